This is an optimization exercise on Yosys and OpenROAD, whose aim is small area, not a production implementation.
RTL that was checked went through simulation tests only; none was proved equivalent to the original.
Runs are listed by start time; runs that overlapped did not see each other's results, and the first one shown may already differ from the original design.
Not every run is shown, and edits may drop behaviour that the tests do not exercise.
Function not checked in runs 11 and 12: the RTL went through the layout flow alone.
In runs 14 to 17 the design's own scripts or RTL, not TritonCTS, make the clock network.
The clock input has no modelled driver; a real chip could not lean on it and would need a root buffer or a full tree.
Power figures rest on the tool's default switching activity, not on a simulated workload.

$ cat flow/design.v
module fifo (
  input  logic       clk, rst,
  input  logic       wr, rd,
  input  logic [7:0] data_in,
  output logic [7:0] data_out,
  output logic       full, empty
);
  reg [3:0] wptr,rptr;
  reg [15:0] mem [16];
  reg [4:0] cnt;
  always@(posedge clk) begin
    if(rst == 1'b1)begin
      wptr <= 0;
      rptr <= 0;
      cnt <= 0;
    end
    else if (wr && !full)begin
      mem[wptr] <= data_in;
      wptr <= wptr+1;
      cnt <= cnt+1;
    end
    else if(rd && !empty)begin
      data_out <= mem[rptr];
      rptr <= rptr+1;
      cnt <= cnt-1;
    end
  end
  assign full = (cnt==16)? 1'b1:1'b0;
  assign empty = (cnt==0)? 1'b1:1'b0;
endmodule
$ cat flow/run.sh
#!/bin/bash
# synth_recipe.tcl (not shown) runs the flow's synth.tcl, then flattens the netlist and writes it again
# the make line also repeats each setting of config.mk as NAME=value (left out here)
make -C /OpenROAD-flow-scripts/flow DESIGN_CONFIG=/design/flow/config.mk WORK_HOME=/design/flow/orfs CLKGATE_MAP_FILE= SYNTH_SCRIPT=/design/flow/synth_recipe.tcl finish
$ cat flow/config.mk
export PLATFORM = sky130hd
export DESIGN_NAME = fifo
export DESIGN_NICKNAME = fifo
export VERILOG_FILES = /design/flow/design.v
export SDC_FILE = /design/flow/constraint.sdc
export NUM_CORES = 4
export LEC_CHECK = 0
export CAP_MARGIN = 20
export CORE_MARGIN = 2
export CORE_UTILIZATION = 40
export SLEW_MARGIN = 20
$ cat flow/constraint.sdc
create_clock -name core_clock -period 5.0 [get_ports {clk}]
set_input_delay 1.0000 -clock core_clock [delete_from_list [all_inputs] [get_ports {clk}]]
set_output_delay 1.0000 -clock core_clock [all_outputs]
set_load 0.01 [all_outputs]
==> flow_summary.json, run 1 <==
{
  "swShare": 0.2485,
  "synth_xor_area_frac": 0.01011,
  "worstSetupStartpointType": "flip-flop",
  "path_buf_inv": 2,
  "tightest_slew_ns": 1.015,
  "synth-compound-area-share": 0.07280,
  "cts-root-buf": "clkbuf_16",
  "critical_path_depth": 4,
  "die-area_um2": 16170,
  "pwr_density_cell_nw_per_um2": 491.2,
  "ctsResizeCount": 0,
  "final_cell_mix": "edfxtp_1 (136), mux2i_1 (34), nor2_1 (23)",
  "cts_tree": "done",
  "nets": 405,
  "initialDrtViolationCount": 339,
  "synth_cells": 357,
  "status": "complete, no violations",
  "yosys.area_share.simple": 0.04413,
  "final_common_cell": "edfxtp_1",
  "antennaDiodeCount": 0,
  "viasPerCell": 5.390,
  "min_to": "wptr[1]",
  "fp.dieW_um": 127.2,
  "regToRegEndpoint": "cnt[4]",
  "required_ns": 4.00,
  "p_switching_w": 0.0008655,
  "clk_path_buf_depth": 2,
  "max_cap_violations": 0,
  "path_max_fanout": 6,
  "cp-startpoint": "cnt[1]",
  "fmax_ghz": 0.3035,
  "overflow": 0,
  "boundaryPins": 22,
  "synth-edff-count": 136,
  "synthMuxAreaShare": 0.1173,
  "dp_hpwl_mm": 7.989,
  "cpLargestDelayFamily": "simple AND/OR/NAND/NOR gates",
  "die_y_um": 127.2,
  "min_period_ns": 3.295,
  "synthAdderAreaFrac": 0.01980,
  "critPathCaptureType": "primary output",
  "wl_mm": 12.23,
  "antenna_found_initial": 0,
  "drt_pass1_iterations": 4,
  "wl_per_cell_um": 20.91,
  "synth_area_leader_cell": "edfxtp_1",
  "ff2ff_setup_slack_ns": 2.09,
  "worstHoldStart": "wptr[1]",
  "nFillCells": 1256,
  "grt_max_degree": 41,
  "yosys_register_bits": 149,
  "finalHoldViolCount": 0,
  "hp-class": "reg -> reg",
  "vias": 3153,
  "drc_errors": 0,
  "synth.area.top_cells": "edfxtp_1 (67%), mux4_2 (5.9%), mux2i_1 (5.6%)",
  "fin_area_um2": 7091,
  "slew_viol_final": 0,
  "pwr-share-comb": 0.182,
  "netlist_area_um2": 6067,
  "rsz0062_at_grt": "false",
  "initial_core_util": 0.4036,
  "synth_warnings": 1,
  "relSlewSlack": 0.3221,
  "synth.distinct_cells": 41,
  "routabilityCongestion": 0.7885,
  "ctsHoldBuffers": 0,
  "worstPathArrival_ns": 2.30,
  "crit_chain": "nor4_1, nand2_1, inv_1, clkdlybuf4s50_1",
  "finalSetupTns_ns": 0,
  "syn_to_final_growth_pct": 16.87,
  "crit-reg2reg-launch": "cnt[1]",
  "power_frac_clock": 0.382,
  "antenna_left": 0,
  "drive_above_1_share": 0.1436,
  "dpl-instance-area_um2": 6469,
  "synth_top_family_by_area": "multiplexers",
  "grt_pass1_vias": 3179,
  "skew_ns": 0.006411,
  "crit_path_top_delay_cell": "nor4_1",
  "synthFlopType": "edfxtp_1",
  "cts.clk_slew.worst_paths_ns": 0.06,
  "cpPeakStageDelay_ns": 0.75,
  "grt_pass1_wl_mm": 18.84,
  "peakVddDrop_v": 0.0003263,
  "postSynthAreaPerCell_um2": 16.99,
  "fp-row-count": 45,
  "rr_worst_depth": 8,
  "setup_viol": 0,
  "clock_sinks": 149,
  "p_int_w": 0.002617,
  "htreeDepth": 4,
  "portBuffers": 21,
  "yosysTopAreaCellShare": 0.6731,
  "clk_latency_ns": 0.42,
  "crit_type": "reg -> out",
  "async_flop_share": 0,
  "final.period_utilization": 0.6591,
  "gr-usage-all-layers": 0.1626,
  "seqPwrFrac": 0.436,
  "numCtsBuffers": 17,
  "core-area_um2": 15030,
  "p_leak_nw": 2.292,
  "holdPathStages": 2,
  "cts_setup_buffers": 0,
  "yosysSeqAreaShare": 0.7160,
  "syn_nets": 378
}
[state kept, by name, summed over array words and instances (netlist names)]
| register | flops |
|---|---|
| mem | 128 |
| data_out | 8 |
| cnt | 5 |
| rptr | 4 |
| wptr | 4 |
[final cells by class]
class / count / area, um^2 / area share
flip-flops and latches: 149 / 4345 / 0.6128
clock buffers: 19 / 432.9 / 0.06106
inverters: 8 / 30.03 / 0.004235
well taps: 188 / 235.2 / 0.03317
repair buffers: 27 / 255.2 / 0.03600
multi-input cells: 181 / 1605 / 0.2264
clock inverters: 13 / 186.4 / 0.02629
[worst reg2reg max path: cells and delay by family, from the launching register on]
family	cells	cell delay (ns)
AND/OR/NAND/NOR	1	0.75
adder cells (fa/ha/maj)	1	0.29
AO/OA/AOI/OAI	5	1.19
buffers and inverters	1	0.20
flip-flops	1	0.39
[routing by layer]
layer | vias to the layer above | GRT usage | wire (um)
met5 | - | 0 | 0
met4 | 0 | 0.06270 | 187
met3 | 13 | 0.04523 | 777
met2 | 79 | 0.2571 | 5881
met1 | 1596 | 0.2156 | 5383
li1 | 1465 | - | -
[stage by stage]
| stage | instances | hold WS (ns) | utilization | power, W | setup WS [ns] |
|---|---|---|---|---|---|
| after global routing | 585 | 0.6135 | 0.4717 | 0.003631 | 1.525 |
| after detailed placement | 553 | 0.5676 | 0.4303 | 0.002184 | 1.341 |
| after global placement | 553 | 0.5634 | 0.4303 | 0.002174 | 1.455 |
| final | 585 | 0.5773 | 0.4717 | 0.003483 | 1.705 |
| after CTS | 585 | 0.5810 | 0.4715 | 0.003514 | 1.700 |
| after floorplan | 357 | 0.5334 | - | 0.001996 | 2.220 |
[cells by family (layout without fill, tap and decap cells)]
kind of cell / after synthesis / in the layout
XOR/XNOR: 7 / 7
multiplexers: 51 / 51
buffers and inverters: 27 / 67
flip-flops: 149 / 149
AO/OA/AOI/OAI: 56 / 56
adder cells (fa/ha/maj): 9 / 9
AND/OR/NAND/NOR: 58 / 58
[synth_stat cells (4+ instances only)]
| library cell | n |
|---|---|
| mux2i_1 | 34 |
| clkbuf_1 | 5 |
| a21oi_1 | 4 |
| edfxtp_1 | 136 |
| a221oi_1 | 16 |
| mux4_2 | 16 |
| inv_1 | 8 |
| buf_2 | 12 |
| dfxtp_1 | 13 |
| nand2_1 | 15 |
| nor2b_1 | 4 |
| nor2_1 | 23 |
| a22oi_1 | 8 |
| xor2_1 | 4 |
| nand2b_1 | 4 |
| nor3_1 | 4 |
| o21ai_0 | 13 |
| ha_1 | 8 |
[power by group through the flow]
stage          Combinational, W  Clock [W]  Sequential [W]
6_report               0.000634    0.00133         0.00152
5_1_grt                0.000694    0.00141         0.00153
4_1_cts                0.000643    0.00135         0.00152
3_5_place_dp           0.000640          0         0.00154
3_3_place_gp           0.000632          0         0.00154
2_1_floorplan          0.000506          0         0.00149
[how the worst max path moves through the flow]
| stage | to | slack, ns |
|---|---|---|
| CTS | full | 1.70 |
| finish | full | 1.70 |
| global placement | cnt[4] | 1.45 |
| detailed placement | cnt[4] | 1.34 |
| global route | full | 1.53 |
| floorplan | cnt[4] | 2.22 |
==> inputs of run 2 (changes only) <==
==> flow/design.v (replaced) <==
module fifo (
  input  logic       clk, rst,
  input  logic       wr, rd,
  input  logic [7:0] data_in,
  output logic [7:0] data_out,
  output logic       full, empty
);
  logic [7:0] mem [16];
  logic [4:0] r;
  assign empty = r[4];
  assign full  = (r == 5'b01111);
  wire do_wr = wr && !full;
  wire do_rd = rd && !empty && !do_wr;
  always_ff @(posedge clk) begin
    if (do_wr) begin
      mem[0] <= data_in;
      for (int i = 1; i < 16; i++) mem[i] <= mem[i-1];
    end
  end
  always_ff @(posedge clk) begin
    if (do_rd) data_out <= mem[r[3:0]];
  end
  always_ff @(posedge clk) begin
    if (rst)        r <= 5'b11111;
    else if (do_wr) r <= r + 5'd1;
    else if (do_rd) r <= r - 5'd1;
  end
endmodule
==> run 2 against run 1 <==
Sequential share of layout area grew 1.1 points. Die area shrank 5.6%. Sequential power is 5% higher. Global-route usage rose by 0.92 points. Worst setup slack gained 0.030 ns. Total power up 1.2%. Utilization is 0.93 points higher. Area after synthesis shrank 5.8%. Critical endpoint unchanged. Via count rose by 4.8%. Critical path type unchanged. Clock skew is 0.0018 ns higher. Non-clock buffer count stayed put. Sequential cell count shrank 8.
==> flow_summary.json, run 2 <==
{
  "initial_core_util": 0.4103,
  "clk_path_buf_depth": 2,
  "peakVddDrop_v": 0.0002661,
  "core-area_um2": 13930,
  "ctsResizeCount": 0,
  "ff2ff_setup_slack_ns": 1.81,
  "routabilityCongestion": 0.8156,
  "final_common_cell": "edfxtp_1",
  "postSynthAreaPerCell_um2": 16.15,
  "path_max_fanout": 43,
  "ctsHoldBuffers": 0,
  "antenna_found_initial": 0,
  "worstSetupStartpointType": "flip-flop",
  "setup_viol": 0,
  "regToRegEndpoint": "data_out[6]",
  "wl_per_cell_um": 21.01,
  "die_y_um": 123.6,
  "numCtsBuffers": 17,
  "p_leak_nw": 2.299,
  "worstPathArrival_ns": 2.27,
  "drc_errors": 0,
  "drt_pass1_iterations": 6,
  "overflow": 0,
  "synthFlopType": "edfxtp_1",
  "antennaDiodeCount": 0,
  "worstHoldStart": "mem[11][3]",
  "swShare": 0.2687,
  "min_to": "mem[12][3]",
  "rr_worst_depth": 5,
  "synth_common_cells": "edfxtp_1 (136), a21oi_1 (15), buf_2 (13)",
  "required_ns": 4.00,
  "fp-row-count": 43,
  "yosys_register_bits": 141,
  "slew_viol_final": 0,
  "grt_max_degree": 58,
  "min_period_ns": 3.266,
  "hp-class": "reg -> reg",
  "dp_hpwl_mm": 7.124,
  "vias": 3305,
  "largest_reg_flops": 128,
  "tightest_slew_ns": 0.9522,
  "viasPerCell": 5.778,
  "power_frac_clock": 0.374,
  "synth.distinct_cells": 60,
  "final_cell_mix": "edfxtp_1 (136), clkdlybuf4s50_1 (21), clkbuf_16 (17)",
  "synth_cells": 354,
  "p_int_w": 0.002577,
  "pwr_density_cell_nw_per_um2": 525.9,
  "die-area_um2": 15260,
  "yosysSeqAreaShare": 0.7319,
  "synth_area_leader_cell": "edfxtp_1",
  "clk_latency_ns": 0.42,
  "p_switching_w": 0.0009471,
  "max_cap_violations": 0,
  "finalSetupTns_ns": 0,
  "place_ws_ns": 1.692,
  "cts-root-buf": "clkbuf_16",
  "top_regs": "mem: 128 flops, data_out: 8 flops, r: 5 flops",
  "antenna_left": 0,
  "synth.area.top_cells": "edfxtp_1 (71%), mux2i_1 (2.1%), dfxtp_1 (1.8%)",
  "synth-edff-count": 136,
  "initialDrtViolationCount": 423,
  "cts_setup_buffers": 0,
  "gr-usage-all-layers": 0.1718,
  "syn_nets": 370,
  "finalHoldViolCount": 0,
  "cts.clk_slew.worst_paths_ns": 0.06,
  "async_flop_share": 0,
  "regMostFlops": "mem",
  "status": "complete, no violations",
  "relSlewSlack": 0.3639,
  "syn_to_final_growth_pct": 17.22,
  "boundaryPins": 22,
  "crit-reg2reg-launch": "r[0]",
  "fmax_ghz": 0.3062,
  "portBuffers": 21,
  "grt_pass1_wl_mm": 18.98,
  "synth_warnings": 2,
  "critPathCaptureType": "primary output",
  "cts_tree": "done",
  "crit_type": "reg -> out",
  "dpl-instance-area_um2": 6083,
  "fin_area_um2": 6701,
  "holdPathStages": 0,
  "yosysTopAreaCellShare": 0.7144,
  "htreeDepth": 4,
  "yosysMostFrequentCell": "edfxtp_1",
  "final.setup.worst_slack_ns": 1.734,
  "rsz0062_at_grt": "false",
  "final.period_utilization": 0.6532,
  "pwr-share-comb": 0.175,
  "clock_sinks": 141,
  "grt_pass1_vias": 3218,
  "seqPwrFrac": 0.452,
  "nets": 395,
  "fp.dieW_um": 123.6,
  "wl_mm": 12.02,
  "netlist_area_um2": 5717,
  "skew_ns": 0.008208,
  "drive_above_1_share": 0.1199
}
[run 2: worst max path at each step]
| stage | start | to | cells past startpoint |
|---|---|---|---|
| floorplan | wr | data_out[0] | 3 |
| global route | r[0] | data_out[0] | 5 |
| detailed placement | wr | data_out[0] | 4 |
| finish | r[0] | full | 4 |
| global placement | wr | mem[0][0] | 4 |
| CTS | r[0] | full | 4 |
[run 2: cell families (layout without fill, tap and decap cells)]
group	Yosys count	after routing	synth area share
buf+inv	28	66	0.02539
simple gates	75	75	0.07376
xor+xnor	2	2	0.003065
compound gates	83	83	0.1086
fa+ha+maj	4	4	0.01007
mux	21	21	0.04728
flops	141	141	0.7319
[run 2: area by class of cell]
class | instances | area [um^2]
Fill cell | 1200 | 7233
Sequential cell | 141 | 4184
Multi-Input combinational cell | 185 | 1390
Clock buffer | 17 | 425.4
Timing Repair Buffer | 27 | 255.2
Tap cell | 180 | 225.2
Clock inverter | 15 | 192.7
Inverter | 7 | 28.78
[run 2: critical path, cell delays in order, from the launching register on]
cell	delay, ns
dfxtp_1	0.30
buf_4	0.42
nand2_1	0.29
nor3_1	0.26
clkdlybuf4s50_1	0.57
[run 2: power by group through the flow]
| stage | clock [W] | sequential [W] | combinational (W) |
|---|---|---|---|
| 4_1_cts | 0.00134 | 0.00159 | 0.000615 |
| 3_5_place_dp | 0 | 0.00161 | 0.000611 |
| 2_1_floorplan | 0 | 0.00159 | 0.000453 |
| 6_report | 0.00132 | 0.00159 | 0.000616 |
| 5_1_grt | 0.00139 | 0.00161 | 0.000669 |
| 3_3_place_gp | 0 | 0.00161 | 0.000596 |
[run 2: metrics by stage]
stage	hold WS (ns)	total power (W)	utilization	instances
6_report	0.4457	0.003524	0.4809	572
2_1_floorplan	0.4168	0.002044	-	354
3_3_place_gp	0.4250	0.002206	0.4364	540
5_1_grt	0.4606	0.003669	0.4809	572
3_5_place_dp	0.4281	0.002225	0.4366	540
4_1_cts	0.4443	0.003549	0.4809	572
[run 2: routing by layer]
metal | part of all wire | vias up | GRT usage
li1 | - | 1484 | -
met1 | 0.44 | 1668 | 0.2494
met2 | 0.46 | 139 | 0.2414
met3 | 0.078 | 14 | 0.04797
met4 | 0.019 | 0 | 0.07457
met5 | 0 | - | 0
==> inputs of run 3 (changes only) <==
--- a/flow/config.mk
+++ b/flow/config.mk
@@ -6,6 +6,10 @@
 export NUM_CORES = 4
 export LEC_CHECK = 0
+export ABC_AREA = 1
 export CAP_MARGIN = 20
 export CORE_MARGIN = 2
 export CORE_UTILIZATION = 40
+export CTS_BUF_LIST = sky130_fd_sc_hd__clkbuf_8
+export CTS_CLUSTER_DIAMETER = 100
+export CTS_CLUSTER_SIZE = 40
 export SLEW_MARGIN = 20
==> run 3 against run 2 <==
Non-clock buffer count down 5. Largest cell class unchanged. Still clean. Clock-buffer cell count did not move. Largest power group unchanged. Utilization decreased by 2.2 points. Critical endpoint unchanged.
==> flow_summary.json, run 3 <==
{
  "htreeDepth": 4,
  "final_common_cell": "nand2_1",
  "postSynthAreaPerCell_um2": 11.91,
  "crit_type": "reg -> out",
  "drc_errors": 0,
  "relSlewSlack": 0.5081,
  "yosys_register_bits": 141,
  "regToRegEndpoint": "data_out[5]",
  "ff2ff_setup_slack_ns": 2.62,
  "drive_above_1_share": 0.06551,
  "die-area_um2": 14920,
  "worstPathArrival_ns": 2.05,
  "die_y_um": 122.2,
  "required_ns": 4.00,
  "clock_sinks": 141,
  "finalHoldViolCount": 0,
  "grt_pass1_wl_mm": 16.23,
  "antennaDiodeCount": 0,
  "cpPeakStageDelay_ns": 0.53,
  "viasPerCell": 4.704,
  "critPathCaptureType": "primary output",
  "nets": 526,
  "ctsHoldBuffers": 0,
  "drt_pass1_iterations": 5,
  "cts.clk_slew.worst_paths_ns": 0.07,
  "routabilityCongestion": 0.8191,
  "path_buf_inv": 2,
  "rsz0062_at_grt": "false",
  "synthFlopType": "edfxtp_1",
  "hp-class": "reg -> reg",
  "holdPathStages": 0,
  "setup_viol": 0,
  "overflow": 0,
  "yosysSeqAreaShare": 0.7491,
  "boundaryPins": 22,
  "yosysTopAreaCellShare": 0.7312,
  "skew_ns": 0.009708,
  "crit_chain": "nand2_2, nor2_4, nand2_2, inv_1, clkdlybuf4s50_1",
  "peakVddDrop_v": 0.0002198,
  "async_flop_share": 0,
  "synth_warnings": 2,
  "synth_area_leader_cell": "edfxtp_1",
  "grt_pass1_vias": 3091,
  "synth.distinct_cells": 18,
  "regMostFlops": "mem",
  "finalSetupTns_ns": 0,
  "netlist_area_um2": 5585,
  "fmax_ghz": 0.3277,
  "clk_latency_ns": 0.43,
  "ctsResizeCount": 0,
  "syn_nets": 485,
  "clk_path_buf_depth": 2,
  "status": "complete, no violations",
  "vias": 3288,
  "max_cap_violations": 0,
  "gr-usage-all-layers": 0.1487,
  "core-area_um2": 13770,
  "path_max_fanout": 9,
  "fp.dieW_um": 122.2,
  "numCtsBuffers": 17,
  "synth_cells": 469,
  "fp-row-count": 43,
  "wl_mm": 10.15,
  "place_ws_ns": 1.996,
  "worstSetupStartpointType": "flip-flop",
  "final_cell_mix": "nand2_1 (189), edfxtp_1 (136), inv_1 (40)",
  "wl_per_cell_um": 14.52,
  "largest_reg_flops": 128,
  "antenna_found_initial": 0,
  "initialDrtViolationCount": 254,
  "worstHoldStart": "mem[5][0]",
  "tightest_slew_ns": 0.7352,
  "min_to": "mem[6][0]",
  "final.period_utilization": 0.6103,
  "cts-root-buf": "clkbuf_8",
  "cpLargestDelayFamily": "buffers and inverters",
  "synth.area.top_cells": "edfxtp_1 (73%), nand2_1 (13%), nand3_1 (3.4%)",
  "min_period_ns": 3.052,
  "grt_max_degree": 94,
  "cts_tree": "done",
  "rr_worst_depth": 6,
  "syn_to_final_growth_pct": 13.15,
  "p_leak_nw": 2.519,
  "crit-reg2reg-launch": "r[0]",
  "portBuffers": 21,
  "synth_common_cells": "nand2_1 (189), edfxtp_1 (136), nor2_1 (39)",
  "initial_core_util": 0.4055,
  "worst_path_most_repeated_cell": "nand2_2",
  "cts_setup_buffers": 0,
  "final.setup.worst_slack_ns": 1.948,
  "top_regs": "mem: 128 flops, data_out: 8 flops, r: 5 flops",
  "pwr_density_cell_nw_per_um2": 412.6,
  "cp-startpoint": "r[0]",
  "dp_hpwl_mm": 6.869,
  "yosysMostFrequentCell": "nand2_1",
  "synth-edff-count": 136,
  "power_w": 0.002608,
  "slew_viol_final": 0,
  "antenna_left": 0,
  "crit_path_top_delay_cell": "clkdlybuf4s50_1"
}
[run 3: changes by cell type in the layout (fill, tap and decap cells not counted), moves of 12 or more]
cell       change
a21oi_1       -12
clkbuf_16     -17
clkbuf_8      +17
inv_1         +36
mux2i_1       -12
nand2_1      +179
nand3_1       +29
nor2_1        +28
[run 3: worst register-to-register path, stage by stage, from the launching register on]
cell	delay (ns)
dfxtp_1	0.46
nand2_2	0.16
nor2_4	0.26
nand2_2	0.13
nand2_4	0.15
inv_4	0.20
nor2_1	0.63
[run 3: kinds of logic after synthesis]
kind of cell,count (synthesis),share of synthesized area
compound gates,6,0.005824
xor+xnor,1,0.001568
fa+ha+maj,4,0.01031
buf+inv,37,0.02487
flops,141,0.7491
simple gates,280,0.2083
[run 3: where the power goes]
part / total [W] / switching (W) / internal (W) / leakage, nW
Combinational: 0.000374 / 0.000255 / 0.000119 / 1.00
Clock: 0.000688 / 0.000376 / 0.000312 / 0.157
Sequential: 0.00155 / 0.0000698 / 0.00148 / 1.36
[run 3: worst max-delay path by stage]
| stage | end | depth (start not counted) |
|---|---|---|
| CTS | full | 5 |
| floorplan | data_out[0] | 3 |
| finish | full | 5 |
| global route | full | 5 |
| detailed placement | r[4] | 7 |
| global placement | r[4] | 7 |
[run 3: area by class of cell]
type,count,area [um^2]
clock inverter,11,42.54
clock buffer,17,234.0
inverter,37,141.4
sequential,141,4184
tap,180,225.2
fill,1282,7453
timing repair buffer,22,230.2
multi-input combinational,291,1262
[run 3: per-layer routing]
metal	wire [um]	GRT usage	vias to the layer above	share of wire
met5	0	0	-	0
met4	88	0.06466	0	0.0087
met3	412	0.04213	8	0.041
met2	4939	0.2235	59	0.49
met1	4712	0.2025	1567	0.46
li1	-	-	1654	-
[run 3: stage by stage]
step | cells | cell area (um^2) | utilization | hold WS [ns]
3_5_place_dp | 671 | 6043 | 0.4388 | 0.4331
3_3_place_gp | 671 | 6043 | 0.4388 | 0.4292
4_1_cts | 699 | 6320 | 0.4588 | 0.4488
2_1_floorplan | 469 | 5585 | - | 0.4268
5_1_grt | 699 | 6320 | 0.4588 | 0.4566
6_report | 699 | 6320 | 0.4588 | 0.4474
==> inputs of run 4 (changes only) <==
==> flow/design.v (replaced) <==
module fifo (
  input  logic       clk, rst,
  input  logic       wr, rd,
  input  logic [7:0] data_in,
  output logic [7:0] data_out,
  output logic       full, empty
);
  logic [7:0] mem [16];
  logic [4:0] r;
  logic all1_2, all1_3, all1_4, all0_2, all0_3, all0_4;
  logic do_wr, do_rd, rst_n;
  logic [4:0] t, nxt;
  fifo_and2  u_a2 (.a(r[0]), .b(r[1]), .y(all1_2));
  fifo_and3  u_a3 (.a(r[0]), .b(r[1]), .c(r[2]), .y(all1_3));
  fifo_and4  u_a4 (.a(r[0]), .b(r[1]), .c(r[2]), .d(r[3]), .y(all1_4));
  fifo_nor2  u_z2 (.a(r[0]), .b(r[1]), .y(all0_2));
  fifo_nor3  u_z3 (.a(r[0]), .b(r[1]), .c(r[2]), .y(all0_3));
  fifo_nor4  u_z4 (.a(r[0]), .b(r[1]), .c(r[2]), .d(r[3]), .y(all0_4));
  fifo_andn  u_full (.a(all1_4), .b(r[4]), .y(full));      
  assign empty = r[4];
  fifo_andn  u_wr (.a(wr), .b(full), .y(do_wr));           
  fifo_and1n2 u_rd (.a(rd), .b(r[4]), .c(do_wr), .y(do_rd));  
  fifo_or2   u_t0 (.a(do_wr), .b(do_rd), .y(t[0]));
  fifo_ao22  u_t1 (.a1(do_wr), .a2(r[0]),   .b1(do_rd), .b2(~r[0]), .y(t[1]));
  fifo_ao22  u_t2 (.a1(do_wr), .a2(all1_2), .b1(do_rd), .b2(all0_2), .y(t[2]));
  fifo_ao22  u_t3 (.a1(do_wr), .a2(all1_3), .b1(do_rd), .b2(all0_3), .y(t[3]));
  fifo_ao22  u_t4 (.a1(do_wr), .a2(all1_4), .b1(do_rd), .b2(all0_4), .y(t[4]));
  fifo_inv   u_rstn (.a(rst), .y(rst_n));
  for (genvar k = 0; k < 5; k++) begin : g_nxt
    logic x;
    fifo_xnor2 u_x (.a(r[k]), .b(t[k]), .y(x));
    fifo_nand2 u_n (.a(x), .b(rst_n), .y(nxt[k]));        
  end
  always_ff @(posedge clk) begin
    if (do_wr) begin
      mem[0] <= data_in;
      for (int i = 1; i < 16; i++) mem[i] <= mem[i-1];
    end
  end
  logic [15:0] sel;
  fifo_dec16 u_dec (.a(r[3:0]), .y(sel));
  logic [7:0] head;
  for (genvar b = 0; b < 8; b++) begin : g_bit
    logic [15:0] m;
    for (genvar i = 0; i < 16; i++) begin : g_m
      assign m[i] = mem[i][b];
    end
    fifo_mux16 u_mux (.s(sel), .d(m), .y(head[b]));
  end
  always_ff @(posedge clk) begin
    if (do_rd) data_out <= head;
  end
  always_ff @(posedge clk) r <= nxt;
endmodule
module fifo_dec16 (
  input  logic [3:0]  a,
  output logic [15:0] y
);
  logic [3:0] an;
  logic [3:0] lo_n, hi_n;
  for (genvar k = 0; k < 4; k++) begin : g_inv
    fifo_inv u (.a(a[k]), .y(an[k]));
  end
  for (genvar j = 0; j < 4; j++) begin : g_pre
    fifo_nand2 u_lo (.a(j[0] ? a[0] : an[0]), .b(j[1] ? a[1] : an[1]), .y(lo_n[j]));
    fifo_nand2 u_hi (.a(j[0] ? a[2] : an[2]), .b(j[1] ? a[3] : an[3]), .y(hi_n[j]));
  end
  for (genvar i = 0; i < 16; i++) begin : g_out
    fifo_nor2 u (.a(lo_n[i % 4]), .b(hi_n[i / 4]), .y(y[i]));
  end
endmodule
module fifo_mux16 (
  input  logic [15:0] s,
  input  logic [15:0] d,
  output logic        y
);
  logic [5:0] t;   
  for (genvar k = 0; k < 5; k++) begin : g_aoi
    fifo_aoi222 u (.a1(s[3*k]), .a2(d[3*k]), .b1(s[3*k+1]), .b2(d[3*k+1]),
                   .c1(s[3*k+2]), .c2(d[3*k+2]), .y(t[k]));
  end
  fifo_nand2 u_last (.a(s[15]), .b(d[15]), .y(t[5]));
  logic t012;
  fifo_and3  u_and (.a(t[0]), .b(t[1]), .c(t[2]), .y(t012));
  fifo_nand4 u_out (.a(t012), .b(t[3]), .c(t[4]), .d(t[5]), .y(y));
endmodule
module fifo_aoi222 (input logic a1, a2, b1, b2, c1, c2, output logic y);
  assign y = ~((a1 & a2) | (b1 & b2) | (c1 & c2));
endmodule
module fifo_nand2 (input logic a, b, output logic y);
  assign y = ~(a & b);
endmodule
module fifo_nor2 (input logic a, b, output logic y);
  assign y = ~(a | b);
endmodule
module fifo_inv (input logic a, output logic y);
  assign y = ~a;
endmodule
module fifo_and3 (input logic a, b, c, output logic y);
  assign y = a & b & c;
endmodule
module fifo_nand4 (input logic a, b, c, d, output logic y);
  assign y = ~(a & b & c & d);
endmodule
module fifo_and2 (input logic a, b, output logic y);
  assign y = a & b;
endmodule
module fifo_and4 (input logic a, b, c, d, output logic y);
  assign y = a & b & c & d;
endmodule
module fifo_nor3 (input logic a, b, c, output logic y);
  assign y = ~(a | b | c);
endmodule
module fifo_nor4 (input logic a, b, c, d, output logic y);
  assign y = ~(a | b | c | d);
endmodule
module fifo_andn (input logic a, b, output logic y);
  assign y = a & ~b;
endmodule
module fifo_and1n2 (input logic a, b, c, output logic y);
  assign y = a & ~b & ~c;
endmodule
module fifo_or2 (input logic a, b, output logic y);
  assign y = a | b;
endmodule
module fifo_ao22 (input logic a1, a2, b1, b2, output logic y);
  assign y = (a1 & a2) | (b1 & b2);
endmodule
module fifo_xnor2 (input logic a, b, output logic y);
  assign y = ~(a ^ b);
endmodule
--- a/flow/config.mk
+++ b/flow/config.mk
@@ -6,10 +6,11 @@
 export NUM_CORES = 4
 export LEC_CHECK = 0
-export ABC_AREA = 1
 export CAP_MARGIN = 20
 export CORE_MARGIN = 2
 export CORE_UTILIZATION = 40
-export CTS_BUF_LIST = sky130_fd_sc_hd__clkbuf_8
+export CTS_BUF_LIST = sky130_fd_sc_hd__clkbuf_4
 export CTS_CLUSTER_DIAMETER = 100
 export CTS_CLUSTER_SIZE = 40
 export SLEW_MARGIN = 20
+export SYNTH_HIERARCHICAL = 1
+export SYNTH_MINIMUM_KEEP_SIZE = 0
==> run 4 against run 3 <==
Clock skew increased by 0.0026 ns. Non-clock buffer count increased by 1. Final cell count decreased by 31%. Largest cell class unchanged. Total power increased by 17%. Via count decreased by 21%.
==> flow_summary.json, run 4 <==
{
  "crit_type": "reg -> out",
  "critPathCaptureType": "primary output",
  "rr_worst_depth": 7,
  "worstPathArrival_ns": 2.12,
  "yosysTopAreaCellShare": 0.8138,
  "wl_per_cell_um": 17.82,
  "antenna_left": 0,
  "top_regs": "mem: 128 flops, data_out: 8 flops, r: 5 flops",
  "core-area_um2": 12110,
  "grt_pass1_wl_mm": 13.54,
  "final_cell_mix": "edfxtp_1 (136), a222oi_1 (40), nand2_1 (21), clkdlybuf4s50_1 (21), clkbuf_4 (18)",
  "vias": 2598,
  "cpLargestDelayFamily": "flip-flops",
  "drt_pass1_iterations": 5,
  "fp-row-count": 40,
  "cpPeakStageDelay_ns": 0.61,
  "async_flop_share": 0,
  "cts.clk_slew.worst_paths_ns": 0.12,
  "synthFlopType": "edfxtp_1",
  "numCtsBuffers": 17,
  "clk_latency_ns": 0.50,
  "pwr-share-comb": 0.155,
  "nets": 313,
  "ff2ff_setup_slack_ns": 2.55,
  "initialDrtViolationCount": 368,
  "finalHoldViolCount": 0,
  "clock_sinks": 141,
  "viasPerCell": 5.390,
  "overflow": 0,
  "regToRegEndpoint": "r[3]",
  "syn_nets": 271,
  "setup_viol": 0,
  "drc_errors": 0,
  "tightest_slew_ns": 0.9254,
  "clk_path_buf_depth": 2,
  "synth_area_leader_cell": "edfxtp_1",
  "die_y_um": 116.0,
  "synth.distinct_cells": 17,
  "boundaryPins": 22,
  "power_frac_clock": 0.268,
  "p_switching_w": 0.0008351,
  "syn_to_final_growth_pct": 15.21,
  "yosysSeqAreaShare": 0.8337,
  "pwr_density_cell_nw_per_um2": 525.8,
  "grt_max_degree": 68,
  "max_cap_violations": 0,
  "p_int_w": 0.002205,
  "finalSetupTns_ns": 0,
  "slew_viol_final": 0,
  "regMostFlops": "mem",
  "synth-edff-count": 136,
  "synth.area.top_cells": "edfxtp_1 (81%), a222oi_1 (8.0%), dfxtp_1 (2.0%)",
  "fp.dieW_um": 116.0,
  "p_leak_nw": 1.878,
  "worstHoldStart": "mem[4][4]",
  "dp_hpwl_mm": 5.521,
  "cts_setup_buffers": 0,
  "path_max_fanout": 12,
  "hp-class": "reg -> reg",
  "grt_pass1_vias": 2474,
  "relSlewSlack": 0.3804,
  "required_ns": 4.00,
  "initial_core_util": 0.4144,
  "min_to": "mem[5][4]",
  "yosysMostFrequentCell": "edfxtp_1",
  "crit_path_top_delay_cell": "dfxtp_1",
  "synth_common_cells": "edfxtp_1 (136), a222oi_1 (40), nand2_1 (21)",
  "yosys_register_bits": 141,
  "final.period_utilization": 0.6245,
  "seqPwrFrac": 0.577,
  "final_common_cell": "edfxtp_1",
  "portBuffers": 21,
  "skew_ns": 0.01227,
  "antennaDiodeCount": 0,
  "postSynthAreaPerCell_um2": 19.38,
  "path_buf_inv": 1,
  "rsz0062_at_grt": "false",
  "crit_chain": "and4_1, nor2b_4, clkdlybuf4s50_1",
  "drive_above_1_share": 0.1210,
  "worstSetupStartpointType": "flip-flop",
  "cts-root-buf": "clkbuf_4",
  "status": "complete, no violations",
  "cts_tree": "done",
  "die-area_um2": 13460,
  "holdPathStages": 0,
  "fmax_ghz": 0.3203,
  "gr-usage-all-layers": 0.1353,
  "htreeDepth": 4,
  "synth_warnings": 8,
  "netlist_area_um2": 5019,
  "synth_cells": 259,
  "largest_reg_flops": 128,
  "min_period_ns": 3.122,
  "antenna_found_initial": 0,
  "ctsResizeCount": 0,
  "wl_mm": 8.588,
  "fin_util": 0.4774,
  "routabilityCongestion": 0.7024,
  "swShare": 0.2747,
  "crit-reg2reg-launch": "r[0]",
  "ctsHoldBuffers": 0,
  "peakVddDrop_v": 0.0002512
}
run 4: cell types whose count changed in the layout (fill, tap and decap cells not counted), sizes merged, moves of 8 or more:
cell and change:
nand3 -42, nand4 +8, a222oi +40, inv -33, nor2 -26, and3 +9
nand2 -173
run 4: kinds of logic after synthesis:
kind of cell           synth area share
buffers and inverters          0.004487
AO/OA/AOI/OAI                   0.08676
AND/OR/NAND/NOR                 0.06632
XOR/XNOR                       0.008726
flip-flops                       0.8337
run 4: power groups by stage:
stage	Sequential [W]	Combinational, W	Clock, W
2_1_floorplan	0.00174	0.000321	0
4_1_cts	0.00175	0.000472	0.000839
3_3_place_gp	0.00176	0.000464	0
6_report	0.00175	0.000471	0.000815
5_1_grt	0.00178	0.000520	0.000891
3_5_place_dp	0.00178	0.000471	0
run 4: modules after synthesis (local to each module, per instance), a selection:
| module | cell area [um^2] | cells inside | flops+latches | copies in the design |
|---|---|---|---|---|
| fifo_andn | 13.76 | 1 | 0 | 2 |
| fifo_ao22 | 8.758 | 1 | 0 | 4 |
| fifo_and4 | 8.758 | 1 | 0 | 1 |
| fifo_nor2 | 3.754 | 1 | 0 | 17 |
| fifo_nand4 | 6.256 | 1 | 0 | 8 |
| fifo_inv | 3.754 | 1 | 0 | 5 |
| fifo_and1n2 | 12.51 | 1 | 0 | 1 |
| fifo_nor3 | 10.01 | 1 | 0 | 1 |
| fifo_or2 | 6.256 | 1 | 0 | 1 |
run 4: final cells by class:
type,instances,area (um^2)
Fill cell,1069,6330
Sequential cell,141,4184
Multi-Input combinational cell,112,812.0
Timing Repair Buffer,23,225.2
Tap cell,168,210.2
Clock inverter,14,192.7
Clock buffer,18,135.1
Inverter,6,22.52
run 4: how the worst max path moves through the flow:
| stage | start | end | slack [ns] | depth (start not counted) |
|---|---|---|---|---|
| floorplan | wr | r[0] | 0.89 | 5 |
| global placement | wr | r[2] | 2.13 | 6 |
| detailed placement | wr | r[1] | 2.06 | 6 |
| CTS | r[0] | full | 1.82 | 3 |
| global route | r[0] | full | 1.74 | 3 |
| finish | r[0] | full | 1.88 | 3 |
run 4: through the flow:
step | cells | instance area (um^2) | power [W] | hold WS, ns | worst slack (ns)
after floorplan | 259 | 5019 | 0.002066 | 0.4252 | 0.8928
after global placement | 450 | 5454 | 0.002225 | 0.4271 | 2.126
after detailed placement | 450 | 5454 | 0.002252 | 0.4348 | 2.062
after CTS | 482 | 5782 | 0.003065 | 0.4578 | 1.823
after global routing | 482 | 5782 | 0.003193 | 0.4630 | 1.736
final | 482 | 5782 | 0.003040 | 0.4550 | 1.878
run 4: per-layer routing:
metal  global-route usage  share of wire  vias to the layer above
li1                     -              -                     1213
met1               0.2034           0.48                     1305
met2               0.1852           0.46                       76
met3              0.03609          0.053                        4
met4              0.05952         0.0054                        0
met5                    0              0                        -
run 4: worst reg2reg max path: stages, from the launching register on:
cell     delay, ns
dfxtp_1       0.61
and4_1        0.30
nor2b_4       0.18
nor2b_4       0.06
nor3b_2       0.75
a22o_1        0.26
xnor2_1       0.12
nand2_1       0.07
==> inputs of run 5 (changes only) <==
==> flow/flow/run.sh (new file) <==
#!/bin/bash
# Layout flow: the standard ORFS flow (standard.sh) with these changes:
#  - port buffers use the smallest buffer (buf_1),
#  - clock tree synthesis without dummy loads, on clkbuf_8.
set -euo pipefail
export BUFFER_PORTS_ARGS="-buffer_cell sky130_fd_sc_hd__buf_1"
export CTS_ARGS="-sink_clustering_enable -repair_clock_nets -dont_use_dummy_load -buf_list sky130_fd_sc_hd__clkbuf_8"
bash standard.sh finish > standard_finish.log 2>&1
==> flow/standard.sh (new file) <==
#!/bin/bash
# synth_recipe.tcl (not shown) runs the flow's synth.tcl, then flattens the netlist and writes it again
# the make line also repeats each setting of config.mk as NAME=value (left out here)
make -C /OpenROAD-flow-scripts/flow DESIGN_CONFIG=/design/flow/config.mk WORK_HOME=/design/flow/orfs CLKGATE_MAP_FILE= SYNTH_SCRIPT=/design/flow/synth_recipe.tcl "${@:-finish}"
--- a/flow/config.mk
+++ b/flow/config.mk
@@ -8,8 +8,6 @@
 export CAP_MARGIN = 20
 export CORE_MARGIN = 2
-export CORE_UTILIZATION = 40
-export CTS_BUF_LIST = sky130_fd_sc_hd__clkbuf_4
-export CTS_CLUSTER_DIAMETER = 100
-export CTS_CLUSTER_SIZE = 40
+export CORE_UTILIZATION = 70
+export PLACE_DENSITY = 0.8
 export SLEW_MARGIN = 20
 export SYNTH_HIERARCHICAL = 1
removed: flow/run.sh
==> run 5 against run 4 <==
Still clean on timing, DRC and antenna. Design area down 5.5%. Final cell count decreased by 18%. Combinational power fell by 4.9%. Utilization rose by 32 points. Routed wire length fell by 5.3%. Worst setup slack gained 0.36 ns. Sequential cell count is the same. Clock power decreased by 22%. Synthesized cell count unchanged. Sequential share of layout area is 4.2 points higher. Fmax rose by 13%. Clock-buffer cell count fell by 1.
==> flow_summary.json, run 5 <==
{
  "multi_input_area_um2": 812.0,
  "status": "complete, no violations",
  "synth_cells": 259,
  "overflow": 0,
  "netlist_area_um2": 5019,
  "peakVddDrop_v": 0.0002919,
  "synth-edff-count": 136,
  "synth_area_leader_cell": "edfxtp_1",
  "yosysTopAreaCellShare": 0.8138,
  "cts_setup_buffers": 0,
  "cpLargestDelayFamily": "buffers and inverters",
  "yosys.area_share.simple": 0.06632,
  "fp-row-count": 30,
  "final.period_utilization": 0.5528,
  "synth.area.top_cells": "edfxtp_1 (81%), a222oi_1 (8.0%), dfxtp_1 (2.0%)",
  "htreeDepth": 4,
  "synth-compound-area-share": 0.08676,
  "synth.distinct_cells": 17,
  "path_buf_inv": 2,
  "cts-root-buf": "clkbuf_8",
  "tightest_slew_ns": 1.022,
  "yosysMostFrequentCell": "edfxtp_1",
  "drc_errors": 0,
  "cts.clk_slew.worst_paths_ns": 0.07,
  "die_y_um": 88.67,
  "async_flop_share": 0,
  "grt_max_degree": 71,
  "synth_top_family_by_area": "compound AO/OA/AOI/OAI gates",
  "synth_warnings": 8,
  "rr_worst_depth": 5,
  "antenna_found_initial": 0,
  "met2_usage": 0.3263,
  "viasPerCell": 6.719,
  "synthFlopType": "edfxtp_1",
  "synthAdderAreaFrac": 0,
  "postSynthAreaPerCell_um2": 19.38,
  "instances_no_fill": 395,
  "p_leak_nw": 1.784,
  "final_cell_mix": "edfxtp_1 (136), a222oi_1 (40), nand2_1 (21), buf_1 (21)",
  "critPathCaptureType": "flip-flop",
  "dp_cells": 378,
  "fin_area_um2": 5466,
  "syn_to_final_growth_pct": 8.925,
  "fp.dieW_um": 88.67,
  "fmax_ghz": 0.3618,
  "antennaDiodeCount": 0,
  "dp_hpwl_mm": 5.208,
  "critical_path_depth": 5,
  "die-area_um2": 7862,
  "cts_tree": "done",
  "dpl-instance-area_um2": 5233,
  "finalHoldViolCount": 0,
  "clk_latency_ns": 0.42,
  "clock_sinks": 141,
  "ctsResizeCount": 0,
  "use_met1": 0.3408,
  "rsz0062_at_grt": "false",
  "grt_use_met3": 0.08302,
  "hp-class": "reg -> reg",
  "gr-usage-all-layers": 0.2329,
  "syn_nets": 271,
  "seq_area_um2": 4184,
  "worstPathArrival_ns": 2.80,
  "ctsHoldBuffers": 0,
  "drive_above_1_share": 0.08027,
  "holdPathStages": 0,
  "worstSetupStartpointType": "flip-flop",
  "setup_viol": 0,
  "numCtsBuffers": 17,
  "initial_core_util": 0.7306,
  "pwr_density_cell_nw_per_um2": 519.2,
  "crit_chain": "and4_1, nor2b_4, nor2b_4, buf_4, buf_4",
  "drt_pass1_iterations": 7,
  "nFillCells": 371,
  "synth_common_cells": "edfxtp_1 (136), a222oi_1 (40), nand2_1 (21)",
  "finalSetupTns_ns": 0,
  "clk_path_buf_depth": 2,
  "initialDrtViolationCount": 424,
  "routabilityCongestion": 0.8120,
  "antenna_left": 0,
  "final.setup.worst_slack_ns": 2.236,
  "wl_mm": 8.132,
  "wl_per_cell_um": 20.59,
  "slew_viol_final": 0,
  "cpPeakStageDelay_ns": 0.77,
  "regMostFlops": "mem",
  "top_regs": "mem: 128 flops, data_out: 8 flops, r: 5 flops",
  "required_ns": 5.04,
  "path_max_fanout": 70,
  "max_cap_violations": 0,
  "final_common_cell": "edfxtp_1",
  "nets": 313,
  "grt_pass1_vias": 2535,
  "portBuffers": 21,
  "grt_pass1_wl_mm": 12.98,
  "yosys_register_bits": 141,
  "min_period_ns": 2.764,
  "place_ws_ns": 1.900,
  "synth_xor_area_frac": 0.008726,
  "yosysSeqAreaShare": 0.8337,
  "grt.busiest_layer": "met1",
  "skew_ns": 0.01830,
  "relSlewSlack": 0.3157,
  "crit_path_top_delay_cell": "buf_4",
  "core-area_um2": 6869,
  "boundaryPins": 22,
  "vias": 2654,
  "largest_reg_flops": 128,
  "synthMuxAreaShare": 0,
  "crit_type": "reg -> reg"
}
run 5: changes by cell type in the layout (fill, tap and decap cells not counted), moves of 4 or more:
cell	delta
buf_1	+21
clkdlybuf4s50_1	-21
bufinv_16	-4
clkinvlp_4	-5
clkbuf_4	-18
clkbuf_8	+17
run 5: layer usage:
metal | up-vias | wire (um)
met5 | - | 0
met4 | 0 | 70
met3 | 5 | 592
met2 | 137 | 3895
met1 | 1324 | 3575
li1 | 1188 | -
run 5: final cells by class:
cell class | instances | area share
timing repair buffer | 23 | 0.01717
clock buffer | 17 | 0.04280
tap | 96 | 0.02197
inverter | 6 | 0.004120
multi-input combinational | 112 | 0.1485
sequential | 141 | 0.7654
run 5: worst paths after layout:
kind              from         end  slack [ns]
max               r[0]  mem[11][6]        2.24
min          mem[6][7]   mem[7][7]        0.45
max reg2reg       r[0]  mem[11][6]        2.24
min reg2reg  mem[6][7]   mem[7][7]        0.45
run 5: where the power goes:
part / total (W) / switching, W / internal [W]
clock network: 0.000632 / 0.000333 / 0.000299
registers: 0.00176 / 0.000134 / 0.00162
logic: 0.000448 / 0.000287 / 0.000161
total: 0.00284 / 0.000754 / 0.00208
run 5: per-module statistics from Yosys, one instance, submodules excluded, excerpt:
| module | cells | times used |
|---|---|---|
| fifo_nand4 | 1 | 8 |
| fifo_and2 | 1 | 1 |
| fifo_nor3 | 1 | 1 |
| fifo_or2 | 1 | 1 |
| fifo_nand2 | 1 | 21 |
| fifo | 142 | 1 |
| fifo_and1n2 | 1 | 1 |
| fifo_nor4 | 1 | 1 |
| fifo_xnor2 | 1 | 5 |
| fifo_inv | 1 | 5 |
| fifo_ao22 | 1 | 4 |
| fifo_nor2 | 1 | 17 |
| fifo_and4 | 1 | 1 |
| fifo_andn | 1 | 2 |
| fifo_aoi222 | 1 | 40 |
| fifo_and3 | 1 | 9 |
run 5: per-stage QoR:
stage               total power [W]    util  hold WS, ns
floorplan                  0.002066       -       0.4252
global placement           0.002184  0.7617       0.4272
detailed placement         0.002221  0.7617       0.4351
CTS                        0.002851  0.7958       0.4417
global route               0.002974  0.7958       0.4532
finish                     0.002838  0.7958       0.4463
run 5: cell families after synthesis:
kind of cell	after synthesis
AND/OR/NAND/NOR	63
XOR/XNOR	5
buffers and inverters	6
AO/OA/AOI/OAI	44
flip-flops	141
==> inputs of run 6 (changes only) <==
==> flow/flow/run.sh (replaced) <==
#!/bin/bash
# Layout flow: the standard ORFS flow (standard.sh) with these changes:
#  - port buffers use the smallest buffer (buf_1),
#  - clock tree synthesis without dummy loads, on clkbuf_4 to 16.
set -euo pipefail
export BUFFER_PORTS_ARGS="-buffer_cell sky130_fd_sc_hd__buf_1"
export CTS_ARGS="-sink_clustering_enable -repair_clock_nets -dont_use_dummy_load -buf_list {sky130_fd_sc_hd__clkbuf_4 sky130_fd_sc_hd__clkbuf_8 sky130_fd_sc_hd__clkbuf_16}"
bash standard.sh finish > standard_finish.log 2>&1
==> run 6 against run 5 <==
Register-to-register slack about the same. Global-route usage up 0.45 points. Sequential cell count unchanged. Critical endpoint is now mem[6][6]. Largest power group unchanged. Highest routed layer unchanged.
==> flow_summary.json, run 6 <==
{
  "status": "complete, no violations",
  "dp_hpwl_mm": 5.208,
  "nets": 313,
  "finalSetupTns_ns": 0,
  "synth_cells": 259,
  "drt_pass1_iterations": 6,
  "p_leak_nw": 1.866,
  "final_common_cell": "edfxtp_1",
  "largest_reg_flops": 128,
  "fp.dieW_um": 88.67,
  "dp_cells": 378,
  "gr-usage-all-layers": 0.2375,
  "ctsHoldBuffers": 0,
  "yosysSeqAreaShare": 0.8337,
  "min_period_ns": 2.771,
  "syn_to_final_growth_pct": 12.52,
  "relSlewSlack": 0.3095,
  "swShare": 0.2570,
  "p_switching_w": 0.0008128,
  "finalHoldViolCount": 0,
  "regMostFlops": "mem",
  "synth_xor_area_frac": 0.008726,
  "synth_area_leader_cell": "edfxtp_1",
  "portBuffers": 21,
  "pwr-share-comb": 0.143,
  "wl_per_cell_um": 21.74,
  "synth_warnings": 8,
  "cp-startpoint": "r[0]",
  "timing.hold.ws_ns": 0.4417,
  "crit_type": "reg -> reg",
  "clk_latency_ns": 0.51,
  "pwr_density_cell_nw_per_um2": 560.1,
  "syn_nets": 271,
  "power_frac_clock": 0.299,
  "synth-compound-area-share": 0.08676,
  "synth_top_family_by_area": "compound AO/OA/AOI/OAI gates",
  "path_max_fanout": 70,
  "yosysMostFrequentCell": "edfxtp_1",
  "worstSetupStartpointType": "flip-flop",
  "peakVddDrop_v": 0.0004971,
  "seqPwrFrac": 0.559,
  "antenna_left": 0,
  "power_w": 0.003163,
  "synthAdderAreaFrac": 0,
  "tightest_slew_ns": 1.031,
  "cts-root-buf": "clkbuf_8",
  "instances_no_fill": 395,
  "place_ws_ns": 1.900,
  "top_regs": "mem: 128 flops, data_out: 8 flops, r: 5 flops",
  "die-area_um2": 7862,
  "initial_core_util": 0.7306,
  "netlist_area_um2": 5019,
  "overflow": 0,
  "core-area_um2": 6869,
  "antennaDiodeCount": 0,
  "slew_viol_final": 0,
  "drive_above_1_share": 0.08027,
  "hp-class": "reg -> reg",
  "async_flop_share": 0,
  "met2WireLength_mm": 4.187,
  "boundaryPins": 22,
  "viasPerCell": 6.858,
  "p_int_w": 0.002350,
  "required_ns": 5.12,
  "grt_pass1_vias": 2569,
  "postSynthAreaPerCell_um2": 19.38,
  "critPathCaptureType": "flip-flop",
  "yosysTopAreaCellShare": 0.8138,
  "top_layer": "met4",
  "worstPathArrival_ns": 2.89,
  "fp-row-count": 30,
  "die_y_um": 88.67,
  "yosys_register_bits": 141,
  "final.setup.worst_slack_ns": 2.229,
  "synth-edff-count": 136,
  "synth.area.top_cells": "edfxtp_1 (81%), a222oi_1 (8.0%), dfxtp_1 (2.0%)",
  "grt_max_degree": 71,
  "htreeDepth": 4,
  "setup_viol": 0,
  "yosys.area_share.simple": 0.06632,
  "cts_tree": "done",
  "max_cap_violations": 0,
  "final.period_utilization": 0.5541,
  "numCtsBuffers": 17,
  "ctsResizeCount": 0,
  "antenna_found_initial": 0,
  "synthMuxAreaShare": 0,
  "grt_pass1_wl_mm": 13.21,
  "rsz0062_at_grt": "false",
  "vias": 2709,
  "met1Wirelength_mm": 3.516,
  "final_cell_mix": "edfxtp_1 (136), a222oi_1 (40), nand2_1 (21), buf_1 (21), nor2_1 (17)",
  "drc_errors": 0,
  "synthFlopType": "edfxtp_1",
  "worstHoldStart": "mem[9][7]",
  "synth.distinct_cells": 17,
  "wl_mm": 8.586,
  "clk_path_buf_depth": 2,
  "crit-reg2reg-launch": "r[0]",
  "initialDrtViolationCount": 546,
  "cts_setup_buffers": 0,
  "routabilityCongestion": 0.8120,
  "clock_sinks": 141,
  "fmax_ghz": 0.3609,
  "synth_common_cells": "edfxtp_1 (136), a222oi_1 (40), nand2_1 (21)",
  "wl_met3_um": 810,
  "skew_ns": 0.01573,
  "cts.clk_slew.worst_paths_ns": 0.05
}
-- run 6: cell count changes in the layout (fill, tap and decap cells not counted) --
cell | before | now
clkbuf_16 | 0 | 16
clkbuf_8 | 17 | 1
-- run 6: worst paths after layout --
check	endpoint	cells past startpoint	slack, ns
max reg2reg	mem[6][6]	5	2.23
min	mem[10][7]	0	0.44
max	mem[6][6]	5	2.23
min reg2reg	mem[10][7]	0	0.44
-- run 6: critical path: stages (launching register included) --
cell and delay (ns):
dfxtp_1 0.42, and4_1 0.25, nor2b_4 0.14, nor2b_4 0.12, buf_4 0.64, buf_4 0.76
-- run 6: metrics by stage --
step	util	instance area [um^2]
after floorplan	-	5019
after global placement	0.7617	5233
after detailed placement	0.7617	5233
after CTS	0.8220	5647
after global routing	0.8220	5647
final	0.8220	5647
-- run 6: modules after synthesis, one instance, submodules excluded, excerpt --
| module | copies in the design | cell area [um^2] |
|---|---|---|
| fifo_nor2 | 17 | 3.754 |
| fifo_nor3 | 1 | 10.01 |
| fifo_nand4 | 8 | 6.256 |
| fifo_and3 | 9 | 6.256 |
| fifo_ao22 | 4 | 8.758 |
| fifo_nor4 | 1 | 12.51 |
| fifo_aoi222 | 40 | 10.01 |
| fifo_inv | 5 | 3.754 |
| fifo_and1n2 | 1 | 12.51 |
| fifo_andn | 2 | 13.76 |
| fifo | 1 | 4188 |
| fifo_or2 | 1 | 6.256 |
| fifo_nand2 | 21 | 3.754 |
| fifo_xnor2 | 5 | 8.758 |
| fifo_and4 | 1 | 8.758 |
-- run 6: routing by layer --
metal / vias to the layer above / global-route usage
li1: 1192 / -
met2: 170 / 0.3562
met5: - / 0
met3: 11 / 0.08769
met4: 0 / 0.08127
met1: 1336 / 0.3293
-- run 6: layout make-up --
cell class | instances | area [um^2]
sequential | 141 | 4184
fill | 349 | 1222
multi-input combinational | 112 | 812.0
clock buffer | 17 | 414.1
tap | 96 | 120.1
timing repair buffer | 23 | 93.84
inverter | 6 | 22.52
-- run 6: power by group through the flow --
| stage | sequential [W] | combinational (W) | clock, W |
|---|---|---|---|
| after floorplan | 0.00174 | 0.000321 | 0 |
| after global placement | 0.00176 | 0.000427 | 0 |
| after detailed placement | 0.00178 | 0.000444 | 0 |
| after CTS | 0.00176 | 0.000446 | 0.000957 |
| after global routing | 0.00179 | 0.000495 | 0.00100 |
| final | 0.00177 | 0.000451 | 0.000945 |
-- run 6: kinds of logic after synthesis --
group,Yosys count
XOR/XNOR,5
AO/OA/AOI/OAI,44
buffers and inverters,6
flip-flops,141
AND/OR/NAND/NOR,63
==> inputs of run 7 (changes only) <==
==> flow/flow/run.sh (replaced) <==
#!/bin/bash
# Layout flow: the standard ORFS flow (standard.sh) with these changes:
#  - port buffers use the smallest buffer (buf_1),
#  - clock tree synthesis without dummy loads, on clkbuf_4.
set -euo pipefail
export BUFFER_PORTS_ARGS="-buffer_cell sky130_fd_sc_hd__buf_1"
export CTS_ARGS="-sink_clustering_enable -repair_clock_nets -dont_use_dummy_load -buf_list sky130_fd_sc_hd__clkbuf_4"
bash standard.sh finish > standard_finish.log 2>&1
--- a/flow/config.mk
+++ b/flow/config.mk
@@ -8,6 +8,6 @@
 export CAP_MARGIN = 20
 export CORE_MARGIN = 2
-export CORE_UTILIZATION = 70
-export PLACE_DENSITY = 0.8
+export CORE_UTILIZATION = 85
+export PLACE_DENSITY = 0.92
 export SLEW_MARGIN = 20
 export SYNTH_HIERARCHICAL = 1
==> run 7 against run 6 <==
Synthesized cell count unchanged. The run now fails in 3_5_place_dp. Area after synthesis did not move.
==> flow_summary.json, run 7 <==
{
  "status": "did not finish",
  "stop_stage": "3_5_place_dp",
  "firstError": "[ERROR DPL-0033] detailed placement checks failed during check placement.",
  "fp.dieW_um": 80.84,
  "synth-edff-count": 136,
  "synth.distinct_cells": 17,
  "routabilityCongestion": 0.8424,
  "boundaryPins": 22,
  "fp-row-count": 27,
  "dp_hpwl_mm": 8.679,
  "portBuffers": 21,
  "netlist_area_um2": 5019,
  "initial_core_util": 0.8949,
  "synth_warnings": 8,
  "postSynthAreaPerCell_um2": 19.38,
  "synth_area_leader_cell": "edfxtp_1",
  "yosys_register_bits": 141,
  "yosysSeqAreaShare": 0.8337,
  "syn_nets": 271,
  "synth_common_cells": "edfxtp_1 (136), a222oi_1 (40), nand2_1 (21)",
  "yosysMostFrequentCell": "edfxtp_1",
  "synth_cells": 259,
  "synthFlopType": "edfxtp_1",
  "die_y_um": 80.84,
  "synth.area.top_cells": "edfxtp_1 (81%), a222oi_1 (8.0%), dfxtp_1 (2.0%)",
  "async_flop_share": 0,
  "yosysTopAreaCellShare": 0.8138
}
[run 7: worst max-delay path by stage]
stage | startpoint | to | slack [ns] | cells after the start
2_1_floorplan | wr | r[0] | 0.89 | 5
3_3_place_gp | wr | mem[0][4] | 2.09 | 3
[run 7: Yosys stat by module (local to each module, per instance), excerpt]
module	flops+latches	times used	cells inside	cell area, um^2
fifo	141	1	142	4188
fifo_and1n2	0	1	1	12.51
fifo_and2	0	1	1	6.256
fifo_and3	0	9	1	6.256
fifo_ao22	0	4	1	8.758
fifo_aoi222	0	40	1	10.01
fifo_inv	0	5	1	3.754
fifo_nand2	0	21	1	3.754
fifo_nand4	0	8	1	6.256
fifo_nor2	0	17	1	3.754
fifo_nor3	0	1	1	10.01
fifo_nor4	0	1	1	12.51
fifo_or2	0	1	1	6.256
fifo_xnor2	0	5	1	8.758
[run 7: cell families after synthesis]
family,count (synthesis),share of synthesized area
AND/OR/NAND/NOR,63,0.06632
XOR/XNOR,5,0.008726
buffers and inverters,6,0.004487
AO/OA/AOI/OAI,44,0.08676
flip-flops,141,0.8337
[run 7: through the flow]
step	area (um^2)	cells	worst slack, ns
floorplan	5019	259	0.8928
global placement	5202	354	2.088
[run 7: power by group through the flow]
stage                   Clock (W)  Sequential, W  Combinational (W)
after floorplan                 0        0.00174           0.000321
after global placement          0        0.00176           0.000424
==> inputs of run 8 (changes only) <==
==> flow/flow/run.sh (replaced) <==
#!/bin/bash
# Layout flow: the standard ORFS flow (standard.sh) with these changes:
#  - port buffers use the smallest buffer (buf_1),
#  - before the placement resizer, every combinational cell is set to its
#    smallest drive strength (downsize.tcl); repair_design then adds what
#    slew and capacitance limits need,
#  - clock tree synthesis without dummy loads, on clkbuf_4.
set -euo pipefail
export BUFFER_PORTS_ARGS="-buffer_cell sky130_fd_sc_hd__buf_1"
export PRE_RESIZE_TCL="$PWD/flow/downsize.tcl"
export CTS_ARGS="-sink_clustering_enable -repair_clock_nets -dont_use_dummy_load -buf_list sky130_fd_sc_hd__clkbuf_4"
bash standard.sh finish > standard_finish.log 2>&1
==> flow/flow/downsize.tcl (new file) <==
# Set every combinational cell to the smallest drive strength of its type;
# repair_design then adds back the drive that slew and capacitance need.
set n 0
foreach inst [get_cells *] {
  set m [get_property $inst ref_name]
  if {![regexp {^(sky130_fd_sc_hd__[a-z0-9]+)_([0-9]+)$} $m -> base sz]} { continue }
  if {$sz == 1} { continue }
  if {[regexp {__(df|edf|sdf|dl|clk|tap|fill|decap|conb)} $base]} { continue }
  set lc [get_lib_cells -quiet */${base}_1]
  if {[llength $lc] == 0} { continue }
  puts "downsize [get_full_name $inst] $m -> ${base}_1"
  replace_cell $inst [lindex $lc 0]
  incr n
}
puts "downsized $n cells"
--- a/flow/config.mk
+++ b/flow/config.mk
@@ -8,6 +8,6 @@
 export CAP_MARGIN = 20
 export CORE_MARGIN = 2
-export CORE_UTILIZATION = 85
-export PLACE_DENSITY = 0.92
+export CORE_UTILIZATION = 78
+export PLACE_DENSITY = 0.88
 export SLEW_MARGIN = 20
 export SYNTH_HIERARCHICAL = 1
==> run 8 against run 7 <==
Now clean on timing, DRC and antenna. Area after synthesis stayed put. Synthesized cell count is the same.
==> flow_summary.json, run 8 <==
{
  "antennaDiodeCount": 0,
  "viasPerCell": 7.468,
  "wl_per_cell_um": 25.54,
  "nFillCells": 252,
  "critPathCaptureType": "flip-flop",
  "yosys_register_bits": 141,
  "antenna_found_initial": 0,
  "finalHoldViolCount": 0,
  "postSynthAreaPerCell_um2": 19.38,
  "skew_ns": 0.02900,
  "routabilityCongestion": 0.7722,
  "slew_viol_final": 0,
  "cts-root-buf": "clkbuf_4",
  "largest_reg_flops": 128,
  "clk_path_buf_depth": 2,
  "dp_hpwl_mm": 6.174,
  "pwr_density_cell_nw_per_um2": 508.4,
  "fin_util": 0.8583,
  "synth_common_cells": "edfxtp_1 (136), a222oi_1 (40), nand2_1 (21)",
  "finalSetupTns_ns": 0,
  "fp-row-count": 29,
  "clk_latency_ns": 0.50,
  "required_ns": 5.18,
  "syn_nets": 271,
  "fmax_ghz": 0.3257,
  "cts_setup_buffers": 0,
  "fp.dieW_um": 84.21,
  "synth-edff-count": 136,
  "final.period_utilization": 0.6142,
  "p_leak_nw": 1.768,
  "initialDrtViolationCount": 621,
  "drive_above_1_share": 0.07921,
  "overflow": 0,
  "nets": 317,
  "rsz0062_at_grt": "false",
  "multi_input_area_um2": 785.8,
  "synth_area_leader_cell": "edfxtp_1",
  "wl_mm": 9.704,
  "peakVddDrop_v": 0.0003787,
  "synth_cells": 259,
  "grt_pass1_vias": 2770,
  "drc_errors": 0,
  "antenna_left": 0,
  "crit_type": "reg -> reg",
  "min_period_ns": 3.071,
  "path_max_fanout": 38,
  "top_regs": "mem: 128 flops, data_out: 8 flops, r: 5 flops",
  "vias": 2838,
  "htreeDepth": 4,
  "boundaryPins": 22,
  "synth.distinct_cells": 17,
  "relSlewSlack": 0.5547,
  "async_flop_share": 0,
  "worstPathArrival_ns": 3.25,
  "synth_warnings": 8,
  "hp-class": "reg -> reg",
  "power_w": 0.002739,
  "core-area_um2": 6277,
  "grt_max_degree": 39,
  "status": "complete, no violations",
  "ctsHoldBuffers": 0,
  "die_y_um": 84.21,
  "initial_core_util": 0.7995,
  "yosysTopAreaCellShare": 0.8138,
  "synth.area.top_cells": "edfxtp_1 (81%), a222oi_1 (8.0%), dfxtp_1 (2.0%)",
  "gr-usage-all-layers": 0.2931,
  "tightest_slew_ns": 0.6656,
  "final_common_cell": "edfxtp_1",
  "seq_area_um2": 4184,
  "regMostFlops": "mem",
  "timing.hold.ws_ns": 0.4431,
  "portBuffers": 21,
  "synthFlopType": "edfxtp_1",
  "numCtsBuffers": 17,
  "cts.clk_slew.worst_paths_ns": 0.10,
  "worstSetupStartpointType": "flip-flop",
  "setup_viol": 0,
  "syn_to_final_growth_pct": 7.355,
  "yosysSeqAreaShare": 0.8337,
  "cts_tree": "done",
  "max_cap_violations": 0,
  "drt_pass1_iterations": 8,
  "final_cell_mix": "edfxtp_1 (136), a222oi_1 (40), nand2_1 (21), buf_1 (21)",
  "netlist_area_um2": 5019,
  "grt_pass1_wl_mm": 15.10,
  "yosysMostFrequentCell": "edfxtp_1",
  "ctsResizeCount": 0,
  "clock_sinks": 141,
  "die-area_um2": 7091
}
run 8: cell counts after synthesis:
Identical to the previous run, type by type.
run 8: through the flow:
step | setup slack (ns) | instance area, um^2 | instances
2_1_floorplan | 0.8928 | 5019 | 259
3_3_place_gp | 2.022 | 5209 | 359
3_5_place_dp | 1.781 | 5260 | 363
4_1_cts | 1.998 | 5388 | 380
5_1_grt | 1.818 | 5388 | 380
6_report | 1.929 | 5388 | 380
run 8: final timing paths:
path | slack [ns] | to | from | cells after the start
worst min register to register | 0.44 | mem[14][4] | mem[13][4] | 0
worst min-delay path | 0.44 | mem[14][4] | mem[13][4] | 0
worst max register to register | 1.93 | mem[7][4] | r[0] | 7
worst max-delay path | 1.93 | mem[7][4] | r[0] | 7
run 8: critical path: stages, from the launching register on:
cell and delay, ns:
dfxtp_1 0.44, and4_1 0.25, nor2b_1 0.16, nor2b_1 0.24, buf_2 0.54, buf_12 0.30, buf_2 0.53, buf_16 0.26
run 8: per-layer routing:
layer	track usage	part of all wire	routed length [um]	up-vias
li1	-	-	-	1206
met3	0.07768	0.10	993	27
met5	0	0	0	-
met4	0.1188	0.036	354	0
met2	0.4560	0.49	4798	225
met1	0.4095	0.37	3557	1380
run 8: modules after synthesis (local to each module, per instance), excerpt:
module	flops+latches	copies in the design	cell area, um^2	cells
fifo_nand2	0	21	3.754	1
fifo_and2	0	1	6.256	1
fifo_and3	0	9	6.256	1
fifo_aoi222	0	40	10.01	1
fifo_nand4	0	8	6.256	1
fifo_inv	0	5	3.754	1
run 8: cell type report:
| class | instances | area share |
|---|---|---|
| flip-flops and latches | 141 | 0.7766 |
| inverters | 6 | 0.004180 |
| clock buffers | 17 | 0.02369 |
| multi-input cells | 112 | 0.1458 |
| well taps | 77 | 0.01788 |
| repair buffers | 27 | 0.03182 |
run 8: power breakdown:
group	leakage [nW]	total [W]	internal [W]	switching, W
logic	0.329	0.000501	0.000177	0.000323
registers	1.36	0.00176	0.00162	0.000144
clock network	0.0782	0.000475	0.000156	0.000320
total	1.77	0.00274	0.00195	0.000787
run 8: kinds of logic after synthesis:
family | Yosys count | synth area share
flops | 141 | 0.8337
xor+xnor | 5 | 0.008726
buf+inv | 6 | 0.004487
compound gates | 44 | 0.08676
simple gates | 63 | 0.06632
==> inputs of run 9 (changes only) <==
--- a/flow/config.mk
+++ b/flow/config.mk
@@ -8,6 +8,6 @@
 export CAP_MARGIN = 20
 export CORE_MARGIN = 2
-export CORE_UTILIZATION = 78
-export PLACE_DENSITY = 0.88
+export CORE_UTILIZATION = 70
+export PLACE_DENSITY = 0.8
 export SLEW_MARGIN = 20
 export SYNTH_HIERARCHICAL = 1
==> run 9 against run 8 <==
Still clean on timing, DRC and antenna. Sequential share of layout area rose by 0.16 points. Critical path depth did not move. Register-to-register slack got worse by 0.05 ns. Fmax fell by 1.5%. Design area fell by 0.21%. Clock-buffer cell count did not move. Routed wire length fell by 15%. Clock skew fell by 0.0019 ns. Clock power fell by 2%. Combinational power fell by 9.0%. Hold slack got worse by 0.0046 ns. Critical endpoint is now mem[10][7]. Highest routed layer unchanged.
==> flow_summary.json, run 9 <==
{
  "synthFlopType": "edfxtp_1",
  "worstPathArrival_ns": 3.28,
  "p_int_w": 0.001941,
  "clock_sinks": 141,
  "regMostFlops": "mem",
  "clk_latency_ns": 0.49,
  "place_ws_ns": 1.553,
  "postSynthAreaPerCell_um2": 19.38,
  "pwr-share-comb": 0.171,
  "synth-edff-count": 136,
  "pwr_density_cell_nw_per_um2": 496.7,
  "p_switching_w": 0.0007294,
  "synth_area_leader_cell": "edfxtp_1",
  "final.period_utilization": 0.6236,
  "initialDrtViolationCount": 449,
  "antennaDiodeCount": 0,
  "hp-class": "reg -> reg",
  "slew_viol_final": 0,
  "ctsResizeCount": 0,
  "synth.distinct_cells": 17,
  "crit_path_top_delay_cell": "buf_2",
  "drc_errors": 0,
  "fmax_ghz": 0.3207,
  "grt_pass1_wl_mm": 12.92,
  "antenna_left": 0,
  "cts_tree": "done",
  "grt_max_degree": 39,
  "syn_to_final_growth_pct": 7.130,
  "swShare": 0.2731,
  "drive_above_1_share": 0.07616,
  "cts-root-buf": "clkbuf_4",
  "grt_pass1_vias": 2556,
  "antenna_found_initial": 0,
  "timing.hold.ws_ns": 0.4385,
  "syn_nets": 271,
  "final.setup.worst_slack_ns": 1.882,
  "crit_type": "reg -> reg",
  "die-area_um2": 7862,
  "crit_chain": "and4_1, nor2b_1, nor2b_1, buf_2, buf_12, buf_2, buf_12",
  "synth.area.top_cells": "edfxtp_1 (81%), a222oi_1 (8.0%), dfxtp_1 (2.0%)",
  "largest_reg_flops": 128,
  "viasPerCell": 6.623,
  "drt_pass1_iterations": 8,
  "rsz0062_at_grt": "false",
  "overflow": 0,
  "skew_ns": 0.02706,
  "async_flop_share": 0,
  "worstSetupStartpointType": "flip-flop",
  "cpPeakStageDelay_ns": 0.62,
  "critPathCaptureType": "flip-flop",
  "vias": 2636,
  "final_cell_mix": "edfxtp_1 (136), a222oi_1 (40), nand2_1 (21), buf_1 (21)",
  "htreeDepth": 4,
  "finalSetupTns_ns": 0,
  "boundaryPins": 22,
  "die_y_um": 88.67,
  "numCtsBuffers": 17,
  "power_frac_clock": 0.175,
  "cts_setup_buffers": 0,
  "peakVddDrop_v": 0.0002739,
  "p_leak_nw": 1.753,
  "path_max_fanout": 38,
  "yosys_register_bits": 141,
  "top_regs": "mem: 128 flops, data_out: 8 flops, r: 5 flops",
  "dp_hpwl_mm": 5.518,
  "seqPwrFrac": 0.654,
  "finalHoldViolCount": 0,
  "min_period_ns": 3.118,
  "max_cap_violations": 0,
  "required_ns": 5.16,
  "core-area_um2": 6869,
  "gr-usage-all-layers": 0.2311,
  "portBuffers": 21,
  "fp.dieW_um": 88.67,
  "clk_path_buf_depth": 2,
  "wl_per_cell_um": 20.61,
  "netlist_area_um2": 5019,
  "relSlewSlack": 0.5198,
  "cts.clk_slew.worst_paths_ns": 0.11,
  "tightest_slew_ns": 0.7203,
  "ctsHoldBuffers": 0,
  "fp-row-count": 30,
  "synth_cells": 259,
  "status": "complete, no violations",
  "setup_viol": 0,
  "routabilityCongestion": 0.8120,
  "final_common_cell": "edfxtp_1",
  "yosysTopAreaCellShare": 0.8138,
  "yosysSeqAreaShare": 0.8337,
  "synth_warnings": 8,
  "wl_mm": 8.201,
  "synth_common_cells": "edfxtp_1 (136), a222oi_1 (40), nand2_1 (21)",
  "yosysMostFrequentCell": "edfxtp_1",
  "nets": 316,
  "initial_core_util": 0.7306
}
[run 9: cell count changes in the layout (fill, tap and decap cells not counted), sizes merged]
cell,previous run,this run
buf,27,26
[run 9: modules after synthesis (local to each module, per instance), excerpt]
module | flip-flops and latches | area (um^2) | copies in the design
fifo_and4 | 0 | 8.758 | 1
fifo_aoi222 | 0 | 10.01 | 40
fifo_nand4 | 0 | 6.256 | 8
fifo_nor3 | 0 | 10.01 | 1
fifo_or2 | 0 | 6.256 | 1
fifo_xnor2 | 0 | 8.758 | 5
[run 9: worst paths after layout]
| path | from | to | slack [ns] | cells past startpoint |
|---|---|---|---|---|
| worst max-delay path | r[0] | mem[10][7] | 1.88 | 7 |
| worst min-delay path | mem[4][5] | mem[5][5] | 0.44 | 0 |
| worst max register to register | r[0] | mem[10][7] | 1.88 | 7 |
| worst min register to register | mem[4][5] | mem[5][5] | 0.44 | 0 |
[run 9: cells by family after synthesis]
| family | Yosys count | share of synthesized area |
|---|---|---|
| xor gates and xnor gates | 5 | 0.008726 |
| AOI/OAI and AO/OA | 44 | 0.08676 |
| DFF | 141 | 0.8337 |
| and+or+nand+nor | 63 | 0.06632 |
| buffers and inverters | 6 | 0.004487 |
[run 9: through the flow]
stage | cells | total power [W] | utilization | instance area [um^2]
final | 398 | 0.002670 | 0.7827 | 5376
after global routing | 398 | 0.002799 | 0.7827 | 5376
after CTS | 398 | 0.002677 | 0.7827 | 5376
after detailed placement | 381 | 0.002225 | 0.7641 | 5249
after global placement | 378 | 0.002184 | 0.7617 | 5233
after floorplan | 259 | 0.002066 | - | 5019
[run 9: area by class of cell]
type                            count  area [um^2]
Clock buffer                       17        127.6
Fill cell                         403         1493
Inverter                            6        22.52
Multi-Input combinational cell    112        785.8
Sequential cell                   141         4184
Tap cell                           96        120.1
Timing Repair Buffer               26        136.4
[run 9: critical path, delay by kind of cell, from the launching register on]
family / cells / cell delay, ns
buffers and inverters: 4 / 1.79
AND/OR/NAND/NOR: 3 / 0.54
flip-flops: 1 / 0.42
[run 9: power groups by stage]
stage	Clock (W)	Combinational, W	Sequential [W]
floorplan	0	0.000321	0.00174
global placement	0	0.000427	0.00176
detailed placement	0	0.000454	0.00177
CTS	0.000476	0.000454	0.00175
global route	0.000522	0.000503	0.00177
finish	0.000467	0.000456	0.00175
[run 9: layer usage]
metal	share of wire	global-route usage	vias to the layer above	wire, um
met1	0.43	0.3233	1283	3493
met4	0.0078	0.07851	0	64
met5	0	0	-	0
met3	0.080	0.08209	6	660
li1	-	-	1205	-
met2	0.49	0.3467	142	3983
==> inputs of run 10 (changes only) <==
==> flow/flow/run.sh (replaced) <==
#!/bin/bash
# Layout flow: the standard ORFS flow (standard.sh) with these changes:
#  - port buffers use the smallest buffer (buf_1),
#  - clock tree synthesis without dummy loads, on clkbuf_4.
set -euo pipefail
export BUFFER_PORTS_ARGS="-buffer_cell sky130_fd_sc_hd__buf_1"
export CTS_ARGS="-sink_clustering_enable -repair_clock_nets -dont_use_dummy_load -buf_list sky130_fd_sc_hd__clkbuf_4"
bash standard.sh finish > standard_finish.log 2>&1
removed: flow/flow/downsize.tcl
==> run 10 against run 9 <==
Non-clock buffer count fell by 3. Utilization fell by 0.24 points. Clock-buffer cell count did not move. Global-route usage fell by 0.21 points. Largest cell class unchanged.
==> flow_summary.json, run 10 <==
{
  "synth_warnings": 8,
  "peakVddDrop_v": 0.0002779,
  "skew_ns": 0.02816,
  "synthFlopType": "edfxtp_1",
  "boundaryPins": 22,
  "power_frac_clock": 0.175,
  "final_cell_mix": "edfxtp_1 (136), a222oi_1 (40), nand2_1 (21), buf_1 (21)",
  "portBuffers": 21,
  "dp_cells": 378,
  "synth.distinct_cells": 17,
  "path_max_fanout": 70,
  "grt_max_degree": 71,
  "yosysMostFrequentCell": "edfxtp_1",
  "initialDrtViolationCount": 437,
  "vias": 2637,
  "timing.hold.ws_ns": 0.4462,
  "p_switching_w": 0.0007314,
  "finalSetupTns_ns": 0,
  "nets": 313,
  "wl_mm": 7.986,
  "antenna_left": 0,
  "min_period_ns": 2.770,
  "initial_core_util": 0.7306,
  "ctsHoldBuffers": 0,
  "fp.dieW_um": 88.67,
  "netlist_area_um2": 5019,
  "top_regs": "mem: 128 flops, data_out: 8 flops, r: 5 flops",
  "synth-edff-count": 136,
  "rsz0062_at_grt": "false",
  "die-area_um2": 7862,
  "fmax_ghz": 0.3610,
  "regToRegEndpoint": "mem[0][6]",
  "drt_pass1_iterations": 5,
  "p_leak_nw": 1.740,
  "synth_common_cells": "edfxtp_1 (136), a222oi_1 (40), nand2_1 (21)",
  "regMostFlops": "mem",
  "crit-reg2reg-launch": "r[0]",
  "syn_nets": 271,
  "ff2ff_setup_slack_ns": 2.23,
  "numCtsBuffers": 17,
  "overflow": 0,
  "postSynthAreaPerCell_um2": 19.38,
  "drc_errors": 0,
  "required_ns": 5.12,
  "cts-root-buf": "clkbuf_4",
  "crit_type": "reg -> reg",
  "htreeDepth": 4,
  "pwr-share-comb": 0.168,
  "final_common_cell": "edfxtp_1",
  "max_cap_violations": 0,
  "yosys_register_bits": 141,
  "wl_per_cell_um": 20.22,
  "ctsResizeCount": 0,
  "yosysTopAreaCellShare": 0.8138,
  "final.setup.worst_slack_ns": 2.230,
  "tightest_slew_ns": 1.023,
  "cts_setup_buffers": 0,
  "fp-row-count": 30,
  "p_int_w": 0.001937,
  "instances_no_fill": 395,
  "cts_tree": "done",
  "synth_area_leader_cell": "edfxtp_1",
  "crit_path_top_delay_cell": "buf_4",
  "setup_viol": 0,
  "status": "complete, no violations",
  "async_flop_share": 0,
  "die_y_um": 88.67,
  "antennaDiodeCount": 0,
  "worstSetupStartpointType": "flip-flop",
  "dp_hpwl_mm": 5.208,
  "relSlewSlack": 0.3153,
  "holdPathStages": 0,
  "finalHoldViolCount": 0,
  "swShare": 0.2741,
  "largest_reg_flops": 128,
  "worstHoldStart": "mem[6][6]",
  "rr_worst_depth": 5,
  "clk_path_buf_depth": 2,
  "crit_chain": "and4_1, nor2b_4, nor2b_4, buf_4, buf_4",
  "synth.area.top_cells": "edfxtp_1 (81%), a222oi_1 (8.0%), dfxtp_1 (2.0%)",
  "syn_to_final_growth_pct": 6.806,
  "yosysSeqAreaShare": 0.8337,
  "synth_cells": 259,
  "grt_pass1_wl_mm": 12.79,
  "pwr_density_cell_nw_per_um2": 497.8,
  "core-area_um2": 6869,
  "min_to": "mem[7][6]",
  "grt_pass1_vias": 2517,
  "viasPerCell": 6.676,
  "worstPathArrival_ns": 2.89,
  "cts.clk_slew.worst_paths_ns": 0.09,
  "drive_above_1_share": 0.08027,
  "cpPeakStageDelay_ns": 0.77,
  "routabilityCongestion": 0.8120,
  "seqPwrFrac": 0.657,
  "antenna_found_initial": 0,
  "hp-class": "reg -> reg",
  "critPathCaptureType": "flip-flop",
  "final.period_utilization": 0.5539,
  "clk_latency_ns": 0.51,
  "clock_sinks": 141,
  "fin_util": 0.7803,
  "place_ws_ns": 1.900,
  "gr-usage-all-layers": 0.2290,
  "slew_viol_final": 0
}
run 10: cell type report:
type	instances	area, um^2
clock buffers	17	127.6
fillers	390	1509
inverters	6	22.52
multi-input cells	112	812.0
flip-flops and latches	141	4184
well taps	96	120.1
repair buffers	23	93.84
run 10: through the flow:
| step | power (W) | area [um^2] |
|---|---|---|
| 2_1_floorplan | 0.002066 | 5019 |
| 3_3_place_gp | 0.002184 | 5233 |
| 3_5_place_dp | 0.002221 | 5233 |
| 4_1_cts | 0.002679 | 5360 |
| 5_1_grt | 0.002802 | 5360 |
| 6_report | 0.002668 | 5360 |
run 10: kinds of logic (layout without fill, tap and decap cells):
group	after synthesis	after routing	share of synthesized area
AND/OR/NAND/NOR	63	63	0.06632
buffers and inverters	6	46	0.004487
XOR/XNOR	5	5	0.008726
AO/OA/AOI/OAI	44	44	0.08676
flip-flops	141	141	0.8337
run 10: Yosys stat by module (local to each module, per instance), a selection:
module	copies in the design	area, um^2	flip-flops and latches
fifo_or2	1	6.256	0
fifo_nor2	17	3.754	0
fifo_ao22	4	8.758	0
fifo_nor4	1	12.51	0
fifo_and2	1	6.256	0
fifo_and4	1	8.758	0
run 10: worst max-delay path by stage:
stage                     from    endpoint  slack [ns]  cells after the start
final                     r[0]   mem[0][6]        2.23                      5
after global routing      r[0]  mem[11][6]        2.02                      5
after CTS                 r[0]   mem[8][6]        2.24                      5
after detailed placement    wr  mem[10][6]        1.90                      4
after global placement      wr  mem[11][6]        1.99                      4
after floorplan             wr        r[0]        0.89                      5
run 10: routing by layer:
layer	track usage	vias to the layer above	share of wire	wire length, um
met5	0	-	0	0
met4	0.08402	0	0.014	114
met3	0.08862	17	0.075	598
met2	0.3223	122	0.48	3803
met1	0.3331	1303	0.43	3470
li1	-	1195	-	-
run 10: critical path: cells and delay by family, from the launching register on:
| family | cells | cell delay (ns) |
|---|---|---|
| and+or+nand+nor | 3 | 0.51 |
| buffers and inverters | 2 | 1.40 |
| DFF | 1 | 0.43 |
run 10: power by group through the flow:
stage | combinational, W | clock [W] | sequential, W
6_report | 0.000447 | 0.000467 | 0.00175
5_1_grt | 0.000494 | 0.000525 | 0.00178
4_1_cts | 0.000443 | 0.000481 | 0.00175
3_5_place_dp | 0.000444 | 0 | 0.00178
3_3_place_gp | 0.000427 | 0 | 0.00176
2_1_floorplan | 0.000321 | 0 | 0.00174
==> inputs of run 11 (changes only) <==
==> flow/design.v (replaced) <==
module fifo (
  input  logic       clk, rst,
  input  logic       wr, rd,
  input  logic [7:0] data_in,
  output logic [7:0] data_out,
  output logic       full, empty
);
  logic [7:0] mem [16];
  logic [4:0] r;
  logic [3:0]  rn;           
  logic [3:0]  lo_n, hi_n;   
  logic [15:0] sel;          
  for (genvar k = 0; k < 4; k++) begin : g_inv
    fifo_inv u (.a(r[k]), .y(rn[k]));
  end
  for (genvar j = 0; j < 4; j++) begin : g_pre
    fifo_nand2 u_lo (.a(j[0] ? r[0] : rn[0]), .b(j[1] ? r[1] : rn[1]), .y(lo_n[j]));
    fifo_nand2 u_hi (.a(j[0] ? r[2] : rn[2]), .b(j[1] ? r[3] : rn[3]), .y(hi_n[j]));
  end
  for (genvar i = 0; i < 16; i++) begin : g_sel
    fifo_nor2 u (.a(lo_n[i % 4]), .b(hi_n[i / 4]), .y(sel[i]));
  end
  logic do_wr, do_rd, wr_n, rd_n;
  assign empty = r[4];
  fifo_nor3  u_full (.a(r[4]), .b(lo_n[3]), .c(hi_n[3]), .y(full));
  fifo_andn  u_wr   (.a(wr), .b(full), .y(do_wr));
  fifo_and1n2 u_rd  (.a(rd), .b(r[4]), .c(do_wr), .y(do_rd));
  fifo_inv   u_wrn  (.a(do_wr), .y(wr_n));
  fifo_inv   u_rdn  (.a(do_rd), .y(rd_n));
  logic all1_3n, all0_3n, rst_n;
  logic [4:0] t, nxt;
  fifo_or2    u_t0 (.a(do_wr), .b(do_rd), .y(t[0]));
  fifo_oai22  u_t1 (.a1(wr_n), .a2(rn[0]),   .b1(rd_n), .b2(r[0]),    .y(t[1]));
  fifo_oai22  u_t2 (.a1(wr_n), .a2(lo_n[3]), .b1(rd_n), .b2(lo_n[0]), .y(t[2]));
  fifo_nand3  u_a3 (.a(r[0]), .b(r[1]), .c(r[2]), .y(all1_3n));
  fifo_or3    u_z3 (.a(r[0]), .b(r[1]), .c(r[2]), .y(all0_3n));
  fifo_oai22  u_t3 (.a1(wr_n), .a2(all1_3n), .b1(rd_n), .b2(all0_3n), .y(t[3]));
  fifo_ao22   u_t4 (.a1(do_wr), .a2(sel[15]), .b1(do_rd), .b2(sel[0]), .y(t[4]));
  fifo_inv    u_rstn (.a(rst), .y(rst_n));
  for (genvar k = 0; k < 5; k++) begin : g_nxt
    logic x;
    fifo_xnor2 u_x (.a(r[k]), .b(t[k]), .y(x));
    fifo_nand2 u_n (.a(x), .b(rst_n), .y(nxt[k]));        
  end
  always_ff @(posedge clk) r <= nxt;
  always_ff @(posedge clk) begin
    if (do_wr) begin
      mem[0] <= data_in;
      for (int i = 1; i < 16; i++) mem[i] <= mem[i-1];
    end
  end
  logic [7:0] head;
  for (genvar b = 0; b < 8; b++) begin : g_bit
    logic [15:0] m;
    for (genvar i = 0; i < 16; i++) begin : g_m
      assign m[i] = mem[i][b];
    end
    fifo_mux16 u_mux (.s(sel), .d(m), .y(head[b]));
  end
  always_ff @(posedge clk) begin
    if (do_rd) data_out <= head;
  end
endmodule
module fifo_mux16 (
  input  logic [15:0] s,
  input  logic [15:0] d,
  output logic        y
);
  logic [5:0] t;   
  for (genvar k = 0; k < 5; k++) begin : g_aoi
    fifo_aoi222 u (.a1(s[3*k]), .a2(d[3*k]), .b1(s[3*k+1]), .b2(d[3*k+1]),
                   .c1(s[3*k+2]), .c2(d[3*k+2]), .y(t[k]));
  end
  fifo_nand2 u_last (.a(s[15]), .b(d[15]), .y(t[5]));
  logic t012;
  fifo_and3  u_and (.a(t[0]), .b(t[1]), .c(t[2]), .y(t012));
  fifo_nand4 u_out (.a(t012), .b(t[3]), .c(t[4]), .d(t[5]), .y(y));
endmodule
module fifo_aoi222 (input logic a1, a2, b1, b2, c1, c2, output logic y);
  assign y = ~((a1 & a2) | (b1 & b2) | (c1 & c2));
endmodule
module fifo_ao22 (input logic a1, a2, b1, b2, output logic y);
  assign y = (a1 & a2) | (b1 & b2);
endmodule
module fifo_oai22 (input logic a1, a2, b1, b2, output logic y);
  assign y = ~((a1 | a2) & (b1 | b2));
endmodule
module fifo_inv (input logic a, output logic y);
  assign y = ~a;
endmodule
module fifo_nand2 (input logic a, b, output logic y);
  assign y = ~(a & b);
endmodule
module fifo_nand3 (input logic a, b, c, output logic y);
  assign y = ~(a & b & c);
endmodule
module fifo_nand4 (input logic a, b, c, d, output logic y);
  assign y = ~(a & b & c & d);
endmodule
module fifo_nor2 (input logic a, b, output logic y);
  assign y = ~(a | b);
endmodule
module fifo_nor3 (input logic a, b, c, output logic y);
  assign y = ~(a | b | c);
endmodule
module fifo_and3 (input logic a, b, c, output logic y);
  assign y = a & b & c;
endmodule
module fifo_or2 (input logic a, b, output logic y);
  assign y = a | b;
endmodule
module fifo_or3 (input logic a, b, c, output logic y);
  assign y = a | b | c;
endmodule
module fifo_andn (input logic a, b, output logic y);
  assign y = a & ~b;
endmodule
module fifo_and1n2 (input logic a, b, c, output logic y);
  assign y = a & ~b & ~c;
endmodule
module fifo_xnor2 (input logic a, b, output logic y);
  assign y = ~(a ^ b);
endmodule
==> run 11 against run 10 <==
Still clean. Sequential share of layout area rose by 0.59 points. Critical path depth fell by 2. Via count fell by 0.87%. Synthesized cell count fell by 1.2%. First-iteration DRC count rose by 3.0%. Routed wire length fell by 1.3%. Clock skew rose by 0.0033 ns. Combinational power fell by 1%. Hold slack got worse by 0.017 ns. Clock-buffer cell count did not move. Final cell count fell by 0.76%. Highest routed layer unchanged.
==> flow_summary.json, run 11 <==
{
  "synth_cells": 256,
  "rsz0062_at_grt": "false",
  "syn_to_final_growth_pct": 6.942,
  "pwr_density_cell_nw_per_um2": 497.8,
  "grt_max_degree": 93,
  "initialDrtViolationCount": 450,
  "synth_warnings": 8,
  "async_flop_share": 0,
  "setup_viol": 0,
  "yosysMostFrequentCell": "edfxtp_1",
  "ff2ff_setup_slack_ns": 2.46,
  "fp-row-count": 30,
  "fin_util": 0.7788,
  "endpoint": "full",
  "drt_pass1_iterations": 6,
  "rr_worst_depth": 8,
  "required_ns": 4.00,
  "regToRegEndpoint": "r[1]",
  "yosys_register_bits": 141,
  "tightest_slew_ns": 0.8417,
  "dp_hpwl_mm": 5.184,
  "portBuffers": 21,
  "largest_reg_flops": 128,
  "cts_setup_buffers": 0,
  "p_leak_nw": 1.721,
  "final.setup.worst_slack_ns": 2.319,
  "worstSetupStartpointType": "flip-flop",
  "antennaDiodeCount": 0,
  "crit-reg2reg-launch": "r[0]",
  "final_cell_mix": "edfxtp_1 (136), a222oi_1 (40), nand2_1 (21), buf_1 (21), clkbuf_4 (17)",
  "clk_latency_ns": 0.49,
  "fmax_ghz": 0.3730,
  "pwr-share-comb": 0.167,
  "wl_mm": 7.883,
  "cp-startpoint": "r[0]",
  "grt_pass1_vias": 2390,
  "antenna_found_initial": 0,
  "viasPerCell": 6.668,
  "wl_per_cell_um": 20.11,
  "max_cap_violations": 0,
  "nets": 310,
  "synth.area.top_cells": "edfxtp_1 (82%), a222oi_1 (8.0%), dfxtp_1 (2.0%)",
  "worstPathArrival_ns": 1.68,
  "nFillCells": 400,
  "yosysSeqAreaShare": 0.8410,
  "path_max_fanout": 7,
  "place_ws_ns": 2.103,
  "power_frac_clock": 0.174,
  "seqPwrFrac": 0.659,
  "swShare": 0.2723,
  "drc_errors": 0,
  "postSynthAreaPerCell_um2": 19.43,
  "crit_type": "reg -> out",
  "cts.clk_slew.worst_paths_ns": 0.11,
  "hp-class": "reg -> reg",
  "syn_nets": 268,
  "timing.hold.ws_ns": 0.4288,
  "p_switching_w": 0.0007212,
  "final_common_cell": "edfxtp_1",
  "drive_above_1_share": 0.07432,
  "clk_path_buf_depth": 2,
  "final.period_utilization": 0.5362,
  "routabilityCongestion": 0.7836,
  "skew_ns": 0.03146,
  "grt_pass1_wl_mm": 12.01,
  "initial_core_util": 0.7282,
  "finalHoldViolCount": 0,
  "htreeDepth": 4,
  "antenna_left": 0,
  "synth_common_cells": "edfxtp_1 (136), a222oi_1 (40), nand2_1 (21)",
  "min_period_ns": 2.681,
  "slew_viol_final": 0,
  "top_regs": "mem: 128 flops, data_out: 8 flops, r: 5 flops",
  "overflow": 0,
  "synth-edff-count": 136,
  "instances_no_fill": 392,
  "ctsHoldBuffers": 0,
  "cts_tree": "done",
  "clock_sinks": 141,
  "synth_area_leader_cell": "edfxtp_1",
  "peakVddDrop_v": 0.0003091,
  "synthFlopType": "edfxtp_1",
  "die_y_um": 88.30,
  "fp.dieW_um": 88.30,
  "boundaryPins": 22,
  "relSlewSlack": 0.4364,
  "netlist_area_um2": 4975,
  "critPathCaptureType": "primary output",
  "gr-usage-all-layers": 0.2164,
  "synth.distinct_cells": 17,
  "numCtsBuffers": 17,
  "p_int_w": 0.001927,
  "status": "complete, no violations",
  "regMostFlops": "mem",
  "cts-root-buf": "clkbuf_4",
  "finalSetupTns_ns": 0,
  "die-area_um2": 7797,
  "core-area_um2": 6832,
  "yosysTopAreaCellShare": 0.8209,
  "vias": 2614,
  "dp_cells": 375,
  "ctsResizeCount": 0
}
run 11: changes by cell type after synthesis, sizes merged:
cell and change:
a22o -3, o22ai +3, and2 -1, and3 -1, and4 -1, inv +1, nand3 +1, nor2 -1
nor2b -1, nor4 -1, or3 +1
run 11: power by group through the flow:
| stage | combinational (W) | clock [W] | sequential, W |
|---|---|---|---|
| after floorplan | 0.000312 | 0 | 0.00174 |
| final | 0.000442 | 0.000461 | 0.00175 |
| after global routing | 0.000486 | 0.000517 | 0.00177 |
| after global placement | 0.000420 | 0 | 0.00175 |
| after CTS | 0.000437 | 0.000478 | 0.00175 |
| after detailed placement | 0.000437 | 0 | 0.00177 |
run 11: layout make-up:
| cell class | count | area [um^2] | area share |
|---|---|---|---|
| sequential | 141 | 4184 | 0.7865 |
| inverter | 7 | 26.28 | 0.004939 |
| tap | 96 | 120.1 | 0.02258 |
| multi-input combinational | 108 | 764.5 | 0.1437 |
| timing repair buffer | 23 | 97.59 | 0.01834 |
| clock buffer | 17 | 127.6 | 0.02399 |
run 11: kinds of logic (layout without fill, tap and decap cells):
family / Yosys count / after routing / share of synthesized area
flops: 141 / 141 / 0.8410
simple gates: 59 / 59 / 0.05885
compound gates: 44 / 44 / 0.08602
buf+inv: 7 / 47 / 0.005283
xor+xnor: 5 / 5 / 0.008802
run 11: worst min path at each step:
stage,from,end,slack [ns],depth (start not counted)
after global routing,mem[11][4],mem[12][4],0.44,0
after CTS,mem[11][4],mem[12][4],0.43,0
after global placement,mem[6][7],mem[7][7],0.43,0
after detailed placement,mem[3][7],mem[4][7],0.43,0
after floorplan,mem[9][0],mem[10][0],0.43,0
final,mem[9][4],mem[10][4],0.43,0
run 11: per-stage QoR:
stage / power (W) / cell area (um^2)
2_1_floorplan: 0.002049 / 4975
3_3_place_gp: 0.002171 / 5189
3_5_place_dp: 0.002207 / 5189
4_1_cts: 0.002660 / 5316
5_1_grt: 0.002773 / 5320
6_report: 0.002648 / 5320
run 11: layer usage:
metal	global-route usage	vias up	share of wire	routed length, um
met3	0.07743	9	0.083	653
met4	0.07438	0	0.0094	74
met5	0	-	0	0
li1	-	1182	-	-
met1	0.3128	1286	0.42	3328
met2	0.3151	137	0.49	3825
run 11: worst max-delay path, cell delays in order (launching register included):
cell and delay, ns:
dfxtp_1 0.47, nand2_1 0.23, nor3_2 0.32, buf_1 0.18
run 11: modules after synthesis (local to each module, per instance), excerpt:
module,cells inside,cell area [um^2]
fifo_ao22,1,8.758
fifo_nand3,1,5.005
fifo_nand2,1,3.754
fifo_oai22,1,6.256
fifo_and3,1,6.256
fifo_xnor2,1,8.758
fifo_aoi222,1,10.01
fifo_or2,1,6.256
fifo_nand4,1,6.256
fifo_and1n2,1,12.51
fifo_inv,1,3.754
fifo_nor2,1,3.754
fifo,141,4184
fifo_nor3,1,10.01
fifo_or3,1,6.256
fifo_andn,1,13.76
==> inputs of run 12 (changes only) <==
==> flow/flow/run.sh (replaced) <==
#!/bin/bash
# Layout flow: the standard ORFS flow (standard.sh) with these changes:
#  - port buffers use the smallest buffer (buf_1),
#  - before the placement resizer, each combinational cell that drives at
#    most 3 pins is set to its smallest drive strength (downsize.tcl);
#    repair_design then adds what slew and capacitance limits need,
#  - clock tree synthesis without dummy loads, on clkbuf_4.
set -euo pipefail
export BUFFER_PORTS_ARGS="-buffer_cell sky130_fd_sc_hd__buf_1"
export PRE_RESIZE_TCL="$PWD/flow/downsize.tcl"
export CTS_ARGS="-sink_clustering_enable -repair_clock_nets -dont_use_dummy_load -buf_list sky130_fd_sc_hd__clkbuf_4"
bash standard.sh finish > standard_finish.log 2>&1
==> flow/flow/downsize.tcl (new file) <==
# Set each combinational cell that drives at most 3 pins to the smallest drive
# strength of its type (synthesis upsizes some cells that drive a single gate);
# repair_design then adds back any drive that slew and capacitance limits need.
set n 0
foreach inst [get_cells *] {
  set m [get_property $inst ref_name]
  if {![regexp {^(sky130_fd_sc_hd__[a-z0-9]+)_([0-9]+)$} $m -> base sz]} { continue }
  if {$sz == 1} { continue }
  if {[regexp {__(df|edf|sdf|dl|clk|tap|fill|decap|conb|buf)} $base]} { continue }
  set lc [get_lib_cells -quiet */${base}_1]
  if {[llength $lc] == 0} { continue }
  set fo 0
  foreach p [get_pins -of_objects $inst -filter "direction==output"] {
    set net [get_nets -quiet -of_objects $p]
    if {[llength $net] == 0} { continue }
    incr fo [llength [get_pins -quiet -of_objects $net -filter "direction==input"]]
    incr fo [llength [get_ports -quiet -of_objects $net]]
  }
  if {$fo > 3} { continue }
  puts "downsize [get_full_name $inst] $m -> ${base}_1 (fanout $fo)"
  replace_cell $inst [lindex $lc 0]
  incr n
}
puts "downsized $n cells"
==> run 12 against run 11 <==
Largest cell class unchanged. Final cell count did not move. Die area did not move. Via count fell by 0.11%. Design area fell by 0.24%. Area after synthesis did not move. Combinational power fell by 1%. Still clean on timing, DRC and antenna. Non-clock buffer count did not move. Register-to-register slack improved by 0.03 ns. Sequential power barely moved. Largest power group unchanged. Clock-buffer cell count did not move. Highest routed layer unchanged. Routed wire length fell by 0.33%.
==> flow_summary.json, run 12 <==
{
  "regMostFlops": "mem",
  "setup_viol": 0,
  "fmax_ghz": 0.3816,
  "synth_warnings": 8,
  "yosysMostFrequentCell": "edfxtp_1",
  "p_leak_nw": 1.715,
  "finalSetupTns_ns": 0,
  "nets": 310,
  "viasPerCell": 6.661,
  "worstSetupStartpointType": "flip-flop",
  "drt_pass1_iterations": 5,
  "rr_worst_depth": 8,
  "grt_pass1_wl_mm": 11.94,
  "regToRegEndpoint": "r[1]",
  "ctsHoldBuffers": 0,
  "holdPathStages": 0,
  "postSynthAreaPerCell_um2": 19.43,
  "final_common_cell": "edfxtp_1",
  "status": "complete, no violations",
  "tightest_slew_ns": 0.8420,
  "wl_per_cell_um": 20.04,
  "min_to": "mem[5][2]",
  "crit-reg2reg-launch": "r[0]",
  "clk_path_buf_depth": 2,
  "numCtsBuffers": 17,
  "synth.area.top_cells": "edfxtp_1 (82%), a222oi_1 (8.0%), dfxtp_1 (2.0%)",
  "htreeDepth": 4,
  "grt_max_degree": 93,
  "synth_common_cells": "edfxtp_1 (136), a222oi_1 (40), nand2_1 (21)",
  "yosys_register_bits": 141,
  "multi_input_area_um2": 752.0,
  "portBuffers": 21,
  "required_ns": 4.00,
  "drc_errors": 0,
  "antenna_left": 0,
  "power_w": 0.002647,
  "ctsResizeCount": 0,
  "final_cell_mix": "edfxtp_1 (136), a222oi_1 (40), nand2_1 (21), buf_1 (21), clkbuf_4 (17)",
  "synth.distinct_cells": 17,
  "slew_viol_final": 0,
  "peakVddDrop_v": 0.0002632,
  "netlist_area_um2": 4975,
  "yosysTopAreaCellShare": 0.8209,
  "rsz0062_at_grt": "false",
  "fp.dieW_um": 88.30,
  "largest_reg_flops": 128,
  "worstHoldStart": "mem[4][2]",
  "crit_type": "reg -> out",
  "gr-usage-all-layers": 0.2177,
  "path_max_fanout": 7,
  "grt_pass1_vias": 2394,
  "critPathCaptureType": "primary output",
  "wl_mm": 7.857,
  "synth_cells": 256,
  "cts_setup_buffers": 0,
  "vias": 2611,
  "dp_hpwl_mm": 5.122,
  "yosysSeqAreaShare": 0.8410,
  "syn_to_final_growth_pct": 6.690,
  "synth_area_leader_cell": "edfxtp_1",
  "die-area_um2": 7797,
  "initial_core_util": 0.7282,
  "max_cap_violations": 0,
  "synthFlopType": "edfxtp_1",
  "pwr_density_cell_nw_per_um2": 498.7,
  "core-area_um2": 6832,
  "cts.clk_slew.worst_paths_ns": 0.10,
  "cts-root-buf": "clkbuf_4",
  "timing.hold.ws_ns": 0.4387,
  "initialDrtViolationCount": 384,
  "seq_area_um2": 4184,
  "ff2ff_setup_slack_ns": 2.49,
  "boundaryPins": 22,
  "cts_tree": "done",
  "drive_above_1_share": 0.06757,
  "cp-startpoint": "r[0]",
  "nFillCells": 396,
  "antenna_found_initial": 0,
  "syn_nets": 268,
  "fp-row-count": 30,
  "clk_latency_ns": 0.50,
  "antennaDiodeCount": 0,
  "relSlewSlack": 0.4362,
  "top_regs": "mem: 128 flops, data_out: 8 flops, r: 5 flops",
  "routabilityCongestion": 0.7836,
  "overflow": 0,
  "skew_ns": 0.02873,
  "clock_sinks": 141,
  "async_flop_share": 0,
  "hp-class": "reg -> reg",
  "worstPathArrival_ns": 1.62,
  "synth-edff-count": 136,
  "final.period_utilization": 0.5242,
  "min_period_ns": 2.621,
  "die_y_um": 88.30,
  "finalHoldViolCount": 0
}
[run 12: cell counts after synthesis]
Identical to the previous run, type by type.
[run 12: power by group]
group,leakage (nW),internal (W),switching [W],total [W]
sequential,1.36,0.00162,0.000121,0.00174
combinational,0.275,0.000147,0.000289,0.000436
clock,0.0782,0.000156,0.000312,0.000468
total,1.71,0.00193,0.000722,0.00265
[run 12: kinds of logic (layout without fill, tap and decap cells)]
kind of cell | Yosys count | in the layout | synth area share
DFF | 141 | 141 | 0.8410
and+or+nand+nor | 59 | 59 | 0.05885
AOI/OAI and AO/OA | 44 | 44 | 0.08602
buffers and inverters | 7 | 47 | 0.005283
xor gates and xnor gates | 5 | 5 | 0.008802
[run 12: modules after synthesis (local to each module, per instance), excerpt]
module,cells inside,flip-flops and latches,cell area [um^2],copies in the design
fifo_andn,1,0,13.76,1
fifo_aoi222,1,0,10.01,40
fifo_inv,1,0,3.754,7
fifo_or3,1,0,6.256,1
fifo_ao22,1,0,8.758,1
fifo_nand4,1,0,6.256,8
fifo_nor3,1,0,10.01,1
fifo_nand2,1,0,3.754,21
fifo_oai22,1,0,6.256,3
fifo_nand3,1,0,5.005,1
fifo_nor2,1,0,3.754,16
fifo_xnor2,1,0,8.758,5
fifo_and3,1,0,6.256,8
[run 12: routing by layer]
metal  global-route usage  vias up  routed length (um)
met5                    0        -                   0
met4              0.09091        0                  62
met3              0.07556        9                 638
met2               0.3117      156                3780
met1               0.3136     1258                3374
li1                     -     1188                   -
[run 12: worst max-delay path by stage]
stage | end | cells after the start | slack [ns]
2_1_floorplan | r[0] | 5 | 0.97
6_report | full | 3 | 2.38
3_3_place_gp | r[3] | 7 | 2.24
4_1_cts | full | 3 | 2.34
5_1_grt | full | 3 | 2.24
3_5_place_dp | r[1] | 7 | 2.01
[run 12: through the flow]
stage	setup slack (ns)	instances	util	cell area [um^2]
finish	2.379	392	0.7769	5308
global route	2.244	392	0.7769	5308
CTS	2.341	392	0.7764	5304
detailed placement	2.014	375	0.7577	5176
global placement	2.236	375	0.7595	5189
floorplan	0.9656	256	-	4975
[run 12: worst max-delay path, stage by stage (launching register included)]
cell and delay (ns):
dfxtp_1 0.46, nand2_1 0.22, nor3_1 0.28, buf_1 0.18
[run 12: final cells by class]
type,count,area share
sequential,141,0.7883
clock buffer,17,0.02405
multi-input combinational,108,0.1417
timing repair buffer,23,0.01839
inverter,7,0.004950
tap,96,0.02263
==> inputs of run 13 (changes only) <==
--- a/flow/design.v
+++ b/flow/design.v
@@ -8,6 +8,8 @@
   logic [7:0] mem [16];
   logic [4:0] r;
+  logic do_wr, do_rd, wr_n, rd_n;
   logic [3:0]  rn;           
   logic [3:0]  lo_n, hi_n;   
+  logic        hi3_n;        
   logic [15:0] sel;          
   for (genvar k = 0; k < 4; k++) begin : g_inv
@@ -16,12 +18,12 @@
   for (genvar j = 0; j < 4; j++) begin : g_pre
     fifo_nand2 u_lo (.a(j[0] ? r[0] : rn[0]), .b(j[1] ? r[1] : rn[1]), .y(lo_n[j]));
-    fifo_nand2 u_hi (.a(j[0] ? r[2] : rn[2]), .b(j[1] ? r[3] : rn[3]), .y(hi_n[j]));
+    fifo_nand3 u_hi (.a(j[0] ? r[2] : rn[2]), .b(j[1] ? r[3] : rn[3]), .c(do_rd), .y(hi_n[j]));
   end
   for (genvar i = 0; i < 16; i++) begin : g_sel
     fifo_nor2 u (.a(lo_n[i % 4]), .b(hi_n[i / 4]), .y(sel[i]));
   end
-  logic do_wr, do_rd, wr_n, rd_n;
   assign empty = r[4];
-  fifo_nor3  u_full (.a(r[4]), .b(lo_n[3]), .c(hi_n[3]), .y(full));
+  fifo_nand2 u_hi3  (.a(r[2]), .b(r[3]), .y(hi3_n));
+  fifo_nor3  u_full (.a(r[4]), .b(lo_n[3]), .c(hi3_n), .y(full));
   fifo_andn  u_wr   (.a(wr), .b(full), .y(do_wr));
   fifo_and1n2 u_rd  (.a(rd), .b(r[4]), .c(do_wr), .y(do_rd));
@@ -36,5 +38,7 @@
   fifo_or3    u_z3 (.a(r[0]), .b(r[1]), .c(r[2]), .y(all0_3n));
   fifo_oai22  u_t3 (.a1(wr_n), .a2(all1_3n), .b1(rd_n), .b2(all0_3n), .y(t[3]));
-  fifo_ao22   u_t4 (.a1(do_wr), .a2(sel[15]), .b1(do_rd), .b2(sel[0]), .y(t[4]));
+  logic all1_4;
+  fifo_nor2   u_a4 (.a(lo_n[3]), .b(hi3_n), .y(all1_4));
+  fifo_ao21   u_t4 (.a1(do_wr), .a2(all1_4), .b1(sel[0]), .y(t[4]));   
   fifo_inv    u_rstn (.a(rst), .y(rst_n));
   for (genvar k = 0; k < 5; k++) begin : g_nxt
@@ -50,5 +54,5 @@
     end
   end
-  logic [7:0] head;
+  logic [7:0] dout_nxt;
   for (genvar b = 0; b < 8; b++) begin : g_bit
     logic [15:0] m;
@@ -56,13 +60,13 @@
       assign m[i] = mem[i][b];
     end
-    fifo_mux16 u_mux (.s(sel), .d(m), .y(head[b]));
+    fifo_mux17 u_mux (.s(sel), .d(m), .hold(rd_n), .q(data_out[b]), .y(dout_nxt[b]));
   end
-  always_ff @(posedge clk) begin
-    if (do_rd) data_out <= head;
-  end
+  always_ff @(posedge clk) data_out <= dout_nxt;
 endmodule
-module fifo_mux16 (
+module fifo_mux17 (
   input  logic [15:0] s,
   input  logic [15:0] d,
+  input  logic        hold,
+  input  logic        q,
   output logic        y
 );
@@ -72,5 +76,5 @@
                    .c1(s[3*k+2]), .c2(d[3*k+2]), .y(t[k]));
   end
-  fifo_nand2 u_last (.a(s[15]), .b(d[15]), .y(t[5]));
+  fifo_aoi22 u_last (.a1(s[15]), .a2(d[15]), .b1(hold), .b2(q), .y(t[5]));
   logic t012;
   fifo_and3  u_and (.a(t[0]), .b(t[1]), .c(t[2]), .y(t012));
@@ -80,6 +84,9 @@
   assign y = ~((a1 & a2) | (b1 & b2) | (c1 & c2));
 endmodule
-module fifo_ao22 (input logic a1, a2, b1, b2, output logic y);
-  assign y = (a1 & a2) | (b1 & b2);
+module fifo_aoi22 (input logic a1, a2, b1, b2, output logic y);
+  assign y = ~((a1 & a2) | (b1 & b2));
+endmodule
+module fifo_ao21 (input logic a1, a2, b1, output logic y);
+  assign y = (a1 & a2) | b1;
 endmodule
 module fifo_oai22 (input logic a1, a2, b1, b2, output logic y);
==> run 13 against run 12 <==
Still clean. Sequential power about the same. Worst setup slack worse by 0.47 ns. Total power fell by 5.0%. Clock skew grew 0.0043 ns. Sequential share of layout area fell by 0.88 points. Synthesized cell count up 0.78%. Via count increased by 3.3%. Sequential cell count is the same. Non-clock buffer count did not move. Area after synthesis barely moved. Routed wire length grew 7.8%. Clock power barely moved. Critical endpoint is now data_out[0]. Largest cell class unchanged. Highest routed layer unchanged.
==> flow_summary.json, run 13 <==
{
  "drt_pass1_iterations": 6,
  "gr-usage-all-layers": 0.2391,
  "wl_mm": 8.469,
  "peakVddDrop_v": 0.0004072,
  "fp-row-count": 30,
  "grt_pass1_vias": 2543,
  "regMostFlops": "mem",
  "clk_latency_ns": 0.51,
  "finalSetupTns_ns": 0,
  "fin_area_um2": 5265,
  "clk_path_buf_depth": 2,
  "antennaDiodeCount": 0,
  "synth_common_cells": "edfxtp_1 (128), a222oi_1 (40), nor2_1 (17)",
  "dp_hpwl_mm": 5.671,
  "required_ns": 5.42,
  "numCtsBuffers": 17,
  "finalHoldViolCount": 0,
  "synth.area.top_cells": "edfxtp_1 (77%), a222oi_1 (8.0%), dfxtp_1 (5.2%)",
  "drive_above_1_share": 0.06711,
  "skew_ns": 0.03308,
  "synth.distinct_cells": 18,
  "dpl-instance-area_um2": 5137,
  "power_frac_clock": 0.187,
  "cpLargestDelayFamily": "simple AND/OR/NAND/NOR gates",
  "critPathCaptureType": "flip-flop",
  "crit_path_top_delay_cell": "nor2_1",
  "portBuffers": 21,
  "synth_area_leader_cell": "edfxtp_1",
  "grt_max_degree": 88,
  "tightest_slew_ns": 1.046,
  "die-area_um2": 7799,
  "top_regs": "mem: 128 flops, data_out: 8 flops, r: 5 flops",
  "swShare": 0.2609,
  "wl_per_cell_um": 21.49,
  "pwr_density_cell_nw_per_um2": 477.4,
  "boundaryPins": 22,
  "cts_tree": "done",
  "postSynthAreaPerCell_um2": 19.29,
  "p_leak_nw": 1.706,
  "core-area_um2": 6832,
  "initialDrtViolationCount": 436,
  "p_int_w": 0.001858,
  "max_cap_violations": 0,
  "cpPeakStageDelay_ns": 0.53,
  "seqPwrFrac": 0.701,
  "yosysSeqAreaShare": 0.8247,
  "synth_warnings": 8,
  "nets": 312,
  "rr_worst_depth": 10,
  "min_period_ns": 3.093,
  "p_switching_w": 0.0006557,
  "final_cell_mix": "edfxtp_1 (128), a222oi_1 (40), buf_1 (21)",
  "syn_to_final_growth_pct": 5.808,
  "synthFlopType": "edfxtp_1",
  "ctsHoldBuffers": 0,
  "netlist_area_um2": 4976,
  "cts_setup_buffers": 0,
  "routabilityCongestion": 0.7980,
  "overflow": 0,
  "yosysTopAreaCellShare": 0.7724,
  "setup_viol": 0,
  "worstSetupStartpointType": "flip-flop",
  "largest_reg_flops": 128,
  "vias": 2697,
  "crit_chain": "nand2_1, nor3_1, nor2b_1, buf_4, nor3b_2, nand3_1, nor2_1, a222oi_1, and3_1, nand4_1",
  "path_max_fanout": 46,
  "drc_errors": 0,
  "cts.clk_slew.worst_paths_ns": 0.10,
  "cts-root-buf": "clkbuf_4",
  "synth_cells": 258,
  "path_buf_inv": 1,
  "syn_nets": 270,
  "final_common_cell": "edfxtp_1",
  "ctsResizeCount": 0,
  "antenna_found_initial": 0,
  "viasPerCell": 6.845,
  "critical_path_depth": 10,
  "status": "complete, no violations",
  "worstPathArrival_ns": 3.51,
  "final.period_utilization": 0.6187,
  "initial_core_util": 0.7284,
  "die_y_um": 88.31,
  "rsz0062_at_grt": "false",
  "fmax_ghz": 0.3233,
  "htreeDepth": 4,
  "holdPathStages": 0,
  "synth-edff-count": 128,
  "grt_pass1_wl_mm": 13.31,
  "fp.dieW_um": 88.31,
  "yosysMostFrequentCell": "edfxtp_1",
  "slew_viol_final": 0,
  "pwr-share-comb": 0.112,
  "relSlewSlack": 0.3027,
  "clock_sinks": 141,
  "yosys_register_bits": 141,
  "async_flop_share": 0,
  "hp-class": "reg -> reg",
  "crit_type": "reg -> reg",
  "antenna_left": 0
}
[run 13: cell count changes in the layout (fill, tap and decap cells not counted)]
| cell | delta |
|---|---|
| a21o_1 | +1 |
| edfxtp_1 | -8 |
| dfxtp_1 | +8 |
| buf_6 | -1 |
| a22o_1 | -1 |
| buf_4 | +1 |
| nand3_1 | +4 |
| nor2_1 | +1 |
| a22oi_1 | +8 |
| nand2_1 | -11 |
[run 13: logic make-up after synthesis]
kind of cell | after synthesis | synth area share
flops | 141 | 0.8247
simple gates | 53 | 0.05532
compound gates | 52 | 0.1059
xor+xnor | 5 | 0.008800
buf+inv | 7 | 0.005281
[run 13: layout make-up]
class	count	area, um^2
sequential	141	4104
fill	420	1567
multi-input combinational	110	793.3
clock buffer	17	127.6
tap	96	120.1
timing repair buffer	23	93.84
inverter	7	26.28
[run 13: power by group through the flow]
stage / clock network, W / registers [W] / logic, W
4_1_cts: 0.000486 / 0.00176 / 0.000281
3_3_place_gp: 0 / 0.00177 / 0.000287
5_1_grt: 0.000530 / 0.00179 / 0.000315
3_5_place_dp: 0 / 0.00178 / 0.000282
6_report: 0.000470 / 0.00176 / 0.000282
2_1_floorplan: 0 / 0.00175 / 0.000197
[run 13: per-stage QoR]
step	setup WS [ns]	hold slack (ns)	instances	util	power [W]
after floorplan	0.7498	0.4252	258	-	0.001949
after global placement	1.790	0.4267	377	0.7597	0.002054
after detailed placement	1.751	0.4333	377	0.7520	0.002066
after CTS	1.914	0.4340	394	0.7707	0.002525
after global routing	1.551	0.4530	394	0.7707	0.002631
final	1.907	0.4334	394	0.7707	0.002513
[run 13: path summary, 6_finish.rpt]
check	start	end	slack, ns
max	r[0]	data_out[0]	1.91
min	mem[11][1]	mem[12][1]	0.43
max reg2reg	r[0]	data_out[0]	1.91
min reg2reg	mem[11][1]	mem[12][1]	0.43
[run 13: metal layers]
metal  routed length, um  track usage  share of wire  up-vias
met4                 109      0.09091          0.013        0
met3                 800      0.07743          0.094       10
met2                3878       0.3404           0.46      150
met1                3680       0.3539           0.43     1339
li1                    -            -              -     1198
met5                   0            0              0        -
[run 13: Yosys stat by module, one instance, submodules excluded, a selection]
| module | cell area (um^2) | times used | flops+latches | cells |
|---|---|---|---|---|
| fifo_andn | 13.76 | 1 | 0 | 1 |
| fifo_nand3 | 5.005 | 5 | 0 | 1 |
| fifo_nor2 | 3.754 | 17 | 0 | 1 |
| fifo_nor3 | 10.01 | 1 | 0 | 1 |
| fifo_and3 | 6.256 | 8 | 0 | 1 |
| fifo_or3 | 6.256 | 1 | 0 | 1 |
| fifo | 4104 | 1 | 141 | 141 |
| fifo_oai22 | 6.256 | 3 | 0 | 1 |
==> inputs of run 14 (changes only) <==
==> flow/flow/run.sh (replaced) <==
#!/bin/bash
# Layout flow: the standard ORFS flow (standard.sh) with these changes:
#  - port buffers use the smallest buffer (buf_1),
#  - before the placement resizer, each combinational cell that drives at
#    most 3 pins is set to its smallest drive strength (downsize.tcl);
#    repair_design then adds what slew and capacitance limits need,
#  - the clock tree is four clkbuf_16 buffers driven by the clock port, one
#    per quarter of the flip-flops (clocktree.tcl, run at the start of the
#    CTS step in place of TritonCTS).
set -euo pipefail
export BUFFER_PORTS_ARGS="-buffer_cell sky130_fd_sc_hd__buf_1"
export PRE_RESIZE_TCL="$PWD/flow/downsize.tcl"
export PRE_CTS_TCL="$PWD/flow/clocktree.tcl"
bash standard.sh finish > standard_finish.log 2>&1
==> flow/flow/clocktree.tcl (new file) <==
set nbuf 4
set cbuf sky130_fd_sc_hd__clkbuf_16
set block [ord::get_db_block]
set clknet [$block findNet clk]
set sinks {}
foreach it [$clknet getITerms] {
  set b [[$it getInst] getBBox]
  lappend sinks [list [expr {([$b xMin] + [$b xMax]) / 2}] [expr {([$b yMin] + [$b yMax]) / 2}] $it]
}
set n [llength $sinks]
set groups {}
set sy [lsort -integer -index 1 $sinks]
set half [expr {($n + 1) / 2}]
foreach rs [list [lrange $sy 0 [expr {$half - 1}]] [lrange $sy $half end]] {
  set rs [lsort -integer -index 0 $rs]
  set m [llength $rs]
  set h [expr {($m + 1) / 2}]
  lappend groups [lrange $rs 0 [expr {$h - 1}]] [lrange $rs $h end]
}
set master [[ord::get_db] findMaster $cbuf]
set k 0
foreach g $groups {
  if {[llength $g] == 0} { continue }
  set sx 0
  set syy 0
  foreach s $g {
    incr sx [lindex $s 0]
    incr syy [lindex $s 1]
  }
  set cx [expr {$sx / [llength $g]}]
  set cy [expr {$syy / [llength $g]}]
  set inst [odb::dbInst_create $block $master "clkbuf_h_$k"]
  set net [odb::dbNet_create $block "clknet_h_$k"]
  $net setSigType CLOCK
  [$inst findITerm A] connect $clknet
  [$inst findITerm X] connect $net
  foreach s $g {
    set it [lindex $s 2]
    $it disconnect
    $it connect $net
  }
  $inst setLocation $cx $cy
  $inst setPlacementStatus PLACED
  puts "clock buffer clkbuf_h_$k: [llength $g] sinks, placed at ($cx, $cy)"
  incr k
}
$clknet setSigType CLOCK

# The tree is built: make the step's clock_tree_synthesis call do nothing.
rename clock_tree_synthesis orfs_clock_tree_synthesis_unused
proc clock_tree_synthesis {args} {
  puts "clock_tree_synthesis skipped: the clock tree was built by clocktree.tcl"
}
==> run 14 against run 13 <==
Still clean. Hold slack improved by 0.022 ns. Critical path depth did not move. Sequential cell count did not move. Routed wire length shrank 2.8%. Design area shrank 0.52%. Fmax shrank 1.2%. Area after synthesis unchanged. Die area did not move. Global-route usage fell by 2.9 points. Sequential share of layout area grew 0.41 points. Largest cell class unchanged. Largest power group unchanged.
==> flow_summary.json, run 14 <==
{
  "relSlewSlack": 0.3093,
  "p_switching_w": 0.0006003,
  "fmax_ghz": 0.3195,
  "slew_viol_final": 0,
  "synth_area_leader_cell": "edfxtp_1",
  "peakVddDrop_v": 0.0004244,
  "max_cap_violations": 0,
  "clk_latency_ns": 0.18,
  "postSynthAreaPerCell_um2": 19.29,
  "finalHoldViolCount": 0,
  "status": "complete, no violations",
  "crit_chain": "nand2_1, nor3_1, nor2b_1, buf_4, nor3b_2, nand3_1, nor2_1, a222oi_1, and3_1, nand4_1",
  "viasPerCell": 6.879,
  "seqPwrFrac": 0.719,
  "worstPathArrival_ns": 3.25,
  "synth.distinct_cells": 18,
  "antenna_found_initial": 0,
  "fp-row-count": 30,
  "final.period_utilization": 0.6261,
  "ctsResizeCount": 0,
  "worstSetupStartpointType": "flip-flop",
  "portBuffers": 21,
  "largest_reg_flops": 128,
  "pwr-share-comb": 0.116,
  "swShare": 0.2449,
  "synth_cells": 258,
  "synth_common_cells": "edfxtp_1 (128), a222oi_1 (40), nor2_1 (17)",
  "gr-usage-all-layers": 0.2098,
  "drc_errors": 0,
  "drive_above_1_share": 0.02456,
  "drt_pass1_iterations": 6,
  "skew_ns": 0.01640,
  "overflow": 0,
  "nets": 299,
  "power_frac_clock": 0.166,
  "path_max_fanout": 46,
  "tightest_slew_ns": 1.036,
  "cts.clk_slew.worst_paths_ns": 0.12,
  "final.setup.worst_slack_ns": 1.870,
  "ctsHoldBuffers": 0,
  "place_ws_ns": 1.751,
  "crit_type": "reg -> reg",
  "boundaryPins": 22,
  "cpLargestDelayFamily": "simple AND/OR/NAND/NOR gates",
  "grt_pass1_vias": 2451,
  "grt_pass1_wl_mm": 12.81,
  "required_ns": 5.12,
  "min_period_ns": 3.130,
  "async_flop_share": 0,
  "antennaDiodeCount": 0,
  "netlist_area_um2": 4976,
  "synthFlopType": "edfxtp_1",
  "routabilityCongestion": 0.7980,
  "wl_mm": 8.236,
  "syn_to_final_growth_pct": 5.255,
  "synth-edff-count": 128,
  "synth_warnings": 8,
  "cpPeakStageDelay_ns": 0.53,
  "finalSetupTns_ns": 0,
  "regMostFlops": "mem",
  "p_leak_nw": 1.677,
  "top_regs": "mem: 128 flops, data_out: 8 flops, r: 5 flops",
  "final_common_cell": "edfxtp_1",
  "rsz0062_at_grt": "false",
  "core-area_um2": 6832,
  "yosysMostFrequentCell": "edfxtp_1",
  "nFillCells": 415,
  "syn_nets": 270,
  "crit_path_top_delay_cell": "nor2_1",
  "setup_viol": 0,
  "antenna_left": 0,
  "vias": 2621,
  "final_cell_mix": "edfxtp_1 (128), a222oi_1 (40), buf_1 (21)",
  "die_y_um": 88.31,
  "cts_setup_buffers": 0,
  "initialDrtViolationCount": 427,
  "path_buf_inv": 1,
  "critPathCaptureType": "flip-flop",
  "dp_hpwl_mm": 5.671,
  "grt_max_degree": 88,
  "wl_per_cell_um": 21.62,
  "fp.dieW_um": 88.31,
  "initial_core_util": 0.7284,
  "yosysTopAreaCellShare": 0.7724,
  "synth.area.top_cells": "edfxtp_1 (77%), a222oi_1 (8.0%), dfxtp_1 (5.2%)",
  "hp-class": "reg -> reg",
  "yosysSeqAreaShare": 0.8247,
  "p_int_w": 0.001851,
  "pwr_density_cell_nw_per_um2": 468.0,
  "yosys_register_bits": 141,
  "die-area_um2": 7799
}
==> run 14: cell counts after synthesis <==
No cell type changed its count.
==> run 14: worst paths after layout <==
| path | start | end | slack, ns | cells after the start |
|---|---|---|---|---|
| worst max-delay path | r[0] | data_out[5] | 1.87 | 10 |
| worst max register to register | r[0] | data_out[5] | 1.87 | 10 |
| worst min-delay path | mem[6][7] | mem[7][7] | 0.46 | 0 |
| worst min register to register | mem[6][7] | mem[7][7] | 0.46 | 0 |
==> run 14: kinds of logic (layout without fill, tap and decap cells) <==
kind of cell | Yosys count | in the layout | synth area share
flip-flops | 141 | 141 | 0.8247
AND/OR/NAND/NOR | 53 | 53 | 0.05532
AO/OA/AOI/OAI | 52 | 52 | 0.1059
buffers and inverters | 7 | 34 | 0.005281
XOR/XNOR | 5 | 5 | 0.008800
==> run 14: Yosys stat by module, one instance, submodules excluded, a selection <==
module | flops+latches | copies in the design
fifo | 141 | 1
fifo_andn | 0 | 1
fifo_and1n2 | 0 | 1
fifo_aoi22 | 0 | 8
fifo_nor3 | 0 | 1
fifo_aoi222 | 0 | 40
fifo_xnor2 | 0 | 5
fifo_ao21 | 0 | 1
fifo_or3 | 0 | 1
fifo_and3 | 0 | 8
fifo_nand4 | 0 | 8
fifo_nand3 | 0 | 5
fifo_nand2 | 0 | 10
fifo_nor2 | 0 | 17
fifo_inv | 0 | 7
==> run 14: final cells by class <==
cell class | count | area, um^2 | share of cell area
repair buffers | 23 | 93.84 | 0.01792
well taps | 96 | 120.1 | 0.02293
inverters | 7 | 26.28 | 0.005017
plain buffers | 4 | 100.1 | 0.01911
flip-flops and latches | 141 | 4104 | 0.7836
multi-input cells | 110 | 793.3 | 0.1515
==> run 14: per-layer routing <==
| layer | global-route usage | part of all wire | vias to the layer above |
|---|---|---|---|
| met5 | 0 | 0 | - |
| met4 | 0.01928 | 0.0090 | 0 |
| met3 | 0.01493 | 0.078 | 7 |
| met2 | 0.3397 | 0.47 | 156 |
| met1 | 0.3383 | 0.45 | 1285 |
| li1 | - | - | 1173 |
==> run 14: power groups by stage <==
stage / logic, W / clock network (W) / registers (W)
finish: 0.000284 / 0.000406 / 0.00176
floorplan: 0.000197 / 0 / 0.00175
CTS: 0.000282 / 0.000314 / 0.00179
global placement: 0.000287 / 0 / 0.00177
detailed placement: 0.000282 / 0 / 0.00178
global route: 0.000315 / 0.000441 / 0.00179
==> run 14: through the flow <==
| step | util | hold WS, ns | total power [W] | area (um^2) | cells |
|---|---|---|---|---|---|
| CTS | 0.7667 | 0.4333 | 0.002384 | 5238 | 381 |
| floorplan | - | 0.4252 | 0.001949 | 4976 | 258 |
| global route | 0.7667 | 0.4660 | 0.002542 | 5238 | 381 |
| finish | 0.7667 | 0.4550 | 0.002451 | 5238 | 381 |
| global placement | 0.7597 | 0.4267 | 0.002054 | 5190 | 377 |
| detailed placement | 0.7520 | 0.4333 | 0.002066 | 5137 | 377 |
==> inputs of run 15 (changes only) <==
--- a/flow/flow/run.sh
+++ b/flow/flow/run.sh
@@ -6,9 +6,10 @@
 #    repair_design then adds what slew and capacitance limits need,
 #  - the clock tree is four clkbuf_16 buffers driven by the clock port, one
-#    per quarter of the flip-flops (clocktree.tcl, run at the start of the
-#    CTS step in place of TritonCTS).
+#    per quarter of the flip-flops, made before global placement
+#    (clocktree.tcl) in place of TritonCTS (clocktree_cts.tcl).
 set -euo pipefail
 export BUFFER_PORTS_ARGS="-buffer_cell sky130_fd_sc_hd__buf_1"
+export PRE_GLOBAL_PLACE_SKIP_IO_TCL="$PWD/flow/clocktree.tcl"
 export PRE_RESIZE_TCL="$PWD/flow/downsize.tcl"
-export PRE_CTS_TCL="$PWD/flow/clocktree.tcl"
+export PRE_CTS_TCL="$PWD/flow/clocktree_cts.tcl"
 bash standard.sh finish > standard_finish.log 2>&1
==> flow/flow/clocktree.tcl (replaced) <==
set cbuf sky130_fd_sc_hd__clkbuf_16
set block [ord::get_db_block]
set clknet [$block findNet clk]
set groups {{} {} {} {}}
set other {}
foreach it [$clknet getITerms] {
  set name [[$it getInst] getName]
  if {[regexp {^mem\[[0-9]+\]\[([0-9]+)\]} $name -> b] ||
      [regexp {^data_out\[([0-9]+)\]} $name -> b]} {
    set g [expr {$b / 2}]
    lset groups $g [concat [lindex $groups $g] [list $it]]
  } else {
    lappend other $it
  }
}
set g 0
foreach it $other {
  lset groups $g [concat [lindex $groups $g] [list $it]]
  set g [expr {($g + 1) % 4}]
}
set core [$block getCoreArea]
set cx [expr {([$core xMin] + [$core xMax]) / 2}]
set cy [expr {([$core yMin] + [$core yMax]) / 2}]
set master [[ord::get_db] findMaster $cbuf]
set k 0
foreach grp $groups {
  set inst [odb::dbInst_create $block $master "clkbuf_h_$k"]
  set net [odb::dbNet_create $block "clknet_h_$k"]
  $net setSigType CLOCK
  [$inst findITerm A] connect $clknet
  [$inst findITerm X] connect $net
  foreach it $grp {
    $it disconnect
    $it connect $net
  }
  $inst setLocation $cx $cy
  $inst setPlacementStatus PLACED
  $inst setDoNotTouch 1
  $net setDoNotTouch 1
  puts "clock buffer clkbuf_h_$k: [llength $grp] sinks"
  incr k
}
$clknet setSigType CLOCK
$clknet setDoNotTouch 1
==> flow/flow/clocktree_cts.tcl (new file) <==
# The clock tree was built before placement (clocktree.tcl): make the CTS
# step's clock_tree_synthesis call do nothing, and let the optimisation that
# follows it size the clock buffers if it needs to.
foreach n {clk clknet_h_0 clknet_h_1 clknet_h_2 clknet_h_3} {
  [[ord::get_db_block] findNet $n] setDoNotTouch 0
}
foreach i {clkbuf_h_0 clkbuf_h_1 clkbuf_h_2 clkbuf_h_3} {
  [[ord::get_db_block] findInst $i] setDoNotTouch 0
}
rename clock_tree_synthesis orfs_clock_tree_synthesis_unused
proc clock_tree_synthesis {args} {
  puts "clock_tree_synthesis skipped: the clock tree was built by clocktree.tcl"
}
==> run 15 against run 14 <==
Still clean. Clock power is 3% higher. First-iteration DRC count fell by 6.8%. Sequential cell count unchanged. Sequential share of layout area down 0.70 points. Final cell count rose by 0.26%. Worst setup slack better by 0.055 ns. Sequential power about the same. Utilization grew 0.70 points. Via count fell by 1.6%. Total power is 0.16% higher. Highest routed layer unchanged.
==> flow_summary.json, run 15 <==
{
  "status": "complete, no violations",
  "fmax_ghz": 0.3251,
  "min_to": "mem[6][5]",
  "synth_common_cells": "edfxtp_1 (128), a222oi_1 (40), nor2_1 (17)",
  "setup_viol": 0,
  "critPathCaptureType": "flip-flop",
  "top_layer": "met4",
  "synth_area_leader_cell": "edfxtp_1",
  "relSlewSlack": 0.5345,
  "boundaryPins": 22,
  "dp_hpwl_mm": 5.705,
  "grt_max_degree": 93,
  "wl_per_cell_um": 20.70,
  "async_flop_share": 0,
  "antenna_found_initial": 0,
  "synth.distinct_cells": 18,
  "synthFlopType": "edfxtp_1",
  "slew_viol_final": 0,
  "initialDrtViolationCount": 398,
  "rsz0062_at_grt": "false",
  "routabilityCongestion": 0.8461,
  "synth_cells": 258,
  "tightest_slew_ns": 0.6957,
  "fp-row-count": 30,
  "max_cap_violations": 0,
  "yosysTopAreaCellShare": 0.7724,
  "syn_to_final_growth_pct": 6.211,
  "cpPeakStageDelay_ns": 0.59,
  "cts.clk_slew.worst_paths_ns": 0.12,
  "gr-usage-all-layers": 0.1983,
  "nets": 300,
  "postSynthAreaPerCell_um2": 19.29,
  "portBuffers": 21,
  "regMostFlops": "mem",
  "power_w": 0.002455,
  "pwr_density_cell_nw_per_um2": 464.5,
  "antenna_left": 0,
  "die-area_um2": 7799,
  "vias": 2580,
  "finalHoldViolCount": 0,
  "ctsResizeCount": 0,
  "crit_type": "reg -> reg",
  "core-area_um2": 6832,
  "worstPathArrival_ns": 3.20,
  "wl_met3_um": 286,
  "timing.hold.ws_ns": 0.4608,
  "holdPathStages": 0,
  "top_regs": "mem: 128 flops, data_out: 8 flops, r: 5 flops",
  "ff2ff_setup_slack_ns": 1.92,
  "fp.dieW_um": 88.31,
  "synth.area.top_cells": "edfxtp_1 (77%), a222oi_1 (8.0%), dfxtp_1 (5.2%)",
  "crit_path_top_delay_cell": "nor2_1",
  "met1Wirelength_mm": 3.606,
  "hp-class": "reg -> reg",
  "skew_ns": 0.01572,
  "crit-reg2reg-launch": "r[0]",
  "rr_worst_depth": 9,
  "worstHoldStart": "mem[5][5]",
  "finalSetupTns_ns": 0,
  "drt_pass1_iterations": 5,
  "syn_nets": 270,
  "yosysMostFrequentCell": "edfxtp_1",
  "min_period_ns": 3.076,
  "initial_core_util": 0.7284,
  "final.period_utilization": 0.6151,
  "synth-edff-count": 128,
  "regToRegEndpoint": "data_out[1]",
  "wl_mm": 7.906,
  "drive_above_1_share": 0.03147,
  "required_ns": 5.13,
  "worstSetupStartpointType": "flip-flop",
  "overflow": 0,
  "crit_chain": "nand2_1, nor3_1, nor2b_4, nor3b_2, nand3_1, nor2_1, a222oi_1, and3_1, nand4_1",
  "p_leak_nw": 1.699,
  "grt_pass1_wl_mm": 12.17,
  "ctsHoldBuffers": 0,
  "die_y_um": 88.31,
  "grt_pass1_vias": 2443,
  "largest_reg_flops": 128,
  "yosys_register_bits": 141,
  "cts_setup_buffers": 0,
  "clk_latency_ns": 0.18,
  "final_cell_mix": "edfxtp_1 (128), a222oi_1 (40), buf_1 (21)",
  "netlist_area_um2": 4976,
  "viasPerCell": 6.754,
  "drc_errors": 0,
  "yosysSeqAreaShare": 0.8247,
  "peakVddDrop_v": 0.0005934,
  "final_common_cell": "edfxtp_1",
  "antennaDiodeCount": 0,
  "synth_warnings": 8,
  "met2WireLength_mm": 3.999,
  "path_max_fanout": 12
}
[run 15: critical path: cells and delay by family (launching register included)]
family | cells | cell delay [ns]
and+or+nand+nor | 8 | 2.29
DFF | 1 | 0.46
AOI/OAI and AO/OA | 1 | 0.27
[run 15: per-stage QoR]
| step | setup slack (ns) | cell area [um^2] | util | std cells |
|---|---|---|---|---|
| after floorplan | 0.7498 | 4976 | - | 258 |
| after global placement | 1.569 | 5283 | 0.7733 | 380 |
| after detailed placement | 1.448 | 5238 | 0.7667 | 380 |
| after CTS | 1.471 | 5238 | 0.7667 | 380 |
| after global routing | 1.695 | 5285 | 0.7736 | 382 |
| final | 1.924 | 5285 | 0.7736 | 382 |
[run 15: per-layer routing]
metal / GRT usage / up-vias
met1: 0.3030 / 1321
met3: 0.007463 / 2
met4: 0.02204 / 0
met5: 0 / -
li1: - / 1176
met2: 0.3404 / 81
[run 15: kinds of logic (layout without fill, tap and decap cells)]
| group | count (synthesis) | count (layout) | share of synthesized area |
|---|---|---|---|
| AO/OA/AOI/OAI | 52 | 52 | 0.1059 |
| XOR/XNOR | 5 | 5 | 0.008800 |
| buffers and inverters | 7 | 35 | 0.005281 |
| flip-flops | 141 | 141 | 0.8247 |
| AND/OR/NAND/NOR | 53 | 53 | 0.05532 |
[run 15: per-module statistics from Yosys, one instance, submodules excluded, excerpt]
module,copies in the design,cell area [um^2],flops+latches
fifo,1,4104,141
fifo_and1n2,1,12.51,0
fifo_and3,8,6.256,0
fifo_andn,1,13.76,0
fifo_ao21,1,7.507,0
fifo_aoi22,8,12.51,0
fifo_aoi222,40,10.01,0
fifo_inv,7,3.754,0
fifo_nand2,10,3.754,0
fifo_nand3,5,5.005,0
fifo_nand4,8,6.256,0
fifo_nor2,17,3.754,0
fifo_nor3,1,10.01,0
fifo_or2,1,6.256,0
fifo_or3,1,6.256,0
fifo_xnor2,5,8.758,0
[run 15: final cells by class]
type / instances / area, um^2
sequential: 141 / 4104
inverter: 7 / 26.28
multi-input combinational: 110 / 800.8
fill: 398 / 1546
tap: 96 / 120.1
timing repair buffer: 24 / 133.9
buffer: 4 / 100.1
[run 15: worst max path at each step]
| stage | startpoint | cells past startpoint | to |
|---|---|---|---|
| finish | r[0] | 9 | data_out[1] |
| global route | r[0] | 9 | data_out[3] |
| CTS | wr | 6 | r[4] |
| detailed placement | wr | 6 | r[4] |
| global placement | wr | 6 | r[4] |
| floorplan | wr | 7 | data_out[0] |
[run 15: power by group]
group / internal [W] / total, W / switching (W)
clock: 0.000150 / 0.000419 / 0.000269
sequential: 0.00161 / 0.00174 / 0.000135
combinational: 0.000104 / 0.000294 / 0.000190
==> inputs of run 16 (changes only) <==
==> flow/flow/run.sh (replaced) <==
#!/bin/bash
# Layout flow: the standard ORFS flow (standard.sh) with these changes:
#  - port buffers use the smallest buffer (buf_1),
#  - before the placement resizer, each combinational cell that drives at
#    most 8 pins is set to its smallest drive strength (downsize.tcl);
#    repair_design then adds what slew and capacitance limits need,
#  - the clock tree is four clkbuf_16 buffers driven by the clock port, one
#    per quarter of the flip-flops (clocktree.tcl, run at the start of the
#    CTS step in place of TritonCTS).
set -euo pipefail
export BUFFER_PORTS_ARGS="-buffer_cell sky130_fd_sc_hd__buf_1"
export PRE_RESIZE_TCL="$PWD/flow/downsize.tcl"
export PRE_CTS_TCL="$PWD/flow/clocktree.tcl"
bash standard.sh finish > standard_finish.log 2>&1
==> flow/flow/clocktree.tcl (replaced) <==
set nbuf 4
set cbuf sky130_fd_sc_hd__clkbuf_16
set block [ord::get_db_block]
set clknet [$block findNet clk]
set sinks {}
foreach it [$clknet getITerms] {
  set b [[$it getInst] getBBox]
  lappend sinks [list [expr {([$b xMin] + [$b xMax]) / 2}] [expr {([$b yMin] + [$b yMax]) / 2}] $it]
}
set n [llength $sinks]
set groups {}
set sy [lsort -integer -index 1 $sinks]
set half [expr {($n + 1) / 2}]
foreach rs [list [lrange $sy 0 [expr {$half - 1}]] [lrange $sy $half end]] {
  set rs [lsort -integer -index 0 $rs]
  set m [llength $rs]
  set h [expr {($m + 1) / 2}]
  lappend groups [lrange $rs 0 [expr {$h - 1}]] [lrange $rs $h end]
}
set master [[ord::get_db] findMaster $cbuf]
set k 0
foreach g $groups {
  if {[llength $g] == 0} { continue }
  set sx 0
  set syy 0
  foreach s $g {
    incr sx [lindex $s 0]
    incr syy [lindex $s 1]
  }
  set cx [expr {$sx / [llength $g]}]
  set cy [expr {$syy / [llength $g]}]
  set inst [odb::dbInst_create $block $master "clkbuf_h_$k"]
  set net [odb::dbNet_create $block "clknet_h_$k"]
  $net setSigType CLOCK
  [$inst findITerm A] connect $clknet
  [$inst findITerm X] connect $net
  foreach s $g {
    set it [lindex $s 2]
    $it disconnect
    $it connect $net
  }
  $inst setLocation $cx $cy
  $inst setPlacementStatus PLACED
  puts "clock buffer clkbuf_h_$k: [llength $g] sinks, placed at ($cx, $cy)"
  incr k
}
$clknet setSigType CLOCK

# The tree is built: make the step's clock_tree_synthesis call do nothing.
rename clock_tree_synthesis orfs_clock_tree_synthesis_unused
proc clock_tree_synthesis {args} {
  puts "clock_tree_synthesis skipped: the clock tree was built by clocktree.tcl"
}
--- a/flow/flow/downsize.tcl
+++ b/flow/flow/downsize.tcl
@@ -1,3 +1,3 @@
-# Set each combinational cell that drives at most 3 pins to the smallest drive
+# Set each combinational cell that drives at most 8 pins to the smallest drive
 # strength of its type (synthesis upsizes some cells that drive a single gate);
 # repair_design then adds back any drive that slew and capacitance limits need.
@@ -17,5 +17,5 @@
     incr fo [llength [get_ports -quiet -of_objects $net]]
   }
-  if {$fo > 3} { continue }
+  if {$fo > 8} { continue }
   puts "downsize [get_full_name $inst] $m -> ${base}_1 (fanout $fo)"
   replace_cell $inst [lindex $lc 0]
removed: flow/flow/clocktree_cts.tcl
==> run 16 against run 15 <==
Still clean on timing, DRC and antenna. Combinational power down 4%. Global-route usage up 1.0 points. Die area unchanged. Fmax down 8.3%. Critical path type unchanged. Highest routed layer unchanged.
==> flow_summary.json, run 16 <==
{
  "status": "complete, no violations",
  "crit_type": "reg -> reg",
  "ctsHoldBuffers": 0,
  "slew_viol_final": 0,
  "die_y_um": 88.31,
  "yosys.area_share.simple": 0.05532,
  "setup_viol": 0,
  "fp.dieW_um": 88.31,
  "largest_reg_flops": 128,
  "async_flop_share": 0,
  "dpl-instance-area_um2": 5132,
  "core-area_um2": 6832,
  "portBuffers": 21,
  "fin_area_um2": 5233,
  "synth_area_leader_cell": "edfxtp_1",
  "grt_pass1_wl_mm": 12.74,
  "synth.area.top_cells": "edfxtp_1 (77%), a222oi_1 (8.0%), dfxtp_1 (5.2%)",
  "synth_warnings": 8,
  "crit_chain": "nand2_1, nor3_1, nor2b_1, buf_4, nor3b_1, nand3_1, nor2_1, a222oi_1, and3_1, nand4_1",
  "yosysSeqAreaShare": 0.8247,
  "die-area_um2": 7799,
  "drc_errors": 0,
  "grt_max_degree": 88,
  "worstSetupStartpointType": "flip-flop",
  "final_cell_mix": "edfxtp_1 (128), a222oi_1 (40), buf_1 (21)",
  "skew_ns": 0.01580,
  "wl_mm": 8.201,
  "relSlewSlack": 0.3020,
  "antennaDiodeCount": 0,
  "fp-row-count": 30,
  "synth.distinct_cells": 18,
  "netlist_area_um2": 4976,
  "antenna_left": 0,
  "synth_xor_area_frac": 0.008801,
  "synth-edff-count": 128,
  "synth_top_family_by_area": "compound AO/OA/AOI/OAI gates",
  "syn_to_final_growth_pct": 5.155,
  "rsz0062_at_grt": "false",
  "antenna_found_initial": 0,
  "yosysTopAreaCellShare": 0.7724,
  "finalSetupTns_ns": 0,
  "synth-compound-area-share": 0.1059,
  "viasPerCell": 6.759,
  "cpPeakStageDelay_ns": 0.57,
  "routabilityCongestion": 0.7980,
  "regMostFlops": "mem",
  "p_leak_nw": 1.675,
  "path_buf_inv": 1,
  "min_period_ns": 3.356,
  "cpLargestDelayFamily": "simple AND/OR/NAND/NOR gates",
  "vias": 2575,
  "finalHoldViolCount": 0,
  "final_common_cell": "edfxtp_1",
  "tightest_slew_ns": 1.047,
  "grt_pass1_vias": 2394,
  "drive_above_1_share": 0.02105,
  "critPathCaptureType": "flip-flop",
  "place_ws_ns": 1.556,
  "yosys_register_bits": 141,
  "boundaryPins": 22,
  "final.setup.worst_slack_ns": 1.644,
  "required_ns": 5.12,
  "yosysMostFrequentCell": "edfxtp_1",
  "synth_cells": 258,
  "max_cap_violations": 0,
  "synthAdderAreaFrac": 0,
  "clk_latency_ns": 0.18,
  "synthMuxAreaShare": 0,
  "synthFlopType": "edfxtp_1",
  "cts_setup_buffers": 0,
  "final.period_utilization": 0.6712,
  "synth_common_cells": "edfxtp_1 (128), a222oi_1 (40), nor2_1 (17)",
  "nets": 299,
  "top_regs": "mem: 128 flops, data_out: 8 flops, r: 5 flops",
  "cts.clk_slew.worst_paths_ns": 0.12,
  "drt_pass1_iterations": 6,
  "postSynthAreaPerCell_um2": 19.29,
  "peakVddDrop_v": 0.0004116,
  "pwr_density_cell_nw_per_um2": 467.1,
  "hp-class": "reg -> reg",
  "syn_nets": 270,
  "worstPathArrival_ns": 3.48,
  "fmax_ghz": 0.2980,
  "path_max_fanout": 46,
  "crit_path_top_delay_cell": "nor3b_1",
  "initialDrtViolationCount": 390,
  "initial_core_util": 0.7284,
  "ctsResizeCount": 0,
  "gr-usage-all-layers": 0.2083,
  "wl_per_cell_um": 21.52,
  "overflow": 0,
  "dp_hpwl_mm": 5.686
}
[run 16: worst paths after layout]
| kind | to | start | slack, ns | depth (start not counted) |
|---|---|---|---|---|
| worst max-delay path | data_out[6] | r[0] | 1.64 | 10 |
| worst min-delay path | mem[7][7] | mem[6][7] | 0.45 | 0 |
| worst max register to register | data_out[6] | r[0] | 1.64 | 10 |
| worst min register to register | mem[7][7] | mem[6][7] | 0.45 | 0 |
[run 16: cell families (layout without fill, tap and decap cells)]
logic type | count (synthesis) | in the layout
flip-flops | 141 | 141
AND/OR/NAND/NOR | 53 | 53
buffers and inverters | 7 | 34
XOR/XNOR | 5 | 5
AO/OA/AOI/OAI | 52 | 52
[run 16: cell type report]
type	count	area, um^2
flip-flops and latches	141	4104
fillers	410	1599
multi-input cells	110	788.3
well taps	96	120.1
plain buffers	4	100.1
repair buffers	23	93.84
inverters	7	26.28
[run 16: Yosys stat by module (local to each module, per instance), a selection]
module	area (um^2)	flip-flops and latches	copies in the design	cells
fifo_and1n2	12.51	0	1	1
fifo_inv	3.754	0	7	1
fifo_nand4	6.256	0	8	1
fifo_or3	6.256	0	1	1
fifo	4104	141	1	141
fifo_nand2	3.754	0	10	1
fifo_or2	6.256	0	1	1
fifo_aoi22	12.51	0	8	1
[run 16: routing by layer]
layer | vias up | GRT usage | wire, um
met4 | 0 | 0.01791 | 65
met2 | 110 | 0.3383 | 3850
met5 | - | 0 | 0
met3 | 6 | 0.01866 | 530
met1 | 1287 | 0.3324 | 3755
li1 | 1172 | - | -
[run 16: worst register-to-register path, delay by kind of cell, from the launching register on]
kind	cells	cell delay (ns)
and+or+nand+nor	8	2.28
DFF	1	0.47
buffers and inverters	1	0.30
AOI/OAI and AO/OA	1	0.23
[run 16: where the power goes]
group	leakage, nW	switching [W]	total, W	internal (W)
combinational	0.271	0.000191	0.000281	0.0000899
sequential	1.36	0.000148	0.00176	0.00161
clock	0.0493	0.000255	0.000405	0.000150
[run 16: stage by stage]
step | total power [W] | instances | hold slack, ns | utilization
floorplan | 0.001949 | 258 | 0.4252 | -
global placement | 0.002054 | 377 | 0.4267 | 0.7597
detailed placement | 0.002063 | 377 | 0.4333 | 0.7513
CTS | 0.002381 | 381 | 0.4333 | 0.7659
global route | 0.002540 | 381 | 0.4648 | 0.7659
finish | 0.002444 | 381 | 0.4502 | 0.7659
==> inputs of run 17 (changes only) <==
--- a/flow/config.mk
+++ b/flow/config.mk
@@ -6,9 +6,9 @@
 export NUM_CORES = 4
 export LEC_CHECK = 0
-export CAP_MARGIN = 20
+export CAP_MARGIN = 5
 export CORE_MARGIN = 2
 export CORE_UTILIZATION = 70
 export PLACE_DENSITY = 0.8
-export SLEW_MARGIN = 20
+export SLEW_MARGIN = 5
 export SYNTH_HIERARCHICAL = 1
 export SYNTH_MINIMUM_KEEP_SIZE = 0
==> run 17 against run 16 <==
Fmax stayed put. Total power unchanged. Design area did not move. First-iteration DRC count unchanged. Worst setup slack is the same. Critical path depth stayed put. Synthesized cell count unchanged. Global-route usage did not move. Sequential share of layout area stayed put. Final cell count stayed put. Critical path type unchanged. Largest cell class unchanged. Largest power group unchanged.
==> flow_summary.json, run 17 <==
{
  "p_leak_nw": 1.675,
  "setup_viol": 0,
  "yosysMostFrequentCell": "edfxtp_1",
  "dpl-instance-area_um2": 5132,
  "portBuffers": 21,
  "async_flop_share": 0,
  "wl_per_cell_um": 21.52,
  "power_w": 0.002444,
  "min_period_ns": 3.356,
  "syn_to_final_growth_pct": 5.155,
  "antenna_left": 0,
  "drive_above_1_share": 0.02105,
  "gr-usage-all-layers": 0.2083,
  "worstPathArrival_ns": 3.48,
  "hp-class": "reg -> reg",
  "fp-row-count": 30,
  "yosysSeqAreaShare": 0.8247,
  "cts.clk_slew.worst_paths_ns": 0.12,
  "synthFlopType": "edfxtp_1",
  "swShare": 0.2428,
  "synth_warnings": 8,
  "postSynthAreaPerCell_um2": 19.29,
  "syn_nets": 270,
  "tightest_slew_ns": 1.047,
  "p_switching_w": 0.0005935,
  "peakVddDrop_v": 0.0004116,
  "die-area_um2": 7799,
  "yosys.area_share.simple": 0.05532,
  "cpPeakStageDelay_ns": 0.57,
  "crit-reg2reg-launch": "r[0]",
  "synthAdderAreaFrac": 0,
  "cpLargestDelayFamily": "simple AND/OR/NAND/NOR gates",
  "wl_mm": 8.201,
  "synth.distinct_cells": 18,
  "drt_pass1_iterations": 6,
  "regMostFlops": "mem",
  "vias": 2575,
  "boundaryPins": 22,
  "yosysTopAreaCellShare": 0.7724,
  "pwr_density_cell_nw_per_um2": 467.1,
  "initial_core_util": 0.7284,
  "grt_max_degree": 88,
  "endpoint": "data_out[6]",
  "drc_errors": 0,
  "synth_xor_area_frac": 0.008801,
  "crit_chain": "nand2_1, nor3_1, nor2b_1, buf_4, nor3b_1, nand3_1, nor2_1, a222oi_1, and3_1, nand4_1",
  "critPathCaptureType": "flip-flop",
  "nets": 299,
  "clk_latency_ns": 0.18,
  "initialDrtViolationCount": 390,
  "rr_worst_depth": 10,
  "viasPerCell": 6.759,
  "final_cell_mix": "edfxtp_1 (128), a222oi_1 (40), buf_1 (21)",
  "final_common_cell": "edfxtp_1",
  "slew_viol_final": 0,
  "rsz0062_at_grt": "false",
  "synth_top_family_by_area": "compound AO/OA/AOI/OAI gates",
  "synth_cells": 258,
  "antennaDiodeCount": 0,
  "finalSetupTns_ns": 0,
  "fmax_ghz": 0.2980,
  "synthMuxAreaShare": 0,
  "path_max_fanout": 46,
  "crit_path_top_delay_cell": "nor3b_1",
  "skew_ns": 0.01580,
  "cts_setup_buffers": 0,
  "final.period_utilization": 0.6712,
  "relSlewSlack": 0.3020,
  "synth_area_leader_cell": "edfxtp_1",
  "grt_pass1_vias": 2394,
  "power_frac_clock": 0.166,
  "netlist_area_um2": 4976,
  "synth-compound-area-share": 0.1059,
  "grt_pass1_wl_mm": 12.74,
  "ff2ff_setup_slack_ns": 1.64,
  "worstSetupStartpointType": "flip-flop",
  "routabilityCongestion": 0.7980,
  "core-area_um2": 6832,
  "max_cap_violations": 0,
  "seqPwrFrac": 0.719,
  "finalHoldViolCount": 0,
  "yosys_register_bits": 141,
  "top_regs": "mem: 128 flops, data_out: 8 flops, r: 5 flops",
  "antenna_found_initial": 0,
  "p_int_w": 0.001851,
  "regToRegEndpoint": "data_out[6]",
  "ctsResizeCount": 0,
  "synth.area.top_cells": "edfxtp_1 (77%), a222oi_1 (8.0%), dfxtp_1 (5.2%)",
  "cp-startpoint": "r[0]",
  "overflow": 0,
  "required_ns": 5.12,
  "path_buf_inv": 1,
  "ctsHoldBuffers": 0,
  "synth-edff-count": 128,
  "die_y_um": 88.31,
  "largest_reg_flops": 128,
  "critical_path_depth": 10,
  "fin_area_um2": 5233,
  "pwr-share-comb": 0.115,
  "fp.dieW_um": 88.31,
  "status": "complete, no violations",
  "dp_hpwl_mm": 5.686,
  "synth_common_cells": "edfxtp_1 (128), a222oi_1 (40), nor2_1 (17)",
  "crit_type": "reg -> reg"
}
## run 17: cell counts after synthesis
Identical to the previous run, type by type.
## run 17: how the worst min path moves through the flow
stage / start / end / slack (ns) / cells past startpoint
detailed placement: mem[11][0] / mem[12][0] / 0.43 / 0
finish: mem[6][7] / mem[7][7] / 0.45 / 0
global placement: mem[12][6] / mem[13][6] / 0.43 / 0
floorplan: mem[9][0] / mem[10][0] / 0.43 / 0
global route: mem[6][7] / mem[7][7] / 0.46 / 0
CTS: mem[11][0] / mem[12][0] / 0.43 / 0
## run 17: modules after synthesis, one instance, submodules excluded, a selection
module	cells	flops+latches
fifo_andn	1	0
fifo_xnor2	1	0
fifo_nor3	1	0
fifo_aoi222	1	0
fifo_or3	1	0
fifo_inv	1	0
fifo_nand4	1	0
fifo_nor2	1	0
fifo_nand2	1	0
fifo_and3	1	0
fifo_oai22	1	0
fifo_and1n2	1	0
## run 17: layout make-up
class	instances	area (um^2)
sequential	141	4104
fill	410	1599
multi-input combinational	110	788.3
tap	96	120.1
buffer	4	100.1
timing repair buffer	23	93.84
inverter	7	26.28
## run 17: power by group through the flow
stage / clock (W) / combinational, W / sequential, W
after floorplan: 0 / 0.000197 / 0.00175
after global placement: 0 / 0.000287 / 0.00177
after detailed placement: 0 / 0.000280 / 0.00178
after CTS: 0.000314 / 0.000280 / 0.00179
after global routing: 0.000441 / 0.000312 / 0.00179
final: 0.000405 / 0.000281 / 0.00176
## run 17: metal layers
metal | vias up | part of all wire | GRT usage
met5 | - | 0 | 0
met4 | 0 | 0.0079 | 0.01791
met3 | 6 | 0.065 | 0.01866
met2 | 110 | 0.47 | 0.3383
met1 | 1287 | 0.46 | 0.3324
li1 | 1172 | - | -
## run 17: worst reg2reg max path, delay by kind of cell, from the launching register on
| family | cells | cell delay (ns) |
|---|---|---|
| AO/OA/AOI/OAI | 1 | 0.23 |
| buffers and inverters | 1 | 0.30 |
| flip-flops | 1 | 0.47 |
| AND/OR/NAND/NOR | 8 | 2.28 |
## run 17: cell families after synthesis
group	count (synthesis)
DFF	141
xor gates and xnor gates	5
AOI/OAI and AO/OA	52
buffers and inverters	7
and+or+nand+nor	53
## run 17: per-stage QoR
step	utilization	cells	hold slack [ns]	setup slack, ns
final	0.7659	381	0.4502	1.644
after global routing	0.7659	381	0.4648	1.344
after CTS	0.7659	381	0.4333	1.553
after detailed placement	0.7513	377	0.4333	1.556
after global placement	0.7597	377	0.4267	1.790
after floorplan	-	258	0.4252	0.7498

-- afterwards: timing with drivers on the ports --
The flow's constraints put no driver on any port. The routed layouts listed below were extracted and timed again, unchanged, in two steps.
Step 1 (the two cells are an assumption about what drives the block):
set clk [get_ports {clk}]
set_driving_cell -lib_cell sky130_fd_sc_hd__clkbuf_16 $clk
set_driving_cell -lib_cell sky130_fd_sc_hd__buf_2 [delete_from_list [all_inputs] $clk]
Step 2 moves the port delays by t, midway between the first and last clock arrival at a register: inputs arrive t later, outputs are due t later. That takes back most of the time a late clock gives input paths.
a / b / c = ideal / step 1 / step 2; a / b = the first two.
| run | shift t [ns] | setup WS [ns] | clock arrival spread, ns | worst slew at a driven data input, ns |
|---|---|---|---|---|
| run 1 | 0.453 | 1.705 / 1.664 / 1.296 | 0.008 / 0.008 | 0.03 |
| run 2 | 0.454 | 1.734 / 1.693 / 1.711 | 0.009 / 0.009 | 0.04 |
| run 3 | 0.462 | 1.948 / 1.915 / 1.988 | 0.010 / 0.009 | 0.03 |
| run 4 | 0.523 | 1.878 / 1.846 / 2.114 | 0.014 / 0.014 | 0.03 |
| run 5 | 0.444 | 2.236 / 2.236 / 1.916 | 0.018 / 0.019 | 0.03 |
| run 6 | 0.532 | 2.229 / 2.229 / 1.908 | 0.016 / 0.016 | 0.03 |
| run 8 | 0.512 | 1.929 / 1.929 / 1.662 | 0.029 / 0.029 | 0.05 |
| run 9 | 0.504 | 1.882 / 1.882 / 1.576 | 0.034 / 0.033 | 0.03 |
| run 10 | 0.522 | 2.230 / 2.230 / 1.914 | 0.029 / 0.029 | 0.03 |
| run 11 | 0.506 | 2.319 / 2.289 / 2.339 | 0.031 / 0.032 | 0.03 |
| run 12 | 0.512 | 2.379 / 2.352 / 2.242 | 0.037 / 0.037 | 0.03 |
| run 13 | 0.517 | 1.907 / 1.907 / 1.735 | 0.033 / 0.034 | 0.03 |
| run 14 | 0.249 | 1.870 / 1.870 / 1.734 | 0.017 / 0.017 | 0.03 |
| run 15 | 0.229 | 1.924 / 1.924 / 1.924 | 0.019 / 0.018 | 0.03 |
| run 16 | 0.251 | 1.644 / 1.644 / 1.528 | 0.016 / 0.016 | 0.03 |
| run 17 | 0.251 | 1.644 / 1.644 / 1.528 | 0.016 / 0.016 | 0.03 |
After both steps setup and hold are still met in every run listed. The setup slack of run 1, which loses most, moves by -0.041 ns with the drivers and by -0.409 ns with both steps.
